Source: an optimization exercise on an open RTL-to-GDS flow (aim: small area, a short achievable clock period and few clock cycles). Production flows keep margins and buffers that such runs may drop.
Where RTL was checked, it was by simulation tests only, not by an equivalence proof against the original.
The runs stand in the order in which they began. Some may have run side by side, so a run need not build on the results above it, and the first need not be the original design.
The series may have gaps, and a smaller design here may also do less where the tests do not look.
For runs 6, 7, 10, 11, 19 and 20, only the layout was checked, not whether the RTL still works.
The clock cells of runs 13 to 26 come from the design's own scripts or RTL, not from TritonCTS.
The clock input has no modelled driver; a real chip could not lean on it and would need a root buffer or a full tree.

[design/flow/design.v]
module procik (clock, reset,
               mem_addr, mem_din, mem_dout, mem_csb, mem_web, halted);
input clock, reset;
output [7:0] mem_addr;
output [15:0] mem_din;
input [15:0] mem_dout;
output mem_csb, mem_web;
output halted;
localparam [2:0] S_A = 3'd0, S_B = 3'd1, S_C = 3'd2, S_C2 = 3'd3, S_D = 3'd4, S_H = 3'd5;
reg [2:0] state;
reg [7:0] addr_q;       
reg [7:0] pc;           
reg csb_q, web_q;
reg [15:0] din_q;
reg halted_q;
reg stale_q;            
reg ld_q;               
reg [2:0] ldr_q;        
reg wb_q;               
reg [2:0] wbr_q;        
reg [15:0] r [0:7];     
reg [7:0] valid;
assign mem_addr = addr_q;
assign mem_din = din_q;
assign mem_csb = csb_q;
assign mem_web = web_q;
assign halted = halted_q;
wire is_load  = (mem_dout[15:12] == 4'd1);
wire is_store = (mem_dout[15:12] == 4'd2);
wire is_halt  = !is_load && !is_store;
wire [2:0] rsel = mem_dout[10:8];
wire [15:0] rdata = valid[rsel] ? r[rsel] : 16'd0;
wire [7:0] inc = pc + 8'd1;
wire hazard = ld_q && is_store && (ldr_q == rsel);
always @(posedge clock)
  if (wb_q) r[wbr_q] <= mem_dout;
always @(posedge clock or posedge reset)
  if (reset) valid <= 8'd0;
  else if (wb_q) valid[wbr_q] <= 1'b1;
always @(posedge clock)
  din_q <= (state == S_C2) ? mem_dout : rdata;
always @(posedge clock)
  wbr_q <= ldr_q;
always @(posedge clock)
  if (state == S_B || state == S_C) ldr_q <= rsel;
always @(posedge clock or posedge reset)
  if (reset) begin
    state <= S_A;
    addr_q <= 8'd0;
    pc <= 8'd0;
    csb_q <= 1'b0;
    web_q <= 1'b1;
    halted_q <= 1'b0;
    stale_q <= 1'b0;
    ld_q <= 1'b0;
    wb_q <= 1'b0;
  end else begin
    wb_q <= ld_q;
    ld_q <= 1'b0;
    case (state)
      S_A: begin
        addr_q <= inc;
        pc <= inc;
        csb_q <= 1'b0;
        web_q <= 1'b1;
        state <= S_B;
      end
      S_B: begin
        if (is_halt) begin
          csb_q <= 1'b1;
          web_q <= 1'b1;
          halted_q <= 1'b1;
          state <= S_H;
        end else begin
          addr_q <= mem_dout[7:0];
          csb_q <= 1'b0;
          web_q <= !is_store;
          ld_q <= is_load;
          stale_q <= is_store && (mem_dout[7:0] == addr_q);
          state <= S_C;
        end
      end
      S_C: begin
        if (stale_q) begin
          addr_q <= pc;
          csb_q <= 1'b0;
          web_q <= 1'b1;
          state <= S_A;
        end else if (is_halt) begin
          csb_q <= 1'b1;
          web_q <= 1'b1;
          halted_q <= 1'b1;
          state <= S_H;
        end else begin
          addr_q <= mem_dout[7:0];
          pc <= inc;
          if (hazard) begin
            csb_q <= 1'b1;
            web_q <= 1'b1;
            state <= S_C2;
          end else begin
            csb_q <= 1'b0;
            web_q <= !is_store;
            ld_q <= is_load;
            state <= S_D;
          end
        end
      end
      S_C2: begin
        csb_q <= 1'b0;
        web_q <= 1'b0;
        state <= S_D;
      end
      S_D: begin
        addr_q <= pc;
        csb_q <= 1'b0;
        web_q <= 1'b1;
        state <= S_A;
      end
      default: begin
        csb_q <= 1'b1;
        web_q <= 1'b1;
      end
    endcase
  end
endmodule
[design/flow/run.sh]
#!/bin/bash
# synth_recipe.tcl (not shown) runs the flow's synth.tcl, then flattens the netlist and writes it again
# the make line also repeats each setting of config.mk as NAME=value (left out here)
make -C /OpenROAD-flow-scripts/flow DESIGN_CONFIG=/design/flow/config.mk WORK_HOME=/design/flow/orfs CLKGATE_MAP_FILE= SYNTH_SCRIPT=/design/flow/synth_recipe.tcl finish
[design/flow/config.mk]
export PLATFORM = sky130hd
export DESIGN_NAME = procik
export DESIGN_NICKNAME = procik
export VERILOG_FILES = /design/flow/design.v
export SDC_FILE = /design/flow/constraint.sdc
export NUM_CORES = 4
export LEC_CHECK = 0
export CAP_MARGIN = 20
export CORE_MARGIN = 2
export CORE_UTILIZATION = 40
export SLEW_MARGIN = 20
[design/flow/constraint.sdc]
create_clock -name core_clock -period 5.0 [get_ports {clock}]
set_input_delay 1.0000 -clock core_clock [delete_from_list [all_inputs] [get_ports {clock}]]
set_output_delay 1.0000 -clock core_clock [all_outputs]
set_load 0.01 [all_outputs]
==> results.cfg, run 1 <==
[synthesis]
avgSynthCellArea_um2 = 16.1
syn_inst = 470
yosysMostFrequentCell = edfxtp_1
synthTopCellsByCount = 131 x edfxtp_1, 36 x nand2_1, 33 x mux4_2, 32 x dfrtp_1
synth.distinct_cells = 59
synth_area_leader_cell = edfxtp_1
synth_ff_type = edfxtp_1
synth_top_area_share_pct = 51.9
synth_area_um2 = 7580
synthTopCellsByArea = edfxtp_1 52%, dfrtp_1 11%, mux4_2 9.8%
async_flop_share_pct = 18.0
synth_edf_count = 131
yosys_register_bits = 183
syn-num-nets = 493
ys_warn_count = 1
ys_seq_area_share_pct = 67.8

[setup_path]
cp_max_fo = 23
cp-end-kind = flip-flop
crit_required_ps = 5260
r2r_slack_ps = 2710
worstSetupStartpointType = input pin
startpoint = mem_dout[10]
endpoint = din_q[0]
rr_startpoint = state[0]
criticalPathCategory = input pin to flip-flop
worstPathArrival_ps = 3430
reg2reg_depth = 3
r2r_end = din_q[0]

[timing]
finalMaxSlewViolations = 0
tns_ps = 0
worst_slew_pin_slew_ps = 1000
setup_viol = 0
clock.fmax_mhz = 315
min_period_ps = 3170
skew_ps = 7.15
hold_viol = 0
grt_setup_unrepaired = false
max_slew_margin_pct = 32.8
setup_ws_ps = 1830
fin_crit_sh_pct = 63.4

[cts]
cts_tree = done
ctsResizeCount = 0
htree_levels = 4
cts_buffers = 17
cts_sinks = 183
clockBufferDepth = 2
hold_buffers = 0
postCtsSetupBuffers = 0
clkTransAtPathRegs_ps = 60
clockRootBuffer = clkbuf_16
worst_skew_pair.late_latency_ps = 420

[routing]
drc_errors = 0
drt-pass1-iter-count = 4
ant_nets = 0
avgRoutedWirePerCell_um = 20.3
drt_iter0_drc = 306
wl_um = 15600
vias = 4130
vias_per_cell = 5.38

[die]
die_w_um = 142
design.core.area_um2 = 18600
die_h_um = 142
initial_core_util_pct = 40.7
dieArea_um2 = 20100
rows = 50
pin_count = 45

[worst_hold_path]
hold_class = flip-flop to flip-flop

[place]
gp_congestion = 0.776
pre_cts_ws_ps = 1380
dp_cells = 735
port_buffers = 44
place_hpwl_um = 9620

[global_routing]
track_usage_pct = 16.4
grt_max_degree = 42
grt_antenna_before_repair = 0
grt_overflow = 0
grt_pass1_vias = 4324
grt_pass1_wl_um = 24500

[cells_and_area]
area_delta_synth_final_pct = 16.2
post-route-util_pct = 47.3
instances_no_fill = 767
drive_gt1_share_pct = 20.5
num-nets-final = 543
num_antenna_cells = 0

[run_status]
status = timing/DRC/antenna clean

[flow_run]
cap_violations = 0
placed cells by master (no fill, tap or decap), types with 8 or more instances in the layout:
cell type	count
a21oi_1	8
buf_4	13
clkbuf_16	17
clkdlybuf4s50_1	42
dfrtp_1	32
dfxtp_1	19
edfxtp_1	131
mux2i_1	21
mux4_2	33
nand2_1	36
nor2_1	21
o21ai_0	13
o21ai_2	11
xnor2_1	17
xor2_1	10
cell families (layout without fill, tap and decap cells):
logic type,after synthesis,in the layout,share of synthesized area [%]
AOI/OAI and AO/OA,75,75,7.36
adders and majority gates,5,5,0.825
and+or+nand+nor,86,86,5.41
muxes,59,59,13.3
xor gates and xnor gates,27,27,3.12
DFF,183,183,67.8
buffers and inverters,35,98,2.15
how the worst min path moves through the flow:
stage	start	endpoint	slack, ps	depth (start not counted)
floorplan	ld_q	wb_q	350	0
global placement	ld_q	wb_q	370	0
detailed placement	ld_q	wb_q	360	0
CTS	ld_q	wb_q	380	0
global route	ld_q	wb_q	400	0
finish	ld_q	wb_q	380	0
state kept, by name, summed over array words and instances, names as in the netlist:
signal / cells
r: 128
din_q: 16
addr_q: 8
pc: 8
valid: 8
ldr_q: 3
state: 3
wbr_q: 3
csb_q: 1
halted_q: 1
ld_q: 1
stale_q: 1
wb_q: 1
web_q: 1
routing by layer:
| layer | global-route usage [%] | wire length (um) | up-vias | share of wire (%) |
|---|---|---|---|---|
| li1 | - | - | 1922 | - |
| met3 | 3.48 | 695 | 15 | 4.5 |
| met1 | 21.5 | 6850 | 2099 | 44 |
| met2 | 27.6 | 7830 | 94 | 50 |
| met5 | 0 | 0 | - | 0 |
| met4 | 5.47 | 176 | 0 | 1.1 |
layout make-up:
cell class | count | area (um^2)
well taps | 234 | 293
fillers | 1645 | 9830
multi-input cells | 252 | 2290
inverters | 9 | 33.8
flip-flops and latches | 183 | 5140
clock inverters | 10 | 83.8
repair buffers | 57 | 528
clock buffers | 22 | 444
critical path: stages:
cell,delay [ps]
clkdlybuf4s50_1,470
buf_4,340
clkinv_1,360
mux4_2,580
o21ai_2,410
o21ai_0,250
through the flow:
| stage | area [um^2] | hold slack [ps] |
|---|---|---|
| 4_1_cts | 8810 | 381 |
| 6_report | 8810 | 378 |
| 2_1_floorplan | 7580 | 353 |
| 5_1_grt | 8810 | 399 |
| 3_5_place_dp | 8280 | 364 |
| 3_3_place_gp | 8280 | 365 |
Testbench counts, summed over its fixed seeds: cycles 8,284.
Power of run 1 is not shown: the default activity estimate is doubtful for this run.
==> run 2, diff against run 1 <==
--- a/design/flow/config.mk
+++ b/design/flow/config.mk
@@ -8,4 +8,5 @@
 export CAP_MARGIN = 20
 export CORE_MARGIN = 2
 export CORE_UTILIZATION = 40
+export SETUP_SLACK_MARGIN = 3.0
 export SLEW_MARGIN = 20
==> results.cfg, run 2 <==
[run_status]
status = timing/DRC/antenna clean

[global_routing]
track_usage_pct = 16.8
grt_max_degree = 45
grt_pass1_vias = 4343
grt_antenna_before_repair = 0
grt_overflow = 0
grt_pass1_wl_um = 24900

[routing]
wl_um = 16200
vias_per_cell = 5.36
top_layer = met4
drt_iter0_drc = 352
m1WireLength_um = 7280
avgRoutedWirePerCell_um = 20.4
drc_errors = 0
vias = 4252
drt-pass1-iter-count = 4
ant_nets = 0
wl_met3_um = 557
dr_wl_met2_um = 8080

[cts]
htree_levels = 4
hold_buffers = 0
clkTransAtPathRegs_ps = 70
clockRootBuffer = clkbuf_16
cts_buffers = 17
clockBufferDepth = 2
worst_skew_pair.late_latency_ps = 420
cts_sinks = 183
cts_tree = done

[setup_path]
worstSetupStartpointType = input pin
r2r_end = addr_q[0]
crit_required_ps = 5310
reg2reg_depth = 4
cp_max_fo = 8
worstPathArrival_ps = 2370
criticalPathCategory = input pin to flip-flop
cp-end-kind = flip-flop
rr_startpoint = state[0]
r2r_slack_ps = 3170

[synthesis]
synth_ff_type = edfxtp_1
synth_edf_count = 131
syn_inst = 470
synthTopCellsByCount = 131 x edfxtp_1, 36 x nand2_1, 33 x mux4_2, 32 x dfrtp_1
synth_area_leader_cell = edfxtp_1
ys_seq_area_share_pct = 67.8
synthXorXnorAreaFrac_pct = 3.12
avgSynthCellArea_um2 = 16.1
synth_fa_ha_area_share_pct = 0.825
synth.distinct_cells = 59
synthTopCellsByArea = edfxtp_1 52%, dfrtp_1 11%, mux4_2 9.8%
ys_warn_count = 1
synth_top_family_by_area = multiplexers
synth-compound-area-share_pct = 7.36
yosysMostFrequentCell = edfxtp_1
muxShareOfSynthArea_pct = 13.3
yosys_register_bits = 183
syn-num-nets = 493
synth_top_area_share_pct = 51.9
synth_area_um2 = 7580
async_flop_share_pct = 18.0
synth-simple-area-share_pct = 5.41

[place]
dp_cells = 734
pre_cts_ws_ps = 1590
port_buffers = 44
place_hpwl_um = 9650
gp_congestion = 0.852
placed_area_um2 = 8330

[cells_and_area]
area_delta_synth_final_pct = 20.4
drive_gt1_share_pct = 33.1
largest_reg_flops = 128
instances_no_fill = 793
num_antenna_cells = 0
postLayoutCellArea_um2 = 9130
fillerInstances = 1597
mostFrequentLayoutCells = 131 x edfxtp_1, 36 x nand2_1, 33 x mux4_2
top_register = r
num-nets-final = 569
largestRegisters = r: 128 flops, din_q: 16 flops
final_common_cell = edfxtp_1

[timing]
max_slew_margin_pct = 64.0
setup_viol = 0
setup_ws_ps = 2940
finalMaxSlewViolations = 0
clock.fmax_mhz = 486
skew_ps = 9.20
hold_viol = 0
fin_crit_sh_pct = 41.2
min_period_ps = 2060
worst_slew_pin_slew_ps = 538
grt_setup_unrepaired = true
tns_ps = 0

[flow_run]
cap_violations = 0

[die]
pin_count = 45
die_w_um = 142
rows = 50
dieArea_um2 = 20100
design.core.area_um2 = 18600
die_h_um = 142
initial_core_util_pct = 40.7

[worst_hold_path]
hold_class = flip-flop to flip-flop
min_from = ldr_q[0]
min_path_cells = 0
holdPathEnd = wbr_q[0]
==> run 2: cell count changes in the layout (fill, tap and decap cells not counted), sizes merged <==
cell,delta
buf,+47
clkdlybuf4s50,-37
clkbuf,+7
clkdlybuf4s15,+4
dlygate4sd2,+3
dlymetal6s2s,+2
inv,+2
bufbuf,+1
bufinv,-1
clkinv,-1
clkinvlp,-1
==> run 2: area by class of cell <==
| class | count | area (um^2) | share of cell area, % |
|---|---|---|---|
| Multi-Input combinational cell | 252 | 2380 | 26.0 |
| Timing Repair Buffer | 83 | 751 | 8.23 |
| Clock inverter | 9 | 55.1 | 0.603 |
| Sequential cell | 183 | 5150 | 56.5 |
| Inverter | 9 | 38.8 | 0.425 |
| Tap cell | 234 | 293 | 3.21 |
| Clock buffer | 23 | 458 | 5.02 |
==> run 2: cell families after synthesis <==
kind of cell	Yosys count
buffers and inverters	35
and+or+nand+nor	86
muxes	59
AOI/OAI and AO/OA	75
DFF	183
adders and majority gates	5
xor gates and xnor gates	27
==> run 2: metrics by stage <==
step | utilization (%) | hold slack (ps)
5_1_grt | 49.0 | 396
4_1_cts | 48.9 | 389
6_report | 49.0 | 389
3_5_place_dp | 44.7 | 374
2_1_floorplan | - | 354
3_3_place_gp | 44.7 | 367
==> run 2: timing repair <==
action,CTS,global route
buffers inserted,23,3
endpoints found under the setup margin,67,42
pin swaps,5,2
cloned,1,0
resized for setup,157,20
==> run 2: worst max-delay path by stage <==
stage	from	to	slack [ps]	cells past startpoint
3_3_place_gp	mem_dout[10]	din_q[2]	1680	6
6_report	mem_dout[8]	din_q[11]	2940	6
5_1_grt	web_q	mem_web	2930	1
4_1_cts	web_q	mem_web	2940	1
2_1_floorplan	mem_dout[8]	din_q[4]	2650	6
3_5_place_dp	mem_dout[10]	din_q[3]	1590	6
==> run 2: per-layer routing <==
metal,vias up,track usage [%]
li1,1970,-
met1,2174,22.1
met2,86,27.9
met3,22,3.48
met4,0,6.00
met5,-,0
==> run 2: critical path, cell delays in order <==
cell and delay (ps):
buf_12 120, mux2_4 310, mux4_2 520, o21ai_4 170
buf_12 180, o21ai_2 50
Power of run 2 is not shown: the default activity estimate is doubtful for this run.
==> run 3, diff against run 2 <==
--- a/design/flow/config.mk
+++ b/design/flow/config.mk
@@ -8,5 +8,5 @@
 export CAP_MARGIN = 20
 export CORE_MARGIN = 2
 export CORE_UTILIZATION = 40
-export SETUP_SLACK_MARGIN = 3.0
+export SETUP_SLACK_MARGIN = 2.5
 export SLEW_MARGIN = 20
==> results.cfg, run 3 <==
[synthesis]
ys_warn_count = 1
synth_ff_type = edfxtp_1
syn-num-nets = 493
syn_inst = 470
synth-simple-area-share_pct = 5.41
avgSynthCellArea_um2 = 16.1
synthTopCellsByCount = 131 x edfxtp_1, 36 x nand2_1, 33 x mux4_2, 32 x dfrtp_1
synth_top_area_share_pct = 51.9
synth_area_um2 = 7580
ys_seq_area_share_pct = 67.8
muxShareOfSynthArea_pct = 13.3
yosys_register_bits = 183
synthTopCellsByArea = edfxtp_1 52%, dfrtp_1 11%, mux4_2 9.8%
synth_edf_count = 131
synth-compound-area-share_pct = 7.36
yosysMostFrequentCell = edfxtp_1
synth.distinct_cells = 59
synth_area_leader_cell = edfxtp_1
synth_fa_ha_area_share_pct = 0.825
synthXorXnorAreaFrac_pct = 3.12
async_flop_share_pct = 18.0
synth_top_family_by_area = multiplexers

[timing]
clock.fmax_mhz = 405
grt_setup_unrepaired = false
finalMaxSlewViolations = 0
min_period_ps = 2470
max_slew_margin_pct = 51.9
hold_viol = 0
setup_viol = 0
worst_slew_pin_slew_ps = 717
tns_ps = 0
skew_ps = 8.10
fin_crit_sh_pct = 49.4

[cts]
htree_levels = 4
cts_tree = done
worst_skew_pair.late_latency_ps = 420
clockBufferDepth = 2
clkTransAtPathRegs_ps = 60
clockRootBuffer = clkbuf_16
cts_buffers = 17
cts_sinks = 183

[setup_path]
slowest_delay_ps = 520
worstPathArrival_ps = 1470
crit_family = flip-flops
slowest_stage = dfstp_2
cp-end-kind = output pin
path_cells = clkdlybuf4s50_1
path_buf_inv = 1
cp_max_fo = 1
crit_required_ps = 4000
reg2reg_depth = 5
criticalPathCategory = flip-flop to output pin
worst-path-stages = 1
worstSetupStartpointType = flip-flop

[global_routing]
grt_max_degree = 42
grt_pass1_vias = 4333
track_usage_pct = 16.5
grt_antenna_before_repair = 1
grt_pass1_wl_um = 24600
grt_overflow = 0

[flow_run]
cap_violations = 0

[worst_hold_path]
hold_class = flip-flop to flip-flop
min_path_cells = 0

[cells_and_area]
multi_input_comb_area_um2 = 2320
num-nets-final = 552
fillerInstances = 1632
drive_gt1_share_pct = 22.3
regArea_um2 = 5140
largest_reg_flops = 128
largestRegisters = r: 128 flops, din_q: 16 flops
mostFrequentLayoutCells = 131 x edfxtp_1, 37 x clkdlybuf4s50_1, 36 x nand2_1
final_common_cell = edfxtp_1
top_register = r
area_delta_synth_final_pct = 18.4

[die]
design.core.area_um2 = 18600
pin_count = 45
dieArea_um2 = 20100
initial_core_util_pct = 40.7
rows = 50
die_w_um = 142
die_h_um = 142

[run_status]
status = timing/DRC/antenna clean

[routing]
avgRoutedWirePerCell_um = 20.3
ant_nets = 0
vias_per_cell = 5.34
drc_errors = 0
vias = 4149
wl_um = 15800
drt-pass1-iter-count = 4
drt_iter0_drc = 254

[place]
gp_congestion = 0.776
place_hpwl_um = 9620
port_buffers = 44
-- run 3: timing repair --
item | in CTS | in global routing
endpoints found under the hold margin | 0 | 0
gates resized for setup | 15 | 3
pin swaps | 0 | 2
hold buffers | 0 | 0
endpoints found under the setup margin | 38 | 17
cloned | 0 | 1
setup buffers | 3 | 5
-- run 3: metal layers --
| metal | share of wire [%] | track usage [%] | vias to the layer above |
|---|---|---|---|
| met5 | 0 | 0 | - |
| met4 | 0.68 | 5.47 | 0 |
| met3 | 4.3 | 3.48 | 9 |
| met2 | 51 | 27.6 | 90 |
| met1 | 44 | 21.5 | 2110 |
| li1 | - | - | 1940 |
-- run 3: cells by family after synthesis --
kind of cell             after synthesis
AO/OA/AOI/OAI                         75
XOR/XNOR                              27
adder cells (fa/ha/maj)                5
flip-flops                           183
multiplexers                          59
buffers and inverters                 35
AND/OR/NAND/NOR                       86
-- run 3: path summary, 6_finish.rpt --
kind	startpoint	endpoint	slack, ps
max	web_q	mem_web	2530
min	ld_q	wb_q	380
max reg2reg	state[0]	din_q[0]	2810
min reg2reg	ld_q	wb_q	380
max in group asynchronous	reset	web_q	3690
min in group asynchronous	reset	valid[2]	970
-- run 3: cell type report --
class,instances,share of cell area (%)
clock inverter,10,0.934
inverter,9,0.432
sequential,183,57.3
timing repair buffer,66,7.31
multi-input combinational,252,25.8
tap,234,3.26
clock buffer,22,4.95
antenna,1,0.0279
-- run 3: metrics by stage --
stage | setup slack, ps | area, um^2 | std cells | hold WS (ps) | utilization [%]
2_1_floorplan | 2600 | 7580 | 470 | 353 | -
6_report | 2530 | 8970 | 777 | 380 | 48.1
4_1_cts | 2510 | 8890 | 770 | 381 | 47.7
5_1_grt | 2490 | 8970 | 777 | 399 | 48.1
3_3_place_gp | 1530 | 8280 | 735 | 365 | 44.4
3_5_place_dp | 1380 | 8280 | 735 | 364 | 44.4
Power of run 3 is not shown: the default activity estimate is doubtful for this run.
==> run 4, diff against run 3 <==
--- a/design/flow/config.mk
+++ b/design/flow/config.mk
@@ -8,5 +8,6 @@
 export CAP_MARGIN = 20
 export CORE_MARGIN = 2
 export CORE_UTILIZATION = 40
-export SETUP_SLACK_MARGIN = 2.5
+export CTS_BUF_LIST = sky130_fd_sc_hd__clkbuf_4 sky130_fd_sc_hd__clkbuf_8
+export SETUP_SLACK_MARGIN = 3.0
 export SLEW_MARGIN = 20
==> results.cfg, run 4 <==
[die]
rows = 50
die_w_um = 142
design.core.area_um2 = 18600
dieArea_um2 = 20100
initial_core_util_pct = 40.7
die_h_um = 142
pin_count = 45

[routing]
drc_errors = 0
ant_nets = 0
vias_per_cell = 5.34
drt-pass1-iter-count = 6
drt_iter0_drc = 426
vias = 4221
avgRoutedWirePerCell_um = 20.1
wl_um = 15900

[setup_path]
path_buf_inv = 1
criticalPathCategory = flip-flop to output pin
crit_family = flip-flops
path_cells = buf_6
cp-end-kind = output pin
worstPathArrival_ps = 1080
r2r_slack_ps = 3200
cp_max_fo = 1
slowest_stage = dfstp_2
crit_required_ps = 4000
slowest_delay_ps = 540
worstSetupStartpointType = flip-flop

[cells_and_area]
num-nets-final = 567
top_register = r
mostFrequentLayoutCells = 131 x edfxtp_1, 36 x nand2_1, 33 x mux4_2
drive_gt1_share_pct = 34.3
instances_no_fill = 791
fillerInstances = 1618
num_antenna_cells = 0
postLayoutCellArea_um2 = 8900
largestRegisters = r: 128 flops, din_q: 16 flops
largest_reg_flops = 128
area_delta_synth_final_pct = 17.4
final_common_cell = edfxtp_1

[global_routing]
grt_max_degree = 45
track_usage_pct = 16.6
grt_antenna_before_repair = 0
grt_pass1_vias = 4276
grt_pass1_wl_um = 24700
grt_overflow = 0

[timing]
clock.fmax_mhz = 480
min_period_ps = 2080
skew_ps = 11.9
setup_viol = 0
hold_viol = 0
fin_crit_sh_pct = 41.7
worst_slew_pin_slew_ps = 533
max_slew_margin_pct = 64.3
grt_setup_unrepaired = true
tns_ps = 0
finalMaxSlewViolations = 0

[synthesis]
syn_inst = 470
synth_top_area_share_pct = 51.9
yosysMostFrequentCell = edfxtp_1
avgSynthCellArea_um2 = 16.1
ys_seq_area_share_pct = 67.8
ys_warn_count = 1
syn-num-nets = 493
async_flop_share_pct = 18.0
synth_ff_type = edfxtp_1
synth_area_leader_cell = edfxtp_1
synthTopCellsByCount = 131 x edfxtp_1, 36 x nand2_1, 33 x mux4_2, 32 x dfrtp_1
synth_edf_count = 131
synthTopCellsByArea = edfxtp_1 52%, dfrtp_1 11%, mux4_2 9.8%
yosys_register_bits = 183
synth_area_um2 = 7580
synth.distinct_cells = 59

[place]
placed_area_um2 = 8330
port_buffers = 44
dp_cells = 734
place_hpwl_um = 9650
gp_congestion = 0.852

[cts]
clockRootBuffer = clkbuf_8
clkTransAtPathRegs_ps = 90
clockBufferDepth = 2
cts_buffers = 17
cts_tree = done
htree_levels = 4
worst_skew_pair.late_latency_ps = 460
cts_sinks = 183

[flow_run]
cap_violations = 0

[run_status]
status = timing/DRC/antenna clean

[worst_hold_path]
hold_class = flip-flop to flip-flop
[run 4: cell counts after synthesis]
No cell type changed its count.
[run 4: layout make-up]
| type | instances | area, um^2 | area share [%] |
|---|---|---|---|
| Clock buffer | 23 | 285 | 3.20 |
| Multi-Input combinational cell | 252 | 2360 | 26.6 |
| Timing Repair Buffer | 81 | 708 | 7.96 |
| Tap cell | 234 | 293 | 3.29 |
| Inverter | 9 | 38.8 | 0.436 |
| Sequential cell | 183 | 5160 | 57.9 |
| Clock inverter | 9 | 55.1 | 0.618 |
[run 4: final timing paths]
kind | startpoint | to | depth (start not counted)
worst max-delay path | web_q | mem_web | 1
worst max register to register | stale_q | pc[1] | 4
max in group asynchronous | reset | addr_q[1] | 3
min in group asynchronous | reset | valid[3] | 3
worst min register to register | ldr_q[0] | wbr_q[0] | 0
worst min-delay path | ldr_q[0] | wbr_q[0] | 0
[run 4: kinds of logic after synthesis]
logic type / Yosys count / synth area share [%]
compound gates: 75 / 7.36
xor+xnor: 27 / 3.12
fa+ha+maj: 5 / 0.825
buf+inv: 35 / 2.15
flops: 183 / 67.8
mux: 59 / 13.3
simple gates: 86 / 5.41
[run 4: routing by layer]
metal	wire [um]	GRT usage [%]
met5	0	0
met3	596	3.95
met2	7910	27.3
met1	7250	22.3
met4	166	4.68
[run 4: stage by stage]
stage / utilization (%) / hold WS [ps] / worst slack, ps
after floorplan: - / 354 / 2650
after global placement: 44.7 / 367 / 1680
after detailed placement: 44.7 / 374 / 1590
after CTS: 47.5 / 395 / 2880
after global routing: 47.7 / 403 / 2870
final: 47.7 / 393 / 2920
[run 4: repair_timing]
action	4_1_cts	5_1_grt
hold buffers	0	0
pin swaps	4	2
endpoints found under the hold margin	0	0
endpoints found under the setup margin	67	35
cloned	1	0
resized for setup	175	6
setup buffers	21	3
Power of run 4 is not shown: the default activity estimate is doubtful for this run.
==> run 5, diff against run 4 <==
--- a/design/flow/config.mk
+++ b/design/flow/config.mk
@@ -7,7 +7,7 @@
 export LEC_CHECK = 0
 export CAP_MARGIN = 20
 export CORE_MARGIN = 2
-export CORE_UTILIZATION = 40
-export CTS_BUF_LIST = sky130_fd_sc_hd__clkbuf_4 sky130_fd_sc_hd__clkbuf_8
+export CORE_UTILIZATION = 60
+export PLACE_DENSITY = 0.7
 export SETUP_SLACK_MARGIN = 3.0
 export SLEW_MARGIN = 20
==> results.cfg, run 5 <==
[routing]
drt_iter0_drc = 439
wl_um = 15500
vias = 4338
ant_nets = 0
vias_per_cell = 5.87
avgRoutedWirePerCell_um = 20.9
drt-pass1-iter-count = 5
drc_errors = 0

[synthesis]
ys_seq_area_share_pct = 67.8
yosysMostFrequentCell = edfxtp_1
synthTopCellsByArea = edfxtp_1 52%, dfrtp_1 11%, mux4_2 9.8%
syn_inst = 470
synth.distinct_cells = 59
synthTopCellsByCount = 131 x edfxtp_1, 36 x nand2_1, 33 x mux4_2, 32 x dfrtp_1
synth_top_area_share_pct = 51.9
synth_area_leader_cell = edfxtp_1
yosys_register_bits = 183
synth_ff_type = edfxtp_1
avgSynthCellArea_um2 = 16.1
async_flop_share_pct = 18.0
ys_warn_count = 1
syn-num-nets = 493
synth_edf_count = 131
synth_area_um2 = 7580

[cells_and_area]
num_antenna_cells = 0
largest_reg_flops = 128
top_register = r
mostFrequentLayoutCells = 131 x edfxtp_1, 36 x nand2_1, 35 x buf_4
num-nets-final = 577
drive_gt1_share_pct = 32.6
largestRegisters = r: 128 flops, din_q: 16 flops
area_delta_synth_final_pct = 21.2
final_common_cell = edfxtp_1

[place]
port_buffers = 44
gp_congestion = 0.828
place_hpwl_um = 9020
pre_cts_ws_ps = 1560

[die]
die_w_um = 116
rows = 41
die_h_um = 116
pin_count = 45
dieArea_um2 = 13600
initial_core_util_pct = 60.8
design.core.area_um2 = 12500

[cts]
clockRootBuffer = clkbuf_16
cts_buffers = 17
htree_levels = 4
clockBufferDepth = 2
hold_buffers = 0
cts_sinks = 183
clkTransAtPathRegs_ps = 60
cts_tree = done
worst_skew_pair.late_latency_ps = 420

[timing]
skew_ps = 6.42
tns_ps = 0
fin_crit_sh_pct = 41.7
clock.fmax_mhz = 480
grt_setup_unrepaired = true
setup_ws_ps = 2920
hold_viol = 0
min_period_ps = 2080
worst_slew_pin_slew_ps = 615
max_slew_margin_pct = 59.0
setup_viol = 0
finalMaxSlewViolations = 0

[worst_hold_path]
holdPathEnd = wb_q
min_path_cells = 0
hold_class = flip-flop to flip-flop
min_from = ld_q

[setup_path]
criticalPathCategory = input pin to flip-flop
cp-end-kind = flip-flop
worstPathArrival_ps = 2390
worstSetupStartpointType = input pin
r2r_slack_ps = 3090
crit_required_ps = 5310
r2r_end = addr_q[1]
reg2reg_depth = 4
cp_max_fo = 6
rr_startpoint = state[2]

[global_routing]
grt_max_degree = 45
grt_overflow = 0
track_usage_pct = 24.2
grt_antenna_before_repair = 0
grt_pass1_vias = 4218
grt_pass1_wl_um = 23400

[run_status]
status = timing/DRC/antenna clean

[flow_run]
cap_violations = 0
## run 5: logic make-up (layout without fill, tap and decap cells)
kind of cell             after synthesis  count (layout)  synth area share [%]
XOR/XNOR                              27              27                  3.12
flip-flops                           183             183                  67.8
AO/OA/AOI/OAI                         75              75                  7.36
buffers and inverters                 35             132                  2.15
AND/OR/NAND/NOR                       86              86                  5.41
adder cells (fa/ha/maj)                5               5                 0.825
multiplexers                          59              59                  13.3
## run 5: layout make-up
| cell class | instances | area [um^2] |
|---|---|---|
| Sequential cell | 183 | 5150 |
| Fill cell | 788 | 3270 |
| Multi-Input combinational cell | 252 | 2360 |
| Timing Repair Buffer | 91 | 852 |
| Clock buffer | 21 | 470 |
| Tap cell | 172 | 215 |
| Clock inverter | 11 | 100 |
| Inverter | 9 | 46.3 |
## run 5: how the worst max path moves through the flow
stage	slack (ps)	endpoint	from
floorplan	2650	din_q[4]	mem_dout[8]
global placement	1710	din_q[15]	mem_dout[10]
detailed placement	1560	din_q[1]	mem_dout[10]
CTS	2950	mem_web	web_q
global route	2930	din_q[11]	mem_dout[8]
finish	2920	din_q[11]	mem_dout[8]
## run 5: timing repair
item / in CTS / in global routing
gates cloned: 2 / 0
pin swaps: 8 / 3
gates resized for setup: 136 / 24
setup buffers: 28 / 5
setup endpoints to repair: 67 / 41
## run 5: layer usage
metal | global-route usage (%) | vias to the layer above | wire length (um)
met2 | 39.3 | 128 | 7840
met1 | 32.6 | 2216 | 6710
met4 | 9.68 | 0 | 159
met3 | 4.77 | 12 | 750
li1 | - | 1982 | -
met5 | 0 | - | 0
## run 5: through the flow
| step | std cells | hold slack (ps) | instance area, um^2 | utilization [%] |
|---|---|---|---|---|
| after global placement | 672 | 371 | 8260 | 66.2 |
| after floorplan | 470 | 354 | 7670 | - |
| after detailed placement | 672 | 376 | 8260 | 66.2 |
| final | 739 | 379 | 9190 | 73.7 |
| after global routing | 739 | 397 | 9190 | 73.7 |
| after CTS | 734 | 383 | 9170 | 73.6 |
## run 5: critical path: stages
cell and delay [ps]:
buf_16 120, mux2_4 290, mux4_2 540, o21ai_4 120
buf_6 140, buf_12 120, o21ai_2 60
Power of run 5 is not shown: the default activity estimate is doubtful for this run.
==> run 6, diff against run 5 <==
--- a/design/flow/design.v
+++ b/design/flow/design.v
@@ -29,7 +29,15 @@
 wire is_store = (mem_dout[15:12] == 4'd2);
 wire is_halt  = !is_load && !is_store;
 wire [2:0] rsel = mem_dout[10:8];
-wire [15:0] rdata = valid[rsel] ? r[rsel] : 16'd0;
+wire fwd = (state == S_C2);
+wire [7:0] rhot = ((8'd1 << rsel) & valid) & {8{!fwd}};
+reg [15:0] rdata;
+integer k;
+always @(*) begin
+  rdata = fwd ? mem_dout : 16'd0;
+  for (k = 0; k < 8; k = k + 1)
+    rdata = rdata | (r[k] & {16{rhot[k]}});
+end
 wire [7:0] inc = pc + 8'd1;
 wire hazard = ld_q && is_store && (ldr_q == rsel);
 always @(posedge clock)
@@ -38,11 +46,11 @@
   if (reset) valid <= 8'd0;
   else if (wb_q) valid[wbr_q] <= 1'b1;
 always @(posedge clock)
-  din_q <= (state == S_C2) ? mem_dout : rdata;
+  din_q <= rdata;
 always @(posedge clock)
   wbr_q <= ldr_q;
 always @(posedge clock)
-  if (state == S_B || state == S_C) ldr_q <= rsel;
+  ldr_q <= rsel;
 always @(posedge clock or posedge reset)
   if (reset) begin
     state <= S_A;
--- a/design/flow/config.mk
+++ b/design/flow/config.mk
@@ -7,7 +7,7 @@
 export LEC_CHECK = 0
 export CAP_MARGIN = 20
 export CORE_MARGIN = 2
-export CORE_UTILIZATION = 60
-export PLACE_DENSITY = 0.7
+export CORE_UTILIZATION = 40
+export CTS_BUF_LIST = sky130_fd_sc_hd__clkbuf_4 sky130_fd_sc_hd__clkbuf_8
 export SETUP_SLACK_MARGIN = 3.0
 export SLEW_MARGIN = 20
==> results.cfg, run 6 <==
[synthesis]
muxShareOfSynthArea_pct = 1.13
ys_warn_count = 1
ys_seq_area_share_pct = 68.6
synth_fa_ha_area_share_pct = 0.672
synth-simple-area-share_pct = 10.6
synth.distinct_cells = 65
synthXorXnorAreaFrac_pct = 3.17
synth_area_leader_cell = edfxtp_1
async_flop_share_pct = 18.0
avgSynthCellArea_um2 = 13.3
synth_area_um2 = 7450
yosysMostFrequentCell = edfxtp_1
synthTopCellsByArea = edfxtp_1 52%, dfrtp_1 11%, dfxtp_1 5.9%
synth_ff_type = edfxtp_1
syn-num-nets = 584
synth_top_family_by_area = compound AO/OA/AOI/OAI gates
yosys_register_bits = 183
synth_top_area_share_pct = 51.6
synthTopCellsByCount = 128 x edfxtp_1, 62 x nand2_1, 34 x nor2_1, 32 x dfrtp_1
synth_edf_count = 128
syn_inst = 562
synth-compound-area-share_pct = 13.6

[cells_and_area]
postLayoutCellArea_um2 = 9150
num_antenna_cells = 0
largestRegisters = r: 128 flops, din_q: 16 flops
drive_gt1_share_pct = 27.1
largest_reg_flops = 128
area_delta_synth_final_pct = 22.9
num-nets-final = 667
final_common_cell = edfxtp_1
post-route-util_pct = 50.4
top_register = r
mostFrequentLayoutCells = 128 x edfxtp_1, 60 x nand2_1, 47 x buf_4

[global_routing]
grt_pass1_vias = 5084
grt_overflow = 0
grt_antenna_before_repair = 0
grt_pass1_wl_um = 29500
track_usage_pct = 20.0
grt_max_degree = 34

[die]
rows = 49
dieArea_um2 = 19700
design.core.area_um2 = 18100
die_h_um = 140
die_w_um = 140
initial_core_util_pct = 41.1
pin_count = 45

[setup_path]
path_buf_inv = 1
crit_required_ps = 4000
r2r_slack_ps = 3140
worst-path-stages = 1
slowest_stage = dfstp_2
reg2reg_depth = 5
worstSetupStartpointType = flip-flop
cp_max_fo = 1
criticalPathCategory = flip-flop to output pin
cp-end-kind = output pin
crit_family = flip-flops
slowest_delay_ps = 530
path_cells = buf_6
worstPathArrival_ps = 1090

[timing]
hold_slack_ps = 380
skew_ps = 20.3
min_period_ps = 2090
hold_viol = 0
tns_ps = 0
fin_crit_sh_pct = 41.8
grt_setup_unrepaired = true
worst_slew_pin_slew_ps = 776
max_slew_margin_pct = 48.3
setup_viol = 0
finalMaxSlewViolations = 0
clock.fmax_mhz = 479

[cts]
clkTransAtPathRegs_ps = 90
htree_levels = 4
hold_buffers = 0
clockRootBuffer = clkbuf_8
worst_skew_pair.late_latency_ps = 480
clockBufferDepth = 2
cts_tree = done
cts_buffers = 17
cts_sinks = 183

[flow_run]
cap_violations = 0

[worst_hold_path]
hold_class = flip-flop to flip-flop
min_path_cells = 0

[place]
placed_area_um2 = 8300
port_buffers = 44
place_hpwl_um = 11700
gp_congestion = 0.901

[routing]
drt-pass1-iter-count = 5
ant_nets = 0
wl_um = 19200
drt_iter0_drc = 387
vias = 5090
drc_errors = 0
avgRoutedWirePerCell_um = 21.6
vias_per_cell = 5.74

[run_status]
status = timing/DRC/antenna clean
==> run 6: cell types whose count changed after synthesis, moves of 16 or more <==
cell	previous run	this run
a31oi_1	2	18
mux2i_1	21	5
nand2_1	36	62
a22oi_1	0	18
mux4_2	33	0
nand3_1	5	22
==> run 6: area by class of cell <==
class                           instances  area (um^2)
Clock buffer                           21          277
Fill cell                            1553         8990
Tap cell                              229          287
Timing Repair Buffer                   98          833
Inverter                                8         30.0
Sequential cell                       183         5120
Clock inverter                         11          196
Multi-Input combinational cell        337         2410
==> run 6: timing repair <==
| action | 4_1_cts | 5_1_grt |
|---|---|---|
| setup buffers | 27 | 10 |
| cloned | 1 | 1 |
| pin swaps | 9 | 7 |
| setup endpoints to repair | 75 | 44 |
| hold endpoints to repair | 0 | 0 |
| gates resized for setup | 183 | 22 |
==> run 6: worst paths after layout <==
path / startpoint / end
hold / removal: ldr_q[0] / wbr_q[0]
setup reg to reg: state[1] / din_q[9]
max in group asynchronous: reset / state[0]
setup / recovery: web_q / mem_web
hold reg to reg: ldr_q[0] / wbr_q[0]
min in group asynchronous: reset / valid[4]
==> run 6: stage by stage <==
| stage | std cells | worst slack, ps |
|---|---|---|
| 3_3_place_gp | 816 | 1480 |
| 4_1_cts | 876 | 2880 |
| 6_report | 887 | 2910 |
| 5_1_grt | 887 | 2880 |
| 3_5_place_dp | 816 | 1370 |
| 2_1_floorplan | 562 | 2780 |
==> run 6: logic make-up after synthesis <==
logic type / Yosys count
mux: 8
simple gates: 163
compound gates: 135
fa+ha+maj: 4
xor+xnor: 27
buf+inv: 42
flops: 183
==> run 6: per-layer routing <==
| metal | vias up | global-route usage [%] | share of wire, % |
|---|---|---|---|
| li1 | 2311 | - | - |
| met1 | 2564 | 27.4 | 45 |
| met2 | 191 | 32.4 | 48 |
| met3 | 24 | 4.34 | 6.0 |
| met4 | 0 | 5.84 | 1.2 |
| met5 | - | 0 | 0 |
Power of run 6 is not shown: the default activity estimate is doubtful for this run.
==> run 7, diff against run 6 <==
--- a/design/flow/config.mk
+++ b/design/flow/config.mk
@@ -5,6 +5,7 @@
 export SDC_FILE = /design/flow/constraint.sdc
 export NUM_CORES = 4
 export LEC_CHECK = 0
+export ABC_AREA = 1
 export CAP_MARGIN = 20
 export CORE_MARGIN = 2
 export CORE_UTILIZATION = 40
==> results.cfg, run 7 <==
[run_status]
status = timing/DRC/antenna clean

[setup_path]
criticalPathCategory = flip-flop to output pin
path_cells = buf_6
reg2reg_depth = 3
crit_family = flip-flops
cp_max_fo = 1
rr_startpoint = wb_q
cp-end-kind = output pin
crit_required_ps = 4000
r2r_end = r[7][0]
slowest_delay_ps = 540
worstPathArrival_ps = 1100
r2r_slack_ps = 3070
slowest_stage = dfstp_2
worstSetupStartpointType = flip-flop
path_buf_inv = 1
startpoint = web_q

[routing]
top_layer = met4
ant_nets = 0
wl_um = 18100
drc_errors = 0
avgRoutedWirePerCell_um = 15.9
m1WireLength_um = 8500
vias = 5508
drt_iter0_drc = 339
drt-pass1-iter-count = 5
wl_met3_um = 940
vias_per_cell = 4.84
dr_wl_met2_um = 8260

[synthesis]
avgSynthCellArea_um2 = 10.0
ys_warn_count = 1
synth-compound-area-share_pct = 2.70
syn-num-nets = 803
yosys_register_bits = 183
syn_inst = 781
synth_fa_ha_area_share_pct = 0.638
synth_top_area_share_pct = 49.0
synthTopCellsByCount = 172 x nand2_1, 128 x edfxtp_1, 125 x nand3_1, 105 x nor2_1, 87 x inv_1
synth_ff_type = edfxtp_1
synth_top_family_by_area = simple AND/OR/NAND/NOR gates
muxShareOfSynthArea_pct = 0
async_flop_share_pct = 18.0
yosysMostFrequentCell = nand2_1
synth_area_um2 = 7840
synth.distinct_cells = 34
synth-simple-area-share_pct = 24.4
synthXorXnorAreaFrac_pct = 1.01
synth_area_leader_cell = edfxtp_1
synthTopCellsByArea = edfxtp_1 49%, dfrtp_1 10%, nand2_1 8.2%
synth_edf_count = 128
ys_seq_area_share_pct = 65.2

[worst_hold_path]
min_path_cells = 0
holdPathEnd = wb_q
hold_class = flip-flop to flip-flop
min_from = ld_q

[timing]
grt_setup_unrepaired = true
skew_ps = 20.8
finalMaxSlewViolations = 0
min_period_ps = 2100
worst_slew_pin_slew_ps = 900
fin_crit_sh_pct = 41.9
max_slew_margin_pct = 39.7
clock.fmax_mhz = 477
setup_viol = 0
tns_ps = 0
hold_viol = 0

[die]
design.core.area_um2 = 19300
die_w_um = 144
dieArea_um2 = 20700
initial_core_util_pct = 40.6
pin_count = 45
die_h_um = 144
rows = 51

[global_routing]
grt_pass1_vias = 5027
grt_antenna_before_repair = 0
grt_max_degree = 62
grt_overflow = 0
track_usage_pct = 18.5
grt_pass1_wl_um = 28300

[cts]
htree_levels = 4
cts_tree = done
cts_sinks = 183
clockBufferDepth = 2
cts_buffers = 17
clkTransAtPathRegs_ps = 100
hold_buffers = 0
worst_skew_pair.late_latency_ps = 470
clockRootBuffer = clkbuf_8

[flow_run]
cap_violations = 0

[cells_and_area]
largestRegisters = r: 128 flops, din_q: 16 flops
final_common_cell = nand2_1
largest_reg_flops = 128
mostFrequentLayoutCells = 170 x nand2_1, 128 x edfxtp_1, 123 x nand3_1
num_antenna_cells = 0
top_register = r
area_delta_synth_final_pct = 16.9
num-nets-final = 882
drive_gt1_share_pct = 15.9

[place]
port_buffers = 44
place_hpwl_um = 11200
gp_congestion = 0.859
## run 7: kinds of logic after synthesis
group | count (synthesis)
buf+inv | 112
flops | 183
fa+ha+maj | 4
xor+xnor | 9
simple gates | 435
compound gates | 38
## run 7: layout make-up
cell class	instances	area [um^2]
Sequential cell	183	5120
Fill cell	1806	10200
Tap cell	265	332
Inverter	90	349
Clock inverter	15	144
Clock buffer	17	234
Multi-Input combinational cell	486	2350
Timing Repair Buffer	82	637
## run 7: what timing repair did
action,4_1_cts,5_1_grt
endpoints found under the hold margin,0,0
resized for setup,161,12
setup buffers,18,9
pin swaps,6,2
endpoints found under the setup margin,67,56
## run 7: worst max-delay path by stage
stage	end	cells after the start	slack, ps
2_1_floorplan	state[0]	9	3010
3_3_place_gp	pc[5]	8	1440
3_5_place_dp	pc[5]	8	1420
4_1_cts	mem_web	1	2870
5_1_grt	mem_web	1	2860
6_report	mem_web	1	2900
## run 7: per-layer routing
metal / up-vias / global-route usage (%)
met5: - / 0
met4: 0 / 7.53
met3: 23 / 3.71
met2: 149 / 27.7
met1: 2577 / 26.6
li1: 2759 / -
## run 7: metrics by stage
stage	worst slack [ps]	cells	hold WS [ps]	cell area (um^2)	utilization (%)
6_report	2900	1138	368	9170	47.4
5_1_grt	2860	1138	371	9170	47.4
4_1_cts	2870	1129	364	9070	46.9
3_5_place_dp	1420	1079	364	8570	44.3
3_3_place_gp	1440	1079	362	8560	44.3
2_1_floorplan	3010	781	351	7840	-
Power of run 7 is not shown: the default activity estimate is doubtful for this run.
==> run 8, diff against run 7 <==
--- a/design/flow/design.v
+++ b/design/flow/design.v
@@ -19,7 +19,6 @@
 reg wb_q;               
 reg [2:0] wbr_q;        
 reg [15:0] r [0:7];     
-reg [7:0] valid;
 assign mem_addr = addr_q;
 assign mem_din = din_q;
 assign mem_csb = csb_q;
@@ -30,7 +29,7 @@
 wire is_halt  = !is_load && !is_store;
 wire [2:0] rsel = mem_dout[10:8];
 wire fwd = (state == S_C2);
-wire [7:0] rhot = ((8'd1 << rsel) & valid) & {8{!fwd}};
+wire [7:0] rhot = (8'd1 << rsel) & {8{!fwd}};
 reg [15:0] rdata;
 integer k;
 always @(*) begin
@@ -40,11 +39,11 @@
 end
 wire [7:0] inc = pc + 8'd1;
 wire hazard = ld_q && is_store && (ldr_q == rsel);
+wire [15:0] wdata = mem_dout & {16{!reset}};
+integer j;
 always @(posedge clock)
-  if (wb_q) r[wbr_q] <= mem_dout;
-always @(posedge clock or posedge reset)
-  if (reset) valid <= 8'd0;
-  else if (wb_q) valid[wbr_q] <= 1'b1;
+  for (j = 0; j < 8; j = j + 1)
+    if (reset || (wb_q && wbr_q == j)) r[j] <= wdata;
 always @(posedge clock)
   din_q <= rdata;
 always @(posedge clock)
--- a/design/flow/config.mk
+++ b/design/flow/config.mk
@@ -5,7 +5,6 @@
 export SDC_FILE = /design/flow/constraint.sdc
 export NUM_CORES = 4
 export LEC_CHECK = 0
-export ABC_AREA = 1
 export CAP_MARGIN = 20
 export CORE_MARGIN = 2
 export CORE_UTILIZATION = 40
==> results.cfg, run 8 <==
[run_status]
status = timing/DRC/antenna clean

[global_routing]
grt_pass1_vias = 4784
grt_antenna_before_repair = 0
grt_max_degree = 33
grt_overflow = 0
track_usage_pct = 19.0
grt_pass1_wl_um = 27800

[routing]
drt-pass1-iter-count = 7
drt_iter0_drc = 520
vias_per_cell = 5.79
vias = 4828
ant_nets = 0
avgRoutedWirePerCell_um = 21.9
drc_errors = 0
wl_um = 18300

[setup_path]
cp-end-kind = flip-flop
crit_family = compound AO/OA/AOI/OAI gates
reg2reg_depth = 5
worstPathArrival_ps = 2470
crit_required_ps = 5350
path_cells = buf_8, buf_12, mux2_2, a22o_1, a22o_1, a221o_1
cp_max_fo = 32
worst-path-stages = 6
criticalPathCategory = input pin to flip-flop
path_buf_inv = 2
slowest_stage = mux2_2
endpoint = din_q[0]
crit_top_cell = a22o_1
slowest_delay_ps = 350
r2r_end = din_q[4]
r2r_slack_ps = 3060
startpoint = mem_dout[10]
rr_startpoint = state[2]
worstSetupStartpointType = input pin

[timing]
clock.fmax_mhz = 473
skew_ps = 11.1
fin_crit_sh_pct = 42.2
hold_slack_ps = 369
tns_ps = 0
setup_viol = 0
max_slew_margin_pct = 60.9
min_period_ps = 2110
setup_ws_ps = 2890
hold_viol = 0
worst_slew_pin_slew_ps = 584
finalMaxSlewViolations = 0
grt_setup_unrepaired = true

[synthesis]
synthTopCellsByCount = 128 x edfxtp_1, 28 x o21ai_0, 24 x a22o_1, 24 x clkbuf_1, 24 x dfrtp_1
synth_edf_count = 128
syn-num-nets = 567
async_flop_share_pct = 14.3
synth_area_leader_cell = edfxtp_1
synthTopCellsByArea = edfxtp_1 52%, dfrtp_1 8.1%, dfxtp_1 5.9%
synth_ff_type = edfxtp_1
synth_top_area_share_pct = 51.8
yosys_register_bits = 175
avgSynthCellArea_um2 = 13.5
synth_area_um2 = 7410
ys_seq_area_share_pct = 66.2
yosysMostFrequentCell = edfxtp_1
synth.distinct_cells = 61
syn_inst = 548
ys_warn_count = 2

[cts]
clockBufferDepth = 2
clkTransAtPathRegs_ps = 90
cts_sinks = 175
cts_buffers = 17
cts_tree = done
clockRootBuffer = clkbuf_8
htree_levels = 4
worst_skew_pair.late_latency_ps = 470

[cells_and_area]
area_delta_synth_final_pct = 17.2
largest_reg_flops = 128
largestRegisters = r: 128 flops, din_q: 16 flops
mostFrequentLayoutCells = 128 x edfxtp_1, 28 x buf_2, 24 x a22o_1
instances_no_fill = 834
num-nets-final = 611
final_common_cell = edfxtp_1
num_antenna_cells = 0
top_register = r
drive_gt1_share_pct = 26.8

[place]
port_buffers = 44
place_hpwl_um = 11500
dp_cells = 785
gp_congestion = 0.812
pre_cts_ws_ps = 1760

[die]
design.core.area_um2 = 18100
pin_count = 45
die_h_um = 140
initial_core_util_pct = 41.0
dieArea_um2 = 19600
rows = 49
die_w_um = 140

[flow_run]
cap_violations = 0

[worst_hold_path]
hold_class = flip-flop to flip-flop
-- run 8: changes by cell type in the layout (fill, tap and decap cells not counted), moves of 11 or more --
cell	delta
a221o_1	+13
a22o_1	+24
a22oi_1	+13
a31oi_1	+16
buf_4	-16
dfrtp_1	-11
inv_1	-81
mux2_2	+14
nand2_1	-154
nand2b_1	+16
nand3_1	-101
nor2_1	-83
nor2b_1	+14
xnor2_1	+11
-- run 8: worst register-to-register path: cells and delay by family (launching register included) --
family | cells | cell delay (ps)
AND/OR/NAND/NOR | 2 | 470
buffers and inverters | 1 | 300
flip-flops | 1 | 580
AO/OA/AOI/OAI | 2 | 470
-- run 8: metal layers --
| metal | GRT usage (%) | part of all wire, % | vias up |
|---|---|---|---|
| li1 | - | - | 2210 |
| met1 | 26.5 | 45 | 2452 |
| met2 | 29.5 | 48 | 144 |
| met3 | 3.38 | 4.6 | 22 |
| met4 | 7.87 | 1.8 | 0 |
| met5 | 0 | 0 | - |
-- run 8: what timing repair did --
item,in CTS,in global routing
gates cloned,1,0
pin swaps,2,1
setup buffers,14,2
setup endpoints to repair,323,50
resized for setup,177,16
hold buffers,0,0
endpoints found under the hold margin,0,0
-- run 8: cell type report --
cell class / instances / area (um^2)
multi-input combinational: 328 / 2550
clock inverter: 12 / 146
fill: 1573 / 9400
clock buffer: 20 / 269
timing repair buffer: 66 / 485
inverter: 4 / 18.8
sequential: 175 / 4930
tap: 229 / 287
-- run 8: worst min-delay path by stage --
stage,from,cells past startpoint,endpoint
3_5_place_dp,ldr_q[0],0,wbr_q[0]
3_3_place_gp,ldr_q[1],0,wbr_q[1]
4_1_cts,ldr_q[1],0,wbr_q[1]
2_1_floorplan,ldr_q[0],0,wbr_q[0]
6_report,ldr_q[1],0,wbr_q[1]
5_1_grt,ldr_q[0],0,wbr_q[0]
-- run 8: logic make-up (layout without fill, tap and decap cells) --
kind of cell | after synthesis | in the layout | synth area share, %
AO/OA/AOI/OAI | 144 | 144 | 14.4
XOR/XNOR | 24 | 24 | 2.94
adder cells (fa/ha/maj) | 1 | 1 | 0.169
buffers and inverters | 46 | 102 | 2.65
flip-flops | 175 | 175 | 66.2
multiplexers | 22 | 22 | 3.22
AND/OR/NAND/NOR | 136 | 137 | 10.3
-- run 8: per-stage QoR --
stage	instance area [um^2]	utilization (%)
after floorplan	7650	-
after global placement	8130	45.0
after detailed placement	8130	45.0
after CTS	8630	47.7
after global routing	8690	48.0
final	8690	48.0
Testbench counts for the RTL of run 8, summed over its fixed seeds: cycles 8,284.
Power of run 8 is not shown: the default activity estimate is doubtful for this run.
==> run 9, diff against run 8 <==
--- a/design/flow/config.mk
+++ b/design/flow/config.mk
@@ -5,6 +5,7 @@
 export SDC_FILE = /design/flow/constraint.sdc
 export NUM_CORES = 4
 export LEC_CHECK = 0
+export ABC_CLOCK_PERIOD_IN_PS = 1200
 export CAP_MARGIN = 20
 export CORE_MARGIN = 2
 export CORE_UTILIZATION = 40
==> results.cfg, run 9 <==
[global_routing]
grt_overflow = 0
grt_pass1_vias = 4784
track_usage_pct = 19.0
grt_pass1_wl_um = 27800
grt_antenna_before_repair = 0
grt_max_degree = 33

[setup_path]
crit_required_ps = 5350
r2r_end = din_q[4]
crit_top_cell = a22o_1
rr_startpoint = state[2]
cp-end-kind = flip-flop
criticalPathCategory = input pin to flip-flop
reg2reg_depth = 5
path_cells = buf_8, buf_12, mux2_2, a22o_1, a22o_1, a221o_1
slowest_delay_ps = 350
r2r_slack_ps = 3060
slowest_stage = mux2_2
worstPathArrival_ps = 2470
worstSetupStartpointType = input pin
cp_max_fo = 32

[cts]
cts_sinks = 175
clockBufferDepth = 2
hold_buffers = 0
clkTransAtPathRegs_ps = 90
cts_buffers = 17
worst_skew_pair.late_latency_ps = 470
clockRootBuffer = clkbuf_8
htree_levels = 4
cts_tree = done

[die]
initial_core_util_pct = 41.0
die_h_um = 140
pin_count = 45
design.core.area_um2 = 18100
rows = 49
die_w_um = 140
dieArea_um2 = 19600

[cells_and_area]
largest_reg_flops = 128
drive_gt1_share_pct = 26.8
largestRegisters = r: 128 flops, din_q: 16 flops
final_common_cell = edfxtp_1
area_delta_synth_final_pct = 17.2
top_register = r
num_antenna_cells = 0
num-nets-final = 611
mostFrequentLayoutCells = 128 x edfxtp_1, 28 x buf_2, 24 x a22o_1

[timing]
worst_slew_pin_slew_ps = 584
fin_crit_sh_pct = 42.2
hold_viol = 0
skew_ps = 11.1
max_slew_margin_pct = 60.9
finalMaxSlewViolations = 0
grt_setup_unrepaired = true
clock.fmax_mhz = 473
tns_ps = 0
setup_viol = 0
min_period_ps = 2110

[place]
gp_congestion = 0.812
port_buffers = 44
place_hpwl_um = 11500

[synthesis]
synthTopCellsByCount = 128 x edfxtp_1, 28 x o21ai_0, 24 x a22o_1, 24 x clkbuf_1, 24 x dfrtp_1
synth_area_um2 = 7410
synth_area_leader_cell = edfxtp_1
syn_inst = 548
yosys_register_bits = 175
async_flop_share_pct = 14.3
synth_edf_count = 128
yosysMostFrequentCell = edfxtp_1
synthTopCellsByArea = edfxtp_1 52%, dfrtp_1 8.1%, dfxtp_1 5.9%
synth_top_area_share_pct = 51.8
ys_warn_count = 2
synth.distinct_cells = 61
ys_seq_area_share_pct = 66.2
avgSynthCellArea_um2 = 13.5
syn-num-nets = 567
synth_ff_type = edfxtp_1

[run_status]
status = timing/DRC/antenna clean

[flow_run]
cap_violations = 0

[routing]
drt_iter0_drc = 520
vias = 4828
ant_nets = 0
wl_um = 18300
avgRoutedWirePerCell_um = 21.9
drc_errors = 0
drt-pass1-iter-count = 7
vias_per_cell = 5.79

[worst_hold_path]
hold_class = flip-flop to flip-flop
min_from = ldr_q[1]
holdPathEnd = wbr_q[1]
min_path_cells = 0
==> run 9: cell counts in the layout (fill, tap and decap cells not counted) <==
No cell type changed its count.
==> run 9: cell families after synthesis <==
| logic type | Yosys count | synth area share, % |
|---|---|---|
| DFF | 175 | 66.2 |
| muxes | 22 | 3.22 |
| xor gates and xnor gates | 24 | 2.94 |
| AOI/OAI and AO/OA | 144 | 14.4 |
| and+or+nand+nor | 136 | 10.3 |
| buffers and inverters | 46 | 2.65 |
| adders and majority gates | 1 | 0.169 |
==> run 9: metrics by stage <==
stage               std cells  utilization [%]  cell area [um^2]  setup slack, ps  hold slack (ps)
floorplan                 548                -              7650             2630              350
global placement          785             45.0              8130             1790              357
detailed placement        785             45.0              8130             1760              358
CTS                       832             47.7              8630             2850              371
global route              834             48.0              8690             2880              384
finish                    834             48.0              8690             2890              369
==> run 9: final cells by class <==
type	instances	area, um^2
Fill cell	1573	9400
Sequential cell	175	4930
Multi-Input combinational cell	328	2550
Timing Repair Buffer	66	485
Tap cell	229	287
Clock buffer	20	269
Clock inverter	12	146
Inverter	4	18.8
==> run 9: per-layer routing <==
metal | global-route usage (%) | wire, um | up-vias
met2 | 29.5 | 8870 | 144
li1 | - | - | 2210
met3 | 3.38 | 833 | 22
met1 | 26.5 | 8270 | 2452
met4 | 7.87 | 325 | 0
met5 | 0 | 0 | -
==> run 9: how the worst max path moves through the flow <==
stage | cells past startpoint | start | end
after floorplan | 5 | mem_dout[14] | pc[5]
after global placement | 4 | mem_dout[9] | din_q[8]
after detailed placement | 5 | mem_dout[8] | din_q[0]
after CTS | 6 | mem_dout[10] | din_q[0]
after global routing | 1 | web_q | mem_web
final | 6 | mem_dout[10] | din_q[0]
==> run 9: worst max-delay path: cells and delay by family <==
kind	cells	cell delay (ps)
AOI/OAI and AO/OA	3	640
buffers and inverters	2	430
muxes	1	350
==> run 9: repair_timing <==
action,CTS,global route
endpoints found under the setup margin,323,50
cloned,1,0
gates resized for setup,177,16
buffers inserted,14,2
pin swaps,2,1
Power of run 9 is not shown: the default activity estimate is doubtful for this run.
==> run 10, diff against run 9 <==
--- a/design/flow/design.v
+++ b/design/flow/design.v
@@ -10,7 +10,7 @@
 reg [2:0] state;
 reg [7:0] addr_q;       
 reg [7:0] pc;           
-reg csb_q, web_q;
+reg csb_q, we_q;         
 reg [15:0] din_q;
 reg halted_q;
 reg stale_q;            
@@ -22,7 +22,7 @@
 assign mem_addr = addr_q;
 assign mem_din = din_q;
 assign mem_csb = csb_q;
-assign mem_web = web_q;
+assign mem_web = !we_q;
 assign halted = halted_q;
 wire is_load  = (mem_dout[15:12] == 4'd1);
 wire is_store = (mem_dout[15:12] == 4'd2);
@@ -56,7 +56,7 @@
     addr_q <= 8'd0;
     pc <= 8'd0;
     csb_q <= 1'b0;
-    web_q <= 1'b1;
+    we_q <= 1'b0;
     halted_q <= 1'b0;
     stale_q <= 1'b0;
     ld_q <= 1'b0;
@@ -69,19 +69,19 @@
         addr_q <= inc;
         pc <= inc;
         csb_q <= 1'b0;
-        web_q <= 1'b1;
+        we_q <= 1'b0;
         state <= S_B;
       end
       S_B: begin
         if (is_halt) begin
           csb_q <= 1'b1;
-          web_q <= 1'b1;
+          we_q <= 1'b0;
           halted_q <= 1'b1;
           state <= S_H;
         end else begin
           addr_q <= mem_dout[7:0];
           csb_q <= 1'b0;
-          web_q <= !is_store;
+          we_q <= is_store;
           ld_q <= is_load;
           stale_q <= is_store && (mem_dout[7:0] == addr_q);
           state <= S_C;
@@ -91,11 +91,11 @@
         if (stale_q) begin
           addr_q <= pc;
           csb_q <= 1'b0;
-          web_q <= 1'b1;
+          we_q <= 1'b0;
           state <= S_A;
         end else if (is_halt) begin
           csb_q <= 1'b1;
-          web_q <= 1'b1;
+          we_q <= 1'b0;
           halted_q <= 1'b1;
           state <= S_H;
         end else begin
@@ -103,11 +103,11 @@
           pc <= inc;
           if (hazard) begin
             csb_q <= 1'b1;
-            web_q <= 1'b1;
+            we_q <= 1'b0;
             state <= S_C2;
           end else begin
             csb_q <= 1'b0;
-            web_q <= !is_store;
+            we_q <= is_store;
             ld_q <= is_load;
             state <= S_D;
           end
@@ -115,18 +115,18 @@
       end
       S_C2: begin
         csb_q <= 1'b0;
-        web_q <= 1'b0;
+        we_q <= 1'b1;
         state <= S_D;
       end
       S_D: begin
         addr_q <= pc;
         csb_q <= 1'b0;
-        web_q <= 1'b1;
+        we_q <= 1'b0;
         state <= S_A;
       end
       default: begin
         csb_q <= 1'b1;
-        web_q <= 1'b1;
+        we_q <= 1'b0;
       end
     endcase
   end
--- a/design/flow/config.mk
+++ b/design/flow/config.mk
@@ -5,7 +5,6 @@
 export SDC_FILE = /design/flow/constraint.sdc
 export NUM_CORES = 4
 export LEC_CHECK = 0
-export ABC_CLOCK_PERIOD_IN_PS = 1200
 export CAP_MARGIN = 20
 export CORE_MARGIN = 2
 export CORE_UTILIZATION = 40
==> results.cfg, run 10 <==
[run_status]
status = timing/DRC/antenna clean

[synthesis]
synthTopCellsByCount = 128 x edfxtp_1, 32 x nor2_1, 28 x nand2_1, 25 x dfrtp_1, 25 x nand3_1
synth_area_um2 = 7520
syn_inst = 560
syn-num-nets = 579
synthTopCellsByArea = edfxtp_1 51%, dfrtp_1 8.3%, dfxtp_1 5.9%
synth.distinct_cells = 73
synth_edf_count = 128
ys_warn_count = 2
synth_area_leader_cell = edfxtp_1
synth_ff_type = edfxtp_1
async_flop_share_pct = 14.3
synth_top_area_share_pct = 51.1
yosys_register_bits = 175
ys_seq_area_share_pct = 65.3
yosysMostFrequentCell = edfxtp_1
avgSynthCellArea_um2 = 13.4

[cells_and_area]
regArea_um2 = 4930
num_antenna_cells = 0
mostFrequentLayoutCells = 128 x edfxtp_1, 29 x buf_2, 25 x nand2_1, 25 x nand3_1, 24 x nor2_1
fillerInstances = 1623
num-nets-final = 636
largest_reg_flops = 128
area_delta_synth_final_pct = 19.2
final_common_cell = edfxtp_1
top_register = r
multi_input_comb_area_um2 = 2660
largestRegisters = r: 128 flops, din_q: 16 flops
drive_gt1_share_pct = 28.9

[cts]
cts_tree = done
htree_levels = 4
hold_buffers = 0
clockRootBuffer = clkbuf_8
cts_sinks = 175
cts_buffers = 17
worst_skew_pair.late_latency_ps = 460
clockBufferDepth = 2
clkTransAtPathRegs_ps = 100

[setup_path]
crit_family = buffers and inverters
path_buf_inv = 1
criticalPathCategory = input pin to flip-flop
slowest_stage = clkdlybuf4s50_1
worstSetupStartpointType = input pin
crit_required_ps = 5380
worstPathArrival_ps = 2470
slowest_delay_ps = 570
cp_max_fo = 4
path_cells = clkdlybuf4s50_1, xor2_1, nor4_1, nand3_1, o21ai_0
cp-end-kind = flip-flop

[timing]
worst_slew_pin_slew_ps = 732
skew_ps = 14.6
grt_setup_unrepaired = true
max_slew_margin_pct = 50.9
finalMaxSlewViolations = 0
hold_viol = 0
clock.fmax_mhz = 479
fin_crit_sh_pct = 41.8
tns_ps = 0
setup_viol = 0
min_period_ps = 2090

[global_routing]
grt_overflow = 0
grt_pass1_vias = 5039
grt_antenna_before_repair = 1
grt_max_degree = 32
track_usage_pct = 20.1
grt_pass1_wl_um = 30000

[routing]
drt_iter0_drc = 544
ant_nets = 0
wl_um = 19400
drc_errors = 0
avgRoutedWirePerCell_um = 22.4
drt-pass1-iter-count = 5
vias = 5015
vias_per_cell = 5.80

[flow_run]
cap_violations = 0

[die]
design.core.area_um2 = 18600
initial_core_util_pct = 40.5
dieArea_um2 = 19900
die_h_um = 141
die_w_um = 141
rows = 50
pin_count = 45

[place]
gp_congestion = 0.892
place_hpwl_um = 12000
port_buffers = 44

[worst_hold_path]
hold_class = flip-flop to flip-flop
[run 10: worst paths after layout]
path	cells after the start	slack, ps	startpoint	endpoint
worst max-delay path	5	2910	mem_dout[0]	stale_q
worst min-delay path	0	370	ldr_q[2]	wbr_q[2]
worst max register to register	4	3080	stale_q	addr_q[7]
worst min register to register	0	370	ldr_q[2]	wbr_q[2]
max in group asynchronous	2	3660	reset	addr_q[1]
min in group asynchronous	2	930	reset	addr_q[3]
[run 10: metal layers]
layer | global-route usage, % | part of all wire [%]
met1 | 29.1 | 46
met2 | 31.2 | 47
met3 | 4.42 | 6.0
met4 | 4.89 | 1.1
met5 | 0 | 0.036
[run 10: metrics by stage]
step	hold WS (ps)	util, %	std cells	setup slack, ps	area (um^2)
floorplan	350	-	560	2680	7790
global placement	357	44.5	806	1880	8270
detailed placement	355	44.5	806	1860	8270
CTS	367	48.2	863	2980	8960
global route	385	48.3	864	2960	8970
finish	371	48.3	864	2910	8970
[run 10: cell families after synthesis]
logic type	synth area share, %
flops	65.3
buf+inv	3.18
xor+xnor	2.89
fa+ha+maj	0.166
mux	5.97
simple gates	10.6
compound gates	11.9
[run 10: what timing repair did]
action	CTS	global route
resized for setup	174	23
gates cloned	3	0
buffers inserted	22	1
endpoints found under the setup margin	262	50
pin swaps	3	4
[run 10: layout make-up]
type | instances | share of cell area [%]
inverters | 13 | 0.628
repair buffers | 74 | 7.44
flip-flops and latches | 175 | 55.0
repair inverters | 1 | 0.0558
clock inverters | 12 | 1.12
multi-input cells | 335 | 29.7
well taps | 234 | 3.26
clock buffers | 20 | 2.86
Power of run 10 is not shown: the default activity estimate is doubtful for this run.
==> run 11, diff against run 10 <==
--- a/design/flow/config.mk
+++ b/design/flow/config.mk
@@ -8,6 +8,8 @@
 export CAP_MARGIN = 20
 export CORE_MARGIN = 2
 export CORE_UTILIZATION = 40
-export CTS_BUF_LIST = sky130_fd_sc_hd__clkbuf_4 sky130_fd_sc_hd__clkbuf_8
+export CTS_BUF_LIST = sky130_fd_sc_hd__clkbuf_8 sky130_fd_sc_hd__clkbuf_16
+export CTS_CLUSTER_DIAMETER = 200
+export CTS_CLUSTER_SIZE = 40
 export SETUP_SLACK_MARGIN = 3.0
 export SLEW_MARGIN = 20
==> results.cfg, run 11 <==
[flow_run]
cap_violations = 0

[timing]
grt_setup_unrepaired = true
setup_viol = 0
worst_slew_pin_slew_ps = 737
clock.fmax_mhz = 500
max_slew_margin_pct = 50.6
skew_ps = 11.3
finalMaxSlewViolations = 0
min_period_ps = 2000
tns_ps = 0
fin_crit_sh_pct = 40.0
hold_viol = 0

[cts]
clockBufferDepth = 2
clkTransAtPathRegs_ps = 70
cts_sinks = 175
cts_buffers = 17
cts_tree = done
clockRootBuffer = clkbuf_16
htree_levels = 4
worst_skew_pair.late_latency_ps = 440

[synthesis]
synthTopCellsByArea = edfxtp_1 51%, dfrtp_1 8.3%, dfxtp_1 5.9%
avgSynthCellArea_um2 = 13.4
synth.distinct_cells = 73
synth_area_um2 = 7520
ys_warn_count = 2
synth_area_leader_cell = edfxtp_1
yosysMostFrequentCell = edfxtp_1
yosys_register_bits = 175
async_flop_share_pct = 14.3
synthTopCellsByCount = 128 x edfxtp_1, 32 x nor2_1, 28 x nand2_1, 25 x dfrtp_1, 25 x nand3_1
syn_inst = 560
syn-num-nets = 579
synth_ff_type = edfxtp_1
synth_top_area_share_pct = 51.1
synth_edf_count = 128
ys_seq_area_share_pct = 65.3

[cells_and_area]
num-nets-final = 646
num_antenna_cells = 0
largest_reg_flops = 128
mostFrequentLayoutCells = 128 x edfxtp_1, 25 x nand2_1, 24 x nor2_1, 24 x nand3_1, 24 x buf_4
top_register = r
drive_gt1_share_pct = 29.4
final_common_cell = edfxtp_1
largestRegisters = r: 128 flops, din_q: 16 flops
area_delta_synth_final_pct = 24.1
post-route-util_pct = 50.2

[routing]
drc_errors = 0
top_layer = met4
dr_wl_met2_um = 9170
wl_met3_um = 1050
avgRoutedWirePerCell_um = 22.7
ant_nets = 0
drt-pass1-iter-count = 5
drt_iter0_drc = 549
m1WireLength_um = 9160
wl_um = 19800
vias_per_cell = 5.80
vias = 5071

[global_routing]
grt_antenna_before_repair = 0
grt_overflow = 0
track_usage_pct = 20.4
grt_max_degree = 32
grt_pass1_vias = 5157
grt_pass1_wl_um = 30300

[run_status]
status = timing/DRC/antenna clean

[die]
rows = 50
die_w_um = 141
pin_count = 45
die_h_um = 141
dieArea_um2 = 19900
design.core.area_um2 = 18600
initial_core_util_pct = 40.5

[setup_path]
cp_max_fo = 8
worstSetupStartpointType = input pin
criticalPathCategory = input pin to flip-flop
cp-end-kind = flip-flop
worstPathArrival_ps = 2160
crit_required_ps = 5160

[worst_hold_path]
hold_class = flip-flop to flip-flop

[place]
port_buffers = 44
place_hpwl_um = 12000
gp_congestion = 0.892
==> run 11: through the flow <==
step	hold slack [ps]	area (um^2)	instances	setup slack, ps
after floorplan	350	7790	560	2680
after global placement	357	8270	806	1880
after detailed placement	355	8270	806	1860
after CTS	367	9230	867	3000
after global routing	380	9330	874	2980
final	366	9330	874	3000
==> run 11: kinds of logic after synthesis <==
logic type | share of synthesized area, %
buf+inv | 3.18
xor+xnor | 2.89
fa+ha+maj | 0.166
flops | 65.3
simple gates | 10.6
mux | 5.97
compound gates | 11.9
==> run 11: layer usage <==
metal / vias up / global-route usage (%)
met5: - / 0
met4: 0 / 7.58
met3: 34 / 4.65
met2: 167 / 30.9
met1: 2585 / 29.0
li1: 2285 / -
==> run 11: path summary, 6_finish.rpt <==
path / cells after the start / endpoint / slack (ps) / start
worst min register to register: 0 / wbr_q[0] / 370 / ldr_q[0]
worst max register to register: 5 / din_q[10] / 3080 / state[1]
max in group asynchronous: 2 / addr_q[1] / 3620 / reset
min in group asynchronous: 2 / addr_q[3] / 960 / reset
worst max-delay path: 3 / r[3][3] / 3000 / mem_dout[3]
worst min-delay path: 0 / wbr_q[0] / 370 / ldr_q[0]
==> run 11: layout make-up <==
cell class,instances,area [um^2]
clock buffer,17,425
clock inverter,15,111
fill,1573,9250
inverter,13,56.3
multi-input combinational,335,2690
sequential,175,4920
tap,234,293
timing repair buffer,84,830
timing repair inverter,1,5.00
==> run 11: critical path: stages <==
cell and delay (ps):
clkdlybuf4s50_1 560, inv_1 120, nor2_1 470
==> run 11: what timing repair did <==
| action | 4_1_cts | 5_1_grt |
|---|---|---|
| pin swaps | 3 | 6 |
| setup endpoints to repair | 273 | 63 |
| gates cloned | 3 | 0 |
| buffers inserted | 26 | 7 |
| gates resized for setup | 162 | 29 |
| hold buffers | 0 | 0 |
Power of run 11 is not shown: the default activity estimate is doubtful for this run.
==> run 12, diff against run 11 <==
--- a/design/flow/design.v
+++ b/design/flow/design.v
@@ -10,7 +10,7 @@
 reg [2:0] state;
 reg [7:0] addr_q;       
 reg [7:0] pc;           
-reg csb_q, we_q;         
+reg csb_q, web_q;
 reg [15:0] din_q;
 reg halted_q;
 reg stale_q;            
@@ -22,7 +22,7 @@
 assign mem_addr = addr_q;
 assign mem_din = din_q;
 assign mem_csb = csb_q;
-assign mem_web = !we_q;
+assign mem_web = web_q;
 assign halted = halted_q;
 wire is_load  = (mem_dout[15:12] == 4'd1);
 wire is_store = (mem_dout[15:12] == 4'd2);
@@ -56,7 +56,7 @@
     addr_q <= 8'd0;
     pc <= 8'd0;
     csb_q <= 1'b0;
-    we_q <= 1'b0;
+    web_q <= 1'b1;
     halted_q <= 1'b0;
     stale_q <= 1'b0;
     ld_q <= 1'b0;
@@ -69,19 +69,19 @@
         addr_q <= inc;
         pc <= inc;
         csb_q <= 1'b0;
-        we_q <= 1'b0;
+        web_q <= 1'b1;
         state <= S_B;
       end
       S_B: begin
         if (is_halt) begin
           csb_q <= 1'b1;
-          we_q <= 1'b0;
+          web_q <= 1'b1;
           halted_q <= 1'b1;
           state <= S_H;
         end else begin
           addr_q <= mem_dout[7:0];
           csb_q <= 1'b0;
-          we_q <= is_store;
+          web_q <= !is_store;
           ld_q <= is_load;
           stale_q <= is_store && (mem_dout[7:0] == addr_q);
           state <= S_C;
@@ -91,11 +91,11 @@
         if (stale_q) begin
           addr_q <= pc;
           csb_q <= 1'b0;
-          we_q <= 1'b0;
+          web_q <= 1'b1;
           state <= S_A;
         end else if (is_halt) begin
           csb_q <= 1'b1;
-          we_q <= 1'b0;
+          web_q <= 1'b1;
           halted_q <= 1'b1;
           state <= S_H;
         end else begin
@@ -103,11 +103,11 @@
           pc <= inc;
           if (hazard) begin
             csb_q <= 1'b1;
-            we_q <= 1'b0;
+            web_q <= 1'b1;
             state <= S_C2;
           end else begin
             csb_q <= 1'b0;
-            we_q <= is_store;
+            web_q <= !is_store;
             ld_q <= is_load;
             state <= S_D;
           end
@@ -115,18 +115,18 @@
       end
       S_C2: begin
         csb_q <= 1'b0;
-        we_q <= 1'b1;
+        web_q <= 1'b0;
         state <= S_D;
       end
       S_D: begin
         addr_q <= pc;
         csb_q <= 1'b0;
-        we_q <= 1'b0;
+        web_q <= 1'b1;
         state <= S_A;
       end
       default: begin
         csb_q <= 1'b1;
-        we_q <= 1'b0;
+        web_q <= 1'b1;
       end
     endcase
   end
==> design/flow/config.mk (replaced) <==
export PLATFORM = sky130hd
export DESIGN_NAME = procik
export DESIGN_NICKNAME = procik
export VERILOG_FILES = /design/flow/design.v
export SDC_FILE = /design/flow/constraint.sdc
export NUM_CORES = 4
export LEC_CHECK = 0
export CAP_MARGIN = 20
export CORE_MARGIN = 2
export CORE_UTILIZATION = 40
export CTS_BUF_LIST = sky130_fd_sc_hd__clkbuf_4 sky130_fd_sc_hd__clkbuf_8
export SETUP_SLACK_MARGIN = 3.0
export SLEW_MARGIN = 20
export TNS_END_PERCENT = 5
==> results.cfg, run 12 <==
[run_status]
status = timing/DRC/antenna clean

[timing]
tns_ps = 0
clock.fmax_mhz = 481
fin_crit_sh_pct = 41.6
setup_viol = 0
worst_slew_pin_slew_ps = 743
max_slew_margin_pct = 50.2
hold_viol = 0
skew_ps = 11.4
grt_setup_unrepaired = true
min_period_ps = 2080
finalMaxSlewViolations = 0

[worst_hold_path]
hold_class = flip-flop to flip-flop
min_path_cells = 0

[global_routing]
grt_pass1_wl_um = 29000
grt_pass1_vias = 5028
grt_overflow = 0
grt_antenna_before_repair = 0
track_usage_pct = 19.9
grt_max_degree = 32

[synthesis]
ys_warn_count = 2
yosys_register_bits = 175
async_flop_share_pct = 14.3
synth_edf_count = 128
synthTopCellsByArea = edfxtp_1 52%, dfrtp_1 8.1%, dfxtp_1 5.9%
synth.distinct_cells = 61
synth_top_area_share_pct = 51.8
synth_area_leader_cell = edfxtp_1
ys_seq_area_share_pct = 66.2
avgSynthCellArea_um2 = 13.5
synth_ff_type = edfxtp_1
syn_inst = 548
synthTopCellsByCount = 128 x edfxtp_1, 28 x o21ai_0, 24 x a22o_1, 24 x clkbuf_1, 24 x dfrtp_1
syn-num-nets = 567
synth_area_um2 = 7410
yosysMostFrequentCell = edfxtp_1

[die]
die_h_um = 140
design.core.area_um2 = 18100
pin_count = 45
dieArea_um2 = 19600
initial_core_util_pct = 41.0
die_w_um = 140
rows = 49

[cts]
clockBufferDepth = 2
htree_levels = 4
clockRootBuffer = clkbuf_8
clkTransAtPathRegs_ps = 80
cts_tree = done
cts_buffers = 17
worst_skew_pair.late_latency_ps = 460
cts_sinks = 175
hold_buffers = 0

[place]
port_buffers = 44
gp_congestion = 0.820
place_hpwl_um = 11300

[routing]
vias = 4915
avgRoutedWirePerCell_um = 22.5
drt-pass1-iter-count = 23
drc_errors = 0
drt_iter0_drc = 346
wl_um = 19000
vias_per_cell = 5.83
ant_nets = 0

[cells_and_area]
drive_gt1_share_pct = 20.2
post-route-util_pct = 48.5
area_delta_synth_final_pct = 18.4
num-nets-final = 621
largest_reg_flops = 128
num_antenna_cells = 0
fillerInstances = 1559
mostFrequentLayoutCells = 128 x edfxtp_1, 27 x o21ai_0, 24 x a22o_1
largestRegisters = r: 128 flops, din_q: 16 flops
top_register = r
final_common_cell = edfxtp_1

[setup_path]
cp-end-kind = output pin
worst-path-stages = 1
criticalPathCategory = flip-flop to output pin
reg2reg_depth = 6
path_buf_inv = 1
path_cells = buf_6
crit_family = flip-flops
slowest_stage = dfstp_2
worstSetupStartpointType = flip-flop
worstPathArrival_ps = 1080
cp_max_fo = 1
crit_required_ps = 4000
slowest_delay_ps = 540

[flow_run]
cap_violations = 0
-- run 12: changes by cell type in the layout (fill, tap and decap cells not counted), sizes merged, moves of 13 or more --
cell	before	now
a22o	2	24
buf	64	36
dlygate4sd2	3	17
inv	22	7
nand2b	3	16
-- run 12: area by class of cell --
type	count	area [um^2]	area share [%]
Timing Repair inverter	1	5.00	0.0570
Tap cell	229	287	3.26
Sequential cell	175	4920	56.0
Clock buffer	20	263	2.99
Clock inverter	11	130	1.48
Timing Repair Buffer	75	701	7.98
Inverter	4	18.8	0.214
Multi-Input combinational cell	328	2450	28.0
-- run 12: cells by family after synthesis --
kind of cell,synth area share (%)
AO/OA/AOI/OAI,14.4
XOR/XNOR,2.94
adder cells (fa/ha/maj),0.169
buffers and inverters,2.65
flip-flops,66.2
multiplexers,3.22
AND/OR/NAND/NOR,10.3
-- run 12: final timing paths --
kind,slack (ps),end,startpoint
worst max-delay path,2920,mem_web,web_q
worst min register to register,370,wbr_q[0],ldr_q[0]
worst min-delay path,370,wbr_q[0],ldr_q[0]
worst max register to register,2970,din_q[3],state[2]
max in group asynchronous,3450,pc[2],reset
min in group asynchronous,1080,wb_q,reset
-- run 12: per-stage QoR --
stage / area [um^2] / hold slack [ps] / worst slack, ps / instances
global route: 8780 / 381 / 2850 / 843
detailed placement: 8080 / 356 / 1510 / 789
floorplan: 7480 / 350 / 2630 / 548
finish: 8780 / 372 / 2920 / 843
global placement: 8080 / 355 / 1580 / 789
CTS: 8800 / 375 / 2860 / 842
-- run 12: repair_timing --
action	in CTS	in global routing
pin swaps	3	1
resized for setup	95	19
gates cloned	3	1
buffers inserted	19	0
endpoints found under the setup margin	211	61
-- run 12: metal layers --
layer / routed length [um] / track usage [%]
met1: 7820 / 24.9
met2: 9580 / 33.5
met3: 1200 / 5.33
met4: 377 / 6.91
met5: 0 / 0
Testbench counts for the RTL of run 12, summed over its fixed seeds: cycles 8,284.
Power of run 12 is not shown: the default activity estimate is doubtful for this run.
==> run 13, diff against run 12 <==
==> design/flow/design.v (replaced) <==
module procik (clock, reset,
               mem_addr, mem_din, mem_dout, mem_csb, mem_web, halted);
input clock, reset;
output [7:0] mem_addr;
output [15:0] mem_din;
input [15:0] mem_dout;
output mem_csb, mem_web;
output halted;
reg s_a, s_b, s_c, s_c2, s_d;
reg halted_q;
reg [7:0] addr_q;       
reg [7:0] pc;           
reg csb_q, we_q;        
reg [15:0] din_q;
reg stale_q;            
reg ld_q;               
reg [2:0] ldr_q;        
reg wb_q;               
reg [2:0] wbr_q;        
reg [15:0] r [0:7];     
assign mem_addr = addr_q;
assign mem_din = din_q;
assign mem_csb = csb_q;
assign mem_web = !we_q;
assign halted = halted_q;
wire is_load  = (mem_dout[15:12] == 4'd1);
wire is_store = (mem_dout[15:12] == 4'd2);
wire is_halt  = !is_load && !is_store;
wire [2:0] rsel = mem_dout[10:8];
wire [7:0] inc = pc + 8'd1;
wire hazard = ld_q && is_store && (ldr_q == rsel);
wire dec_b = s_b;
wire dec_c = s_c && !stale_q;
wire [7:0] rhot = (8'd1 << rsel) & {8{!s_c2}};
reg [15:0] rdata;
integer k;
always @(*) begin
  rdata = s_c2 ? mem_dout : 16'd0;
  for (k = 0; k < 8; k = k + 1)
    rdata = rdata | (r[k] & {16{rhot[k]}});
end
always @(posedge clock)
  din_q <= rdata;
wire [15:0] wdata = mem_dout & {16{!reset}};
integer j;
always @(posedge clock)
  for (j = 0; j < 8; j = j + 1)
    if (reset || (wb_q && wbr_q == j)) r[j] <= wdata;
always @(posedge clock) begin
  ldr_q <= rsel;
  wbr_q <= ldr_q;
  stale_q <= is_store && (mem_dout[7:0] == addr_q);
end
always @(posedge clock or posedge reset)
  if (reset) begin
    s_a <= 1'b1;
    s_b <= 1'b0;
    s_c <= 1'b0;
    s_c2 <= 1'b0;
    s_d <= 1'b0;
    halted_q <= 1'b0;
    csb_q <= 1'b0;
    we_q <= 1'b0;
    ld_q <= 1'b0;
    wb_q <= 1'b0;
  end else begin
    s_a <= s_d || (s_c && stale_q);
    s_b <= s_a;
    s_c <= s_b && !is_halt;
    s_c2 <= dec_c && !is_halt && hazard;
    s_d <= s_c2 || (dec_c && !is_halt && !hazard);
    halted_q <= halted_q || ((dec_b || dec_c) && is_halt);
    csb_q <= halted_q || ((dec_b || dec_c) && (is_halt || hazard));
    we_q <= s_c2 || ((dec_b || dec_c) && is_store && !hazard);
    ld_q <= (dec_b || dec_c) && is_load;
    wb_q <= ld_q;
  end
always @(posedge clock or posedge reset)
  if (reset) begin
    addr_q <= 8'd0;
    pc <= 8'd0;
  end else begin
    if (s_a || dec_c) pc <= inc;
    if (s_a) addr_q <= inc;
    else if (s_b || dec_c) addr_q <= mem_dout[7:0];
    else if (s_c || s_d) addr_q <= pc;
  end
endmodule
==> design/flow/flow/run.sh (new file) <==
#!/bin/bash
# The standard ORFS layout, except that the clock tree is built by
# flow/manual_cts.tcl: two levels of clock buffers placed by k-means over the
# flip-flops, in place of TritonCTS (shorter clock latency).
set -euo pipefail
here=$(pwd)
bash standard.sh "PRE_CTS_TCL=$here/flow/manual_cts.tcl" finish > "$here/orfs_make.log" 2>&1
test -f out/final.def
==> design/flow/flow/manual_cts.tcl (new file) <==
# Sourced by ORFS's cts.tcl before clock_tree_synthesis (PRE_CTS_TCL).
# Builds a two-level clock tree: the clock port drives NBUF clock buffers,
# each driving NSUB buffers that drive the flip-flops of part of its region,
# and replaces clock_tree_synthesis with a no-op.
set nbuf 4
if {[info exists ::env(MANUAL_CTS_NBUF)]} { set nbuf $::env(MANUAL_CTS_NBUF) }
set bufcell sky130_fd_sc_hd__clkbuf_16
if {[info exists ::env(MANUAL_CTS_BUF)]} { set bufcell $::env(MANUAL_CTS_BUF) }
set block [ord::get_db_block]
set clknet [$block findNet clock]
set sinks {}
foreach it [$clknet getITerms] {
  if {[$it isInputSignal]} { lappend sinks $it }
}
puts "manual_cts: [llength $sinks] sinks, $nbuf buffers of $bufcell"
# sink positions
set pts {}
foreach it $sinks {
  set b [[$it getInst] getBBox]
  lappend pts [list [expr {([$b xMin] + [$b xMax]) / 2}] [expr {([$b yMin] + [$b yMax]) / 2}] $it]
}
# k-means with equal-size-ish clusters: start from sorted strips
proc kmeans {pts k iters} {
  set n [llength $pts]
  set sorted [lsort -integer -index 0 $pts]
  set cents {}
  for {set c 0} {$c < $k} {incr c} {
    set grp [lrange $sorted [expr {$c * $n / $k}] [expr {($c + 1) * $n / $k - 1}]]
    set sx 0; set sy 0
    foreach p $grp { set sx [expr {$sx + [lindex $p 0]}]; set sy [expr {$sy + [lindex $p 1]}] }
    lappend cents [list [expr {$sx / [llength $grp]}] [expr {$sy / [llength $grp]}]]
  }
  set cap [expr {($n + $k - 1) / $k + 2}]
  for {set it 0} {$it < $iters} {incr it} {
    # capacitated assignment: greedy by distance
    set pairs {}
    set i 0
    foreach p $pts {
      for {set c 0} {$c < $k} {incr c} {
        set d [expr {abs([lindex $p 0] - [lindex $cents $c 0]) + abs([lindex $p 1] - [lindex $cents $c 1])}]
        lappend pairs [list $d $i $c]
      }
      incr i
    }
    set pairs [lsort -real -index 0 $pairs]
    array unset asg; array unset cnt
    for {set c 0} {$c < $k} {incr c} { set cnt($c) 0 }
    foreach pr $pairs {
      lassign $pr d i c
      if {[info exists asg($i)]} continue
      if {$cnt($c) >= $cap} continue
      set asg($i) $c; incr cnt($c)
    }
    set new {}
    for {set c 0} {$c < $k} {incr c} { set ax($c) 0; set ay($c) 0 }
    for {set i 0} {$i < $n} {incr i} {
      set c $asg($i)
      set ax($c) [expr {$ax($c) + [lindex $pts $i 0]}]
      set ay($c) [expr {$ay($c) + [lindex $pts $i 1]}]
    }
    for {set c 0} {$c < $k} {incr c} {
      lappend new [list [expr {$ax($c) / max(1,$cnt($c))}] [expr {$ay($c) / max(1,$cnt($c))}]]
    }
    set cents $new
  }
  set res {}
  for {set i 0} {$i < $n} {incr i} { lappend res $asg($i) }
  return [list $cents $res]
}
# level 1: nbuf regions, each driven by one buffer from the clock port;
# level 2: nsub buffers per region, each driving the nearby flip-flops
set nsub 4
if {[info exists ::env(MANUAL_CTS_NSUB)]} { set nsub $::env(MANUAL_CTS_NSUB) }
set subcell sky130_fd_sc_hd__clkbuf_8
if {[info exists ::env(MANUAL_CTS_SUBBUF)]} { set subcell $::env(MANUAL_CTS_SUBBUF) }
lassign [kmeans $pts $nbuf 12] cents asg
set master [[ord::get_db] findMaster $bufcell]
set submaster [[ord::get_db] findMaster $subcell]
proc mkbuf {block master name innet x y} {
  set inst [odb::dbInst_create $block $master $name]
  set net [odb::dbNet_create $block "net_$name"]
  $net setSigType CLOCK
  [$inst findITerm A] connect $innet
  [$inst findITerm X] connect $net
  $inst setLocation $x $y
  $inst setPlacementStatus PLACED
  return $net
}
for {set c 0} {$c < $nbuf} {incr c} {
  set grp {}
  set i 0
  foreach p $pts {
    if {[lindex $asg $i] == $c} { lappend grp $p }
    incr i
  }
  set k [expr {min($nsub, [llength $grp])}]
  lassign [kmeans $grp $k 12] scents sasg
  # level-1 buffer at the middle of its level-2 buffers
  set sx 0; set sy 0
  foreach sc $scents { set sx [expr {$sx + [lindex $sc 0]}]; set sy [expr {$sy + [lindex $sc 1]}] }
  set l1net [mkbuf $block $master "clkbuf_l1_$c" $clknet [expr {$sx / $k}] [expr {$sy / $k}]]
  for {set s 0} {$s < $k} {incr s} {
    set l2net($s) [mkbuf $block $submaster "clkbuf_l2_${c}_$s" $l1net [lindex $scents $s 0] [lindex $scents $s 1]]
  }
  set i 0
  foreach p $grp {
    set it [lindex $p 2]
    $it disconnect
    $it connect $l2net([lindex $sasg $i])
    incr i
  }
}
$clknet setSigType CLOCK
set_propagated_clock [all_clocks]
proc clock_tree_synthesis {args} { puts "manual_cts: clock_tree_synthesis skipped" }
==> design/flow/standard.sh (new file) <==
#!/bin/bash
# synth_recipe.tcl (not shown) runs the flow's synth.tcl, then flattens the netlist and writes it again
# the make line also repeats each setting of config.mk as NAME=value (left out here)
make -C /OpenROAD-flow-scripts/flow DESIGN_CONFIG=/design/flow/config.mk WORK_HOME=/design/flow/orfs CLKGATE_MAP_FILE= SYNTH_SCRIPT=/design/flow/synth_recipe.tcl "${@:-finish}"
--- a/design/flow/config.mk
+++ b/design/flow/config.mk
@@ -8,7 +8,5 @@
 export CAP_MARGIN = 20
 export CORE_MARGIN = 2
 export CORE_UTILIZATION = 40
-export CTS_BUF_LIST = sky130_fd_sc_hd__clkbuf_4 sky130_fd_sc_hd__clkbuf_8
 export SETUP_SLACK_MARGIN = 3.0
 export SLEW_MARGIN = 20
-export TNS_END_PERCENT = 5
removed: design/flow/run.sh
==> results.cfg, run 13 <==
[cells_and_area]
mostFrequentLayoutCells = 128 x edfxtp_1, 25 x nand3_1, 25 x dlygate4sd2_1
drive_gt1_share_pct = 22.2
num-nets-final = 520
fillerInstances = 1395
num_antenna_cells = 0
area_delta_synth_final_pct = 22.4
final_common_cell = edfxtp_1
largest_reg_flops = 128
largestRegisters = r: 128 flops, din_q: 16 flops
top_register = r

[global_routing]
track_usage_pct = 18.1
grt_max_degree = 17
grt_pass1_wl_um = 24900
grt_antenna_before_repair = 0
grt_pass1_vias = 4120
grt_overflow = 0

[cts]
clkTransAtPathRegs_ps = 80
worst_skew_pair.late_latency_ps = 280

[timing]
skew_ps = 20.3
setup_viol = 0
max_slew_margin_pct = 48.3
min_period_ps = 2020
finalMaxSlewViolations = 0
grt_setup_unrepaired = true
fin_crit_sh_pct = 40.4
clock.fmax_mhz = 495
hold_viol = 0
worst_slew_pin_slew_ps = 769
tns_ps = 0

[synthesis]
syn_inst = 427
yosys_register_bits = 177
yosysMostFrequentCell = edfxtp_1
synth_area_um2 = 6750
ys_seq_area_share_pct = 73.4
synth_edf_count = 128
synthTopCellsByArea = edfxtp_1 57%, dfrtp_1 9.3%, dfxtp_1 6.8%
async_flop_share_pct = 14.7
ys_warn_count = 2
synth_ff_type = edfxtp_1
synth_area_leader_cell = edfxtp_1
avgSynthCellArea_um2 = 15.8
synthTopCellsByCount = 128 x edfxtp_1, 25 x dfrtp_1, 25 x nand3_1, 23 x dfxtp_1
synth.distinct_cells = 48
syn-num-nets = 446
synth_top_area_share_pct = 56.9

[die]
design.core.area_um2 = 16500
pin_count = 45
rows = 47
dieArea_um2 = 17900
die_h_um = 134
die_w_um = 134
initial_core_util_pct = 40.8

[setup_path]
crit_required_ps = 5230
worstSetupStartpointType = input pin
criticalPathCategory = input pin to flip-flop
cp_max_fo = 13
worstPathArrival_ps = 2250
cp-end-kind = flip-flop

[routing]
drt-pass1-iter-count = 5
drt_iter0_drc = 397
ant_nets = 0
drc_errors = 0
wl_um = 16700
avgRoutedWirePerCell_um = 23.2
vias_per_cell = 5.70
vias = 4099

[place]
place_hpwl_um = 9320
gp_congestion = 0.806
port_buffers = 44

[worst_hold_path]
hold_class = flip-flop to flip-flop

[flow_run]
cap_violations = 0

[run_status]
status = timing/DRC/antenna clean
[run 13: layout make-up]
| class | instances | area (um^2) | share of cell area (%) |
|---|---|---|---|
| flip-flops and latches | 177 | 4960 | 60.0 |
| multi-input cells | 220 | 1940 | 23.5 |
| repair buffers | 75 | 733 | 8.88 |
| plain buffers | 20 | 320 | 3.88 |
| well taps | 220 | 275 | 3.33 |
| inverters | 6 | 26.3 | 0.318 |
| repair inverters | 1 | 5.00 | 0.0606 |
[run 13: path summary, 6_finish.rpt]
| path | cells after the start | startpoint | to | slack [ps] |
|---|---|---|---|---|
| worst max-delay path | 6 | mem_dout[9] | din_q[14] | 2980 |
| worst min-delay path | 0 | ldr_q[1] | wbr_q[1] | 370 |
| worst max register to register | 5 | s_c2 | din_q[6] | 3020 |
| worst min register to register | 0 | ldr_q[1] | wbr_q[1] | 370 |
| max in group asynchronous | 3 | reset | addr_q[5] | 3340 |
| min in group asynchronous | 5 | reset | s_c2 | 1250 |
[run 13: what timing repair did]
action,CTS,global route
hold buffers,0,0
cloned,2,1
pin swaps,4,6
buffers inserted,9,11
resized for setup,81,24
setup endpoints to repair,301,78
[run 13: metal layers]
layer | GRT usage [%] | vias to the layer above | wire length, um
li1 | - | 1846 | -
met1 | 24.6 | 2107 | 7200
met2 | 32.3 | 117 | 8460
met3 | 1.40 | 29 | 677
met4 | 3.31 | 0 | 332
met5 | 0 | - | 0
[run 13: kinds of logic (layout without fill, tap and decap cells)]
group	count (synthesis)	after routing	synth area share, %
DFF	177	177	73.4
AOI/OAI and AO/OA	98	98	12.0
and+or+nand+nor	96	96	8.58
buffers and inverters	30	102	2.50
xor gates and xnor gates	21	21	2.72
muxes	4	4	0.612
adders and majority gates	1	1	0.185
[run 13: worst max-delay path, cell delays in order]
cell and delay [ps]:
buf_6 170, nor4bb_4 430, buf_2 330, a22o_1 190, a221oi_2 40, nand3_1 90
[run 13: through the flow]
stage / hold WS, ps / worst slack, ps / utilization (%) / instance area [um^2] / cells
after detailed placement: 362 / 1440 / 45.7 / 7560 / 676
after CTS: 371 / 3000 / 49.0 / 8100 / 707
final: 371 / 2980 / 50.0 / 8260 / 719
after global placement: 358 / 1480 / 45.7 / 7560 / 676
after global routing: 378 / 2940 / 50.0 / 8260 / 719
after floorplan: 349 / 2660 / - / 6940 / 427
Testbench counts for the RTL of run 13, summed over its fixed seeds: cycles 8,284.
Power of run 13 is not shown: the default activity estimate is doubtful for this run.
==> run 14, diff against run 13 <==
--- a/design/flow/config.mk
+++ b/design/flow/config.mk
@@ -8,5 +8,5 @@
 export CAP_MARGIN = 20
 export CORE_MARGIN = 2
 export CORE_UTILIZATION = 40
-export SETUP_SLACK_MARGIN = 3.0
+export SETUP_SLACK_MARGIN = 3.1
 export SLEW_MARGIN = 20
==> results.cfg, run 14 <==
[synthesis]
synth_area_leader_cell = edfxtp_1
async_flop_share_pct = 14.7
avgSynthCellArea_um2 = 15.8
ys_warn_count = 2
synth_edf_count = 128
synth_top_area_share_pct = 56.9
synth.distinct_cells = 48
yosys_register_bits = 177
synth_ff_type = edfxtp_1
synthTopCellsByCount = 128 x edfxtp_1, 25 x dfrtp_1, 25 x nand3_1, 23 x dfxtp_1
yosysMostFrequentCell = edfxtp_1
synthTopCellsByArea = edfxtp_1 57%, dfrtp_1 9.3%, dfxtp_1 6.8%
syn-num-nets = 446
synth_area_um2 = 6750
ys_seq_area_share_pct = 73.4
syn_inst = 427

[die]
pin_count = 45
rows = 47
initial_core_util_pct = 40.8
die_h_um = 134
design.core.area_um2 = 16500
die_w_um = 134
dieArea_um2 = 17900

[timing]
finalMaxSlewViolations = 0
fin_crit_sh_pct = 38.6
setup_viol = 0
hold_viol = 0
grt_setup_unrepaired = true
clock.fmax_mhz = 518
max_slew_margin_pct = 51.7
tns_ps = 0
skew_ps = 23.6
worst_slew_pin_slew_ps = 718
min_period_ps = 1930

[setup_path]
worstSetupStartpointType = input pin
cp_max_fo = 8
cp-end-kind = flip-flop
path_cells = buf_12, nor4bb_4, buf_4, buf_8, a222oi_1, nand3_1
crit_required_ps = 5150
slowest_delay_ps = 360
crit_family = buffers and inverters
slowest_stage = a222oi_1
path_buf_inv = 3
worstPathArrival_ps = 2080
criticalPathCategory = input pin to flip-flop

[flow_run]
cap_violations = 0

[cts]
worst_skew_pair.late_latency_ps = 280
hold_buffers = 0
clkTransAtPathRegs_ps = 80

[cells_and_area]
multi_input_comb_area_um2 = 1980
mostFrequentLayoutCells = 128 x edfxtp_1, 27 x buf_4, 25 x nand3_1
fillerInstances = 1364
num-nets-final = 531
largestRegisters = r: 128 flops, din_q: 16 flops
num_antenna_cells = 0
largest_reg_flops = 128
final_common_cell = edfxtp_1
regArea_um2 = 4960
top_register = r
drive_gt1_share_pct = 27.3
area_delta_synth_final_pct = 24.0

[routing]
vias_per_cell = 5.74
drt_iter0_drc = 457
drc_errors = 0
vias = 4192
avgRoutedWirePerCell_um = 23.8
wl_um = 17400
ant_nets = 0
drt-pass1-iter-count = 5

[global_routing]
track_usage_pct = 18.5
grt_pass1_wl_um = 25300
grt_pass1_vias = 4121
grt_max_degree = 17
grt_antenna_before_repair = 0
grt_overflow = 0

[run_status]
status = timing/DRC/antenna clean

[place]
place_hpwl_um = 9350
port_buffers = 44
gp_congestion = 0.834

[worst_hold_path]
hold_class = flip-flop to flip-flop
run 14: routing by layer:
layer / global-route usage (%) / vias to the layer above / wire, um
met5: 0 / - / 0
met4: 3.37 / 0 / 287
met3: 2.08 / 31 / 965
met2: 31.8 / 148 / 8660
met1: 25.8 / 2139 / 7440
li1: - / 1874 / -
run 14: worst paths after layout:
kind	slack [ps]	endpoint	from	depth (start not counted)
max in group asynchronous	3400	pc[1]	reset	3
min	370	wbr_q[2]	ldr_q[2]	0
max reg2reg	3140	din_q[3]	s_c2	4
min in group asynchronous	1220	pc[2]	reset	3
max	3070	din_q[10]	mem_dout[8]	6
min reg2reg	370	wbr_q[2]	ldr_q[2]	0
run 14: cell type report:
cell class,instances,area share (%)
well taps,220,3.29
plain buffers,20,3.83
repair buffers,83,9.63
repair inverters,1,0.0598
flip-flops and latches,177,59.3
inverters,6,0.314
multi-input cells,223,23.6
run 14: worst register-to-register path, cell delays in order (launching register included):
cell and delay [ps]:
dfrtp_4 590, buf_6 260, and4b_4 330, a222oi_1 360, nand3_1 180
run 14: cells by family (layout without fill, tap and decap cells):
logic type	count (synthesis)	in the layout	share of synthesized area (%)
xor gates and xnor gates	21	21	2.72
buffers and inverters	30	110	2.50
and+or+nand+nor	96	99	8.58
muxes	4	4	0.612
adders and majority gates	1	1	0.185
DFF	177	177	73.4
AOI/OAI and AO/OA	98	98	12.0
run 14: metrics by stage:
step / cell area, um^2 / hold slack (ps) / instances / utilization (%) / setup WS (ps)
finish: 8370 / 371 / 730 / 50.7 / 3070
global route: 8370 / 381 / 730 / 50.7 / 3060
CTS: 8220 / 370 / 720 / 49.8 / 3090
detailed placement: 7560 / 357 / 676 / 45.7 / 1600
global placement: 7560 / 357 / 676 / 45.7 / 1620
floorplan: 6950 / 349 / 427 / - / 2660
run 14: timing repair:
item / 4_1_cts / 5_1_grt
pin swaps: 14 / 11
setup buffers: 19 / 6
setup endpoints to repair: 332 / 108
gates resized for setup: 138 / 34
cloned: 5 / 4
Power of run 14 is not shown: the default activity estimate is doubtful for this run.
==> run 15, diff against run 14 <==
--- a/design/flow/config.mk
+++ b/design/flow/config.mk
@@ -8,5 +8,5 @@
 export CAP_MARGIN = 20
 export CORE_MARGIN = 2
 export CORE_UTILIZATION = 40
-export SETUP_SLACK_MARGIN = 3.1
+export SETUP_SLACK_MARGIN = 3.3
 export SLEW_MARGIN = 20
==> results.cfg, run 15 <==
[synthesis]
ys_warn_count = 2
avgSynthCellArea_um2 = 15.8
ys_seq_area_share_pct = 73.4
synth.distinct_cells = 48
synth_ff_type = edfxtp_1
synthTopCellsByCount = 128 x edfxtp_1, 25 x dfrtp_1, 25 x nand3_1, 23 x dfxtp_1
synth_area_um2 = 6750
synthXorXnorAreaFrac_pct = 2.72
synth_fa_ha_area_share_pct = 0.185
syn-num-nets = 446
synth_area_leader_cell = edfxtp_1
yosysMostFrequentCell = edfxtp_1
synth_top_family_by_area = compound AO/OA/AOI/OAI gates
muxShareOfSynthArea_pct = 0.612
synth-compound-area-share_pct = 12.0
yosys_register_bits = 177
async_flop_share_pct = 14.7
syn_inst = 427
synthTopCellsByArea = edfxtp_1 57%, dfrtp_1 9.3%, dfxtp_1 6.8%
synth_edf_count = 128
synth-simple-area-share_pct = 8.58
synth_top_area_share_pct = 56.9

[routing]
wl_um = 17500
drc_errors = 0
drt_iter0_drc = 413
drt-pass1-iter-count = 7
vias = 4233
vias_per_cell = 5.73
avgRoutedWirePerCell_um = 23.7
ant_nets = 0

[die]
dieArea_um2 = 17900
design.core.area_um2 = 16500
die_h_um = 134
die_w_um = 134
initial_core_util_pct = 40.8
pin_count = 45
rows = 47

[place]
place_hpwl_um = 9470
gp_congestion = 0.834
port_buffers = 44
dp_cells = 676

[timing]
finalMaxSlewViolations = 0
clock.fmax_mhz = 531
grt_setup_unrepaired = true
worst_slew_pin_slew_ps = 678
setup_viol = 0
hold_viol = 0
max_slew_margin_pct = 54.5
min_period_ps = 1880
tns_ps = 0
skew_ps = 24.2
fin_crit_sh_pct = 37.7

[setup_path]
slowest_stage = nor4bb_4
criticalPathCategory = input pin to flip-flop
slowest_delay_ps = 330
startpoint = mem_dout[9]
reg2reg_depth = 6
rr_startpoint = s_c2
endpoint = din_q[7]
path_cells = bufbuf_16, nor4bb_4, buf_12, a22o_1, a221oi_2, nand3_1
cp_max_fo = 11
crit_required_ps = 5210
worstSetupStartpointType = input pin
r2r_end = din_q[7]
cp-end-kind = flip-flop
r2r_slack_ps = 3260
worstPathArrival_ps = 2100

[cts]
worst_skew_pair.late_latency_ps = 280
clkTransAtPathRegs_ps = 80

[flow_run]
cap_violations = 0

[worst_hold_path]
hold_class = flip-flop to flip-flop

[cells_and_area]
instances_no_fill = 739
num-nets-final = 540
multi_input_comb_area_um2 = 2040
area_delta_synth_final_pct = 27.8
num_antenna_cells = 0
mostFrequentLayoutCells = 128 x edfxtp_1, 29 x buf_4, 25 x buf_6
final_common_cell = edfxtp_1
top_register = r
fillerInstances = 1337
regArea_um2 = 4970
largestRegisters = r: 128 flops, din_q: 16 flops
drive_gt1_share_pct = 35.5
largest_reg_flops = 128

[global_routing]
grt_pass1_wl_um = 26100
grt.met2_usage_pct = 34.6
use_met3_pct = 1.32
grt_max_degree = 17
grt_pass1_vias = 4231
use_met1_pct = 25.9
grt_overflow = 0
track_usage_pct = 19.3
top_usage_layer = met2
grt_antenna_before_repair = 0

[run_status]
status = timing/DRC/antenna clean
run 15: changes by cell type in the layout (fill, tap and decap cells not counted), moves of 3 or more:
cell           previous run  this run
buf_12                    5         9
buf_2                    11        15
buf_6                     5        25
dfxtp_1                  22        11
dfxtp_2                   1        12
dlygate4sd2_1            15         4
nand2_4                   3         0
nand2_8                   3         6
nor2b_1                   5         0
nor2b_2                  12        17
run 15: worst min-delay path by stage:
stage / startpoint / end / cells after the start
floorplan: ldr_q[1] / wbr_q[1] / 0
global placement: ldr_q[0] / wbr_q[0] / 0
detailed placement: ldr_q[0] / wbr_q[0] / 0
CTS: ldr_q[2] / wbr_q[2] / 0
global route: ldr_q[1] / wbr_q[1] / 0
finish: ldr_q[2] / wbr_q[2] / 0
run 15: kinds of logic after synthesis:
kind of cell	count (synthesis)
compound gates	98
simple gates	96
mux	4
xor+xnor	21
buf+inv	30
fa+ha+maj	1
flops	177
run 15: area by class of cell:
cell class,count,area share [%]
Buffer,20,3.71
Inverter,6,0.348
Multi-Input combinational cell,223,23.7
Sequential cell,177,57.7
Tap cell,220,3.19
Timing Repair Buffer,92,11.3
Timing Repair inverter,1,0.0580
run 15: repair_timing:
action	CTS	global route
hold buffers	0	0
gates resized for setup	252	21
setup endpoints to repair	345	63
gates cloned	10	0
setup buffers	28	5
pin swaps	21	10
run 15: worst max-delay path: cells and delay by family:
| kind | cells | cell delay, ps |
|---|---|---|
| compound gates | 2 | 210 |
| buf+inv | 2 | 450 |
| simple gates | 2 | 430 |
run 15: per-stage QoR:
| step | utilization, % | cell area, um^2 | setup slack [ps] | hold slack (ps) |
|---|---|---|---|---|
| floorplan | - | 6970 | 2660 | 349 |
| global placement | 45.8 | 7570 | 1520 | 359 |
| detailed placement | 45.8 | 7570 | 1440 | 358 |
| CTS | 51.7 | 8550 | 3140 | 376 |
| global route | 52.2 | 8630 | 3090 | 386 |
| finish | 52.2 | 8630 | 3120 | 376 |
run 15: layer usage:
layer | share of wire, % | wire, um
met5 | 0 | 0
met4 | 2.0 | 354
met3 | 4.6 | 806
met2 | 51 | 9000
met1 | 42 | 7350
Power of run 15 is not shown: the default activity estimate is doubtful for this run.
==> run 16, diff against run 15 <==
--- a/design/flow/design.v
+++ b/design/flow/design.v
@@ -41,11 +41,14 @@
 end
 always @(posedge clock)
   din_q <= rdata;
-wire [15:0] wdata = mem_dout & {16{!reset}};
+reg rst_q;
+always @(posedge clock)
+  rst_q <= reset;
+wire [15:0] wdata = mem_dout & {16{!rst_q}};
 integer j;
 always @(posedge clock)
   for (j = 0; j < 8; j = j + 1)
-    if (reset || (wb_q && wbr_q == j)) r[j] <= wdata;
+    if (rst_q || (wb_q && wbr_q == j)) r[j] <= wdata;
 always @(posedge clock) begin
   ldr_q <= rsel;
   wbr_q <= ldr_q;
==> design/flow/flow/run.sh (replaced) <==
#!/bin/bash
# The standard ORFS layout, except that the clock tree is built by
# flow/manual_cts.tcl: two levels of clock buffers placed by k-means over the
# flip-flops, in place of TritonCTS (shorter clock latency), and port
# buffers that start as buf_2 (timing repair upsizes the ones that need it).
set -euo pipefail
here=$(pwd)
bash standard.sh "PRE_CTS_TCL=$here/flow/manual_cts.tcl" \
  "BUFFER_PORTS_ARGS=-buffer_cell sky130_fd_sc_hd__buf_2" finish > "$here/orfs_make.log" 2>&1
test -f out/final.def
--- a/design/flow/config.mk
+++ b/design/flow/config.mk
@@ -8,5 +8,5 @@
 export CAP_MARGIN = 20
 export CORE_MARGIN = 2
 export CORE_UTILIZATION = 40
-export SETUP_SLACK_MARGIN = 3.3
+export SETUP_SLACK_MARGIN = 3.2
 export SLEW_MARGIN = 20
==> results.cfg, run 16 <==
[synthesis]
syn-num-nets = 450
synth.distinct_cells = 53
async_flop_share_pct = 14.6
synth_area_leader_cell = edfxtp_1
yosysMostFrequentCell = edfxtp_1
synth_ff_type = edfxtp_1
ys_warn_count = 2
synth_area_um2 = 6920
synth_edf_count = 128
yosys_register_bits = 178
syn_inst = 431
synth_top_area_share_pct = 55.6
avgSynthCellArea_um2 = 16.1
ys_seq_area_share_pct = 71.9
synthTopCellsByArea = edfxtp_1 56%, dfrtp_1 9.0%, dfxtp_1 6.9%
synthTopCellsByCount = 128 x edfxtp_1, 25 x dfrtp_1, 24 x dfxtp_1, 20 x nand3_1, 19 x nor2b_1

[die]
die_w_um = 136
design.core.area_um2 = 17100
rows = 48
die_h_um = 136
dieArea_um2 = 18400
initial_core_util_pct = 40.4
pin_count = 45

[cells_and_area]
largest_reg_flops = 128
final_common_cell = edfxtp_1
largestRegisters = r: 128 flops, din_q: 16 flops
drive_gt1_share_pct = 31.1
mostFrequentLayoutCells = 128 x edfxtp_1, 43 x buf_2, 25 x buf_4
num_antenna_cells = 0
area_delta_synth_final_pct = 18.6
top_register = r
num-nets-final = 533

[worst_hold_path]
min_path_cells = 0
min_from = ldr_q[1]
hold_class = flip-flop to flip-flop
holdPathEnd = wbr_q[1]

[global_routing]
grt_pass1_vias = 4192
grt_max_degree = 27
track_usage_pct = 18.1
grt_antenna_before_repair = 0
grt_pass1_wl_um = 25200
grt_overflow = 0

[routing]
drt_iter0_drc = 404
ant_nets = 0
drt-pass1-iter-count = 7
drc_errors = 0
wl_um = 16800
avgRoutedWirePerCell_um = 22.8
vias_per_cell = 5.66
vias = 4168

[cts]
clkTransAtPathRegs_ps = 70
worst_skew_pair.late_latency_ps = 290
hold_buffers = 0

[setup_path]
crit_family = flip-flops
criticalPathCategory = flip-flop to output pin
cp_max_fo = 3
cp-end-kind = output pin
path_buf_inv = 1
rr_startpoint = s_c2
path_cells = buf_2
reg2reg_depth = 5
r2r_end = din_q[14]
worstPathArrival_ps = 840
worstSetupStartpointType = flip-flop
r2r_slack_ps = 3260
slowest_delay_ps = 420
slowest_stage = dfrtp_1
crit_required_ps = 4000

[timing]
hold_viol = 0
setup_viol = 0
clock.fmax_mhz = 544
skew_ps = 29.1
grt_setup_unrepaired = true
worst_slew_pin_slew_ps = 636
fin_crit_sh_pct = 36.8
min_period_ps = 1840
tns_ps = 0
finalMaxSlewViolations = 0
max_slew_margin_pct = 57.3

[run_status]
status = timing/DRC/antenna clean

[flow_run]
cap_violations = 0

[place]
gp_congestion = 0.754
place_hpwl_um = 9790
port_buffers = 44
[run 16: cell types whose count changed after synthesis, moves of 4 or more]
cell / previous run / this run
buf_6: 4 / 11
nor3_1: 10 / 3
xnor2_1: 12 / 18
nand3_1: 25 / 20
nor3b_1: 0 / 5
a221oi_1: 16 / 12
a221oi_2: 1 / 5
clkbuf_1: 7 / 3
nand2_1: 8 / 12
[run 16: area by class of cell]
class | instances | area (um^2)
Buffer | 20 | 320
Fill cell | 1468 | 8910
Inverter | 7 | 26.3
Multi-Input combinational cell | 220 | 1890
Sequential cell | 178 | 4980
Tap cell | 225 | 282
Timing Repair Buffer | 87 | 709
[run 16: what timing repair did]
item	in CTS	in global routing
gates resized for setup	42	7
setup buffers	18	12
pin swaps	23	19
endpoints found under the setup margin	165	34
hold endpoints to repair	0	0
gates cloned	4	2
[run 16: how the worst max path moves through the flow]
stage	from	end	slack, ps	cells past startpoint
floorplan	mem_dout[9]	din_q[13]	2950	6
global placement	mem_dout[8]	din_q[4]	2240	6
detailed placement	mem_dout[8]	din_q[14]	2190	6
CTS	addr_q[1]	mem_addr[1]	3160	1
global route	mem_dout[8]	din_q[2]	3120	6
finish	addr_q[1]	mem_addr[1]	3160	1
[run 16: metrics by stage]
step,instances,area (um^2),utilization (%),setup slack (ps),hold slack (ps)
finish,737,8210,47.9,3160,385
floorplan,431,7000,-,2950,350
detailed placement,681,7360,43.0,2190,359
CTS,723,8010,46.8,3160,371
global placement,681,7360,43.0,2240,356
global route,737,8210,47.9,3120,399
[run 16: routing by layer]
layer  share of wire, %  track usage [%]
met3                5.8             2.32
met4                1.8             3.53
met5                  0                0
met2                 50             31.4
met1                 42             24.6
[run 16: worst register-to-register path: cells and delay by family, from the launching register on]
| family | cells | cell delay [ps] |
|---|---|---|
| simple gates | 2 | 450 |
| compound gates | 2 | 410 |
| flops | 1 | 410 |
| buf+inv | 1 | 300 |
[run 16: cells by family after synthesis]
kind of cell | after synthesis | share of synthesized area (%)
AND/OR/NAND/NOR | 95 | 8.70
AO/OA/AOI/OAI | 99 | 12.8
adder cells (fa/ha/maj) | 1 | 0.181
buffers and inverters | 33 | 3.22
XOR/XNOR | 24 | 3.04
flip-flops | 178 | 71.9
multiplexers | 1 | 0.145
Testbench counts for the RTL of run 16, summed over its fixed seeds: cycles 8,284.
Power of run 16 is not shown: the default activity estimate is doubtful for this run.
==> run 17, diff against run 16 <==
--- a/design/flow/config.mk
+++ b/design/flow/config.mk
@@ -8,5 +8,5 @@
 export CAP_MARGIN = 20
 export CORE_MARGIN = 2
 export CORE_UTILIZATION = 40
-export SETUP_SLACK_MARGIN = 3.2
+export SETUP_SLACK_MARGIN = 3.1
 export SLEW_MARGIN = 20
==> results.cfg, run 17 <==
[cts]
clkTransAtPathRegs_ps = 80
worst_skew_pair.late_latency_ps = 290
hold_buffers = 0

[routing]
drt_iter0_drc = 304
avgRoutedWirePerCell_um = 22.9
drc_errors = 0
wl_um = 16400
drt-pass1-iter-count = 5
vias_per_cell = 5.63
ant_nets = 0
vias = 4028

[synthesis]
synthTopCellsByCount = 128 x edfxtp_1, 25 x dfrtp_1, 24 x dfxtp_1, 20 x nand3_1, 19 x nor2b_1
syn_inst = 431
async_flop_share_pct = 14.6
synth_area_um2 = 6920
avgSynthCellArea_um2 = 16.1
ys_warn_count = 2
synth_ff_type = edfxtp_1
synth_top_area_share_pct = 55.6
synthTopCellsByArea = edfxtp_1 56%, dfrtp_1 9.0%, dfxtp_1 6.9%
yosys_register_bits = 178
synth_edf_count = 128
ys_seq_area_share_pct = 71.9
synth_area_leader_cell = edfxtp_1
syn-num-nets = 450
yosysMostFrequentCell = edfxtp_1
synth.distinct_cells = 53

[global_routing]
grt_overflow = 0
grt_pass1_wl_um = 24600
grt_pass1_vias = 4120
grt_antenna_before_repair = 0
grt_max_degree = 27
track_usage_pct = 17.7

[die]
die_w_um = 136
design.core.area_um2 = 17100
die_h_um = 136
pin_count = 45
initial_core_util_pct = 40.4
rows = 48
dieArea_um2 = 18400

[setup_path]
cp_max_fo = 15
crit_required_ps = 5160
r2r_slack_ps = 3210
r2r_end = din_q[10]
cp-end-kind = flip-flop
reg2reg_depth = 5
rr_startpoint = s_c2
worstPathArrival_ps = 2040
criticalPathCategory = input pin to flip-flop
worstSetupStartpointType = input pin

[place]
place_hpwl_um = 9580
port_buffers = 44
placed_area_um2 = 7350
gp_congestion = 0.785

[cells_and_area]
num_antenna_cells = 0
num-nets-final = 511
post-route-util_pct = 46.1
fillerInstances = 1529
multi_input_comb_area_um2 = 1820
area_delta_synth_final_pct = 14.0
postLayoutCellArea_um2 = 7890
top_register = r
regArea_um2 = 4980
drive_gt1_share_pct = 25.3
final_common_cell = edfxtp_1
largest_reg_flops = 128
largestRegisters = r: 128 flops, din_q: 16 flops
mostFrequentLayoutCells = 128 x edfxtp_1, 41 x buf_2, 24 x dfrtp_1, 24 x dfxtp_1, 20 x nand3_1

[timing]
worst_slew_pin_slew_ps = 629
skew_ps = 23.6
finalMaxSlewViolations = 0
hold_viol = 0
grt_setup_unrepaired = true
clock.fmax_mhz = 532
max_slew_margin_pct = 57.7
setup_viol = 0
hold_slack_ps = 370
fin_crit_sh_pct = 37.6
min_period_ps = 1880
tns_ps = 0

[worst_hold_path]
hold_class = flip-flop to flip-flop
min_from = ldr_q[2]
min_path_cells = 0
holdPathEnd = wbr_q[2]

[flow_run]
cap_violations = 0

[run_status]
status = timing/DRC/antenna clean
==> run 17: cell types whose count changed in the layout (fill, tap and decap cells not counted), sizes merged <==
cell    previous run  this run
clkbuf            22        20
buf               84        65
bufbuf             1         0
==> run 17: final cells by class <==
type | count | share of cell area (%)
buffer | 20 | 4.06
timing repair buffer | 65 | 5.82
tap | 225 | 3.57
inverter | 7 | 0.333
sequential | 178 | 63.1
multi-input combinational | 220 | 23.1
==> run 17: repair_timing <==
item / 4_1_cts / 5_1_grt
buffers inserted: 6 / 7
endpoints found under the setup margin: 48 / 23
pin swaps: 4 / 4
hold endpoints to repair: 0 / 0
resized for setup: 25 / 10
==> run 17: metrics by stage <==
| stage | setup slack, ps | instances |
|---|---|---|
| floorplan | 2950 | 431 |
| global placement | 2200 | 682 |
| detailed placement | 2180 | 682 |
| CTS | 3110 | 708 |
| global route | 3080 | 715 |
| finish | 3120 | 715 |
==> run 17: routing by layer <==
layer | part of all wire (%) | global-route usage, %
met2 | 49 | 31.0
met4 | 2.3 | 3.88
met1 | 43 | 23.8
met5 | 0 | 0
met3 | 5.5 | 2.28
==> run 17: worst max path at each step <==
| stage | start | end |
|---|---|---|
| 3_5_place_dp | mem_dout[8] | din_q[4] |
| 6_report | mem_dout[10] | din_q[3] |
| 3_3_place_gp | mem_dout[8] | din_q[4] |
| 5_1_grt | mem_dout[10] | din_q[10] |
| 2_1_floorplan | mem_dout[9] | din_q[13] |
| 4_1_cts | mem_dout[10] | din_q[15] |
==> run 17: logic make-up (layout without fill, tap and decap cells) <==
family                   after synthesis  after routing  synth area share [%]
adder cells (fa/ha/maj)                1              1                 0.181
flip-flops                           178            178                  71.9
AND/OR/NAND/NOR                       95             95                  8.70
XOR/XNOR                              24             24                  3.04
multiplexers                           1              1                 0.145
AO/OA/AOI/OAI                         99             99                  12.8
buffers and inverters                 33             92                  3.22
==> run 17: worst max-delay path: stages <==
cell,delay (ps)
buf_12,130
nor4bb_4,160
buf_6,170
buf_4,150
a221oi_1,290
nand3_1,120
Power of run 17 is not shown: the default activity estimate is doubtful for this run.
==> run 18, diff against run 17 <==
--- a/design/flow/config.mk
+++ b/design/flow/config.mk
@@ -7,6 +7,6 @@
 export LEC_CHECK = 0
 export CAP_MARGIN = 20
 export CORE_MARGIN = 2
-export CORE_UTILIZATION = 40
+export CORE_UTILIZATION = 55
 export SETUP_SLACK_MARGIN = 3.1
 export SLEW_MARGIN = 20
==> results.cfg, run 18 <==
[die]
die_w_um = 116
dieArea_um2 = 13500
pin_count = 45
design.core.area_um2 = 12200
rows = 40
die_h_um = 116
initial_core_util_pct = 56.9

[setup_path]
worstSetupStartpointType = input pin
cp_max_fo = 6
reg2reg_depth = 4
r2r_end = din_q[13]
startpoint = mem_dout[9]
endpoint = din_q[1]
cp-end-kind = flip-flop
criticalPathCategory = input pin to flip-flop
rr_startpoint = s_c2
r2r_slack_ps = 3220
crit_required_ps = 5140
worstPathArrival_ps = 2050

[timing]
fin_crit_sh_pct = 38.2
hold_viol = 0
finalMaxSlewViolations = 0
grt_setup_unrepaired = true
skew_ps = 23.8
max_slew_margin_pct = 53.4
setup_viol = 0
tns_ps = 0
clock.fmax_mhz = 524
min_period_ps = 1910
worst_slew_pin_slew_ps = 694

[cts]
clkTransAtPathRegs_ps = 80
worst_skew_pair.late_latency_ps = 290

[global_routing]
track_usage_pct = 24.4
grt_max_degree = 27
grt_pass1_vias = 4115
grt_overflow = 0
grt_pass1_wl_um = 24300
grt_antenna_before_repair = 0

[synthesis]
synth_top_area_share_pct = 55.6
async_flop_share_pct = 14.6
syn_inst = 431
synthTopCellsByArea = edfxtp_1 56%, dfrtp_1 9.0%, dfxtp_1 6.9%
syn-num-nets = 450
synth_area_um2 = 6920
synth_area_leader_cell = edfxtp_1
synthTopCellsByCount = 128 x edfxtp_1, 25 x dfrtp_1, 24 x dfxtp_1, 20 x nand3_1, 19 x nor2b_1
ys_warn_count = 2
yosysMostFrequentCell = edfxtp_1
avgSynthCellArea_um2 = 16.1
synth.distinct_cells = 53
ys_seq_area_share_pct = 71.9
synth_ff_type = edfxtp_1
synth_edf_count = 128
yosys_register_bits = 178

[run_status]
status = timing/DRC/antenna clean

[routing]
vias_per_cell = 6.18
avgRoutedWirePerCell_um = 24.4
ant_nets = 0
wl_um = 16300
drt_iter0_drc = 363
drc_errors = 0
vias = 4132
drt-pass1-iter-count = 5

[cells_and_area]
mostFrequentLayoutCells = 128 x edfxtp_1, 41 x buf_2, 25 x dfrtp_1
largestRegisters = r: 128 flops, din_q: 16 flops
drive_gt1_share_pct = 27.9
num_antenna_cells = 0
largest_reg_flops = 128
num-nets-final = 522
area_delta_synth_final_pct = 16.0
final_common_cell = edfxtp_1
top_register = r

[place]
place_hpwl_um = 9250
gp_congestion = 0.786
port_buffers = 44

[worst_hold_path]
hold_class = flip-flop to flip-flop

[flow_run]
cap_violations = 0
run 18: changes by cell type in the layout (fill, tap and decap cells not counted):
cell       delta
nor3_1        -1
buf_8         +1
clkbuf_16     +1
buf_6         +6
nor3_2        +1
clkbuf_8      +1
a221oi_1      -5
buf_16        +2
dfrtp_1       +1
dfrtp_4       -1
a221oi_2      +5
run 18: worst min-delay path by stage:
stage,slack (ps),start,end,cells after the start
CTS,370,ldr_q[1],wbr_q[1],0
detailed placement,360,ldr_q[1],wbr_q[1],0
global placement,360,ldr_q[0],wbr_q[0],0
finish,370,ldr_q[1],wbr_q[1],0
floorplan,350,ldr_q[0],wbr_q[0],0
global route,390,ldr_q[0],wbr_q[0],0
run 18: what timing repair did:
item	CTS	global route
gates cloned	2	1
endpoints found under the setup margin	50	32
hold buffers	0	0
setup buffers	9	12
pin swaps	10	9
gates resized for setup	37	6
run 18: worst max-delay path, cell delays in order:
cell and delay, ps:
buf_12 110, nor4b_4 120, buf_6 160, buf_12 140, a22o_1 210, a221oi_2 170
nand3_1 130
run 18: final cells by class:
type / count / area, um^2
repair buffers: 76 / 636
inverters: 7 / 26.3
flip-flops and latches: 178 / 4980
fillers: 922 / 4140
well taps: 168 / 210
plain buffers: 20 / 320
multi-input cells: 220 / 1860
run 18: cells by family after synthesis:
logic type	count (synthesis)	share of synthesized area, %
DFF	178	71.9
AOI/OAI and AO/OA	99	12.8
and+or+nand+nor	95	8.70
buffers and inverters	33	3.22
xor gates and xnor gates	24	3.04
muxes	1	0.145
adders and majority gates	1	0.181
run 18: per-stage QoR:
stage                     hold slack, ps  cells  util [%]  instance area (um^2)  worst slack, ps
after global routing                 386    669      66.0                  8030             3060
after detailed placement             361    625      59.9                  7280             2160
final                                372    669      66.0                  8030             3090
after global placement               360    625      59.9                  7280             2180
after floorplan                      350    431         -                  6990             2950
after CTS                            373    656      64.7                  7870             3060
run 18: routing by layer:
| metal | wire, um | vias up | track usage [%] |
|---|---|---|---|
| met4 | 397 | 0 | 6.59 |
| met3 | 760 | 32 | 2.54 |
| met1 | 7160 | 2121 | 33.7 |
| met2 | 8000 | 133 | 41.9 |
| li1 | - | 1846 | - |
| met5 | 0 | - | 0 |
Power of run 18 is not shown: the default activity estimate is doubtful for this run.
==> run 19, diff against run 18 <==
--- a/design/flow/design.v
+++ b/design/flow/design.v
@@ -61,7 +61,6 @@
     s_c <= 1'b0;
     s_c2 <= 1'b0;
     s_d <= 1'b0;
-    halted_q <= 1'b0;
     csb_q <= 1'b0;
     we_q <= 1'b0;
     ld_q <= 1'b0;
@@ -72,20 +71,22 @@
     s_c <= s_b && !is_halt;
     s_c2 <= dec_c && !is_halt && hazard;
     s_d <= s_c2 || (dec_c && !is_halt && !hazard);
-    halted_q <= halted_q || ((dec_b || dec_c) && is_halt);
     csb_q <= halted_q || ((dec_b || dec_c) && (is_halt || hazard));
     we_q <= s_c2 || ((dec_b || dec_c) && is_store && !hazard);
     ld_q <= (dec_b || dec_c) && is_load;
     wb_q <= ld_q;
   end
 always @(posedge clock or posedge reset)
-  if (reset) begin
-    addr_q <= 8'd0;
+  if (reset)
     pc <= 8'd0;
-  end else begin
-    if (s_a || dec_c) pc <= inc;
-    if (s_a) addr_q <= inc;
-    else if (s_b || dec_c) addr_q <= mem_dout[7:0];
-    else if (s_c || s_d) addr_q <= pc;
-  end
+  else if (s_a || dec_c)
+    pc <= inc;
+always @(posedge clock)
+  if (reset) halted_q <= 1'b0;
+  else halted_q <= halted_q || ((dec_b || dec_c) && is_halt);
+always @(posedge clock)
+  if (reset) addr_q <= 8'd0;
+  else if (s_a) addr_q <= inc;
+  else if (s_b || dec_c) addr_q <= mem_dout[7:0];
+  else if (s_c || s_d) addr_q <= pc;
 endmodule
--- a/design/flow/config.mk
+++ b/design/flow/config.mk
@@ -7,6 +7,6 @@
 export LEC_CHECK = 0
 export CAP_MARGIN = 20
 export CORE_MARGIN = 2
-export CORE_UTILIZATION = 55
-export SETUP_SLACK_MARGIN = 3.1
+export CORE_UTILIZATION = 40
+export SETUP_SLACK_MARGIN = 3.2
 export SLEW_MARGIN = 20
==> results.cfg, run 19 <==
[setup_path]
crit_family = simple AND/OR/NAND/NOR gates
worstPathArrival_ps = 2070
cp_max_fo = 7
cp-end-kind = flip-flop
crit_required_ps = 5170
criticalPathCategory = input pin to flip-flop
path_cells = buf_12, xnor2_4, nand4_1, or4_4, a31o_1
path_buf_inv = 1
slowest_stage = or4_4
slowest_delay_ps = 460
worstSetupStartpointType = input pin

[global_routing]
track_usage_pct = 18.3
grt_overflow = 0
grt_pass1_vias = 4203
grt_max_degree = 27
grt_pass1_wl_um = 25200
grt_antenna_before_repair = 0

[cells_and_area]
multi_input_comb_area_um2 = 1870
num_antenna_cells = 0
regArea_um2 = 4940
largest_reg_flops = 128
final_common_cell = edfxtp_1
area_delta_synth_final_pct = 20.5
fillerInstances = 1421
largestRegisters = r: 128 flops, din_q: 16 flops
drive_gt1_share_pct = 30.6
instances_no_fill = 733
num-nets-final = 534
mostFrequentLayoutCells = 128 x edfxtp_1, 37 x buf_2, 25 x nand3_1, 25 x buf_4, 24 x dfxtp_1
top_register = r

[timing]
skew_ps = 20.6
min_period_ps = 1900
hold_viol = 0
setup_ws_ps = 3100
setup_viol = 0
fin_crit_sh_pct = 38.1
grt_setup_unrepaired = true
tns_ps = 0
max_slew_margin_pct = 56.1
finalMaxSlewViolations = 0
clock.fmax_mhz = 526
worst_slew_pin_slew_ps = 658

[die]
design.core.area_um2 = 16600
die_w_um = 135
dieArea_um2 = 18100
die_h_um = 135
rows = 47
pin_count = 45
initial_core_util_pct = 40.9

[synthesis]
synth_edf_count = 128
synthXorXnorAreaFrac_pct = 2.96
synth_area_um2 = 6810
synth-compound-area-share_pct = 11.7
synth_area_leader_cell = edfxtp_1
synth_ff_type = edfxtp_1
ys_warn_count = 2
yosysMostFrequentCell = edfxtp_1
synth-simple-area-share_pct = 9.68
async_flop_share_pct = 9.55
syn_inst = 430
syn-num-nets = 449
synth_top_family_by_area = compound AO/OA/AOI/OAI gates
ys_seq_area_share_pct = 72.4
yosys_register_bits = 178
muxShareOfSynthArea_pct = 0.606
avgSynthCellArea_um2 = 15.8
synth_top_area_share_pct = 56.4
synth.distinct_cells = 52
synthTopCellsByArea = edfxtp_1 56%, dfxtp_1 9.7%, dfrtp_1 5.9%
synth_fa_ha_area_share_pct = 0.184
synthTopCellsByCount = 128 x edfxtp_1, 33 x dfxtp_1, 25 x nand3_1, 21 x nor2b_1, 18 x xnor2_1

[routing]
vias = 4157
avgRoutedWirePerCell_um = 23.2
drc_errors = 0
drt-pass1-iter-count = 5
drt_iter0_drc = 493
vias_per_cell = 5.67
ant_nets = 0
wl_um = 17000

[place]
place_hpwl_um = 9320
port_buffers = 44
dp_cells = 678
gp_congestion = 0.766
pre_cts_ws_ps = 2120

[run_status]
status = timing/DRC/antenna clean

[flow_run]
cap_violations = 0

[cts]
hold_buffers = 0
clkTransAtPathRegs_ps = 70
worst_skew_pair.late_latency_ps = 280

[worst_hold_path]
hold_class = flip-flop to flip-flop
run 19: worst paths after layout:
path                             startpoint        end  slack [ps]  cells after the start
worst max-delay path            mem_dout[9]        s_d        3100                      5
worst min-delay path                   ld_q       wb_q         390                      0
worst max register to register         s_c2  din_q[12]        3210                      5
worst min register to register         ld_q       wb_q         390                      0
max in group asynchronous             reset        s_a        4040                      2
min in group asynchronous             reset       ld_q         710                      2
run 19: per-layer routing:
metal	wire (um)	share of wire (%)	GRT usage [%]
met1	7040	41	24.2
met2	8730	51	32.4
met3	812	4.8	2.10
met4	456	2.7	4.33
met5	0	0	0
run 19: stage by stage:
| step | util (%) | instance area [um^2] | hold slack (ps) |
|---|---|---|---|
| after floorplan | - | 6960 | 350 |
| after global placement | 44.0 | 7330 | 360 |
| after detailed placement | 44.0 | 7330 | 363 |
| after CTS | 48.2 | 8020 | 380 |
| after global routing | 49.3 | 8210 | 392 |
| final | 49.3 | 8210 | 386 |
run 19: cells by family (layout without fill, tap and decap cells):
kind of cell             count (synthesis)  in the layout
AO/OA/AOI/OAI                           95             95
XOR/XNOR                                23             23
adder cells (fa/ha/maj)                  1              1
buffers and inverters                   30            113
flip-flops                             178            178
multiplexers                             4              4
AND/OR/NAND/NOR                         99             99
run 19: cell type report:
| class | instances | area share (%) |
|---|---|---|
| Sequential cell | 178 | 60.2 |
| Multi-Input combinational cell | 222 | 22.8 |
| Timing Repair Buffer | 87 | 9.39 |
| Buffer | 20 | 3.90 |
| Tap cell | 220 | 3.35 |
| Inverter | 6 | 0.335 |
run 19: what timing repair did:
item	4_1_cts	5_1_grt
endpoints found under the setup margin	78	35
buffers inserted	15	14
gates resized for setup	46	13
gates cloned	5	1
pin swaps	19	13
Power of run 19 is not shown: the default activity estimate is doubtful for this run.
==> run 20, diff against run 19 <==
--- a/design/flow/config.mk
+++ b/design/flow/config.mk
@@ -8,5 +8,5 @@
 export CAP_MARGIN = 20
 export CORE_MARGIN = 2
 export CORE_UTILIZATION = 40
-export SETUP_SLACK_MARGIN = 3.2
+export SETUP_SLACK_MARGIN = 3.1
 export SLEW_MARGIN = 20
==> results.cfg, run 20 <==
[run_status]
status = timing/DRC/antenna clean

[setup_path]
crit_required_ps = 5170
slowest_delay_ps = 510
criticalPathCategory = input pin to flip-flop
r2r_slack_ps = 3230
rr_startpoint = rst_q
startpoint = mem_dout[12]
cp-end-kind = flip-flop
worstSetupStartpointType = input pin
reg2reg_depth = 2
worstPathArrival_ps = 2080
path_cells = buf_2, nand2b_1, or4_4, a31o_1
cp_max_fo = 5
r2r_end = r[5][0]
endpoint = s_d
slowest_stage = or4_4

[routing]
avgRoutedWirePerCell_um = 23.0
drt_iter0_drc = 538
ant_nets = 0
vias_per_cell = 5.65
vias = 4050
drc_errors = 0
drt-pass1-iter-count = 5
wl_um = 16500

[synthesis]
avgSynthCellArea_um2 = 15.8
synthTopCellsByArea = edfxtp_1 56%, dfxtp_1 9.7%, dfrtp_1 5.9%
synth_area_um2 = 6810
synth_top_area_share_pct = 56.4
synth_area_leader_cell = edfxtp_1
ys_seq_area_share_pct = 72.4
synth.distinct_cells = 52
syn-num-nets = 449
yosys_register_bits = 178
synth_ff_type = edfxtp_1
syn_inst = 430
ys_warn_count = 2
async_flop_share_pct = 9.55
synthTopCellsByCount = 128 x edfxtp_1, 33 x dfxtp_1, 25 x nand3_1, 21 x nor2b_1, 18 x xnor2_1
yosysMostFrequentCell = edfxtp_1
synth_edf_count = 128

[global_routing]
grt_overflow = 0
track_usage_pct = 18.0
grt_max_degree = 27
grt_antenna_before_repair = 0
grt_pass1_vias = 4177
grt_pass1_wl_um = 24800

[place]
port_buffers = 44
place_hpwl_um = 9320
gp_congestion = 0.766

[timing]
tns_ps = 0
setup_viol = 0
worst_slew_pin_slew_ps = 927
min_period_ps = 1910
fin_crit_sh_pct = 38.1
hold_viol = 0
finalMaxSlewViolations = 0
skew_ps = 20.8
grt_setup_unrepaired = true
max_slew_margin_pct = 38.2
clock.fmax_mhz = 525

[cts]
hold_buffers = 0
worst_skew_pair.late_latency_ps = 280
clkTransAtPathRegs_ps = 70

[cells_and_area]
largest_reg_flops = 128
num-nets-final = 518
mostFrequentLayoutCells = 128 x edfxtp_1, 41 x buf_2, 33 x dfxtp_1
top_register = r
drive_gt1_share_pct = 26.4
final_common_cell = edfxtp_1
area_delta_synth_final_pct = 17.1
largestRegisters = r: 128 flops, din_q: 16 flops
num_antenna_cells = 0

[die]
die_w_um = 135
dieArea_um2 = 18100
die_h_um = 135
design.core.area_um2 = 16600
pin_count = 45
initial_core_util_pct = 40.9
rows = 47

[worst_hold_path]
hold_class = flip-flop to flip-flop

[flow_run]
cap_violations = 0
-- run 20: cell counts after synthesis --
Identical to the previous run, type by type.
-- run 20: worst min-delay path by stage --
stage	startpoint	end	slack, ps	cells after the start
2_1_floorplan	ldr_q[0]	wbr_q[0]	350	0
3_3_place_gp	ld_q	wb_q	360	0
3_5_place_dp	ld_q	wb_q	360	0
4_1_cts	ld_q	wb_q	380	0
5_1_grt	ld_q	wb_q	390	0
6_report	ld_q	wb_q	380	0
-- run 20: area by class of cell --
class | count | area, um^2
fillers | 1440 | 8660
flip-flops and latches | 178 | 4930
multi-input cells | 222 | 1860
repair buffers | 71 | 572
plain buffers | 20 | 320
well taps | 220 | 275
inverters | 6 | 23.8
-- run 20: repair_timing --
action | in CTS | in global routing
buffers inserted | 8 | 6
endpoints found under the hold margin | 0 | 0
pin swaps | 8 | 8
resized for setup | 23 | 11
endpoints found under the setup margin | 26 | 39
cloned | 3 | 2
-- run 20: logic make-up after synthesis --
family / after synthesis / synth area share, %
AND/OR/NAND/NOR: 99 / 9.68
AO/OA/AOI/OAI: 95 / 11.7
multiplexers: 4 / 0.606
XOR/XNOR: 23 / 2.96
flip-flops: 178 / 72.4
adder cells (fa/ha/maj): 1 / 0.184
buffers and inverters: 30 / 2.55
-- run 20: critical path: cells and delay by family --
| family | cells | cell delay (ps) |
|---|---|---|
| AOI/OAI and AO/OA | 1 | 230 |
| buffers and inverters | 1 | 160 |
| and+or+nand+nor | 2 | 680 |
-- run 20: routing by layer --
metal  track usage (%)  share of wire (%)  up-vias
li1                  -                  -     1846
met1              23.4                 41     2057
met2              32.2                 51      121
met3              2.06                5.2       26
met4              4.39                2.7        0
met5                 0                  0        -
-- run 20: per-stage QoR --
stage | std cells | setup slack (ps) | hold slack (ps) | utilization [%] | area [um^2]
2_1_floorplan | 430 | 2870 | 350 | - | 6960
3_3_place_gp | 678 | 2130 | 360 | 44.0 | 7330
3_5_place_dp | 678 | 2120 | 363 | 44.0 | 7330
4_1_cts | 709 | 3050 | 380 | 47.4 | 7890
5_1_grt | 717 | 3080 | 391 | 47.9 | 7980
6_report | 717 | 3090 | 384 | 47.9 | 7980
Power of run 20 is not shown: the default activity estimate is doubtful for this run.
==> run 21, diff against run 20 <==
--- a/design/flow/design.v
+++ b/design/flow/design.v
@@ -61,6 +61,7 @@
     s_c <= 1'b0;
     s_c2 <= 1'b0;
     s_d <= 1'b0;
+    halted_q <= 1'b0;
     csb_q <= 1'b0;
     we_q <= 1'b0;
     ld_q <= 1'b0;
@@ -71,22 +72,20 @@
     s_c <= s_b && !is_halt;
     s_c2 <= dec_c && !is_halt && hazard;
     s_d <= s_c2 || (dec_c && !is_halt && !hazard);
+    halted_q <= halted_q || ((dec_b || dec_c) && is_halt);
     csb_q <= halted_q || ((dec_b || dec_c) && (is_halt || hazard));
     we_q <= s_c2 || ((dec_b || dec_c) && is_store && !hazard);
     ld_q <= (dec_b || dec_c) && is_load;
     wb_q <= ld_q;
   end
 always @(posedge clock or posedge reset)
-  if (reset)
+  if (reset) begin
+    addr_q <= 8'd0;
     pc <= 8'd0;
-  else if (s_a || dec_c)
-    pc <= inc;
-always @(posedge clock)
-  if (reset) halted_q <= 1'b0;
-  else halted_q <= halted_q || ((dec_b || dec_c) && is_halt);
-always @(posedge clock)
-  if (reset) addr_q <= 8'd0;
-  else if (s_a) addr_q <= inc;
-  else if (s_b || dec_c) addr_q <= mem_dout[7:0];
-  else if (s_c || s_d) addr_q <= pc;
+  end else begin
+    if (s_a || dec_c) pc <= inc;
+    if (s_a) addr_q <= inc;
+    else if (s_b || dec_c) addr_q <= mem_dout[7:0];
+    else if (s_c || s_d) addr_q <= pc;
+  end
 endmodule
==> design/flow/flow/run.sh (replaced) <==
#!/bin/bash
# The standard ORFS layout, except that the clock tree is built by
# flow/manual_cts.tcl: two levels of clock buffers placed by k-means over the
# flip-flops, in place of TritonCTS (shorter clock latency), and port
# buffers that start as buf_1 (timing repair upsizes the ones that need it).
set -euo pipefail
here=$(pwd)
bash standard.sh "PRE_CTS_TCL=$here/flow/manual_cts.tcl" \
  "BUFFER_PORTS_ARGS=-buffer_cell sky130_fd_sc_hd__buf_1" finish > "$here/orfs_make.log" 2>&1
test -f out/final.def
==> results.cfg, run 21 <==
[cts]
worst_skew_pair.late_latency_ps = 290
hold_buffers = 0
clkTransAtPathRegs_ps = 70

[routing]
wl_um = 16900
vias = 4160
drt-pass1-iter-count = 7
drt_iter0_drc = 393
avgRoutedWirePerCell_um = 23.2
drc_errors = 0
ant_nets = 0
vias_per_cell = 5.71

[cells_and_area]
num-nets-final = 524
drive_gt1_share_pct = 20.5
top_register = r
instances_no_fill = 728
largestRegisters = r: 128 flops, din_q: 16 flops
largest_reg_flops = 128
area_delta_synth_final_pct = 16.6
final_common_cell = edfxtp_1
num_antenna_cells = 0
mostFrequentLayoutCells = 128 x edfxtp_1, 40 x buf_1, 24 x dfrtp_1, 24 x dfxtp_1

[synthesis]
synth_top_area_share_pct = 55.6
synth_ff_type = edfxtp_1
synth_area_um2 = 6920
synthTopCellsByArea = edfxtp_1 56%, dfrtp_1 9.0%, dfxtp_1 6.9%
synth_edf_count = 128
yosysMostFrequentCell = edfxtp_1
syn_inst = 431
avgSynthCellArea_um2 = 16.1
async_flop_share_pct = 14.6
synth_area_leader_cell = edfxtp_1
syn-num-nets = 450
ys_warn_count = 2
ys_seq_area_share_pct = 71.9
synth.distinct_cells = 53
synthTopCellsByCount = 128 x edfxtp_1, 25 x dfrtp_1, 24 x dfxtp_1, 20 x nand3_1, 19 x nor2b_1
yosys_register_bits = 178

[setup_path]
crit_family = compound AO/OA/AOI/OAI gates
slowest_delay_ps = 370
path_cells = buf_8, nor4bb_4, buf_12, a222oi_1, nand3_1
worstPathArrival_ps = 2030
slowest_stage = a222oi_1
path_buf_inv = 2
worstSetupStartpointType = input pin
cp-end-kind = flip-flop
cp_max_fo = 16
crit_required_ps = 5130
criticalPathCategory = input pin to flip-flop

[global_routing]
grt_antenna_before_repair = 0
grt_overflow = 0
grt_pass1_wl_um = 24700
grt_pass1_vias = 3957
grt_max_degree = 27
track_usage_pct = 18.0

[timing]
max_slew_margin_pct = 56.9
finalMaxSlewViolations = 0
skew_ps = 36.5
worst_slew_pin_slew_ps = 647
hold_viol = 0
hold_slack_ps = 386
setup_ws_ps = 3100
tns_ps = 0
min_period_ps = 1900
fin_crit_sh_pct = 38.0
setup_viol = 0
grt_setup_unrepaired = true
clock.fmax_mhz = 526

[worst_hold_path]
hold_class = flip-flop to flip-flop

[die]
design.core.area_um2 = 17100
initial_core_util_pct = 40.4
pin_count = 45
die_w_um = 136
die_h_um = 136
rows = 48
dieArea_um2 = 18400

[place]
port_buffers = 44
gp_congestion = 0.773
place_hpwl_um = 9660
dp_cells = 682
pre_cts_ws_ps = 1910

[run_status]
status = timing/DRC/antenna clean

[flow_run]
cap_violations = 0
-- run 21: cells by family after synthesis --
family	count (synthesis)	share of synthesized area (%)
AO/OA/AOI/OAI	99	12.8
XOR/XNOR	24	3.04
adder cells (fa/ha/maj)	1	0.181
buffers and inverters	33	3.22
flip-flops	178	71.9
multiplexers	1	0.145
AND/OR/NAND/NOR	95	8.70
-- run 21: metal layers --
| metal | vias up | track usage (%) | share of wire, % |
|---|---|---|---|
| li1 | 1849 | - | - |
| met1 | 2145 | 25.7 | 45 |
| met2 | 143 | 30.4 | 49 |
| met3 | 23 | 1.68 | 5.1 |
| met4 | 0 | 3.47 | 1.8 |
| met5 | - | 0 | 0 |
-- run 21: final timing paths --
path,start,end,slack (ps),cells after the start
min in group asynchronous,reset,csb_q,670,2
hold / removal,ldr_q[1],wbr_q[1],390,0
hold reg to reg,ldr_q[1],wbr_q[1],390,0
setup / recovery,mem_dout[9],din_q[1],3100,5
max in group asynchronous,reset,s_a,3820,3
setup reg to reg,s_c2,din_q[8],3130,6
-- run 21: through the flow --
stage / util (%) / area, um^2
detailed placement: 42.6 / 7300
floorplan: - / 6990
global route: 47.1 / 8070
global placement: 42.6 / 7300
finish: 47.1 / 8070
CTS: 46.3 / 7920
-- run 21: final cells by class --
cell class / instances / area (um^2)
Multi-Input combinational cell: 220 / 1890
Tap cell: 225 / 282
Fill cell: 1493 / 9050
Timing Repair Buffer: 78 / 576
Buffer: 20 / 320
Sequential cell: 178 / 4980
Inverter: 7 / 26.3
-- run 21: what timing repair did --
action | 4_1_cts | 5_1_grt
endpoints found under the setup margin | 56 | 73
setup buffers | 18 | 5
gates cloned | 1 | 1
pin swaps | 13 | 17
gates resized for setup | 35 | 20
Testbench counts for the RTL of run 21, summed over its fixed seeds: cycles 8,284.
Power of run 21 is not shown: the default activity estimate is doubtful for this run.
==> run 22, diff against run 21 <==
==> design/flow/flow/run.sh (replaced) <==
#!/bin/bash
# The standard ORFS layout, except that the clock tree is built by
# flow/manual_cts.tcl: two levels of clock buffers placed by k-means over the
# flip-flops, in place of TritonCTS (shorter clock latency), and port
# buffers that start as buf_2 (timing repair upsizes the ones that need it).
set -euo pipefail
here=$(pwd)
bash standard.sh "PRE_CTS_TCL=$here/flow/manual_cts.tcl" \
  "BUFFER_PORTS_ARGS=-buffer_cell sky130_fd_sc_hd__buf_2" finish > "$here/orfs_make.log" 2>&1
test -f out/final.def
--- a/design/flow/flow/manual_cts.tcl
+++ b/design/flow/flow/manual_cts.tcl
@@ -69,7 +69,7 @@
 }
 # level 1: nbuf regions, each driven by one buffer from the clock port;
 # level 2: nsub buffers per region, each driving the nearby flip-flops
-set nsub 4
+set nsub 3
 if {[info exists ::env(MANUAL_CTS_NSUB)]} { set nsub $::env(MANUAL_CTS_NSUB) }
 set subcell sky130_fd_sc_hd__clkbuf_8
 if {[info exists ::env(MANUAL_CTS_SUBBUF)]} { set subcell $::env(MANUAL_CTS_SUBBUF) }
==> results.cfg, run 22 <==
[run_status]
status = timing/DRC/antenna clean

[routing]
drt-pass1-iter-count = 6
drc_errors = 0
vias = 4020
vias_per_cell = 5.65
drt_iter0_drc = 339
avgRoutedWirePerCell_um = 23.4
ant_nets = 0
wl_um = 16700

[cts]
clkTransAtPathRegs_ps = 110
worst_skew_pair.late_latency_ps = 300

[cells_and_area]
fillerInstances = 1528
largestRegisters = r: 128 flops, din_q: 16 flops
largest_reg_flops = 128
mostFrequentLayoutCells = 128 x edfxtp_1, 40 x buf_2, 24 x dfrtp_1, 24 x dfxtp_1, 20 x nand3_1
num_antenna_cells = 0
num-nets-final = 508
top_register = r
final_common_cell = edfxtp_1
drive_gt1_share_pct = 24.8
instances_no_fill = 712
area_delta_synth_final_pct = 13.6

[die]
dieArea_um2 = 18400
rows = 48
initial_core_util_pct = 40.4
die_w_um = 136
die_h_um = 136
pin_count = 45
design.core.area_um2 = 17100

[global_routing]
grt_max_degree = 27
grt_overflow = 0
grt_pass1_vias = 4031
grt_antenna_before_repair = 0
grt_pass1_wl_um = 24700
track_usage_pct = 17.8

[timing]
finalMaxSlewViolations = 0
fin_crit_sh_pct = 38.2
grt_setup_unrepaired = true
clock.fmax_mhz = 523
setup_viol = 0
tns_ps = 0
worst_slew_pin_slew_ps = 618
min_period_ps = 1910
skew_ps = 36.8
max_slew_margin_pct = 58.5
hold_viol = 0

[synthesis]
synth.distinct_cells = 53
synth_area_um2 = 6920
ys_warn_count = 2
async_flop_share_pct = 14.6
synthTopCellsByCount = 128 x edfxtp_1, 25 x dfrtp_1, 24 x dfxtp_1, 20 x nand3_1, 19 x nor2b_1
syn_inst = 431
ys_seq_area_share_pct = 71.9
yosysMostFrequentCell = edfxtp_1
yosys_register_bits = 178
syn-num-nets = 450
synthTopCellsByArea = edfxtp_1 56%, dfrtp_1 9.0%, dfxtp_1 6.9%
synth_edf_count = 128
avgSynthCellArea_um2 = 16.1
synth_top_area_share_pct = 55.6
synth_area_leader_cell = edfxtp_1
synth_ff_type = edfxtp_1

[setup_path]
worstPathArrival_ps = 2080
path_buf_inv = 3
path_cells = buf_12, nor4bb_4, buf_4, buf_6, a222oi_1, nand3_1
slowest_delay_ps = 390
crit_required_ps = 5170
slowest_stage = a222oi_1
criticalPathCategory = input pin to flip-flop
cp-end-kind = flip-flop
worstSetupStartpointType = input pin
crit_family = compound AO/OA/AOI/OAI gates
cp_max_fo = 6

[flow_run]
cap_violations = 0

[place]
place_hpwl_um = 9580
dp_cells = 682
port_buffers = 44
gp_congestion = 0.785

[worst_hold_path]
hold_class = flip-flop to flip-flop
[run 22: metal layers]
layer / track usage (%) / vias to the layer above / share of wire (%)
li1: - / 1819 / -
met1: 24.5 / 2036 / 43
met2: 31.3 / 144 / 50
met3: 1.87 / 21 / 5.1
met4: 3.07 / 0 / 2.1
met5: 0 / - / 0
[run 22: kinds of logic (layout without fill, tap and decap cells)]
group | after synthesis | after routing | synth area share (%)
flip-flops | 178 | 178 | 71.9
AO/OA/AOI/OAI | 99 | 99 | 12.8
AND/OR/NAND/NOR | 95 | 95 | 8.70
buffers and inverters | 33 | 89 | 3.22
XOR/XNOR | 24 | 24 | 3.04
adder cells (fa/ha/maj) | 1 | 1 | 0.181
multiplexers | 1 | 1 | 0.145
[run 22: through the flow]
| step | hold slack, ps | utilization [%] | area, um^2 | setup slack, ps |
|---|---|---|---|---|
| 4_1_cts | 368 | 45.3 | 7760 | 3080 |
| 2_1_floorplan | 350 | - | 6990 | 2950 |
| 3_3_place_gp | 358 | 43.0 | 7350 | 2200 |
| 5_1_grt | 373 | 45.9 | 7860 | 3070 |
| 6_report | 367 | 45.9 | 7860 | 3090 |
| 3_5_place_dp | 358 | 43.0 | 7350 | 2180 |
[run 22: final cells by class]
class / instances / area [um^2] / share of cell area (%)
sequential: 178 / 4980 / 63.3
tap: 225 / 282 / 3.58
buffer: 16 / 265 / 3.37
multi-input combinational: 220 / 1810 / 23.1
timing repair buffer: 66 / 494 / 6.29
inverter: 7 / 26.3 / 0.334
[run 22: path summary, 6_finish.rpt]
path	start	to	slack, ps	depth (start not counted)
worst min register to register	ldr_q[1]	wbr_q[1]	370	0
max in group asynchronous	reset	pc[0]	3820	2
worst max register to register	s_c2	din_q[15]	3190	6
worst max-delay path	mem_dout[8]	din_q[10]	3090	6
min in group asynchronous	reset	s_c2	750	2
worst min-delay path	ldr_q[1]	wbr_q[1]	370	0
[run 22: timing repair]
action / CTS / global route
resized for setup: 26 / 7
setup endpoints to repair: 56 / 22
buffers inserted: 8 / 4
cloned: 0 / 2
hold buffers: 0 / 0
pin swaps: 8 / 6
Power of run 22 is not shown: the default activity estimate is doubtful for this run.
==> run 23, diff against run 22 <==
--- a/design/flow/flow/manual_cts.tcl
+++ b/design/flow/flow/manual_cts.tcl
@@ -69,7 +69,7 @@
 }
 # level 1: nbuf regions, each driven by one buffer from the clock port;
 # level 2: nsub buffers per region, each driving the nearby flip-flops
-set nsub 3
+set nsub 4
 if {[info exists ::env(MANUAL_CTS_NSUB)]} { set nsub $::env(MANUAL_CTS_NSUB) }
 set subcell sky130_fd_sc_hd__clkbuf_8
 if {[info exists ::env(MANUAL_CTS_SUBBUF)]} { set subcell $::env(MANUAL_CTS_SUBBUF) }
--- a/design/flow/config.mk
+++ b/design/flow/config.mk
@@ -8,5 +8,5 @@
 export CAP_MARGIN = 20
 export CORE_MARGIN = 2
 export CORE_UTILIZATION = 40
-export SETUP_SLACK_MARGIN = 3.1
+export SETUP_SLACK_MARGIN = 3.15
 export SLEW_MARGIN = 20
==> results.cfg, run 23 <==
[synthesis]
synth_top_area_share_pct = 55.6
syn-num-nets = 450
yosysMostFrequentCell = edfxtp_1
syn_inst = 431
synth_ff_type = edfxtp_1
async_flop_share_pct = 14.6
synth.distinct_cells = 53
synthTopCellsByArea = edfxtp_1 56%, dfrtp_1 9.0%, dfxtp_1 6.9%
synthTopCellsByCount = 128 x edfxtp_1, 25 x dfrtp_1, 24 x dfxtp_1, 20 x nand3_1, 19 x nor2b_1
ys_warn_count = 2
synth_edf_count = 128
synth_area_leader_cell = edfxtp_1
synth_area_um2 = 6920
avgSynthCellArea_um2 = 16.1
yosys_register_bits = 178
ys_seq_area_share_pct = 71.9

[place]
gp_congestion = 0.785
port_buffers = 44
place_hpwl_um = 9580

[die]
design.core.area_um2 = 17100
pin_count = 45
die_h_um = 136
dieArea_um2 = 18400
die_w_um = 136
rows = 48
initial_core_util_pct = 40.4

[global_routing]
grt_pass1_wl_um = 24700
grt_max_degree = 27
track_usage_pct = 17.7
grt_pass1_vias = 4141
grt_antenna_before_repair = 0
grt_overflow = 0

[run_status]
status = timing/DRC/antenna clean

[cells_and_area]
drive_gt1_share_pct = 28.7
regArea_um2 = 4980
mostFrequentLayoutCells = 128 x edfxtp_1, 40 x buf_2, 24 x dfrtp_1, 24 x dfxtp_1, 24 x buf_4
fillerInstances = 1517
final_common_cell = edfxtp_1
num_antenna_cells = 0
largest_reg_flops = 128
multi_input_comb_area_um2 = 1850
largestRegisters = r: 128 flops, din_q: 16 flops
area_delta_synth_final_pct = 17.1
num-nets-final = 526
top_register = r

[timing]
min_period_ps = 1840
hold_viol = 0
finalMaxSlewViolations = 0
worst_slew_pin_slew_ps = 620
grt_setup_unrepaired = true
clock.fmax_mhz = 543
fin_crit_sh_pct = 36.8
skew_ps = 24.6
max_slew_margin_pct = 58.4
tns_ps = 0
setup_viol = 0

[routing]
avgRoutedWirePerCell_um = 23.4
drt-pass1-iter-count = 6
drc_errors = 0
dr_wl_met2_um = 8300
ant_nets = 0
wl_met3_um = 806
top_layer = met4
vias = 4109
wl_um = 17100
m1WireLength_um = 7590
vias_per_cell = 5.63
drt_iter0_drc = 294

[setup_path]
slowest_stage = a222oi_1
reg2reg_depth = 6
cp-end-kind = flip-flop
worstPathArrival_ps = 1980
cp_max_fo = 8
crit_required_ps = 5140
worstSetupStartpointType = input pin
r2r_slack_ps = 3260
path_cells = buf_12, nor4bb_4, buf_6, a222oi_1, nand3_1
path_buf_inv = 2
rr_startpoint = s_c2
r2r_end = din_q[13]
criticalPathCategory = input pin to flip-flop
crit_family = compound AO/OA/AOI/OAI gates
slowest_delay_ps = 360

[flow_run]
cap_violations = 0

[cts]
clkTransAtPathRegs_ps = 80
worst_skew_pair.late_latency_ps = 290

[worst_hold_path]
hold_class = flip-flop to flip-flop
holdPathEnd = wbr_q[2]
min_path_cells = 0
min_from = ldr_q[2]
## run 23: cell counts after synthesis
No cell type changed its count.
## run 23: metrics by stage
| stage | setup WS (ps) | util [%] | hold WS [ps] | cells | cell area [um^2] |
|---|---|---|---|---|---|
| after floorplan | 2950 | - | 350 | 431 | 6990 |
| after global placement | 2200 | 43.0 | 358 | 682 | 7350 |
| after detailed placement | 2180 | 43.0 | 358 | 682 | 7350 |
| after CTS | 3110 | 45.9 | 371 | 715 | 7860 |
| after global routing | 3120 | 47.4 | 387 | 730 | 8110 |
| final | 3160 | 47.4 | 370 | 730 | 8110 |
## run 23: worst max-delay path by stage
stage | to | cells after the start | slack, ps | startpoint
floorplan | din_q[13] | 6 | 2950 | mem_dout[9]
global placement | din_q[4] | 5 | 2200 | mem_dout[8]
detailed placement | din_q[4] | 5 | 2180 | mem_dout[8]
CTS | din_q[10] | 5 | 3110 | mem_dout[10]
global route | din_q[10] | 6 | 3120 | mem_dout[9]
finish | din_q[1] | 5 | 3160 | mem_dout[9]
## run 23: worst reg2reg max path, stage by stage (launching register included)
cell and delay [ps]:
dfrtp_4 450, buf_4 260, nor4_4 90, buf_6 140
buf_4 150, a222oi_1 380, nand3_1 120
## run 23: cell type report
class                   count  area share, %
plain buffers              20           3.95
inverters                   7          0.324
multi-input cells         220           22.8
flip-flops and latches    178           61.4
well taps                 225           3.47
repair buffers             80           7.97
## run 23: layer usage
metal	up-vias	track usage [%]
met5	-	0
met3	27	2.10
met2	115	31.2
met1	2111	23.9
met4	0	3.47
li1	1856	-
## run 23: kinds of logic after synthesis
kind of cell / share of synthesized area, %
AOI/OAI and AO/OA: 12.8
xor gates and xnor gates: 3.04
adders and majority gates: 0.181
buffers and inverters: 3.22
DFF: 71.9
muxes: 0.145
and+or+nand+nor: 8.70
## run 23: repair_timing
item	CTS	global route
gates cloned	0	5
hold buffers	0	0
pin swaps	6	16
gates resized for setup	28	20
buffers inserted	13	10
setup endpoints to repair	84	23
Power of run 23 is not shown: the default activity estimate is doubtful for this run.
==> run 24, diff against run 23 <==
--- a/design/flow/config.mk
+++ b/design/flow/config.mk
@@ -8,5 +8,5 @@
 export CAP_MARGIN = 20
 export CORE_MARGIN = 2
 export CORE_UTILIZATION = 40
-export SETUP_SLACK_MARGIN = 3.15
+export SETUP_SLACK_MARGIN = 3.05
 export SLEW_MARGIN = 20
==> results.cfg, run 24 <==
[die]
rows = 48
design.core.area_um2 = 17100
die_w_um = 136
pin_count = 45
initial_core_util_pct = 40.4
die_h_um = 136
dieArea_um2 = 18400

[routing]
drt-pass1-iter-count = 6
avgRoutedWirePerCell_um = 23.0
vias_per_cell = 5.69
wl_um = 16300
ant_nets = 0
drt_iter0_drc = 294
vias = 4025
drc_errors = 0

[synthesis]
avgSynthCellArea_um2 = 16.1
synth_area_leader_cell = edfxtp_1
synth_edf_count = 128
syn_inst = 431
synth_top_area_share_pct = 55.6
synth_area_um2 = 6920
yosysMostFrequentCell = edfxtp_1
synth_ff_type = edfxtp_1
ys_seq_area_share_pct = 71.9
async_flop_share_pct = 14.6
ys_warn_count = 2
yosys_register_bits = 178
syn-num-nets = 450
synthTopCellsByArea = edfxtp_1 56%, dfrtp_1 9.0%, dfxtp_1 6.9%
synth.distinct_cells = 53
synthTopCellsByCount = 128 x edfxtp_1, 25 x dfrtp_1, 24 x dfxtp_1, 20 x nand3_1, 19 x nor2b_1

[timing]
worst_slew_pin_slew_ps = 1000
hold_slack_ps = 370
finalMaxSlewViolations = 0
skew_ps = 23.4
tns_ps = 0
hold_viol = 0
min_period_ps = 1910
setup_viol = 0
max_slew_margin_pct = 33.3
grt_setup_unrepaired = false
clock.fmax_mhz = 523
fin_crit_sh_pct = 38.2

[place]
port_buffers = 44
place_hpwl_um = 9580
gp_congestion = 0.785
dp_cells = 682

[setup_path]
rr_startpoint = rst_q
reg2reg_depth = 2
cp-end-kind = flip-flop
criticalPathCategory = input pin to flip-flop
worstPathArrival_ps = 2050
endpoint = din_q[1]
r2r_slack_ps = 3150
cp_max_fo = 16
crit_required_ps = 5140
worstSetupStartpointType = input pin
r2r_end = r[7][9]
startpoint = mem_dout[10]

[global_routing]
grt_overflow = 0
top_usage_layer = met2
grt_pass1_wl_um = 24600
use_met1_pct = 23.9
track_usage_pct = 17.7
grt_pass1_vias = 4120
grt_max_degree = 27
grt.met2_usage_pct = 30.9
use_met3_pct = 2.13
grt_antenna_before_repair = 0

[run_status]
status = timing/DRC/antenna clean

[worst_hold_path]
hold_class = flip-flop to flip-flop

[cts]
worst_skew_pair.late_latency_ps = 290
clkTransAtPathRegs_ps = 80

[cells_and_area]
num_antenna_cells = 0
final_common_cell = edfxtp_1
num-nets-final = 504
fillerInstances = 1531
largest_reg_flops = 128
mostFrequentLayoutCells = 128 x edfxtp_1, 41 x buf_2, 24 x dfrtp_1, 24 x dfxtp_1, 20 x nand3_1
area_delta_synth_final_pct = 12.6
instances_no_fill = 708
largestRegisters = r: 128 flops, din_q: 16 flops
drive_gt1_share_pct = 23.4
top_register = r

[flow_run]
cap_violations = 0
[run 24: worst max-delay path, stage by stage]
cell      delay (ps)
buf_6            130
nor4bb_4         170
buf_6            180
a222oi_1         390
nand3_1          160
[run 24: worst min path at each step]
stage / start / to / slack, ps / depth (start not counted)
floorplan: ldr_q[0] / wbr_q[0] / 350 / 0
global placement: ldr_q[1] / wbr_q[1] / 360 / 0
detailed placement: ldr_q[0] / wbr_q[0] / 360 / 0
CTS: ldr_q[2] / wbr_q[2] / 370 / 0
global route: ldr_q[2] / wbr_q[2] / 390 / 0
finish: ldr_q[2] / wbr_q[2] / 370 / 0
[run 24: repair_timing]
item | CTS | global route
endpoints found under the setup margin | 22 | 25
hold buffers | 0 | 0
gates resized for setup | 18 | 6
buffers inserted | 6 | 0
pin swaps | 3 | 4
[run 24: cell type report]
cell class | count | area (um^2) | area share [%]
tap | 225 | 282 | 3.61
inverter | 7 | 26.3 | 0.337
buffer | 20 | 320 | 4.11
sequential | 178 | 4980 | 63.9
timing repair buffer | 58 | 374 | 4.80
multi-input combinational | 220 | 1810 | 23.2
[run 24: kinds of logic after synthesis]
kind of cell | after synthesis | share of synthesized area [%]
fa+ha+maj | 1 | 0.181
xor+xnor | 24 | 3.04
flops | 178 | 71.9
buf+inv | 33 | 3.22
simple gates | 95 | 8.70
mux | 1 | 0.145
compound gates | 99 | 12.8
[run 24: layer usage]
layer | up-vias | wire length [um]
met2 | 125 | 8010
met5 | - | 0
met4 | 0 | 380
li1 | 1805 | -
met3 | 26 | 839
met1 | 2069 | 7070
[run 24: per-stage QoR]
stage          instance area (um^2)  util (%)  worst slack [ps]
5_1_grt                        7790      45.5              3050
2_1_floorplan                  6990         -              2950
3_3_place_gp                   7350      43.0              2200
3_5_place_dp                   7350      43.0              2180
4_1_cts                        7770      45.4              3070
6_report                       7790      45.5              3090
Power of run 24 is not shown: the default activity estimate is doubtful for this run.
==> run 25, diff against run 24 <==
--- a/design/flow/config.mk
+++ b/design/flow/config.mk
@@ -7,6 +7,6 @@
 export LEC_CHECK = 0
 export CAP_MARGIN = 20
 export CORE_MARGIN = 2
-export CORE_UTILIZATION = 40
-export SETUP_SLACK_MARGIN = 3.05
+export CORE_UTILIZATION = 48
+export SETUP_SLACK_MARGIN = 3.1
 export SLEW_MARGIN = 20
==> results.cfg, run 25 <==
[worst_hold_path]
hold_class = flip-flop to flip-flop
min_from = ldr_q[2]

[cells_and_area]
largest_reg_flops = 128
num-nets-final = 512
final_common_cell = edfxtp_1
top_register = r
largestRegisters = r: 128 flops, din_q: 16 flops
mostFrequentLayoutCells = 128 x edfxtp_1, 41 x buf_2, 24 x dfrtp_1
area_delta_synth_final_pct = 13.5
drive_gt1_share_pct = 26.5
num_antenna_cells = 0

[timing]
worst_slew_pin_slew_ps = 671
grt_setup_unrepaired = true
hold_viol = 0
min_period_ps = 1910
max_slew_margin_pct = 55.0
setup_viol = 0
tns_ps = 0
clock.fmax_mhz = 523
fin_crit_sh_pct = 38.3
finalMaxSlewViolations = 0
skew_ps = 26.4

[routing]
drt_iter0_drc = 446
vias = 4058
vias_per_cell = 6.05
avgRoutedWirePerCell_um = 24.2
drc_errors = 0
ant_nets = 0
wl_um = 16300
drt-pass1-iter-count = 5

[synthesis]
synthTopCellsByCount = 128 x edfxtp_1, 25 x dfrtp_1, 24 x dfxtp_1, 20 x nand3_1, 19 x nor2b_1
synth.distinct_cells = 53
ys_warn_count = 2
syn-num-nets = 450
syn_inst = 431
synthTopCellsByArea = edfxtp_1 56%, dfrtp_1 9.0%, dfxtp_1 6.9%
synth_area_leader_cell = edfxtp_1
yosys_register_bits = 178
yosysMostFrequentCell = edfxtp_1
async_flop_share_pct = 14.6
synth_ff_type = edfxtp_1
synth_edf_count = 128
avgSynthCellArea_um2 = 16.1
synth_area_um2 = 6920
ys_seq_area_share_pct = 71.9
synth_top_area_share_pct = 55.6

[setup_path]
crit_required_ps = 5230
crit_top_cell = buf_8
path_cells = buf_8, nor4bb_4, buf_8, a22o_1, a221oi_2, nand3_1
criticalPathCategory = input pin to flip-flop
worstPathArrival_ps = 2140
rr_startpoint = wb_q
worstSetupStartpointType = input pin
startpoint = mem_dout[10]
r2r_slack_ps = 3270
cp_max_fo = 12
cp-end-kind = flip-flop
slowest_stage = nor4bb_4
slowest_delay_ps = 510

[cts]
hold_buffers = 0
clkTransAtPathRegs_ps = 80
worst_skew_pair.late_latency_ps = 280

[global_routing]
grt_max_degree = 27
grt_antenna_before_repair = 0
grt_pass1_vias = 3964
grt_overflow = 0
grt_pass1_wl_um = 23900
track_usage_pct = 21.2

[die]
design.core.area_um2 = 14000
die_w_um = 124
die_h_um = 124
rows = 43
pin_count = 45
initial_core_util_pct = 49.5
dieArea_um2 = 15400

[flow_run]
cap_violations = 0

[place]
place_hpwl_um = 9340
gp_congestion = 0.784
port_buffers = 44

[run_status]
status = timing/DRC/antenna clean
-- run 25: kinds of logic after synthesis --
group | synth area share, %
XOR/XNOR | 3.04
AND/OR/NAND/NOR | 8.70
adder cells (fa/ha/maj) | 0.181
flip-flops | 71.9
AO/OA/AOI/OAI | 12.8
multiplexers | 0.145
buffers and inverters | 3.22
-- run 25: layout make-up --
| cell class | count | area (um^2) |
|---|---|---|
| tap | 180 | 225 |
| multi-input combinational | 220 | 1850 |
| sequential | 178 | 4980 |
| timing repair buffer | 66 | 457 |
| inverter | 7 | 26.3 |
| fill | 1135 | 6130 |
| buffer | 20 | 320 |
-- run 25: what timing repair did --
| item | 4_1_cts | 5_1_grt |
|---|---|---|
| pin swaps | 3 | 9 |
| endpoints found under the hold margin | 0 | 0 |
| cloned | 2 | 1 |
| setup buffers | 3 | 9 |
| gates resized for setup | 27 | 10 |
| endpoints found under the setup margin | 154 | 14 |
-- run 25: path summary, 6_finish.rpt --
check                      cells after the start         to
min reg2reg                                    0   wbr_q[2]
min                                            0   wbr_q[2]
max reg2reg                                    2   r[4][12]
max                                            6  din_q[10]
min in group asynchronous                      2  addr_q[6]
max in group asynchronous                      2       s_c2
-- run 25: worst max-delay path: cells and delay by family --
family	cells	cell delay, ps
AOI/OAI and AO/OA	2	200
buffers and inverters	2	340
and+or+nand+nor	2	600
-- run 25: per-stage QoR --
stage,hold WS [ps],instances,utilization [%],worst slack [ps],instance area (um^2)
floorplan,350,431,-,2950,6990
global placement,358,636,52.1,2370,7290
detailed placement,358,636,52.1,2360,7290
CTS,369,661,55.2,3090,7720
global route,380,671,56.2,3070,7860
finish,369,671,56.2,3090,7860
-- run 25: routing by layer --
layer	GRT usage, %	vias to the layer above	part of all wire [%]
li1	-	1831	-
met1	29.5	2067	43
met2	36.0	134	50
met3	2.52	26	4.8
met4	4.63	0	2.3
met5	0	-	0
Power of run 25 is not shown: the default activity estimate is doubtful for this run.
==> run 26, diff against run 25 <==
--- a/design/flow/config.mk
+++ b/design/flow/config.mk
@@ -7,6 +7,6 @@
 export LEC_CHECK = 0
 export CAP_MARGIN = 20
 export CORE_MARGIN = 2
-export CORE_UTILIZATION = 48
+export CORE_UTILIZATION = 30
 export SETUP_SLACK_MARGIN = 3.1
 export SLEW_MARGIN = 20
==> results.cfg, run 26 <==
[global_routing]
grt_max_degree = 27
grt_overflow = 0
track_usage_pct = 13.7
grt_antenna_before_repair = 0
grt_pass1_wl_um = 25700
grt_pass1_vias = 4106

[setup_path]
crit_required_ps = 5160
path_cells = buf_12, and4bb_4, buf_4, buf_4, a222oi_1, nand3_1
cp_max_fo = 13
reg2reg_depth = 2
cp-end-kind = flip-flop
crit_family = buffers and inverters
worst-path-stages = 6
path_buf_inv = 3
criticalPathCategory = input pin to flip-flop
slowest_stage = a222oi_1
worstSetupStartpointType = input pin
worstPathArrival_ps = 2060
r2r_slack_ps = 3160
slowest_delay_ps = 270
crit_top_cell = buf_4

[timing]
finalMaxSlewViolations = 0
clock.fmax_mhz = 526
worst_slew_pin_slew_ps = 974
setup_viol = 0
fin_crit_sh_pct = 38.0
tns_ps = 0
hold_viol = 0
skew_ps = 22.7
min_period_ps = 1900
grt_setup_unrepaired = true
max_slew_margin_pct = 35.0

[cells_and_area]
largest_reg_flops = 128
postLayoutCellArea_um2 = 8170
instances_no_fill = 788
num-nets-final = 524
largestRegisters = r: 128 flops, din_q: 16 flops
mostFrequentLayoutCells = 128 x edfxtp_1, 41 x buf_2, 24 x dfrtp_1, 24 x dfxtp_1, 20 x nand3_1
area_delta_synth_final_pct = 18.0
post-route-util_pct = 36.1
num_antenna_cells = 0
final_common_cell = edfxtp_1
top_register = r
drive_gt1_share_pct = 27.6

[synthesis]
synth_ff_type = edfxtp_1
async_flop_share_pct = 14.6
synth_top_area_share_pct = 55.6
synth.distinct_cells = 53
synthTopCellsByArea = edfxtp_1 56%, dfrtp_1 9.0%, dfxtp_1 6.9%
yosys_register_bits = 178
synth_area_leader_cell = edfxtp_1
syn-num-nets = 450
ys_seq_area_share_pct = 71.9
ys_warn_count = 2
synth_area_um2 = 6920
avgSynthCellArea_um2 = 16.1
syn_inst = 431
synthTopCellsByCount = 128 x edfxtp_1, 25 x dfrtp_1, 24 x dfxtp_1, 20 x nand3_1, 19 x nor2b_1
yosysMostFrequentCell = edfxtp_1
synth_edf_count = 128

[die]
pin_count = 45
rows = 55
initial_core_util_pct = 30.6
die_w_um = 156
die_h_um = 156
dieArea_um2 = 24300
design.core.area_um2 = 22600

[flow_run]
cap_violations = 0

[routing]
vias = 4134
ant_nets = 0
drc_errors = 0
vias_per_cell = 5.25
wl_um = 17300
drt-pass1-iter-count = 5
drt_iter0_drc = 485
avgRoutedWirePerCell_um = 21.9

[place]
place_hpwl_um = 10100
port_buffers = 44
placed_area_um2 = 7430
dp_cells = 742
gp_congestion = 0.832

[cts]
worst_skew_pair.late_latency_ps = 280
clkTransAtPathRegs_ps = 80

[worst_hold_path]
min_path_cells = 0
hold_class = flip-flop to flip-flop

[run_status]
status = timing/DRC/antenna clean
==> run 26: cell count changes in the layout (fill, tap and decap cells not counted), moves of 2 or more <==
cell / change
buf_12: +4
buf_6: +4
buf_4: +3
clkbuf_16: +2
==> run 26: layout make-up <==
| type | count | area (um^2) |
|---|---|---|
| Fill cell | 2124 | 14500 |
| Buffer | 20 | 320 |
| Sequential cell | 178 | 4980 |
| Tap cell | 285 | 357 |
| Timing Repair Buffer | 78 | 639 |
| Inverter | 7 | 26.3 |
| Multi-Input combinational cell | 220 | 1850 |
==> run 26: through the flow <==
stage	setup slack, ps	hold WS, ps
after floorplan	2950	350
final	3100	353
after CTS	3070	351
after global routing	3080	355
after detailed placement	2280	355
after global placement	2330	358
==> run 26: worst reg2reg max path, cell delays in order (launching register included) <==
cell and delay, ps:
dfxtp_1 310, buf_4 300, a41o_1 820
==> run 26: routing by layer <==
metal	up-vias	share of wire [%]	wire [um]	GRT usage, %
li1	1853	-	-	-
met1	2098	44	7580	19.6
met2	160	48	8320	22.7
met3	23	6.0	1040	1.89
met4	0	2.0	338	2.14
met5	-	0	0	0
==> run 26: kinds of logic after synthesis <==
kind of cell	count (synthesis)	share of synthesized area, %
and+or+nand+nor	95	8.70
muxes	1	0.145
adders and majority gates	1	0.181
buffers and inverters	33	3.22
AOI/OAI and AO/OA	99	12.8
xor gates and xnor gates	24	3.04
DFF	178	71.9
==> run 26: worst paths after layout <==
| kind | start | to |
|---|---|---|
| max | mem_dout[8] | din_q[9] |
| min | ldr_q[1] | wbr_q[1] |
| max reg2reg | rst_q | r[3][13] |
| min reg2reg | ldr_q[1] | wbr_q[1] |
| max in group asynchronous | reset | pc[1] |
| min in group asynchronous | reset | csb_q |
==> run 26: what timing repair did <==
item / CTS / global route
cloned: 2 / 2
pin swaps: 5 / 7
buffers inserted: 9 / 12
hold buffers: 0 / 0
resized for setup: 22 / 21
endpoints found under the setup margin: 27 / 55
Power of run 26 is not shown: the default activity estimate is doubtful for this run.

-- static timing again, ports no longer ideal --
No port has a modelled driver above. Below, the same layouts with a new extraction and two added sets of constraints.
Step 1: set_driving_cell puts a clkbuf_16 on clock and a buf_2 on each other input, an assumption about the parent block.
Step 2 adds t to the input delays and takes it off the output delays; t is the mean of the earliest and latest rising clock arrival at the registers after step 1. Input paths then give back, and output paths get back, about the clock's delay inside the block.
a / b / c = ideal / step 1 / step 2; a / b = the first two.
run	t (ns)	slack for setup (ns)	worst hold slack (ns)	worst register clock-pin slew, ns
run 1	0.458	1.829 / 1.841 / 1.383	0.378 / 0.378 / 0.378	0.06 / 0.06
run 2	0.462	2.942 / 2.915 / 2.467	0.389 / 0.389 / 0.389	0.07 / 0.07
run 3	0.459	2.530 / 2.491 / 2.163	0.380 / 0.380 / 0.380	0.07 / 0.07
run 4	0.486	2.917 / 2.881 / 2.464	0.393 / 0.393 / 0.393	0.09 / 0.09
run 5	0.458	2.915 / 2.876 / 2.418	0.379 / 0.379 / 0.379	0.07 / 0.07
run 6	0.505	2.910 / 2.874 / 2.399	0.380 / 0.380 / 0.380	0.10 / 0.10
run 7	0.496	2.903 / 2.865 / 2.591	0.368 / 0.368 / 0.368	0.11 / 0.11
run 8	0.498	2.888 / 2.873 / 2.374	0.369 / 0.369 / 0.369	0.10 / 0.10
run 9	0.498	2.888 / 2.873 / 2.374	0.369 / 0.369 / 0.369	0.10 / 0.10
run 10	0.489	2.912 / 2.927 / 2.438	0.371 / 0.371 / 0.371	0.10 / 0.10
run 11	0.472	3.001 / 2.989 / 2.546	0.366 / 0.366 / 0.366	0.07 / 0.07
run 12	0.485	2.921 / 2.888 / 2.469	0.372 / 0.372 / 0.372	0.09 / 0.09
run 13	0.371	2.979 / 2.936 / 2.669	0.371 / 0.371 / 0.371	0.09 / 0.09
run 14	0.362	3.071 / 3.037 / 2.709	0.371 / 0.371 / 0.371	0.09 / 0.09
run 15	0.364	3.117 / 3.080 / 2.753	0.376 / 0.376 / 0.376	0.08 / 0.08
run 16	0.363	3.160 / 3.077 / 2.818	0.385 / 0.385 / 0.385	0.09 / 0.09
run 17	0.364	3.120 / 3.061 / 2.789	0.370 / 0.370 / 0.370	0.09 / 0.09
run 18	0.363	3.092 / 3.054 / 2.715	0.372 / 0.372 / 0.372	0.08 / 0.08
run 19	0.365	3.097 / 3.069 / 2.703	0.386 / 0.386 / 0.386	0.09 / 0.09
run 20	0.363	3.094 / 3.037 / 2.673	0.384 / 0.384 / 0.384	0.09 / 0.09
run 21	0.359	3.099 / 3.059 / 2.700	0.386 / 0.386 / 0.386	0.09 / 0.09
run 22	0.375	3.088 / 3.039 / 2.715	0.367 / 0.367 / 0.367	0.12 / 0.12
run 23	0.365	3.159 / 3.073 / 2.760	0.370 / 0.370 / 0.370	0.10 / 0.10
run 24	0.364	3.088 / 3.049 / 2.777	0.370 / 0.370 / 0.370	0.09 / 0.09
run 25	0.365	3.087 / 3.046 / 2.754	0.369 / 0.369 / 0.369	0.08 / 0.08
run 26	0.358	3.100 / 3.056 / 2.727	0.353 / 0.353 / 0.353	0.08 / 0.08
After both steps setup and hold are still met in every run listed.
